This is an optimization exercise on Yosys and OpenROAD, whose aim is small area, not a production implementation. RTL that was checked went through simulation tests only; none was proved equivalent to the original. Runs are listed by start time; runs that overlapped did not see each other's results, and the first one shown may already differ from the original design. Not every run is shown, and edits may drop behaviour that the tests do not exercise. Function not checked in run 1: the RTL went through the layout flow alone.

===== design/flow/config.mk =====
export PLATFORM = sky130hd
export DESIGN_NAME = filter_all
export DESIGN_NICKNAME = filter_all
export VERILOG_FILES = /design/flow/design.v
export SDC_FILE = /design/flow/constraint.sdc
export NUM_CORES = 8
export LEC_CHECK = 0
export CAP_MARGIN = 20
export CORE_MARGIN = 2
export CORE_UTILIZATION = 40
export SLEW_MARGIN = 20

===== design/flow/constraint.sdc =====
create_clock -name core_clock -period 10.0 [get_ports {clk}]
set_input_delay 2.0000 -clock core_clock [delete_from_list [all_inputs] [get_ports {clk}]]
set_output_delay 2.0000 -clock core_clock [all_outputs]
set_load 0.01 [all_outputs]

===== design/flow/design.v =====
module multiplier (
    input wire clk,
    input wire rst,
    input wire [15:0] X,
    input wire [15:0] Y,
    output  reg [31:0] product
);
    reg [31:0] P;
    reg [15:0] Q;
    reg [5:0] count;
    wire [15:0] X_abs;
    wire [15:0] Y_abs;
    reg [15:0] X_reg;
    reg [15:0] Y_reg;
    assign X_abs = (X_reg[15]==1) ? ~X_reg + 1 : X_reg ;     
    assign Y_abs = (Y[15]==1) ? ~Y + 1 : Y ;            
    always @(posedge clk or negedge rst)                 
    begin
        if (!rst)
            count <= 6'd0;
        else if (count == 6'd33)
            count <= 6'd0;
        else
            count <= count + 6'd1;
    end
    always @(posedge clk or negedge rst)
    begin
        if (!rst) begin
            P <= 16'd0;
            Q <= 16'd0;
        end
        else if (count == 6'd0) begin                     
            P <= 16'd0; 
            Q <= Y_abs;                                 
            X_reg<=X;
            Y_reg<=Y;
        end
        else if(count[0]==6'd1 && count[0]!=6'd33)begin      
            if(Q[0]==1)begin
                P<=P+X_abs;
                Q<=Q;
            end
            else begin
                P<=P;
                Q<=Q;
            end
        end
        else if(count[0]==6'd0 && count!=6'd0)begin      
            {P,Q}<={P,Q}>>1;
        end
    end
always @(posedge clk or negedge rst)                 
    begin
        if (!rst) begin
            product<=32'd0;
        end
        else if(count==6'd33&&X==X_reg&&Y==Y_reg)begin
            if(X[15] ^ Y[15]==1'b0)                                             
                product <= {P[15:0],Q[15:0]};
            else
                product <=  ~ { P[15:0], Q[15:0] } + 1;                 
        end
    end
endmodule
module filter_cx_2node 
#(  
     parameter a1 =  16'd0,
     parameter a2 =  16'd0,
     parameter a3 =  16'd0,
     parameter a4 =  16'd0,
     parameter a5 =  16'd0,   
     parameter a6 =  16'd0,
     parameter b1 =  16'd0,     
     parameter b2 =  16'd0,
     parameter b3 =  16'd0,     
     parameter b4 =  16'd0,      
     parameter b5 =  16'd0,
     parameter b6 =  16'd0
)(
	input   	rst,
	input		clk,
	input	 signed [15:0]	din,
	output   signed [15:0]	dout,
    input  [15:0] yiwei_1 ,
    input  [15:0] yiwei_2 
	);
	wire signed [33:0] Xout_1;
	wire signed [15:0] Yin_1;
	wire signed [33:0] Yout_1;
    wire signed [15:0]	dout_node;
	 Zero_2node 
    #(
     .a1(a1), 
     .a2(a2),
     .a3(a3)
    )U0(
		.rst (rst),
		.clk (clk),
		.Xin (din),
		.Xout (Xout_1)
		);
    Pole_2node  
    #(
     .b1(b1), 
     .b2(b2),
     .b3(b3)
    )U1(
		.rst (rst),
		.clk (clk),
		.Yin (Yin_1),
		.Yout (Yout_1)
		);
    wire signed [33:0] Ysum_1;
    assign Ysum_1 = Xout_1 - Yout_1;
	wire signed [33:0] Ydiv_1;
	assign Ydiv_1 = Ysum_1 >>> b1;
	assign Yin_1 = ((!rst) ? 16'd0 : Ydiv_1[15:0]);
	assign dout_node = Yin_1<<yiwei_1;
    wire signed [33:0] Xout_2;
    wire signed [15:0] Yin_2;
	wire signed [33:0] Yout_2;
    Zero_2node 
    #(
     .a1(a4), 
     .a2(a5),
     .a3(a6)
    )U2(
		.rst (rst),
		.clk (clk),
		.Xin (dout_node),
		.Xout (Xout_2)
		);
    Pole_2node  
    #(
     .b1(b4), 
     .b2(b5),
     .b3(b6)
    )U3(
		.rst (rst),
		.clk (clk),
		.Yin (Yin_2),
		.Yout (Yout_2)
		);
    wire signed [33:0] Ysum_2;
    assign Ysum_2 = Xout_2 - Yout_2;
	wire signed [33:0] Ydiv_2;
	assign Ydiv_2 = Ysum_2 >>> b4;   
	assign Yin_2 = ((!rst) ? 16'd0 : Ydiv_2[15:0]);
	assign dout = Yin_2<<yiwei_2;
endmodule
module Zero_2node
#(
     parameter a1 =  16'd0, 
     parameter a2 =  16'd0,
     parameter a3 =  16'd0
)
(
    input               rst,  
    input               clk,
    input   signed [15:0] Xin,   
    output  signed [33:0] Xout    
);
    reg signed [15:0] Xin_Reg[2:0];   
    always @(posedge clk or negedge rst) begin
        if (!rst) begin 
         Xin_Reg[0] <= 16'd0;   
         Xin_Reg[1] <= 16'd0;   
         Xin_Reg[2] <= 16'd0;   
        end else begin
        if(Xin_Reg[0]!=Xin)begin
         Xin_Reg[2] <= Xin_Reg[1];   
         Xin_Reg[1] <= Xin_Reg[0];   
         Xin_Reg[0] <= Xin;   
        end
        end
    end
    wire signed [31:0] Mult_Reg[2:0];    
    multiplier Umult0 (
        .clk(clk),
        .rst(rst),
        .X (Xin_Reg[0]),
        .Y (a1),
        .product (Mult_Reg[0])   
    );	
    multiplier Umult1 (
        .clk(clk),
        .rst(rst),
        .X (Xin_Reg[1]),
        .Y (a2),
        .product (Mult_Reg[1])   
    );
    multiplier Umult2 (
        .clk(clk),
        .rst(rst),
        .X (Xin_Reg[2]),
        .Y (a3),
        .product (Mult_Reg[2])   
    );
    assign Xout = {{2{Mult_Reg[0][31]}}, Mult_Reg[0]} +   
                   {{2{Mult_Reg[1][31]}}, Mult_Reg[1]} +   
                   {{2{Mult_Reg[2][31]}},  Mult_Reg[2]};   
endmodule
module Pole_2node
#(
     parameter b1 =  16'd0, 
     parameter b2 =  16'd0,
     parameter b3 =  16'd0
)(
    input               rst,  
    input               clk,
    input   signed [15:0] Yin,   
    output  signed [33:0] Yout    
);
    reg signed [15:0] Yin_Reg[2:0];   
    always @(posedge clk or negedge rst) begin
        if (!rst) begin 
         Yin_Reg[0] <= 16'd0;   
         Yin_Reg[1] <= 16'd0;   
         Yin_Reg[2] <= 16'd0;   
        end else begin
        if(Yin_Reg[0]!=Yin)begin
         Yin_Reg[2] <= Yin_Reg[1];   
         Yin_Reg[1] <= Yin_Reg[0];   
         Yin_Reg[0] <= Yin;   
        end
        end
    end
    wire signed [31:0] Mult_Reg[1:0];    
    multiplier Umult0 (
        .clk(clk),
        .rst(rst),
        .X (Yin_Reg[1]),
        .Y (b2),
        .product (Mult_Reg[0])   
    );	
    multiplier Umult1 (
        .clk(clk),
        .rst(rst),
        .X (Yin_Reg[2]),
        .Y (b3),
        .product (Mult_Reg[1])   
    );
    assign Yout = {{2{Mult_Reg[0][31]}}, Mult_Reg[0]} +   
                   {{2{Mult_Reg[1][31]}}, Mult_Reg[1]};   
endmodule
module mix_filter_32bits
#(  
     parameter a1 =  16'd0,
     parameter a2 =  16'd0,
     parameter a3 =  16'd0,
     parameter a4 =  16'd0,
     parameter a5 =  16'd0,   
     parameter a6 =  16'd0,
     parameter b1 =  16'd0,     
     parameter b2 =  16'd0,
     parameter b3 =  16'd0,     
     parameter b4 =  16'd0,      
     parameter b5 =  16'd0,
     parameter b6 =  16'd0
)(
        input clk,
        input reset_n,
        input [31:0] audio_in,  
        output reg [31:0] audio_out,  
        input valid_in,  
        output reg valid_out,  
        input  [15:0] yiwei_1,
        input  [15:0] yiwei_2 
);
    wire signed [15:0] left_channel = audio_in[31:16] ;
    wire signed [15:0] right_channel = audio_in[15:0] ;
    wire signed [15:0] filtered_left ;
    wire signed [15:0] filtered_right ;
 filter_cx_2node
 #(
     .a1(a1), 
     .a2(a2),
     .a3(a3),
     .a4(a4),
     .a5(a5),
     .a6(a6),  
     .b1(b1), 
     .b2(b2),
     .b3(b3),
     .b4(b4),
     .b5(b5),
     .b6(b6)
    )
 filter_left_0 (
        .clk(clk),
        .rst(reset_n),
        .din(left_channel),
        .dout(filtered_left),
     .yiwei_1(yiwei_1),
     .yiwei_2(yiwei_2)
    ); 
always @(posedge clk or negedge reset_n) begin
        if (!reset_n) begin
            valid_out <= 0;
            audio_out <= 0;
        end else begin
            if (valid_in) begin
                if (1) begin
                   audio_out <= {filtered_left, filtered_left};  
                    valid_out <= 1;  
                end else begin
                    valid_out <= 0;  
                end
            end
        end
end  
endmodule
module filter_all
               (
             input   clk,
             input    clk_enable,
             input     reset,
             input signed [31:0]   filter_in,
             output  reg signed [31:0]   filter_out_all,
      input  [15:0]  filter_gain_100_1k_1,
      input  [15:0]  filter_gain_100_1k_2,
      input  [15:0]  filter_gain_1k_3k_1,
      input  [15:0]  filter_gain_1k_3k_2,
      input  [15:0]  filter_gain_3k_5k_1,
      input  [15:0]  filter_gain_3k_5k_2,
      input  [15:0]  filter_gain_5k_8k_1,
      input  [15:0]  filter_gain_5k_8k_2,
      input  [15:0]  filter_gain_6k_15k_1,
      input  [15:0]  filter_gain_6k_15k_2
                );
  wire   signed [31:0] filter_out[4:0];
  wire   signed [31:0]filter_out_a;
  assign filter_out_a=(filter_gain_100_1k_1)?filter_in:0;
     parameter a1_100_1k =  16'd927 ; 
     parameter a2_100_1k =  16'd0;
     parameter a3_100_1k =  -16'd927;     
     parameter a4_100_1k =  16'd927;
     parameter a5_100_1k =  16'd0;
     parameter a6_100_1k =  -16'd927; 
     parameter b1_100_1k =  16'd16;    
     parameter b2_100_1k =  -16'd32478;
     parameter b3_100_1k =  16'd16097;
     parameter b4_100_1k =  16'd16;
     parameter b5_100_1k =  -16'd30279;
     parameter b6_100_1k =  16'd14116;
     parameter a1_1k_3k =  16'd1966 ; 
     parameter a2_1k_3k =  16'd0;
     parameter a3_1k_3k =  -16'd1966;     
     parameter a4_1k_3k =  16'd1966;
     parameter a5_1k_3k =  16'd0;
     parameter a6_1k_3k =  -16'd1966; 
     parameter b1_1k_3k =  16'd16;    
     parameter b2_1k_3k =  -16'd30704;
     parameter b3_1k_3k =  16'd14659;
     parameter b4_1k_3k =  16'd16;
     parameter b5_1k_3k =  -16'd27287;
     parameter b6_1k_3k =  16'd12647;
     parameter a1_3k_5k =  16'd1966 ; 
     parameter a2_3k_5k =  16'd0;
     parameter a3_3k_5k =  -16'd1966;     
     parameter a4_3k_5k =  16'd1966;
     parameter a5_3k_5k =  16'd0;
     parameter a6_3k_5k =  -16'd1966; 
     parameter b1_3k_5k =  16'd16;    
     parameter b2_3k_5k =  -16'd24232;
     parameter b3_3k_5k =  16'd13199;
     parameter b4_3k_5k =  16'd16;
     parameter b5_3k_5k =  -16'd27761;
     parameter b6_3k_5k =  16'd14044;
     parameter a1_5k_8k =  16'd3056 ; 
     parameter a2_5k_8k =  16'd0;
     parameter a3_5k_8k =  -16'd3056;     
     parameter a4_5k_8k =  16'd3056;
     parameter a5_5k_8k =  16'd0;
     parameter a6_5k_8k =  -16'd3056; 
     parameter b1_5k_8k =  16'd16;    
     parameter b2_5k_8k =  -16'd20931;
     parameter b3_5k_8k =  16'd12567;
     parameter b4_5k_8k =  16'd16;
     parameter b5_5k_8k =  -16'd13402;
     parameter b6_5k_8k =  16'd11679;
     parameter a1_6k_15k =  16'd2238 ; 
     parameter a2_6k_15k =  16'd0;
     parameter a3_6k_15k =  -16'd2238;     
     parameter a4_6k_15k =  16'd2238;
     parameter a5_6k_15k =  16'd0;
     parameter a6_6k_15k =  -16'd2238; 
     parameter b1_6k_15k =  16'd16;    
     parameter b2_6k_15k =  -16'd29802;
     parameter b3_6k_15k =  16'd14189;
     parameter b4_6k_15k =  16'd16;
     parameter b5_6k_15k =  -16'd25864;
     parameter b6_6k_15k =  16'd412350;
   mix_filter_32bits   
#(
     .a1(a1_100_1k), 
     .a2(a2_100_1k),
     .a3(a3_100_1k),
     .a4(a4_100_1k),
     .a5(a5_100_1k),
     .a6(a6_100_1k),  
     .b1(b1_100_1k), 
     .b2(b2_100_1k),
     .b3(b3_100_1k),
     .b4(b4_100_1k),
     .b5(b5_100_1k),
     .b6(b6_100_1k)
    )filter_100_1k( 
        .clk(clk),
        .reset_n(reset),
        .valid_in(clk_enable),
        .audio_in(filter_in),
        .audio_out(filter_out[0]),
        .valid_out(),
     .yiwei_1(filter_gain_100_1k_1),
     .yiwei_2(filter_gain_100_1k_2));
 mix_filter_32bits   
#(
     .a1(a1_1k_3k), 
     .a2(a2_1k_3k),
     .a3(a3_1k_3k),
     .a4(a4_1k_3k),
     .a5(a5_1k_3k),
     .a6(a6_1k_3k),  
     .b1(b1_1k_3k), 
     .b2(b2_1k_3k),
     .b3(b3_1k_3k),
     .b4(b4_1k_3k),
     .b5(b5_1k_3k),
     .b6(b6_1k_3k)
    )filter_1k_3k( 
        .clk(clk),
        .reset_n(reset),
        .valid_in(clk_enable),
        .audio_in(filter_in),
        .audio_out(filter_out[1]),
        .valid_out(),
      .yiwei_1(filter_gain_1k_3k_1),
     .yiwei_2(filter_gain_1k_3k_2));
  mix_filter_32bits   
#(
     .a1(a1_3k_5k), 
     .a2(a2_3k_5k),
     .a3(a3_3k_5k),
     .a4(a4_3k_5k),
     .a5(a5_3k_5k),
     .a6(a6_3k_5k),  
     .b1(b1_3k_5k), 
     .b2(b2_3k_5k),
     .b3(b3_3k_5k),
     .b4(b4_3k_5k),
     .b5(b5_3k_5k),
     .b6(b6_3k_5k)
    )filter_3k_5k( 
        .clk(clk),
        .reset_n(reset),
        .valid_in(clk_enable),
        .audio_in(filter_in),
        .audio_out(filter_out[2]),
        .valid_out(),
     .yiwei_1(filter_gain_3k_5k_1),
     .yiwei_2(filter_gain_3k_5k_2));
  mix_filter_32bits   
#(
     .a1(a1_5k_8k), 
     .a2(a2_5k_8k),
     .a3(a3_5k_8k),
     .a4(a4_5k_8k),
     .a5(a5_5k_8k),
     .a6(a6_5k_8k),  
     .b1(b1_5k_8k), 
     .b2(b2_5k_8k),
     .b3(b3_5k_8k),
     .b4(b4_5k_8k),
     .b5(b5_5k_8k),
     .b6(b6_5k_8k)
    )filter_5k_8k( 
        .clk(clk),
        .reset_n(reset),
        .valid_in(clk_enable),
        .audio_in(filter_in),
        .audio_out(filter_out[3]),
        .valid_out(),
     .yiwei_1(filter_gain_5k_8k_2),
     .yiwei_2(filter_gain_5k_8k_2));
  mix_filter_32bits   
#(
     .a1(a1_6k_15k), 
     .a2(a2_6k_15k),
     .a3(a3_6k_15k),
     .a4(a4_6k_15k),
     .a5(a5_6k_15k),
     .a6(a6_6k_15k),  
     .b1(b1_6k_15k), 
     .b2(b2_6k_15k),
     .b3(b3_6k_15k),
     .b4(b4_6k_15k),
     .b5(b5_6k_15k),
     .b6(b6_6k_15k)
    )filter_6k_15k( 
        .clk(clk),
        .reset_n(reset),
        .valid_in(clk_enable),
        .audio_in(filter_in),
        .audio_out(filter_out[4]),
        .valid_out(),
     .yiwei_1(filter_gain_6k_15k_1),
     .yiwei_2(filter_gain_6k_15k_2));      
   always @( posedge clk or negedge reset)
      if (!reset) filter_out_all <= 0;
      else begin
      filter_out_all <=  filter_out_a  + filter_out[0] + filter_out[1] + filter_out[2] + filter_out[3] + filter_out[4]   ;
        end
endmodule

===== design/flow/run.sh =====
#!/bin/bash
# synth_recipe.tcl (not shown) runs the flow's synth.tcl, then flattens the netlist and writes it again
# the make line also repeats each setting of config.mk as NAME=value (left out here)
make -C /OpenROAD-flow-scripts/flow DESIGN_CONFIG=/design/flow/config.mk WORK_HOME=/design/flow/orfs CLKGATE_MAP_FILE= SYNTH_SCRIPT=/design/flow/synth_recipe.tcl finish

==> results.json, run 1 <==
{
  "remaining_drc_errors": 0,
  "numCtsBuffers": 731,
  "drv_cap": 0,
  "synth_area_per_cell_um2": 9.529,
  "grt_pass1_vias": 286800,
  "r2r_slack_ns": 2.46,
  "min_to": "filter_1k_3k.filter_left_0.U1.Umult1.product[17]",
  "crit_type": "in2reg",
  "ys_ff_latch": 6172,
  "core_area_um2": 965200,
  "synth_compound_area_frac": 0.1389,
  "drt-initial-drc-count": 24090,
  "synth_top_family_by_area": "simple AND/OR/NAND/NOR gates",
  "place.port_buffers": 210,
  "syn_to_final_growth_pct": 10.37,
  "setup_viol": 0,
  "layout.nets": 42660,
  "cts_tree": "done",
  "yosysTopAreaCell": "dfrtp_1",
  "via_count": 294600,
  "ctsLongestPathBuffers": 5,
  "drive_gt1_frac": 0.06775,
  "final-instance-count-excl-fill": 53540,
  "ys_async_sr_fraction": 0.8704,
  "fmax_ghz": 0.1235,
  "antenna_found_initial": 51,
  "netlist_area_um2": 386800,
  "cts.clk_slew.worst_paths_ns": 0.06,
  "synth_edf_count": 800,
  "worstReg2RegEnd": "filter_100_1k.filter_left_0.U2.Xin_Reg[2][14]",
  "synth_ff_type": "dfrtp_1",
  "wirelength_mm": 1060,
  "slowest_delay_ns": 0.55,
  "period_minus_slack_ns": 8.095,
  "worst_slack_ns": 1.905,
  "yosys_warnings": 50,
  "ctsHoldBuffers": 0,
  "cts.sinks": 6172,
  "cts_resized": 0,
  "seq_area_frac_synth": 0.4097,
  "dp_slack_ns": 0.7426,
  "grt_max_degree": 162,
  "synth_simple_gate_area_frac": 0.1456,
  "ios": 227,
  "rsz0062_at_grt": "false",
  "crit_family": "compound AO/OA/AOI/OAI gates",
  "r2r_cells": 23,
  "setup_tns_ns": 0,
  "overflow": 0,
  "synthTopCellsByArea": "dfrtp_1 35%, xnor2_1 6.9%, edfxtp_1 6.2%",
  "hpwl_mm": 783.5,
  "startpoint_type": "input port",
  "htreeDepth": 6,
  "syn-num-nets": 43250,
  "synth_xor_area_frac": 0.1069,
  "insertion_delay_ns": 1.11,
  "rows": 361,
  "slew_violations": 0,
  "netlist_instances": 40590,
  "place.gp.congestion": 0.9317,
  "grt_pass1_wl_mm": 1674,
  "ys_types": 105,
  "cp.buffers_inverters": 6,
  "synth_top_area_frac": 0.3476,
  "worstMarginPinSlew_ns": 1.249,
  "ant_nets": 0,
  "timing.slew.headroom": 0.1623,
  "yosys.area_share.adder": 0.1002,
  "die_x_um": 987.4,
  "viasPerCell": 5.502,
  "critPathCaptureType": "register",
  "post-cts-setup-buffers": 0,
  "start_util": 0.4007,
  "status": "finished clean",
  "critPathMaxFanout": 29,
  "die_area_um2": 974900,
  "grt_util_all_layers": 0.2115,
  "dp_cells": 52150,
  "wire_per_inst_um": 19.80,
  "die_height_um": 987.4,
  "cts_root_buf": "clkbuf_16",
  "post-route-period-util": 0.8095,
  "cp.arrival_ns": 9.12,
  "hold_viol": 0,
  "crit_slowest_cell": "fa_1",
  "synth.area.mux_share": 0.05657,
  "firstDrtPassIters": 6,
  "hold_start": "filter_1k_3k.filter_left_0.U1.Umult1.product[17]",
  "hp-class": "reg2reg",
  "skew_ns": 0.1009,
  "critPathRequiredTime_ns": 11.03,
  "hold_depth": 2
}
cell usage after synthesis (42+ instances only):
| cell type | number |
|---|---|
| o21ai_0 | 3056 |
| a21boi_0 | 198 |
| nor3_1 | 1114 |
| o31a_1 | 48 |
| nor2_1 | 3816 |
| a2111oi_0 | 70 |
| mux2i_1 | 1277 |
| nor3b_1 | 78 |
| edfxtp_1 | 800 |
| mux2_2 | 765 |
| o211ai_1 | 136 |
| nand3_1 | 721 |
| nand2_1 | 3362 |
| o2111ai_1 | 55 |
| or3_1 | 393 |
| nor2b_1 | 308 |
| a31oi_1 | 238 |
| o21bai_1 | 74 |
| o31ai_1 | 461 |
| clkbuf_1 | 1803 |
| o21a_1 | 102 |
| and2_1 | 204 |
| xor2_1 | 1679 |
| or4_1 | 246 |
| ha_1 | 1390 |
| and4_1 | 74 |
| nand2b_1 | 315 |
| dfrtp_1 | 5372 |
| and3_1 | 396 |
| buf_1 | 156 |
| a21o_1 | 231 |
| a211o_1 | 42 |
| or2_2 | 106 |
| nand4_1 | 333 |
| nor4_1 | 387 |
| a21oi_1 | 2305 |
| xnor2_1 | 3040 |
| inv_1 | 2292 |
| nand3b_1 | 59 |
| o41ai_1 | 247 |
| a211oi_1 | 1010 |
| fa_1 | 1068 |
worst max path at each step:
stage                                  from                  to  cells after the start
finish              filter_gain_100_1k_1[7]  filter_out_all[30]                     28
global route        filter_gain_100_1k_1[6]  filter_out_all[30]                     29
CTS                 filter_gain_100_1k_1[6]  filter_out_all[30]                     28
detailed placement  filter_gain_100_1k_1[6]  filter_out_all[30]                     28
global placement    filter_gain_100_1k_1[7]  filter_out_all[30]                     28
floorplan           filter_gain_100_1k_1[1]  filter_out_all[30]                     28
worst register-to-register path: cells and delay by family (launching register included):
family          cells  cell delay, ns
fa+ha+maj           4            1.88
buf+inv             5            0.65
flops               1            0.34
xor+xnor            1            0.24
mux                 1            0.41
simple gates        4            1.44
compound gates      8            2.42
layout by cell type, fill, tap and decap left out, types with 1009 or more instances in the layout:
cell and instances:
mux2i_1 1277, xnor2_1 3039, a21oi_1 2305, nor3_1 1111
dfrtp_1 5321, nor2_1 3806, a211oi_1 1009, xor2_1 1679
o21ai_0 3055, fa_1 1068, nand2_1 3362, inv_1 2290
ha_1 1390
layer usage:
metal,global-route usage,share of wire,vias up
met5,0,0.000080,-
met4,0.05894,0.030,14
met3,0.02735,0.055,1466
met2,0.3294,0.44,6962
met1,0.3096,0.47,145900
li1,-,-,140300
cell type report:
class | instances | area [um2]
Antenna cell | 50 | 125.1
Clock buffer | 1002 | 20640
Clock inverter | 333 | 4502
Fill cell | 91330 | 538400
Inverter | 2322 | 8725
Multi-Input combinational cell | 30100 | 212500
Sequential cell | 6172 | 158500
Tap cell | 12890 | 16120
Timing Repair Buffer | 672 | 5751
metrics by stage:
stage	cell area (um2)	hold slack, ns	utilization
final	426900	0.4777	0.4423
after detailed placement	401400	0.4705	0.4159
after CTS	426600	0.4826	0.4419
after floorplan	386800	0.4231	-
after global placement	401300	0.4640	0.4157
after global routing	426800	0.4955	0.4422
cell families after synthesis:
group | after synthesis
buf+inv | 4316
mux | 2070
xor+xnor | 4719
compound gates | 8795
simple gates | 12060
flops | 6172
fa+ha+maj | 2458
Power of run 1 is not shown: the default activity estimate is doubtful for this run.
==> run 2, diff against run 1 <==
==> design/flow/design.v (replaced) <==
module eq_band #(
    parameter integer A  = 0,
    parameter integer B2 = 0,
    parameter integer B3 = 0,
    parameter integer B5 = 0,
    parameter integer B6 = 0
) (
    input         clk,
    input         rst,
    input         f0,
    input         f33,
    input         ser,
    input  [3:0]  k,
    input  [31:0] az1,
    input  [15:0] g1,
    input  [15:0] g2,
    output [15:0] dout
);
  wire [15:0] y1, y2;
  eq_pole #(.B2(B2), .B3(B3)) p1 (
    .clk(clk), .rst(rst), .f33(f33), .ser(ser), .k(k), .az(az1), .y(y1));
  wire [15:0] x2 = y1 << g1;
  wire signed [16:0] d2;
  eq_zero z2 (.clk(clk), .rst(rst), .f0(f0), .f33(f33), .x(x2), .d(d2));
  wire signed [31:0] d2x = d2;
  wire [31:0] az2;
  generate
    if (A == 927)
      assign az2 = (d2x <<< 10) - (d2x <<< 7) + (d2x <<< 5) - d2x;
    else if (A == 1966)
      assign az2 = (d2x <<< 11) - (d2x <<< 6) - (d2x <<< 4) - (d2x <<< 1);
    else if (A == 3056)
      assign az2 = (d2x <<< 12) - (d2x <<< 10) - (d2x <<< 4);
    else
      assign az2 = (d2x <<< 11) + (d2x <<< 8) - (d2x <<< 6) - (d2x <<< 1);
  endgenerate
  eq_pole #(.B2(B5), .B3(B6)) p2 (
    .clk(clk), .rst(rst), .f33(f33), .ser(ser), .k(k), .az(az2), .y(y2));
  assign dout = y2 << g2;
endmodule
module eq_zero (
    input                clk,
    input                rst,
    input                f0,
    input                f33,
    input         [15:0] x,
    output signed [16:0] d
);
  reg [15:0] r0, r1, r2, v0, v2;
  reg [15:0] s0, s2;
  wire u0 = (r0 == s0);
  wire u2 = (r2 == s2);
  always @(posedge clk or negedge rst)
    if (!rst) begin
      r0 <= 16'd0; r1 <= 16'd0; r2 <= 16'd0;
      v0 <= 16'd0; v2 <= 16'd0;
    end else begin
      if (x != r0) begin
        r0 <= x; r1 <= r0; r2 <= r1;
      end
      if (f33 & u0) v0 <= r0;
      if (f33 & u2) v2 <= r2;
    end
  always @(posedge clk)
    if (f0) begin
      s0 <= r0; s2 <= r2;
    end
  wire signed [15:0] n0 = u0 ? s0 : v0;
  wire signed [15:0] n2 = u2 ? s2 : v2;
  assign d = n0 - n2;
endmodule
module eq_pole #(
    parameter integer B2 = 0,
    parameter integer B3 = 0
) (
    input         clk,
    input         rst,
    input         f33,
    input         ser,
    input  [3:0]  k,
    input  [31:0] az,
    output reg [15:0] y
);
  reg [15:0] h1, h2;
  reg        shifted;
  reg [31:0] tp;
  wire [31:0] t = az - tp;
  wire [15:0] ynew = t[31:16];
  wire        chg = (ynew != y);
  always @(posedge clk or negedge rst)
    if (!rst) begin
      y <= 16'd0; h1 <= 16'd0; h2 <= 16'd0; shifted <= 1'b0;
    end else if (f33) begin
      y <= ynew;
      shifted <= chg;
      if (chg) begin
        h1 <= y; h2 <= h1;
      end
    end
  wire        bit1 = h1[k];
  wire        bit2 = h2[k];
  wire signed [15:0] c2 = B2;
  wire signed [15:0] c3 = B3;
  wire signed [15:0] c23 = B2 + B3;
  wire signed [15:0] xs = bit1 ? (bit2 ? c23 : c2) : (bit2 ? c3 : 16'sd0);
  wire signed [16:0] xa = (k == 4'd15) ? -{xs[15], xs} : {xs[15], xs};
  wire signed [16:0] acc = (k == 4'd0) ? 17'sd0 : {tp[31], tp[31:16]};
  wire signed [16:0] sum = acc + xa;
  always @(posedge clk)
    if (ser & ~shifted)
      tp <= {sum[16:1], sum[0], tp[15:1]};
endmodule
module filter_all (
    input             clk,
    input             clk_enable,
    input             reset,
    input      [31:0] filter_in,
    output reg [31:0] filter_out_all,
    input      [15:0] filter_gain_100_1k_1,
    input      [15:0] filter_gain_100_1k_2,
    input      [15:0] filter_gain_1k_3k_1,
    input      [15:0] filter_gain_1k_3k_2,
    input      [15:0] filter_gain_3k_5k_1,
    input      [15:0] filter_gain_3k_5k_2,
    input      [15:0] filter_gain_5k_8k_1,
    input      [15:0] filter_gain_5k_8k_2,
    input      [15:0] filter_gain_6k_15k_1,
    input      [15:0] filter_gain_6k_15k_2
);
  reg [5:0] cnt;
  always @(posedge clk or negedge reset)
    if (!reset) cnt <= 6'd0;
    else if (cnt == 6'd33) cnt <= 6'd0;
    else cnt <= cnt + 6'd1;
  wire f0  = (cnt == 6'd0);
  wire f33 = (cnt == 6'd33);
  wire ser = ~cnt[5] & ~cnt[4];         
  wire [3:0] k = cnt[3:0];
  wire signed [16:0] d1;
  eq_zero z1 (.clk(clk), .rst(reset), .f0(f0), .f33(f33),
              .x(filter_in[31:16]), .d(d1));
  wire signed [31:0] d1x = d1;
  wire [31:0] p927  = (d1x <<< 10) - (d1x <<< 7) + (d1x <<< 5) - d1x;
  wire [31:0] p1966 = (d1x <<< 11) - (d1x <<< 6) - (d1x <<< 4) - (d1x <<< 1);
  wire [31:0] p3056 = (d1x <<< 12) - (d1x <<< 10) - (d1x <<< 4);
  wire [31:0] p2238 = (d1x <<< 11) + (d1x <<< 8) - (d1x <<< 6) - (d1x <<< 1);
  wire [15:0] o0, o1, o2, o3, o4;
  eq_band #(.A(927),  .B2(-32478), .B3(16097), .B5(-30279), .B6(14116)) b0 (
    .clk(clk), .rst(reset), .f0(f0), .f33(f33), .ser(ser), .k(k), .az1(p927),
    .g1(filter_gain_100_1k_1), .g2(filter_gain_100_1k_2), .dout(o0));
  eq_band #(.A(1966), .B2(-30704), .B3(14659), .B5(-27287), .B6(12647)) b1 (
    .clk(clk), .rst(reset), .f0(f0), .f33(f33), .ser(ser), .k(k), .az1(p1966),
    .g1(filter_gain_1k_3k_1), .g2(filter_gain_1k_3k_2), .dout(o1));
  eq_band #(.A(1966), .B2(-24232), .B3(13199), .B5(-27761), .B6(14044)) b2 (
    .clk(clk), .rst(reset), .f0(f0), .f33(f33), .ser(ser), .k(k), .az1(p1966),
    .g1(filter_gain_3k_5k_1), .g2(filter_gain_3k_5k_2), .dout(o2));
  eq_band #(.A(3056), .B2(-20931), .B3(12567), .B5(-13402), .B6(11679)) b3 (
    .clk(clk), .rst(reset), .f0(f0), .f33(f33), .ser(ser), .k(k), .az1(p3056),
    .g1(filter_gain_5k_8k_2), .g2(filter_gain_5k_8k_2), .dout(o3));
  eq_band #(.A(2238), .B2(-29802), .B3(14189), .B5(-25864), .B6(19134)) b4 (
    .clk(clk), .rst(reset), .f0(f0), .f33(f33), .ser(ser), .k(k), .az1(p2238),
    .g1(filter_gain_6k_15k_1), .g2(filter_gain_6k_15k_2), .dout(o4));
  reg [18:0] s;
  always @(posedge clk or negedge reset)
    if (!reset) s <= 19'd0;
    else if (clk_enable) s <= o0 + o1 + o2 + o3 + o4;
  wire [31:0] dry = (|filter_gain_100_1k_1) ? filter_in : 32'd0;
  wire [31:0] bands = {s[15:0] + {13'd0, s[18:16]}, s[15:0]};
  always @(posedge clk or negedge reset)
    if (!reset) filter_out_all <= 32'd0;
    else filter_out_all <= dry + bands;
endmodule
==> run 2 against run 1 <==
Against the previous run:
- the layout now fails its checks (negative setup slack)
- fmax shrank 21%
- via count fell by 69%
- first-iteration DRC count shrank 77%
- final area is 66% lower
- sequential cell count decreased by 4633
- non-clock buffer count up 1013
- setup slack worse by 2.1 ns
- critical path depth up 25
- area after synthesis fell by 70%
- wire length fell by 70%
- largest cell class unchanged
==> results.json, run 2 <==
{
  "ant_nets": 0,
  "start_util": 0.4028,
  "cp.buffers_inverters": 14,
  "fmax_ghz": 0.09774,
  "slew_violations": 0,
  "rows": 197,
  "wl_met3_mm": 14.62,
  "htreeDepth": 4,
  "whs_ns": 0.4444,
  "place_area_um2": 131000,
  "hpwl_mm": 240.2,
  "drv_cap": 0,
  "core_area_um2": 288600,
  "overflow": 0,
  "synth_edf_count": 512,
  "cts.sinks": 1539,
  "setup_viol": 108,
  "top_layer_used": "met5",
  "hold_viol": 0,
  "place.gp.congestion": 0.9303,
  "viasPerCell": 5.303,
  "critPathRequiredTime_ns": 10.73,
  "yosysMostFrequentCell": "ha_1",
  "layout.nets": 14490,
  "die_area_um2": 295000,
  "ctsHoldBuffers": 0,
  "so_faults": "negative setup slack",
  "syn-num-nets": 13040,
  "wire_per_inst_um": 18.74,
  "wirelength_mm": 320.4,
  "synth_ff_type": "dfrtp_1",
  "setup_tns_ns": -11.94,
  "ys_types": 121,
  "syn_to_final_growth_pct": 23.19,
  "crit_type": "reg2reg",
  "antenna_found_initial": 25,
  "slowest_delay_ns": 0.52,
  "cp_common_cell": "buf_4",
  "netlist_instances": 11600,
  "worst_slack_ns": -0.2312,
  "critPathCaptureType": "register",
  "ctsLongestPathBuffers": 4,
  "ys_async_sr_fraction": 0.6673,
  "via_count": 90650,
  "cp.arrival_ns": 10.96,
  "rsz0062_at_grt": "true",
  "final_common_cell": "buf_4",
  "insertion_delay_ns": 0.87,
  "post-route-period-util": 1.023,
  "period_minus_slack_ns": 10.23,
  "startpoint_type": "register",
  "grt_pass1_vias": 92110,
  "synth_area_per_cell_um2": 10.03,
  "drive_gt1_frac": 0.2509,
  "cts_root_buf": "clkbuf_16",
  "skew_ns": 0.03853,
  "netlist_area_um2": 116300,
  "wl_met1_mm": 145.9,
  "die_height_um": 543.1,
  "drt-initial-drc-count": 5610,
  "numCtsBuffers": 184,
  "cts.clk_slew.worst_paths_ns": 0.06,
  "critPathMaxFanout": 7,
  "firstDrtPassIters": 6,
  "crit_slowest_cell": "fa_1",
  "ys_top_cells_by_count": "1,031 x ha_1, 1,027 x dfrtp_1, 995 x inv_1",
  "yosysTopAreaCell": "dfrtp_1",
  "stdcell_area_um2": 143200,
  "most-common-layout-cells": "1,367 x buf_4, 1,018 x dfrtp_1, 978 x inv_1, 965 x ha_1, 902 x nand2_1",
  "ios": 227,
  "crit_family": "compound AO/OA/AOI/OAI gates",
  "grt_util_all_layers": 0.2101,
  "yosys_warnings": 12,
  "synthTopCellsByArea": "dfrtp_1 22%, edfxtp_1 13%, ha_1 11%",
  "hp-class": "reg2reg",
  "place.port_buffers": 210,
  "grt_pass1_wl_mm": 501.7,
  "grt_max_degree": 172,
  "ys_ff_latch": 1539,
  "seq_area_frac_synth": 0.3533,
  "remaining_drc_errors": 0,
  "wl_met2_mm": 151.3,
  "timing.slew.headroom": 0.1870,
  "synth_top_area_frac": 0.2210,
  "worstMarginPinSlew_ns": 1.211,
  "status": "failed layout checks",
  "die_x_um": 543.1,
  "cts_tree": "done"
}
run 2: worst register-to-register path: cells and delay by family (launching register included):
kind            cells  cell delay (ns)
xor+xnor            5             0.88
fa+ha+maj           5             1.63
mux                 2             0.49
buf+inv            14             1.81
simple gates        8             1.87
flops               1             0.40
compound gates     19             3.00
run 2: cell families (layout without fill, tap and decap cells):
group                      after synthesis  in the layout  synth area share
and+or+nand+nor                       2823           2823            0.1128
DFF                                   1539           1539            0.3533
other                                    0              6                 0
muxes                                 1222           1222            0.1301
adders and majority gates             1246           1246            0.1476
xor gates and xnor gates              1071           1071           0.08278
buffers and inverters                 1424           3033           0.04746
AOI/OAI and AO/OA                     2273           2273            0.1260
run 2: final cells by class:
cell class | count | area [um2]
Tap cell | 3880 | 4855
Sequential cell | 1539 | 41090
Clock inverter | 75 | 743.2
Fill cell | 25890 | 145400
Clock buffer | 266 | 5313
Inverter | 1007 | 3790
Multi-Input combinational cell | 8635 | 73240
Timing Repair Buffer | 1685 | 14190
Antenna cell | 6 | 15.01
run 2: per-layer routing:
layer	vias to the layer above	global-route usage
met3	443	0.02562
met4	10	0.05970
met1	44480	0.2843
met2	1835	0.3523
met5	-	0
li1	43880	-
run 2: through the flow:
stage / util / worst slack (ns) / std cells
floorplan: - / 0.0009850 / 11600
global placement: 0.4539 / -0.7928 / 16480
detailed placement: 0.4539 / -1.010 / 16480
CTS: 0.4859 / -0.2266 / 16970
global route: 0.4962 / -0.6981 / 17090
finish: 0.4962 / -0.2312 / 17090
run 2: timing repair:
| action | 4_1_cts | 5_1_grt |
|---|---|---|
| pin swaps | 177 | 271 |
| resized for setup | 369 | 443 |
| cloned | 13 | 17 |
| setup endpoints to repair | 267 | 331 |
| buffers inserted | 142 | 113 |
run 2: worst paths after layout:
kind | from | end | slack, ns | cells after the start
min in group asynchronous | reset | b4.z2.r2[8] | 1.06 | 1
min reg2reg | b3.p1.tp[1] | b3.p1.tp[0] | 0.44 | 0
max in group asynchronous | reset | b2.z2.r2[8] | 6.90 | 3
max reg2reg | b4.z2.s0[9] | b4.p2.h1[12] | -0.23 | 53
max | b4.z2.s0[9] | b4.p2.h1[12] | -0.23 | 53
min | b3.p1.tp[1] | b3.p1.tp[0] | 0.44 | 0
Power of run 2 is not shown: the default activity estimate is doubtful for this run.
==> run 3, diff against run 2 <==
==> design/flow/design.v (replaced) <==
module eq_amul #(
    parameter integer A = 0
) (
    input  [16:0] d,
    output [31:0] s,
    output [31:0] c
);
  wire [31:0] p = {{15{d[16]}}, d};
  wire [31:0] n = ~p;
  wire [31:0] s1, c1, c0;
  assign c = {c0[30:0], 1'b0};
  generate
    if (A == 927) begin : a927          
      eq_csa #(.W(32)) r1 (.a((p << 10) | 32'd129), .b(n << 7), .c(p << 5), .s(s1), .y(c1));
      eq_csa #(.W(32)) r2 (.a(s1), .b(c1 << 1), .c(n), .s(s), .y(c0));
    end else if (A == 1966) begin : a1966  
      eq_csa #(.W(32)) r1 (.a((p << 11) | 32'd82), .b(n << 6), .c(n << 4), .s(s1), .y(c1));
      eq_csa #(.W(32)) r2 (.a(s1), .b(c1 << 1), .c(n << 1), .s(s), .y(c0));
    end else if (A == 3056) begin : a3056  
      eq_csa #(.W(32)) r1 (.a((p << 12) | 32'd1040), .b(n << 10), .c(n << 4), .s(s), .y(c0));
    end else begin : a2238               
      eq_csa #(.W(32)) r1 (.a(p << 11), .b((p << 8) | 32'd66), .c(n << 6), .s(s1), .y(c1));
      eq_csa #(.W(32)) r2 (.a(s1), .b(c1 << 1), .c(n << 1), .s(s), .y(c0));
    end
  endgenerate
endmodule
module eq_csa #(
    parameter integer W = 32
) (
    input  [W-1:0] a,
    input  [W-1:0] b,
    input  [W-1:0] c,
    output [W-1:0] s,
    output [W-1:0] y
);
  assign s = a ^ b ^ c;
  assign y = (a & b) | (a & c) | (b & c);
endmodule
module eq_rca #(
    parameter integer W = 16
) (
    input  [W-1:0] a,
    input  [W-1:0] b,
    input          ci,
    output [W-1:0] s
);
  wire [W:0] c;
  assign c[0] = ci;
  genvar i;
  generate
    for (i = 0; i < W; i = i + 1) begin : g
      assign s[i]   = a[i] ^ b[i] ^ c[i];
      assign c[i+1] = (a[i] & b[i]) | (c[i] & (a[i] ^ b[i]));
    end
  endgenerate
endmodule
module eq_band #(
    parameter integer A  = 0,
    parameter integer B2 = 0,
    parameter integer B3 = 0,
    parameter integer B5 = 0,
    parameter integer B6 = 0
) (
    input         clk,
    input         rst,
    input         f0,
    input         f32,
    input         f33,
    input         ser,
    input         sfst,
    input         slst,
    input  [3:0]  k,
    input  [31:0] zs1,
    input  [31:0] zc1,
    input  [15:0] g1,
    input  [15:0] g2,
    output [15:0] dout
);
  wire [15:0] y1, y2;
  eq_pole #(.B2(B2), .B3(B3)) p1 (
    .clk(clk), .rst(rst), .f33(f33), .ser(ser), .sfst(sfst), .slst(slst), .k(k),
    .zs(zs1), .zc(zc1), .y(y1));
  wire [15:0] x2 = y1 << g1;
  wire [16:0] d2;
  eq_zero z2 (.clk(clk), .rst(rst), .f0(f0), .f32(f32), .x(x2), .d(d2));
  wire [31:0] zs2, zc2;
  eq_amul #(.A(A)) m2 (.d(d2), .s(zs2), .c(zc2));
  eq_pole #(.B2(B5), .B3(B6)) p2 (
    .clk(clk), .rst(rst), .f33(f33), .ser(ser), .sfst(sfst), .slst(slst), .k(k),
    .zs(zs2), .zc(zc2), .y(y2));
  assign dout = y2 << g2;
endmodule
module eq_zero (
    input         clk,
    input         rst,
    input         f0,
    input         f32,
    input  [15:0] x,
    output reg [16:0] d
);
  reg [15:0] r0, r1, r2, v0, v2;
  reg [15:0] s0, s2;
  reg q1, q2;
  wire sh = (x != r0);
  wire e0 = f32 & (x == s0);
  wire e2 = f32 & (sh ? q1 : q2);
  wire signed [15:0] n0 = e0 ? s0 : v0;
  wire signed [15:0] n2 = e2 ? s2 : v2;
  always @(posedge clk or negedge rst)
    if (!rst) begin
      r0 <= 16'd0; r1 <= 16'd0; r2 <= 16'd0;
      v0 <= 16'd0; v2 <= 16'd0;
    end else begin
      r0 <= x;
      if (sh) begin
        r1 <= r0; r2 <= r1;
      end
      v0 <= n0;
      v2 <= n2;
    end
  always @(posedge clk)
    if (f0) begin
      s0 <= r0; s2 <= r2;
    end
  always @(posedge clk)
    d <= n0 - n2;
  always @(posedge clk) begin
    q1 <= ((sh ? r0 : r1) == s2);
    q2 <= ((sh ? r1 : r2) == s2);
  end
endmodule
module eq_pole #(
    parameter integer B2 = 0,
    parameter integer B3 = 0
) (
    input         clk,
    input         rst,
    input         f33,
    input         ser,
    input         sfst,
    input         slst,
    input  [3:0]  k,
    input  [31:0] zs,
    input  [31:0] zc,
    output reg [15:0] y
);
  reg [15:0] h1, h2;
  reg        shifted;
  reg [31:0] tp;
  wire [31:0] ts, tc;
  eq_csa #(.W(32)) sub (.a(zs), .b(zc), .c(~tp), .s(ts), .y(tc));
  wire [31:0] t = ts + {tc[30:0], 1'b1};
  wire [15:0] ynew = t[31:16];
  wire        chg = (ynew != y);
  always @(posedge clk or negedge rst)
    if (!rst) begin
      y <= 16'd0; h1 <= 16'd0; h2 <= 16'd0; shifted <= 1'b0;
    end else if (f33) begin
      y <= ynew;
      shifted <= chg;
      if (chg) begin
        h1 <= y; h2 <= h1;
      end
    end
  reg         bit1, bit2;
  always @(posedge clk) begin
    bit1 <= h1[k];
    bit2 <= h2[k];
  end
  wire signed [15:0] c2 = B2;
  wire signed [15:0] c3 = B3;
  wire signed [15:0] c23 = B2 + B3;
  wire signed [15:0] xs = bit1 ? (bit2 ? c23 : c2) : (bit2 ? c3 : 16'sd0);
  wire signed [16:0] xa = slst ? -{xs[15], xs} : {xs[15], xs};
  wire signed [16:0] acc = sfst ? 17'sd0 : {tp[31], tp[31:16]};
  wire signed [16:0] sum = acc + xa;
  always @(posedge clk)
    if (ser & ~shifted)
      tp <= {sum[16:1], sum[0], tp[15:1]};
endmodule
module filter_all (
    input             clk,
    input             clk_enable,
    input             reset,
    input      [31:0] filter_in,
    output reg [31:0] filter_out_all,
    input      [15:0] filter_gain_100_1k_1,
    input      [15:0] filter_gain_100_1k_2,
    input      [15:0] filter_gain_1k_3k_1,
    input      [15:0] filter_gain_1k_3k_2,
    input      [15:0] filter_gain_3k_5k_1,
    input      [15:0] filter_gain_3k_5k_2,
    input      [15:0] filter_gain_5k_8k_1,
    input      [15:0] filter_gain_5k_8k_2,
    input      [15:0] filter_gain_6k_15k_1,
    input      [15:0] filter_gain_6k_15k_2
);
  reg [5:0] cnt;
  always @(posedge clk or negedge reset)
    if (!reset) cnt <= 6'd0;
    else if (cnt == 6'd33) cnt <= 6'd0;
    else cnt <= cnt + 6'd1;
  wire f0  = (cnt == 6'd0);
  wire f32 = (cnt == 6'd32);
  wire [3:0] k = cnt[3:0];              
  reg f33, ser, sfst, slst;
  always @(posedge clk or negedge reset)
    if (!reset) begin
      f33 <= 1'b0; ser <= 1'b0; sfst <= 1'b0; slst <= 1'b0;
    end else begin
      f33  <= f32;
      ser  <= ~cnt[5] & ~cnt[4];
      sfst <= f0;
      slst <= (cnt == 6'd15);
    end
  wire [16:0] d1;
  eq_zero z1 (.clk(clk), .rst(reset), .f0(f0), .f32(f32),
              .x(filter_in[31:16]), .d(d1));
  wire [31:0] s927, c927, s1966, c1966, s3056, c3056, s2238, c2238;
  eq_amul #(.A(927))  m0 (.d(d1), .s(s927),  .c(c927));
  eq_amul #(.A(1966)) m1 (.d(d1), .s(s1966), .c(c1966));
  eq_amul #(.A(3056)) m3 (.d(d1), .s(s3056), .c(c3056));
  eq_amul #(.A(2238)) m4 (.d(d1), .s(s2238), .c(c2238));
  wire [15:0] o0, o1, o2, o3, o4;
  eq_band #(.A(927),  .B2(-32478), .B3(16097), .B5(-30279), .B6(14116)) b0 (
    .clk(clk), .rst(reset), .f0(f0), .f32(f32), .f33(f33), .ser(ser), .sfst(sfst), .slst(slst), .k(k),
    .zs1(s927), .zc1(c927),
    .g1(filter_gain_100_1k_1), .g2(filter_gain_100_1k_2), .dout(o0));
  eq_band #(.A(1966), .B2(-30704), .B3(14659), .B5(-27287), .B6(12647)) b1 (
    .clk(clk), .rst(reset), .f0(f0), .f32(f32), .f33(f33), .ser(ser), .sfst(sfst), .slst(slst), .k(k),
    .zs1(s1966), .zc1(c1966),
    .g1(filter_gain_1k_3k_1), .g2(filter_gain_1k_3k_2), .dout(o1));
  eq_band #(.A(1966), .B2(-24232), .B3(13199), .B5(-27761), .B6(14044)) b2 (
    .clk(clk), .rst(reset), .f0(f0), .f32(f32), .f33(f33), .ser(ser), .sfst(sfst), .slst(slst), .k(k),
    .zs1(s1966), .zc1(c1966),
    .g1(filter_gain_3k_5k_1), .g2(filter_gain_3k_5k_2), .dout(o2));
  eq_band #(.A(3056), .B2(-20931), .B3(12567), .B5(-13402), .B6(11679)) b3 (
    .clk(clk), .rst(reset), .f0(f0), .f32(f32), .f33(f33), .ser(ser), .sfst(sfst), .slst(slst), .k(k),
    .zs1(s3056), .zc1(c3056),
    .g1(filter_gain_5k_8k_2), .g2(filter_gain_5k_8k_2), .dout(o3));
  eq_band #(.A(2238), .B2(-29802), .B3(14189), .B5(-25864), .B6(19134)) b4 (
    .clk(clk), .rst(reset), .f0(f0), .f32(f32), .f33(f33), .ser(ser), .sfst(sfst), .slst(slst), .k(k),
    .zs1(s2238), .zc1(c2238),
    .g1(filter_gain_6k_15k_1), .g2(filter_gain_6k_15k_2), .dout(o4));
  reg [18:0] s;
  always @(posedge clk or negedge reset)
    if (!reset) s <= 19'd0;
    else if (clk_enable) s <= o0 + o1 + o2 + o3 + o4;
  wire [31:0] dry = (|filter_gain_100_1k_1) ? filter_in : 32'd0;
  wire [31:0] bands = {s[15:0] + {13'd0, s[18:16]}, s[15:0]};
  always @(posedge clk or negedge reset)
    if (!reset) filter_out_all <= 32'd0;
    else filter_out_all <= dry + bands;
endmodule
==> run 3 against run 2 <==
Against the previous run:
- now clean on timing, DRC and antenna
- sequential cell count up 138
- setup slack better by 2.1 ns
- core utilization down 4.9 points
- via count decreased by 11%
==> results.json, run 3 <==
{
  "synth_area_per_cell_um2": 10.71,
  "insertion_delay_ns": 0.89,
  "grt_pass1_vias": 83440,
  "wirelength_mm": 300.2,
  "numCtsBuffers": 195,
  "critPathRequiredTime_ns": 10.75,
  "die_x_um": 544.6,
  "die_height_um": 544.6,
  "cp.arrival_ns": 8.87,
  "cts_root_buf": "clkbuf_16",
  "htreeDepth": 4,
  "hpwl_mm": 230.5,
  "die_area_um2": 296500,
  "rows": 198,
  "setup_viol": 0,
  "critPathCaptureType": "register",
  "synth.area.mux_share": 0.1286,
  "antenna_found_initial": 27,
  "fmax_ghz": 0.1232,
  "yosys.area_share.adder": 0.1676,
  "fillers": 26950,
  "r2r-start": "z1.d[6]",
  "place.port_buffers": 210,
  "status": "finished clean",
  "start_util": 0.4019,
  "period_minus_slack_ns": 8.114,
  "final_common_cell": "inv_1",
  "rsz0062_at_grt": "false",
  "r2r_cells": 20,
  "post-cts-setup-buffers": 0,
  "grt_util_all_layers": 0.2019,
  "whs_ns": 0.4160,
  "worstReg2RegEnd": "b1.p1.h1[3]",
  "netlist_area_um2": 116900,
  "ios": 227,
  "layout.nets": 12540,
  "timing.slew.headroom": 0.2777,
  "worstMarginPinSlew_ns": 1.084,
  "post-route-period-util": 0.8114,
  "syn_to_final_growth_pct": 11.32,
  "crit_type": "reg2reg",
  "ctsLongestPathBuffers": 4,
  "ys_top_cells_by_count": "1,297 x inv_1, 1,031 x dfrtp_1, 819 x ha_1",
  "wire_per_inst_um": 19.83,
  "ant_nets": 0,
  "cts.sinks": 1677,
  "r2r_slack_ns": 1.89,
  "overflow": 0,
  "grt_max_degree": 163,
  "remaining_drc_errors": 0,
  "drt-initial-drc-count": 5418,
  "setup_tns_ns": 0,
  "synth_compound_area_frac": 0.09661,
  "viasPerCell": 5.343,
  "yosys_warnings": 12,
  "synth_top_area_frac": 0.2207,
  "firstDrtPassIters": 6,
  "syn-num-nets": 12390,
  "drive_gt1_frac": 0.1293,
  "synth_ff_type": "dfrtp_1",
  "ctsHoldBuffers": 0,
  "ys_types": 110,
  "via_count": 80870,
  "netlist_instances": 10910,
  "synth_xor_area_frac": 0.07582,
  "worstSetupEndpoint": "b1.p1.h1[3]",
  "ys_ff_latch": 1677,
  "startpoint_type": "register",
  "ys_async_sr_fraction": 0.6148,
  "cts_tree": "done",
  "slew_violations": 0,
  "place.gp.congestion": 0.8966,
  "hold_viol": 0,
  "synthTopCellsByArea": "dfrtp_1 22%, edfxtp_1 13%, ha_1 8.8%",
  "cts.clk_slew.worst_paths_ns": 0.06,
  "yosysTopAreaCell": "dfrtp_1",
  "core_area_um2": 290800,
  "grt_pass1_wl_mm": 476.0,
  "yosysMostFrequentCell": "inv_1",
  "crit_start": "z1.d[6]",
  "hp-class": "reg2reg",
  "most-common-layout-cells": "1,297 x inv_1, 1,025 x dfrtp_1, 819 x ha_1, 769 x mux2_2, 660 x xnor2_1",
  "synth_top_family_by_area": "adder cells",
  "seq_area_frac_synth": 0.3752,
  "drv_cap": 0,
  "synth_edf_count": 512,
  "skew_ns": 0.06715,
  "cts_resized": 0,
  "synth_simple_gate_area_frac": 0.1014,
  "critPathMaxFanout": 21
}
[run 3: cell count changes in the layout (fill, tap and decap cells not counted), sizes merged, moves of 81 or more]
cell,previous run,this run
a21oi,637,421
nor2,820,652
fa,211,466
xnor2,579,660
a21o,240,131
dfxtp,0,134
ha,1031,819
nand2,914,553
nor2b,119,257
o21ai,556,376
xor2,476,300
inv,1017,1312
buf,1465,98
[run 3: cell families after synthesis]
kind of cell | count (synthesis)
multiplexers | 1200
adder cells (fa/ha/maj) | 1286
AND/OR/NAND/NOR | 2394
buffers and inverters | 1668
XOR/XNOR | 980
AO/OA/AOI/OAI | 1709
flip-flops | 1677
[run 3: per-layer routing]
| metal | routed length [um] | track usage | up-vias | share of wire |
|---|---|---|---|---|
| met5 | 42 | 0 | - | 0.00014 |
| met4 | 8339 | 0.05657 | 6 | 0.028 |
| met3 | 12590 | 0.02234 | 402 | 0.042 |
| met2 | 141800 | 0.3355 | 1758 | 0.47 |
| met1 | 137500 | 0.2782 | 40420 | 0.46 |
| li1 | - | - | 38290 | - |
[run 3: worst min path at each step]
stage                    to  cells after the start          from
2_1_floorplan   b3.p1.tp[1]                      0   b3.p1.tp[2]
3_3_place_gp       z1.s2[4]                      0      z1.r2[4]
3_5_place_dp       z1.s2[5]                      0      z1.r2[5]
4_1_cts        b4.z2.s2[13]                      0  b4.z2.r2[13]
5_1_grt        b4.z2.s2[13]                      0  b4.z2.r2[13]
6_report       b4.z2.s2[13]                      0  b4.z2.r2[13]
[run 3: area by class of cell]
| cell class | count | area (um2) | share of cell area |
|---|---|---|---|
| flip-flops and latches | 1677 | 43880 | 0.3372 |
| clock buffers | 277 | 5723 | 0.04398 |
| clock inverters | 87 | 988.4 | 0.007597 |
| diodes | 11 | 27.53 | 0.0002116 |
| inverters | 1308 | 4911 | 0.03774 |
| well taps | 3900 | 4880 | 0.03750 |
| repair buffers | 306 | 2917 | 0.02241 |
| multi-input cells | 7569 | 66790 | 0.5133 |
[run 3: critical path: stages, from the launching register on]
cell	delay, ns
dfxtp_1	0.86
inv_1	0.61
fa_1	0.68
inv_1	0.05
fa_1	0.52
inv_1	0.06
fa_1	0.47
ha_1	0.34
o21ai_0	0.16
o21ai_0	0.15
a221o_1	0.38
a22o_1	0.25
o31ai_1	0.60
a21oi_1	0.17
a2111o_1	0.38
a2111oi_0	0.67
nand4_1	0.23
nor4_1	0.46
a41oi_4	0.37
buf_16	0.28
mux2_2	0.28
[run 3: stage by stage]
stage                     instance area, um2  setup slack (ns)  instances  utilization
after floorplan                       116900             2.329      10910            -
after global placement                123300             1.094      14760       0.4240
after detailed placement              123300            0.9867      14760       0.4240
after CTS                             130000             1.775      15120       0.4471
after global routing                  130100             1.181      15130       0.4473
final                                 130100             1.886      15140       0.4474
Power of run 3 is not shown: the default activity estimate is doubtful for this run.
==> run 4, diff against run 3 <==
--- a/design/flow/design.v
+++ b/design/flow/design.v
@@ -55,2 +55,35 @@
   endgenerate
+endmodule
+module eq_add #(
+    parameter integer W = 32
+) (
+    input  [W-1:0] a,
+    input  [W-1:0] b,
+    input          ci,
+    output [W-1:0] s
+);
+  localparam integer L = (W <= 2) ? 1 : (W <= 4) ? 2 : (W <= 8) ? 3 :
+                         (W <= 16) ? 4 : (W <= 32) ? 5 : 6;
+  wire [W-1:0] p0 = a ^ b;
+  wire [W-1:0] g0 = (a & b) | {{(W-1){1'b0}}, p0[0] & ci};
+  wire [W-1:0] gl [0:L];
+  wire [W-1:0] pl [0:L];
+  assign gl[0] = g0;
+  assign pl[0] = p0;
+  genvar l, i;
+  generate
+    for (l = 0; l < L; l = l + 1) begin : lv
+      for (i = 0; i < W; i = i + 1) begin : bt
+        if ((i >> l) & 1) begin : m
+          localparam integer J = ((i >> l) << l) - 1;
+          assign gl[l+1][i] = gl[l][i] | (pl[l][i] & gl[l][J]);
+          assign pl[l+1][i] = pl[l][i] & pl[l][J];
+        end else begin : t
+          assign gl[l+1][i] = gl[l][i];
+          assign pl[l+1][i] = pl[l][i];
+        end
+      end
+    end
+  endgenerate
+  assign s = p0 ^ {gl[L][W-2:0], ci};
 endmodule
@@ -124,4 +157,6 @@
     end
+  wire [16:0] dn;
+  eq_add #(.W(17)) sub (.a({n0[15], n0}), .b(~{n2[15], n2}), .ci(1'b1), .s(dn));
   always @(posedge clk)
-    d <= n0 - n2;
+    d <= dn;
   always @(posedge clk) begin
@@ -147,7 +182,9 @@
   reg [15:0] h1, h2;
+  reg        hv1, hv2;
   reg        shifted;
-  reg [31:0] tp;
+  reg [31:0] ntp;
   wire [31:0] ts, tc;
-  eq_csa #(.W(32)) sub (.a(zs), .b(zc), .c(~tp), .s(ts), .y(tc));
-  wire [31:0] t = ts + {tc[30:0], 1'b1};
+  eq_csa #(.W(32)) sub (.a(zs), .b(zc), .c(ntp), .s(ts), .y(tc));
+  wire [31:0] t;
+  eq_add #(.W(32)) cpa (.a(ts), .b({tc[30:0], 1'b0}), .ci(1'b0), .s(t));
   wire [15:0] ynew = t[31:16];
@@ -156,3 +193,3 @@
     if (!rst) begin
-      y <= 16'd0; h1 <= 16'd0; h2 <= 16'd0; shifted <= 1'b0;
+      y <= 16'd0; hv1 <= 1'b0; hv2 <= 1'b0; shifted <= 1'b0;
     end else if (f33) begin
@@ -161,4 +198,8 @@
       if (chg) begin
-        h1 <= y; h2 <= h1;
+        hv1 <= 1'b1; hv2 <= hv1;
       end
+    end
+  always @(posedge clk)
+    if (f33 & chg) begin
+      h1 <= y; h2 <= h1;
     end
@@ -166,15 +207,16 @@
   always @(posedge clk) begin
-    bit1 <= h1[k];
-    bit2 <= h2[k];
+    bit1 <= h1[k] & hv1;
+    bit2 <= h2[k] & hv2;
   end
-  wire signed [15:0] c2 = B2;
-  wire signed [15:0] c3 = B3;
-  wire signed [15:0] c23 = B2 + B3;
+  wire signed [15:0] c2 = -B2;
+  wire signed [15:0] c3 = -B3;
+  wire signed [15:0] c23 = -(B2 + B3);
   wire signed [15:0] xs = bit1 ? (bit2 ? c23 : c2) : (bit2 ? c3 : 16'sd0);
   wire signed [16:0] xa = slst ? -{xs[15], xs} : {xs[15], xs};
-  wire signed [16:0] acc = sfst ? 17'sd0 : {tp[31], tp[31:16]};
-  wire signed [16:0] sum = acc + xa;
+  wire signed [16:0] acc = sfst ? 17'sd0 : {ntp[31], ntp[31:16]};
+  wire signed [16:0] sum;
+  eq_rca #(.W(17)) add (.a(acc), .b(xa), .ci(1'b0), .s(sum));
   always @(posedge clk)
     if (ser & ~shifted)
-      tp <= {sum[16:1], sum[0], tp[15:1]};
+      ntp <= {sum[16:1], sum[0], ntp[15:1]};
 endmodule
@@ -244,2 +286,9 @@
     .g1(filter_gain_6k_15k_1), .g2(filter_gain_6k_15k_2), .dout(o4));
+  wire [18:0] a0 = {3'd0, o0}, a1 = {3'd0, o1}, a2 = {3'd0, o2},
+              a3 = {3'd0, o3}, a4 = {3'd0, o4};
+  wire [18:0] u1s, u1c, u2s, u2c, u3s, u3c, sn;
+  eq_csa #(.W(19)) sa1 (.a(a0), .b(a1), .c(a2), .s(u1s), .y(u1c));
+  eq_csa #(.W(19)) sa2 (.a(u1s), .b({u1c[17:0], 1'b0}), .c(a3), .s(u2s), .y(u2c));
+  eq_csa #(.W(19)) sa3 (.a(u2s), .b({u2c[17:0], 1'b0}), .c(a4), .s(u3s), .y(u3c));
+  eq_add #(.W(19)) sa4 (.a(u3s), .b({u3c[17:0], 1'b0}), .ci(1'b0), .s(sn));
   reg [18:0] s;
@@ -247,8 +296,10 @@
     if (!reset) s <= 19'd0;
-    else if (clk_enable) s <= o0 + o1 + o2 + o3 + o4;
+    else if (clk_enable) s <= sn;
   wire [31:0] dry = (|filter_gain_100_1k_1) ? filter_in : 32'd0;
-  wire [31:0] bands = {s[15:0] + {13'd0, s[18:16]}, s[15:0]};
+  wire [15:0] bh = s[15:0] + {13'd0, s[18:16]};
+  wire [31:0] on;
+  eq_add #(.W(32)) oa2 (.a(dry), .b({bh, s[15:0]}), .ci(1'b0), .s(on));
   always @(posedge clk or negedge reset)
     if (!reset) filter_out_all <= 32'd0;
-    else filter_out_all <= dry + bands;
-endmodule
+    else filter_out_all <= on;
+endmodule
==> run 4 against run 3 <==
Against the previous run:
- critical endpoint is now b4.p1.h1[15]
- sequential cell count is 6 higher
- area after synthesis is 7.2% lower
- core utilization is 0.23 points higher
- clock-buffer cell count is 10 higher
- critical path depth is 3 higher
- register-to-register slack worse by 0.51 ns
- still clean on timing, DRC and antenna
- final area is 6.6% lower
- final cell count is 14% lower
- clock skew is 0.016 ns higher
- non-clock buffer count is 26 higher
- die area is 7.2% lower
==> results.json, run 4 <==
{
  "via_count": 68830,
  "ys_top_cells_by_count": "962 x inv_1, 818 x edfxtp_1, 731 x dfrtp_1",
  "status": "finished clean",
  "worstReg2RegEnd": "b4.p1.h1[15]",
  "hold_depth": 0,
  "dp_cells": 12650,
  "cts_tree": "done",
  "cts.clk_slew.worst_paths_ns": 0.06,
  "firstDrtPassIters": 9,
  "timing.slew.headroom": 0.2713,
  "r2r_slack_ns": 1.37,
  "min_to": "b3.p2.h2[10]",
  "ys_types": 108,
  "remaining_drc_errors": 0,
  "ctsLongestPathBuffers": 4,
  "dp_slack_ns": 0.7187,
  "hold_viol": 0,
  "drv_cap": 0,
  "viasPerCell": 5.281,
  "yosysMostFrequentCell": "inv_1",
  "startpoint_type": "register",
  "die_height_um": 524.7,
  "wire_per_inst_um": 20.92,
  "ff_latch_area_um2": 45560,
  "numCtsBuffers": 201,
  "synth_ff_type": "edfxtp_1",
  "fillers": 24390,
  "setup_viol": 0,
  "stdcell_area_um2": 121500,
  "antenna_found_initial": 28,
  "cp_common_cell": "fa_1",
  "ant_nets": 0,
  "critPathRequiredTime_ns": 10.59,
  "netlist_area_um2": 108400,
  "crit_slowest_cell": "o41ai_1",
  "place_area_um2": 114900,
  "synth_area_per_cell_um2": 12.00,
  "hpwl_mm": 208.6,
  "drt-initial-drc-count": 4719,
  "fmax_ghz": 0.1159,
  "final-instance-count-excl-fill": 13030,
  "cts.sinks": 1683,
  "place.port_buffers": 210,
  "die_x_um": 524.7,
  "skew_ns": 0.08356,
  "yosysTopAreaCell": "edfxtp_1",
  "grt_pass1_vias": 72460,
  "htreeDepth": 4,
  "drive_gt1_frac": 0.1185,
  "yosys_warnings": 15,
  "ys_async_sr_fraction": 0.4343,
  "slowest_delay_ns": 0.87,
  "rsz0062_at_grt": "false",
  "grt_util_all_layers": 0.1975,
  "cts_root_buf": "clkbuf_16",
  "multi_input_area_um2": 58160,
  "period_minus_slack_ns": 8.627,
  "grt_max_degree": 151,
  "hold_start": "b3.p2.h1[10]",
  "overflow": 0,
  "worstMarginPinSlew_ns": 1.093,
  "worst_slack_ns": 1.373,
  "synth_edf_count": 818,
  "insertion_delay_ns": 0.88,
  "syn-num-nets": 10510,
  "synth_top_area_frac": 0.2265,
  "hp-class": "reg2reg",
  "post-cts-setup-buffers": 0,
  "top_regs": "b0.p1.ntp: 32 flops, b0.p2.ntp: 32 flops, filter_out_all: 32 flops",
  "syn_to_final_growth_pct": 12.08,
  "post-route-period-util": 0.8627,
  "die_area_um2": 275300,
  "ys_ff_latch": 1683,
  "grt_pass1_wl_mm": 427.9,
  "core_area_um2": 270300,
  "final_common_cell": "inv_1",
  "start_util": 0.4012,
  "place.gp.congestion": 0.9092,
  "slew_violations": 0,
  "rows": 191,
  "synthTopCellsByArea": "edfxtp_1 23%, dfrtp_1 17%, fa_1 12%",
  "setup_tns_ns": 0,
  "cts_resized": 0,
  "critPathMaxFanout": 32,
  "critPathCaptureType": "register",
  "netlist_instances": 9038,
  "layout.nets": 10760,
  "r2r_cells": 23,
  "wirelength_mm": 272.7,
  "crit_chain": "inv_1, fa_1, fa_1, inv_1, fa_1, ha_1, and3_1, o211ai_1, nor4_1, a211oi_2, nand2_1, fa_1, xor2_1, a31oi_1, nand3_1, nor3_1, nand4_1, a311oi_1, o311ai_0, or4_1, o41ai_1, inv_1, buf_4",
  "most-common-layout-cells": "957 x inv_1, 818 x edfxtp_1, 725 x dfrtp_1, 645 x fa_1, 630 x ha_1",
  "ios": 227,
  "cp.arrival_ns": 9.22,
  "r2r-start": "z1.d[4]",
  "crit_type": "reg2reg",
  "seq_area_frac_synth": 0.4200,
  "ctsHoldBuffers": 0
}
==> run 4: cell types whose count changed in the layout (fill, tap and decap cells not counted), sizes merged, moves of 94 or more <==
cell,change
a21oi,-125
dfrtp,-300
edfxtp,+306
fa,+179
ha,-189
inv,-334
mux2,-358
mux2i,+94
nand2,-242
nand2b,+97
nor2,-231
nor2b,-126
o21ai,-150
xnor2,-99
==> run 4: layout make-up <==
cell class	count	area share
Antenna cell	11	0.0002265
Clock buffer	287	0.04790
Timing Repair Buffer	332	0.02513
Sequential cell	1683	0.3749
Multi-Input combinational cell	6097	0.4786
Clock inverter	81	0.006527
Tap cell	3570	0.03675
Inverter	972	0.03002
==> run 4: worst max path at each step <==
stage | startpoint | to | slack, ns | depth (start not counted)
2_1_floorplan | filter_gain_100_1k_2[1] | s[16] | 1.80 | 24
3_3_place_gp | filter_gain_1k_3k_1[0] | b1.z2.d[16] | 0.86 | 27
3_5_place_dp | filter_gain_1k_3k_1[0] | b1.z2.d[15] | 0.72 | 27
4_1_cts | z1.d[5] | b4.p1.h2[4] | 1.43 | 23
5_1_grt | z1.d[4] | b4.p1.h1[13] | 0.99 | 23
6_report | z1.d[4] | b4.p1.h1[15] | 1.37 | 23
==> run 4: layer usage <==
metal  GRT usage  vias up  wire length (um)
met5           0        -               172
met4     0.05975       26              8310
met3     0.03040      402             12520
met2      0.3320     1356            132200
met1      0.2626    34850            119500
li1            -    32200                 -
==> run 4: cells by family (layout without fill, tap and decap cells) <==
kind of cell	count (synthesis)	in the layout	synth area share
AO/OA/AOI/OAI	1169	1169	0.07206
buffers and inverters	1258	1672	0.04446
XOR/XNOR	864	864	0.07084
flip-flops	1683	1683	0.4200
AND/OR/NAND/NOR	1841	1841	0.08836
other	0	11	0
multiplexers	946	946	0.1124
adder cells (fa/ha/maj)	1277	1277	0.1920
==> run 4: critical path, delay by kind of cell, from the launching register on <==
family	cells	cell delay, ns
compound gates	6	2.44
buf+inv	4	1.03
xor+xnor	1	0.18
flops	1	0.69
fa+ha+maj	5	2.50
simple gates	7	1.50
==> run 4: metrics by stage <==
step,util,hold WS [ns]
6_report,0.4497,0.4051
5_1_grt,0.4496,0.4182
4_1_cts,0.4495,0.3954
2_1_floorplan,-,0.4194
3_3_place_gp,0.4250,0.4238
3_5_place_dp,0.4250,0.4274
Power of run 4 is not shown: the default activity estimate is doubtful for this run.
==> run 5, diff against run 4 <==
--- a/design/flow/design.v
+++ b/design/flow/design.v
@@ -101,6 +101,7 @@
     input         f33,
-    input         ser,
+    input         stp1,
+    input         stp2,
     input         sfst,
     input         slst,
-    input  [3:0]  k,
+    input  [4:0]  k,
     input  [31:0] zs1,
@@ -112,5 +113,10 @@
   wire [15:0] y1, y2;
-  eq_pole #(.B2(B2), .B3(B3)) p1 (
-    .clk(clk), .rst(rst), .f33(f33), .ser(ser), .sfst(sfst), .slst(slst), .k(k),
-    .zs(zs1), .zc(zc1), .y(y1));
+  wire [31:0] ntp1, ntp2;
+  wire [15:0] h11, h12, h21, h22;
+  wire        hv11, hv12, hv21, hv22;
+  wire [16:0] sum;
+  eq_pole p1 (
+    .clk(clk), .rst(rst), .f33(f33), .stp(stp1), .sum(sum),
+    .zs(zs1), .zc(zc1), .ntp(ntp1),
+    .h1(h11), .h2(h12), .hv1(hv11), .hv2(hv12), .y(y1));
   wire [15:0] x2 = y1 << g1;
@@ -120,6 +126,38 @@
   eq_amul #(.A(A)) m2 (.d(d2), .s(zs2), .c(zc2));
-  eq_pole #(.B2(B5), .B3(B6)) p2 (
-    .clk(clk), .rst(rst), .f33(f33), .ser(ser), .sfst(sfst), .slst(slst), .k(k),
-    .zs(zs2), .zc(zc2), .y(y2));
+  eq_pole p2 (
+    .clk(clk), .rst(rst), .f33(f33), .stp(stp2), .sum(sum),
+    .zs(zs2), .zc(zc2), .ntp(ntp2),
+    .h1(h21), .h2(h22), .hv1(hv21), .hv2(hv22), .y(y2));
   assign dout = y2 << g2;
+  reg bit1, bit2, ph;
+  always @(posedge clk) begin
+    bit1 <= k[4] ? (h21[k[3:0]] & hv21) : (h11[k[3:0]] & hv11);
+    bit2 <= k[4] ? (h22[k[3:0]] & hv22) : (h12[k[3:0]] & hv12);
+    ph   <= k[4];
+  end
+  localparam signed [16:0] C2  = -B2;
+  localparam signed [16:0] C3  = -B3;
+  localparam signed [16:0] C23 = -(B2 + B3);
+  localparam signed [16:0] C5  = -B5;
+  localparam signed [16:0] C6  = -B6;
+  localparam signed [16:0] C56 = -(B5 + B6);
+  reg signed [16:0] xa;
+  always @(*)
+    case ({ph, slst, bit1, bit2})
+      4'b0001: xa = C3;
+      4'b0010: xa = C2;
+      4'b0011: xa = C23;
+      4'b0101: xa = -C3;
+      4'b0110: xa = -C2;
+      4'b0111: xa = -C23;
+      4'b1001: xa = C6;
+      4'b1010: xa = C5;
+      4'b1011: xa = C56;
+      4'b1101: xa = -C6;
+      4'b1110: xa = -C5;
+      4'b1111: xa = -C56;
+      default: xa = 17'sd0;
+    endcase
+  wire [16:0] acc = sfst ? 17'd0 : (ph ? {ntp2[31], ntp2[31:16]} : {ntp1[31], ntp1[31:16]});
+  eq_rca #(.W(17)) add (.a(acc), .b(xa), .ci(1'b0), .s(sum));
 endmodule
@@ -131,3 +169,3 @@
     input  [15:0] x,
-    output reg [16:0] d
+    output [16:0] d
 );
@@ -157,6 +195,3 @@
     end
-  wire [16:0] dn;
-  eq_add #(.W(17)) sub (.a({n0[15], n0}), .b(~{n2[15], n2}), .ci(1'b1), .s(dn));
-  always @(posedge clk)
-    d <= dn;
+  eq_add #(.W(17)) sub (.a({v0[15], v0}), .b(~{v2[15], v2}), .ci(1'b1), .s(d));
   always @(posedge clk) begin
@@ -166,21 +201,18 @@
 endmodule
-module eq_pole #(
-    parameter integer B2 = 0,
-    parameter integer B3 = 0
-) (
-    input         clk,
-    input         rst,
-    input         f33,
-    input         ser,
-    input         sfst,
-    input         slst,
-    input  [3:0]  k,
-    input  [31:0] zs,
-    input  [31:0] zc,
+module eq_pole (
+    input             clk,
+    input             rst,
+    input             f33,
+    input             stp,
+    input      [16:0] sum,
+    input      [31:0] zs,
+    input      [31:0] zc,
+    output reg [31:0] ntp,
+    output reg [15:0] h1,
+    output reg [15:0] h2,
+    output reg        hv1,
+    output reg        hv2,
     output reg [15:0] y
 );
-  reg [15:0] h1, h2;
-  reg        hv1, hv2;
-  reg        shifted;
-  reg [31:0] ntp;
+  reg         shifted;
   wire [31:0] ts, tc;
@@ -205,17 +237,4 @@
     end
-  reg         bit1, bit2;
-  always @(posedge clk) begin
-    bit1 <= h1[k] & hv1;
-    bit2 <= h2[k] & hv2;
-  end
-  wire signed [15:0] c2 = -B2;
-  wire signed [15:0] c3 = -B3;
-  wire signed [15:0] c23 = -(B2 + B3);
-  wire signed [15:0] xs = bit1 ? (bit2 ? c23 : c2) : (bit2 ? c3 : 16'sd0);
-  wire signed [16:0] xa = slst ? -{xs[15], xs} : {xs[15], xs};
-  wire signed [16:0] acc = sfst ? 17'sd0 : {ntp[31], ntp[31:16]};
-  wire signed [16:0] sum;
-  eq_rca #(.W(17)) add (.a(acc), .b(xa), .ci(1'b0), .s(sum));
   always @(posedge clk)
-    if (ser & ~shifted)
+    if (stp & ~shifted)
       ntp <= {sum[16:1], sum[0], ntp[15:1]};
@@ -246,12 +265,13 @@
   wire f32 = (cnt == 6'd32);
-  wire [3:0] k = cnt[3:0];              
-  reg f33, ser, sfst, slst;
+  wire [4:0] k = cnt[4:0];              
+  reg f33, stp1, stp2, sfst, slst;
   always @(posedge clk or negedge reset)
     if (!reset) begin
-      f33 <= 1'b0; ser <= 1'b0; sfst <= 1'b0; slst <= 1'b0;
+      f33 <= 1'b0; stp1 <= 1'b0; stp2 <= 1'b0; sfst <= 1'b0; slst <= 1'b0;
     end else begin
       f33  <= f32;
-      ser  <= ~cnt[5] & ~cnt[4];
-      sfst <= f0;
-      slst <= (cnt == 6'd15);
+      stp1 <= ~cnt[5] & ~cnt[4];
+      stp2 <= ~cnt[5] & cnt[4];
+      sfst <= ~cnt[5] & (cnt[3:0] == 4'd0);
+      slst <= ~cnt[5] & (cnt[3:0] == 4'd15);
     end
@@ -267,3 +287,3 @@
   eq_band #(.A(927),  .B2(-32478), .B3(16097), .B5(-30279), .B6(14116)) b0 (
-    .clk(clk), .rst(reset), .f0(f0), .f32(f32), .f33(f33), .ser(ser), .sfst(sfst), .slst(slst), .k(k),
+    .clk(clk), .rst(reset), .f0(f0), .f32(f32), .f33(f33), .stp1(stp1), .stp2(stp2), .sfst(sfst), .slst(slst), .k(k),
     .zs1(s927), .zc1(c927),
@@ -271,3 +291,3 @@
   eq_band #(.A(1966), .B2(-30704), .B3(14659), .B5(-27287), .B6(12647)) b1 (
-    .clk(clk), .rst(reset), .f0(f0), .f32(f32), .f33(f33), .ser(ser), .sfst(sfst), .slst(slst), .k(k),
+    .clk(clk), .rst(reset), .f0(f0), .f32(f32), .f33(f33), .stp1(stp1), .stp2(stp2), .sfst(sfst), .slst(slst), .k(k),
     .zs1(s1966), .zc1(c1966),
@@ -275,3 +295,3 @@
   eq_band #(.A(1966), .B2(-24232), .B3(13199), .B5(-27761), .B6(14044)) b2 (
-    .clk(clk), .rst(reset), .f0(f0), .f32(f32), .f33(f33), .ser(ser), .sfst(sfst), .slst(slst), .k(k),
+    .clk(clk), .rst(reset), .f0(f0), .f32(f32), .f33(f33), .stp1(stp1), .stp2(stp2), .sfst(sfst), .slst(slst), .k(k),
     .zs1(s1966), .zc1(c1966),
@@ -279,3 +299,3 @@
   eq_band #(.A(3056), .B2(-20931), .B3(12567), .B5(-13402), .B6(11679)) b3 (
-    .clk(clk), .rst(reset), .f0(f0), .f32(f32), .f33(f33), .ser(ser), .sfst(sfst), .slst(slst), .k(k),
+    .clk(clk), .rst(reset), .f0(f0), .f32(f32), .f33(f33), .stp1(stp1), .stp2(stp2), .sfst(sfst), .slst(slst), .k(k),
     .zs1(s3056), .zc1(c3056),
@@ -283,3 +303,3 @@
   eq_band #(.A(2238), .B2(-29802), .B3(14189), .B5(-25864), .B6(19134)) b4 (
-    .clk(clk), .rst(reset), .f0(f0), .f32(f32), .f33(f33), .ser(ser), .sfst(sfst), .slst(slst), .k(k),
+    .clk(clk), .rst(reset), .f0(f0), .f32(f32), .f33(f33), .stp1(stp1), .stp2(stp2), .sfst(sfst), .slst(slst), .k(k),
     .zs1(s2238), .zc1(c2238),
==> run 5 against run 4 <==
Against the previous run:
- core utilization is 0.055 points higher
- register-to-register slack worse by 0.71 ns
- sequential share of layout area is 0.40 points lower
- clock-buffer cell count is 51 lower
- first-iteration DRC count is 5.2% higher
- die area is 3.7% lower
- critical path depth is 14 higher
- critical path type unchanged
- critical endpoint is now b2.p1.hv2
- highest routed layer unchanged
==> results.json, run 5 <==
{
  "r2r-start": "z1.v0[0]",
  "synth_top_area_frac": 0.2352,
  "yosys_warnings": 11,
  "hp-class": "reg2reg",
  "critPathMaxFanout": 12,
  "r2r_cells": 37,
  "startpoint_type": "register",
  "cts_tree": "done",
  "critPathCaptureType": "register",
  "grt_pass1_vias": 70680,
  "slew_violations": 0,
  "die_x_um": 514.9,
  "synthTopCellsByArea": "edfxtp_1 24%, dfrtp_1 18%, fa_1 11%",
  "die_area_um2": 265100,
  "place.gp.congestion": 0.9628,
  "overflow": 0,
  "htreeDepth": 4,
  "slowest_delay_ns": 0.69,
  "drive_gt1_frac": 0.1268,
  "ctsLongestPathBuffers": 3,
  "rows": 187,
  "cp.arrival_ns": 10.00,
  "period_minus_slack_ns": 9.335,
  "ios": 227,
  "setup_tns_ns": 0,
  "cts.clk_slew.worst_paths_ns": 0.06,
  "grt_pass1_wl_mm": 430.1,
  "syn-num-nets": 10340,
  "post-route-period-util": 0.9335,
  "core_area_um2": 259700,
  "crit_start": "z1.v0[0]",
  "seq_area_frac_synth": 0.4151,
  "worstMarginPinSlew_ns": 1.227,
  "synth_edf_count": 818,
  "wirelength_mm": 279.3,
  "netlist_instances": 8987,
  "crit_type": "reg2reg",
  "firstDrtPassIters": 6,
  "cp_common_cell": "fa_1",
  "final_common_cell": "inv_1",
  "netlist_area_um2": 104400,
  "antenna_found_initial": 23,
  "start_util": 0.4021,
  "place.port_buffers": 210,
  "ys_top_cells_by_count": "859 x inv_1, 818 x edfxtp_1, 732 x dfrtp_1",
  "numCtsBuffers": 178,
  "hold_viol": 0,
  "fillers": 23820,
  "ys_async_sr_fraction": 0.4654,
  "layout.nets": 10530,
  "grt_max_degree": 157,
  "remaining_drc_errors": 0,
  "cts_root_buf": "clkbuf_16",
  "worstReg2RegEnd": "b2.p1.hv2",
  "via_count": 69150,
  "ys_ff_latch": 1573,
  "rsz0062_at_grt": "false",
  "ys_types": 114,
  "grt_util_all_layers": 0.2104,
  "critPathRequiredTime_ns": 10.66,
  "yosysMostFrequentCell": "inv_1",
  "yosysTopAreaCell": "edfxtp_1",
  "status": "finished clean",
  "die_height_um": 514.9,
  "timing.slew.headroom": 0.1819,
  "setup_viol": 0,
  "most-common-layout-cells": "857 x inv_1, 818 x edfxtp_1, 726 x dfrtp_1, 606 x ha_1, 586 x xnor2_1",
  "top_regs": "b0.p1.ntp: 32 flops, b0.p2.ntp: 32 flops, filter_out_all: 32 flops",
  "r2r_slack_ns": 0.66,
  "viasPerCell": 5.424,
  "synth_area_per_cell_um2": 11.62,
  "hpwl_mm": 215.7,
  "insertion_delay_ns": 0.84,
  "crit_slowest_cell": "fa_1",
  "synth_ff_type": "edfxtp_1",
  "worstSetupEndpoint": "b2.p1.hv2",
  "wire_per_inst_um": 21.91,
  "cts.sinks": 1573,
  "drt-initial-drc-count": 4965,
  "skew_ns": 0.06118,
  "fmax_ghz": 0.1071,
  "drv_cap": 0,
  "ant_nets": 0,
  "syn_to_final_growth_pct": 11.98
}
## run 5: changes by cell type after synthesis, sizes merged, moves of 31 or more
cell	previous run	this run
or2	27	58
nand2	311	425
o21ai	226	339
nand2b	189	81
dfxtp	134	23
inv	964	863
nor2	421	528
mux2	427	459
and2	122	86
a21oi	296	374
mux2i	346	292
fa	645	548
nor2b	131	69
## run 5: cells by family (layout without fill, tap and decap cells)
logic type,Yosys count,after routing,share of synthesized area
buffers and inverters,1196,1545,0.04438
adder cells (fa/ha/maj),1159,1159,0.1782
AO/OA/AOI/OAI,1357,1357,0.08320
XOR/XNOR,898,898,0.07587
flip-flops,1573,1573,0.4151
other,0,11,0
AND/OR/NAND/NOR,1895,1895,0.09140
multiplexers,909,909,0.1119
## run 5: timing repair
item,4_1_cts,5_1_grt
hold buffers,0,0
setup endpoints to repair,0,114
gates resized for setup,0,7
setup buffers,0,0
## run 5: metrics by stage
step	hold slack, ns	setup slack (ns)	std cells	utilization	area [um2]
finish	0.4242	0.6649	12750	0.4502	116900
global route	0.4441	0.09959	12750	0.4502	116900
detailed placement	0.4270	0.5088	12400	0.4259	110600
CTS	0.4188	0.4248	12740	0.4499	116800
floorplan	0.3454	0.7654	8987	-	104400
global placement	0.4206	0.5373	12400	0.4259	110600
## run 5: area by class of cell
type | count | area [um2] | area share
clock buffer | 236 | 4986 | 0.04264
clock inverter | 101 | 1245 | 0.01065
sequential | 1573 | 43360 | 0.3708
timing repair buffer | 338 | 3161 | 0.02703
antenna | 11 | 27.53 | 0.0002354
multi-input combinational | 6218 | 56620 | 0.4843
inverter | 870 | 3266 | 0.02793
tap | 3402 | 4257 | 0.03641
## run 5: critical path, delay by kind of cell, from the launching register on
family,cells,cell delay (ns)
DFF,1,0.38
muxes,1,0.32
and+or+nand+nor,6,0.73
AOI/OAI and AO/OA,13,3.03
adders and majority gates,8,3.47
xor gates and xnor gates,1,0.15
buffers and inverters,8,1.05
## run 5: worst min-delay path by stage
stage                        end  depth (start not counted)         start  slack [ns]
floorplan                  b3.ph                          0        cnt[4]        0.35
finish              b3.p1.h2[14]                          0  b3.p1.h1[14]        0.42
CTS                 b3.p1.h2[14]                          0  b3.p1.h1[14]        0.42
detailed placement  b1.p2.h2[14]                          0  b1.p2.h1[14]        0.43
global route        b4.p2.h2[11]                          0  b4.p2.h1[11]        0.44
global placement     b1.p2.h2[2]                          0   b1.p2.h1[2]        0.42
## run 5: routing by layer
layer  up-vias  GRT usage  wire [um]
li1      32150          -          -
met1     35020     0.2917     125700
met2      1651     0.3433     131400
met3       321    0.03404      15340
met4         6    0.05180       6857
met5         -          0         47
Power of run 5 is not shown: the default activity estimate is doubtful for this run.
==> run 6, diff against run 5 <==
--- a/design/flow/config.mk
+++ b/design/flow/config.mk
@@ -9,3 +9,6 @@
 export CORE_MARGIN = 2
-export CORE_UTILIZATION = 40
+export CORE_UTILIZATION = 65
+export CTS_BUF_LIST = sky130_fd_sc_hd__clkbuf_8 sky130_fd_sc_hd__clkbuf_16
+export CTS_CLUSTER_DIAMETER = 70
+export CTS_CLUSTER_SIZE = 25
 export SLEW_MARGIN = 20
==> run 6 against run 5 <==
Against the previous run:
- core utilization increased by 26 points
- sequential share of layout area increased by 1.3 points
- critical path type unchanged
- still clean on timing, DRC and antenna
- critical endpoint unchanged
- setup slack got worse by 0.034 ns
- hold slack improved by 0.015 ns
- clock skew is 0.021 ns lower
- die area is 38% lower
- sequential cell count stayed put
- critical path depth unchanged
- largest cell class unchanged
==> results.json, run 6 <==
{
  "status": "finished clean",
  "hp-class": "reg2reg",
  "layout.nets": 10460,
  "cts_root_buf": "clkbuf_16",
  "rsz0062_at_grt": "false",
  "ctsHoldBuffers": 0,
  "ant_nets": 0,
  "ys_ff_latch": 1573,
  "grt_use_met2": 0.5369,
  "fmax_ghz": 0.1067,
  "netlist_instances": 8987,
  "skew_ns": 0.03970,
  "start_util": 0.6525,
  "via_count": 69610,
  "grt_util_all_layers": 0.3292,
  "crit_type": "reg2reg",
  "hold_depth": 0,
  "cts_tree": "done",
  "dp_cells": 11080,
  "yosys.area_share.adder": 0.1782,
  "period_minus_slack_ns": 9.370,
  "drive_gt1_frac": 0.1171,
  "timing.slew.headroom": 0.2863,
  "yosysMostFrequentCell": "inv_1",
  "setup_viol": 0,
  "ios": 227,
  "worstReg2RegEnd": "b2.p1.hv2",
  "grt_pass1_vias": 70620,
  "synth_top_area_frac": 0.2352,
  "slew_violations": 0,
  "met3_usage": 0.05080,
  "insertion_delay_ns": 0.78,
  "wire_per_inst_um": 23.55,
  "synth_compound_area_frac": 0.08320,
  "synth_top_family_by_area": "adder cells",
  "place.port_buffers": 210,
  "worst_slack_ns": 0.6304,
  "synth.area.mux_share": 0.1119,
  "die_height_um": 404.8,
  "crit_slowest_cell": "fa_1",
  "ys_types": 114,
  "numCtsBuffers": 109,
  "cts_resized": 0,
  "ys_top_cells_by_count": "859 x inv_1, 818 x edfxtp_1, 732 x dfrtp_1",
  "ctsLongestPathBuffers": 3,
  "remaining_drc_errors": 0,
  "gr-usage-met1": 0.4597,
  "netlist_area_um2": 104400,
  "most-common-layout-cells": "868 x inv_1, 818 x edfxtp_1, 726 x dfrtp_1, 606 x ha_1, 586 x xnor2_1",
  "min_to": "b1.p1.h2[13]",
  "r2r_cells": 37,
  "top_regs": "b0.p1.ntp: 32 flops, b0.p2.ntp: 32 flops, filter_out_all: 32 flops",
  "r2r_slack_ns": 0.63,
  "hold_viol": 0,
  "core_area_um2": 160000,
  "drt-initial-drc-count": 6294,
  "cp.arrival_ns": 10.03,
  "yosys_warnings": 11,
  "synth_simple_gate_area_frac": 0.09140,
  "grt_busiest_layer": "met2",
  "viasPerCell": 6.160,
  "hpwl_mm": 205.0,
  "cts.sinks": 1573,
  "post-cts-setup-buffers": 0,
  "slowest_delay_ns": 0.60,
  "critPathMaxFanout": 9,
  "final-instance-count-excl-fill": 11300,
  "setup_tns_ns": 0,
  "synthTopCellsByArea": "edfxtp_1 24%, dfrtp_1 18%, fa_1 11%",
  "place_area_um2": 108900,
  "firstDrtPassIters": 8,
  "yosysTopAreaCell": "edfxtp_1",
  "hold_start": "b1.p1.h1[13]",
  "antenna_found_initial": 26,
  "synth_ff_type": "edfxtp_1",
  "final_common_cell": "inv_1",
  "drv_cap": 0,
  "rows": 147,
  "syn-num-nets": 10340,
  "r2r-start": "z1.v0[0]",
  "wirelength_mm": 266.1,
  "cts.clk_slew.worst_paths_ns": 0.09,
  "syn_to_final_growth_pct": 8.289,
  "critPathCaptureType": "register",
  "synth_xor_area_frac": 0.07587,
  "post-route-period-util": 0.9370,
  "ys_async_sr_fraction": 0.4654,
  "worstMarginPinSlew_ns": 1.067,
  "synth_edf_count": 818,
  "htreeDepth": 3,
  "die_x_um": 404.8,
  "stdcell_area_um2": 113100,
  "grt_pass1_wl_mm": 414.3,
  "seq_area_frac_synth": 0.4151,
  "grt_max_degree": 162,
  "startpoint_type": "register",
  "die_area_um2": 163900,
  "overflow": 0,
  "dp_slack_ns": 0.5686,
  "synth_area_per_cell_um2": 11.62,
  "place.gp.congestion": 0.9869,
  "critPathRequiredTime_ns": 10.67
}
==> run 6: cell counts after synthesis <==
No cell type changed its count.
==> run 6: area by class of cell <==
type	count	area (um2)
antenna	13	32.53
fill	11580	46940
inverter	870	3269
clock inverter	90	1237
tap	2086	2610
timing repair buffer	334	3102
multi-input combinational	6218	56600
clock buffer	116	2858
sequential	1573	43360
==> run 6: through the flow <==
stage	hold WS (ns)	util
after floorplan	0.3454	-
after global placement	0.4218	0.6805
after detailed placement	0.4260	0.6806
after CTS	0.4390	0.7062
after global routing	0.4449	0.7066
final	0.4388	0.7066
==> run 6: worst max-delay path: cells and delay by family, from the launching register on <==
kind | cells | cell delay, ns
and+or+nand+nor | 7 | 1.14
buffers and inverters | 7 | 1.12
DFF | 1 | 0.38
xor gates and xnor gates | 1 | 0.17
muxes | 1 | 0.32
adders and majority gates | 7 | 2.87
AOI/OAI and AO/OA | 14 | 3.26
==> run 6: cell families after synthesis <==
group / Yosys count
AO/OA/AOI/OAI: 1357
flip-flops: 1573
buffers and inverters: 1196
AND/OR/NAND/NOR: 1895
XOR/XNOR: 898
adder cells (fa/ha/maj): 1159
multiplexers: 909
==> run 6: worst max-delay path by stage <==
| stage | end | depth (start not counted) | from |
|---|---|---|---|
| after floorplan | b0.z2.s0[0] | 6 | cnt[0] |
| after global placement | b2.p1.hv2 | 32 | z1.v0[0] |
| after detailed placement | b4.p1.h1[8] | 33 | z1.v0[0] |
| after CTS | b2.p1.hv2 | 32 | z1.v0[0] |
| after global routing | b0.p2.h1[4] | 32 | b0.z2.v0[0] |
| final | b2.p1.hv2 | 37 | z1.v0[0] |
==> run 6: layer usage <==
metal  vias up  wire (um)
met4        14       8584
li1      31960          -
met5         -         82
met2      2184     127800
met1     35080     112100
met3       371      17640
Power of run 6 is not shown: the default activity estimate is doubtful for this run.
==> run 7, diff against run 6 <==
--- a/design/flow/design.v
+++ b/design/flow/design.v
@@ -173,6 +173,7 @@
   reg [15:0] s0, s2;
-  reg q1, q2;
-  wire sh = (x != r0);
-  wire e0 = f32 & (x == s0);
-  wire e2 = f32 & (sh ? q1 : q2);
+  wire        sh  = (x != r0);
+  wire [15:0] r1n = sh ? r0 : r1;
+  wire [15:0] r2n = sh ? r1 : r2;
+  wire        e0  = f32 & (x == s0);
+  wire        e2  = f32 & (r2n == s2);
   wire signed [15:0] n0 = e0 ? s0 : v0;
@@ -185,5 +186,4 @@
       r0 <= x;
-      if (sh) begin
-        r1 <= r0; r2 <= r1;
-      end
+      r1 <= r1n;
+      r2 <= r2n;
       v0 <= n0;
@@ -196,6 +196,2 @@
   eq_add #(.W(17)) sub (.a({v0[15], v0}), .b(~{v2[15], v2}), .ci(1'b1), .s(d));
-  always @(posedge clk) begin
-    q1 <= ((sh ? r0 : r1) == s2);
-    q2 <= ((sh ? r1 : r2) == s2);
-  end
 endmodule
==> run 7 against run 6 <==
Against the previous run:
- still clean
- fmax rose by 0.13%
- clock skew rose by 0.011 ns
- area after synthesis fell by 0.57%
- core utilization rose by 0.45 points
- final area fell by 0.28%
- critical path depth fell by 3
- sequential share of layout area fell by 0.11 points
- setup slack improved by 0.012 ns
- sequential cell count fell by 12
- first-iteration DRC count rose by 6.3%
- global-route usage barely moved
- non-clock buffer count rose by 8
- critical endpoint is now b0.p1.h2[1]
- largest cell class unchanged
- highest routed layer unchanged
==> results.json, run 7 <==
{
  "rows": 146,
  "fmax_ghz": 0.1069,
  "top_regs": "b0.p1.ntp: 32 flops, b0.p2.ntp: 32 flops, filter_out_all: 32 flops",
  "remaining_drc_errors": 0,
  "synth_edf_count": 818,
  "grt_util_all_layers": 0.3287,
  "r2r-start": "z1.v0[0]",
  "drt-initial-drc-count": 6691,
  "place.gp.congestion": 0.9664,
  "cts.sinks": 1561,
  "netlist_instances": 8770,
  "place_area_um2": 108300,
  "final-instance-count-excl-fill": 11080,
  "start_util": 0.6548,
  "gr-usage-met1": 0.4703,
  "htreeDepth": 3,
  "ctsLongestPathBuffers": 3,
  "seq_area_frac_synth": 0.4151,
  "hpwl_mm": 203.8,
  "hp-class": "reg2reg",
  "grt_pass1_vias": 69400,
  "syn_to_final_growth_pct": 8.604,
  "firstDrtPassIters": 6,
  "critPathRequiredTime_ns": 10.51,
  "die_height_um": 403.7,
  "ios": 227,
  "cts_tree": "done",
  "ys_async_sr_fraction": 0.4689,
  "slew_violations": 0,
  "startpoint_type": "register",
  "post-route-period-util": 0.9358,
  "viasPerCell": 6.229,
  "synth_top_area_frac": 0.2366,
  "grt_pass1_wl_mm": 410.1,
  "insertion_delay_ns": 0.82,
  "cts_root_buf": "clkbuf_16",
  "ant_nets": 0,
  "yosys_warnings": 11,
  "syn-num-nets": 10120,
  "setup_viol": 0,
  "critPathMaxFanout": 32,
  "status": "finished clean",
  "crit_type": "reg2reg",
  "hold_start": "b3.z2.r2[15]",
  "most-common-layout-cells": "902 x inv_1, 818 x edfxtp_1, 726 x dfrtp_1, 606 x ha_1, 547 x fa_1",
  "crit_slowest_cell": "fa_1",
  "netlist_area_um2": 103800,
  "critPathCaptureType": "register",
  "hold_viol": 0,
  "yosysTopAreaCell": "edfxtp_1",
  "overflow": 0,
  "synthTopCellsByArea": "edfxtp_1 24%, dfrtp_1 18%, fa_1 11%",
  "core_area_um2": 158600,
  "crit_family": "compound AO/OA/AOI/OAI gates",
  "cts.clk_slew.worst_paths_ns": 0.10,
  "antenna_found_initial": 16,
  "worstMarginPinSlew_ns": 1.149,
  "dp_cells": 10850,
  "yosysMostFrequentCell": "inv_1",
  "numCtsBuffers": 113,
  "cp.buffers_inverters": 7,
  "fillers": 11190,
  "final_common_cell": "inv_1",
  "drive_gt1_frac": 0.1300,
  "whs_ns": 0.4319,
  "synth_area_per_cell_um2": 11.84,
  "grt_use_met2": 0.5288,
  "place.port_buffers": 210,
  "ys_types": 118,
  "stdcell_area_um2": 112800,
  "ys_ff_latch": 1561,
  "setup_tns_ns": 0,
  "slowest_delay_ns": 0.53,
  "skew_ns": 0.05101,
  "layout.nets": 10250,
  "grt_busiest_layer": "met2",
  "timing.slew.headroom": 0.2272,
  "synth_ff_type": "edfxtp_1",
  "crit_start": "z1.v0[0]",
  "die_area_um2": 162900,
  "wire_per_inst_um": 23.91,
  "wirelength_mm": 264.9,
  "ys_top_cells_by_count": "900 x inv_1, 818 x edfxtp_1, 732 x dfrtp_1",
  "die_x_um": 403.7,
  "via_count": 69010,
  "met3_usage": 0.04886,
  "drv_cap": 0,
  "cp.arrival_ns": 9.87,
  "period_minus_slack_ns": 9.358,
  "grt_max_degree": 180
}
-- run 7: cell count changes after synthesis, moves of 16 or more --
cell and change:
a21oi_1 -22, a31oi_1 -26, and2_1 -33, inv_1 +41, mux4_2 +26, nand2_1 -28, nand3_1 -17, nor2_1 -68
nor2b_1 +38, o21ai_0 -66, or3_1 +16, xnor2_1 -95, xor2_1 -51
-- run 7: kinds of logic after synthesis --
group	after synthesis	synth area share
compound gates	1301	0.08293
xor+xnor	768	0.06747
fa+ha+maj	1159	0.1792
buf+inv	1236	0.04654
flops	1561	0.4151
mux	972	0.1220
simple gates	1773	0.08674
-- run 7: path summary, 6_finish.rpt --
check | end | slack (ns) | cells after the start
worst max-delay path | b0.p1.h2[1] | 0.64 | 34
worst min-delay path | b3.z2.s2[15] | 0.43 | 0
worst max register to register | b0.p1.h2[1] | 0.64 | 34
worst min register to register | b3.z2.s2[15] | 0.43 | 0
max in group asynchronous | filter_out_all[26] | 6.99 | 3
min in group asynchronous | b0.z2.v2[2] | 1.08 | 1
-- run 7: what timing repair did --
| item | 4_1_cts | 5_1_grt |
|---|---|---|
| hold buffers | 0 | 0 |
| setup endpoints to repair | 0 | 68 |
| gates resized for setup | 0 | 15 |
| setup buffers | 0 | 5 |
-- run 7: final cells by class --
class / instances / area, um2 / area share
flip-flops and latches: 1561 / 43120 / 0.3824
clock inverters: 98 / 1434 / 0.01272
clock buffers: 117 / 2905 / 0.02577
diodes: 6 / 15.01 / 0.0001332
repair buffers: 342 / 3194 / 0.02833
multi-input cells: 5973 / 56080 / 0.4974
well taps: 2072 / 2592 / 0.02299
inverters: 909 / 3416 / 0.03029
-- run 7: per-stage QoR --
stage	utilization	worst slack, ns
finish	0.7111	0.6424
CTS	0.7101	0.2758
global placement	0.6827	0.5278
detailed placement	0.6827	0.3430
global route	0.7111	-0.02737
floorplan	-	0.1108
-- run 7: routing by layer --
metal / up-vias / wire length, um
li1: 31320 / -
met1: 35000 / 112800
met2: 2305 / 125900
met3: 373 / 18280
met4: 8 / 7896
met5: - / 48
-- run 7: worst reg2reg max path, delay by kind of cell (launching register included) --
kind	cells	cell delay (ns)
adder cells (fa/ha/maj)	6	2.46
XOR/XNOR	2	0.49
AO/OA/AOI/OAI	15	3.92
buffers and inverters	7	0.89
flip-flops	1	0.39
AND/OR/NAND/NOR	4	0.91
Power of run 7 is not shown: the default activity estimate is doubtful for this run.
==> run 8, diff against run 7 <==
==> design/flow/flow/run.sh (new file) <==
#!/bin/bash
# Own layout flow. It runs the standard synthesis unchanged, then maps the
# combinational logic again for area (registers, adder cells and tie cells
# stay as the standard synthesis made them), then the standard layout
# steps with two changes: the port buffers are buf_1 cells, and clock tree
# synthesis inserts no dummy loads. Each tool writes its output to a log file
# of its own in the work folder (log_*.txt).
set -euo pipefail
W=$(pwd)
F=$W/flow
R=$W/orfs/results/${FLOW_PLATFORM}/filter_all/base
LIB=$FLOW_HOME/platforms/${FLOW_PLATFORM}/lib/sky130_fd_sc_hd__tt_025C_1v80.lib
YOSYS=$FLOW_HOME/../tools/install/yosys/bin/yosys
[ -x "$YOSYS" ] || YOSYS=yosys

# 1. the standard synthesis
bash standard.sh synth > $W/log_1_synth.txt 2>&1

# 2. area-oriented re-mapping of the combinational logic
cp $R/1_2_yosys.v $W/netlist_standard.v
python3 $F/conv.py $LIB $W/netlist_standard.v $W/remap_in.v $W/remap_stubs.v > $W/log_2_conv.txt 2>&1
DONT_USE="-dont_use sky130_fd_sc_hd__lpflow_bleeder_1 -dont_use sky130_fd_sc_hd__lpflow_clkbufkapwr_1 -dont_use sky130_fd_sc_hd__lpflow_clkbufkapwr_16 -dont_use sky130_fd_sc_hd__lpflow_clkbufkapwr_2 -dont_use sky130_fd_sc_hd__lpflow_clkbufkapwr_4 -dont_use sky130_fd_sc_hd__lpflow_clkbufkapwr_8 -dont_use sky130_fd_sc_hd__lpflow_clkinvkapwr_1 -dont_use sky130_fd_sc_hd__lpflow_clkinvkapwr_16 -dont_use sky130_fd_sc_hd__lpflow_clkinvkapwr_2 -dont_use sky130_fd_sc_hd__lpflow_clkinvkapwr_4 -dont_use sky130_fd_sc_hd__lpflow_clkinvkapwr_8 -dont_use sky130_fd_sc_hd__lpflow_decapkapwr_12 -dont_use sky130_fd_sc_hd__lpflow_decapkapwr_3 -dont_use sky130_fd_sc_hd__lpflow_decapkapwr_4 -dont_use sky130_fd_sc_hd__lpflow_decapkapwr_6 -dont_use sky130_fd_sc_hd__lpflow_decapkapwr_8 -dont_use sky130_fd_sc_hd__lpflow_inputiso0n_1 -dont_use sky130_fd_sc_hd__lpflow_inputiso0p_1 -dont_use sky130_fd_sc_hd__lpflow_inputiso1n_1 -dont_use sky130_fd_sc_hd__lpflow_inputiso1p_1 -dont_use sky130_fd_sc_hd__lpflow_inputisolatch_1 -dont_use sky130_fd_sc_hd__lpflow_isobufsrc_1 -dont_use sky130_fd_sc_hd__lpflow_isobufsrc_16 -dont_use sky130_fd_sc_hd__lpflow_isobufsrc_2 -dont_use sky130_fd_sc_hd__lpflow_isobufsrc_4 -dont_use sky130_fd_sc_hd__lpflow_isobufsrc_8 -dont_use sky130_fd_sc_hd__lpflow_isobufsrckapwr_16 -dont_use sky130_fd_sc_hd__lpflow_lsbuf_lh_hl_isowell_tap_1 -dont_use sky130_fd_sc_hd__lpflow_lsbuf_lh_hl_isowell_tap_2 -dont_use sky130_fd_sc_hd__lpflow_lsbuf_lh_hl_isowell_tap_4 -dont_use sky130_fd_sc_hd__lpflow_lsbuf_lh_isowell_4 -dont_use sky130_fd_sc_hd__lpflow_lsbuf_lh_isowell_tap_1 -dont_use sky130_fd_sc_hd__lpflow_lsbuf_lh_isowell_tap_2 -dont_use sky130_fd_sc_hd__lpflow_lsbuf_lh_isowell_tap_4 -dont_use sky130_fd_sc_hd__probe_p_8 -dont_use sky130_fd_sc_hd__probec_p_8 "
$YOSYS -l $W/log_3_remap.txt -p "read_verilog $W/remap_stubs.v; read_verilog $W/remap_in.v; hierarchy -check -top $FLOW_TOP; proc; opt; techmap; opt -purge; abc -liberty $LIB $DONT_USE -constr $F/abc.constr -script $F/remap.abc; opt_clean -purge; stat -liberty $LIB; write_verilog -noattr $W/netlist_remapped.v" > /dev/null 2>&1
cp $W/netlist_remapped.v $R/1_2_yosys.v
touch $R/1_2_yosys.v

# 3. the standard layout of the re-mapped netlist
bash standard.sh \
  "BUFFER_PORTS_ARGS=-buffer_cell sky130_fd_sc_hd__buf_1" \
  "CTS_ARGS=-sink_clustering_enable -repair_clock_nets -dont_use_dummy_load -sink_clustering_size 25 -sink_clustering_max_diameter 70 -buf_list {sky130_fd_sc_hd__clkbuf_8 sky130_fd_sc_hd__clkbuf_16}" \
  finish > $W/log_4_layout.txt 2>&1
==> design/flow/flow/abc.constr (new file) <==
set_driving_cell sky130_fd_sc_hd__buf_1
set_load 5
==> design/flow/flow/conv.py (new file) <==
#!/usr/bin/env python3
"""Turn a mapped netlist into one yosys can re-map: every single-output
combinational cell becomes an assign of its liberty function; registers,
adder cells (fa, ha), tie cells and multi-output cells stay as instances of
black-box modules (written to the stub file).

usage: conv.py LIBERTY NETLIST OUT_NETLIST OUT_STUBS
"""
import re
import sys

lib_path, net_path, out_path, stub_path = sys.argv[1:5]
lib = open(lib_path).read()


def cell_body(name):
    m = re.search(r'\n\s*cell\s*\(\s*"?%s"?\s*\)\s*\{' % re.escape(name), lib)
    start = m.end()
    depth, i = 1, start
    while depth > 0:
        c = lib[i]
        if c == '{':
            depth += 1
        elif c == '}':
            depth -= 1
        i += 1
    return lib[start:i]


info = {}


def cell_info(name):
    if name not in info:
        body = cell_body(name)
        outs = re.findall(r'pin\s*\(\s*"?(\w+)"?\s*\)\s*\{[^{}]*?direction\s*:\s*"?output"?\s*;'
                          r'[^{}]*?function\s*:\s*"([^"]+)"', body, re.S)
        seq = ('ff (' in body or 'ff(' in body or 'latch (' in body or 'latch(' in body
               or 'statetable' in body)
        pins = re.findall(r'pin\s*\(\s*"?(\w+)"?\s*\)\s*\{[^{}]*?direction\s*:\s*"?(\w+)"?',
                          body, re.S)
        info[name] = (outs, seq, pins)
    return info[name]


def keep(t):
    outs, seq, _ = cell_info(t)
    base = t.split('__', 1)[1]
    return seq or len(outs) != 1 or base.startswith(('fa_', 'ha_', 'conb_'))


kept = set()


def conv(m):
    typ, conns = m.group(1), m.group(3)
    pins = dict((p, n.strip()) for p, n in re.findall(r'\.(\w+)\(([^()]*)\)', conns))
    if keep(typ):
        kept.add(typ)
        return m.group(0)
    (opin, f), = cell_info(typ)[0]
    e = re.sub(r'\b([A-Za-z]\w*)\b',
               lambda mm: '(' + pins[mm.group(1)] + ' )' if mm.group(1) in pins else mm.group(1), f)
    e = e.replace('!', '~')
    e = re.sub(r'\)\s+\(', ') & (', e)
    return "assign %s = %s;" % (pins[opin], e)


net = open(net_path).read()
net = re.sub(r'(sky130_fd_sc_hd__\w+)\s+(\S+)\s*\((.*?)\);', conv, net, flags=re.S)
open(out_path, 'w').write(net)

stubs = []
for t in sorted(kept):
    pins = cell_info(t)[2]
    decl = "\n".join("  %s %s;" % ('output' if d == 'output' else 'input', p) for p, d in pins)
    stubs.append("(* blackbox *)\nmodule %s(%s);\n%s\nendmodule\n" % (t, ", ".join(p for p, d in pins), decl))
open(stub_path, 'w').write("\n".join(stubs))
print("kept cell types:", " ".join(sorted(kept)))
==> design/flow/flow/remap.abc (new file) <==
strash
dc2
&get -n
&st
&syn2
&dch
&nf -a
&put
&get -n
&st
&dch
&nf -a
&put
topo
buffer -c
upsize -c
dnsize -c
stime -c
==> design/flow/standard.sh (new file) <==
#!/bin/bash
# synth_recipe.tcl (not shown) runs the flow's synth.tcl, then flattens the netlist and writes it again
# the make line also repeats each setting of config.mk as NAME=value (left out here)
make -C /OpenROAD-flow-scripts/flow DESIGN_CONFIG=/design/flow/config.mk WORK_HOME=/design/flow/orfs CLKGATE_MAP_FILE= SYNTH_SCRIPT=/design/flow/synth_recipe.tcl "${@:-finish}"
removed: design/flow/run.sh
==> run 8 against run 7 <==
Against the previous run:
- setup slack worse by 0.22 ns
- non-clock buffer count is 40 higher
- fmax is 2.3% lower
- hold slack worse by 0.021 ns
- via count is 2.4% lower
- die area is 4.8% lower
- clock-buffer cell count is 7 lower
- critical path type unchanged
- final area is 6.2% lower
- area after synthesis is 4.8% lower
- final cell count is 1.3% lower
- critical endpoint is now b2.p1.h2[10]
==> results.json, run 8 <==
{
  "die_height_um": 394.0,
  "critPathRequiredTime_ns": 10.46,
  "grt_util_all_layers": 0.3427,
  "firstDrtPassIters": 6,
  "setup_viol": 0,
  "start_util": 0.6522,
  "wirelength_mm": 263.0,
  "grt_pass1_wl_mm": 406.9,
  "die_x_um": 394.0,
  "cts.clk_slew.worst_paths_ns": 0.09,
  "period_minus_slack_ns": 9.582,
  "post-route-period-util": 0.9582,
  "syn-num-nets": 10040,
  "antenna_found_initial": 12,
  "yosys_warnings": 11,
  "hold_start": "b3.p1.h1[12]",
  "rows": 143,
  "hp-class": "reg2reg",
  "remaining_drc_errors": 0,
  "r2r_slack_ns": 0.42,
  "place.gp.congestion": 0.9604,
  "startpoint_type": "register",
  "place.port_buffers": 210,
  "fillers": 11140,
  "cts.sinks": 1561,
  "hold_viol": 0,
  "fmax_ghz": 0.1044,
  "r2r_cells": 45,
  "drt-initial-drc-count": 6278,
  "status": "finished clean",
  "dp_slack_ns": 0.1294,
  "final-instance-count-excl-fill": 10940,
  "stdcell_area_um2": 105800,
  "cp_common_cell": "a21oi_2",
  "synth_area_per_cell_um2": 11.37,
  "htreeDepth": 3,
  "wl_met2_mm": 121.5,
  "post-route-util": 0.6981,
  "syn_to_final_growth_pct": 7.031,
  "via_count": 67370,
  "netlist_area_um2": 98840,
  "r2r-start": "z1.v0[0]",
  "hold_depth": 0,
  "skew_ns": 0.09580,
  "ant_nets": 0,
  "multi_input_area_um2": 51760,
  "worstReg2RegEnd": "b2.p1.h2[10]",
  "grt_pass1_vias": 67880,
  "cp.arrival_ns": 10.05,
  "worst_slack_ns": 0.4185,
  "worstMarginPinSlew_ns": 1.133,
  "wl_met3_mm": 19.51,
  "critPathCaptureType": "register",
  "ff_latch_area_um2": 43120,
  "hpwl_mm": 202.6,
  "slew_violations": 0,
  "die_area_um2": 155200,
  "insertion_delay_ns": 0.78,
  "ios": 227,
  "place_area_um2": 102600,
  "grt_max_degree": 160,
  "ctsLongestPathBuffers": 3,
  "timing.slew.headroom": 0.2444,
  "wire_per_inst_um": 24.04,
  "most-common-layout-cells": "883 x inv_1, 818 x edfxtp_1, 726 x dfrtp_1, 703 x nor2_1, 605 x ha_1",
  "crit_start": "z1.v0[0]",
  "viasPerCell": 6.159,
  "crit_slowest_cell": "a21oi_4",
  "cts_root_buf": "clkbuf_16",
  "wl_met1_mm": 111.3,
  "min_to": "b3.p1.h2[12]",
  "critPathMaxFanout": 23,
  "overflow": 0,
  "drv_cap": 0,
  "netlist_instances": 8694,
  "core_area_um2": 151500,
  "slowest_delay_ns": 0.64,
  "numCtsBuffers": 110,
  "top_layer_used": "met5",
  "cts_tree": "done",
  "drive_gt1_frac": 0.1024,
  "crit_type": "reg2reg",
  "final_common_cell": "inv_1",
  "dp_cells": 10810,
  "layout.nets": 10260,
  "top_regs": "b0.p1.ntp: 32 flops, b0.p2.ntp: 32 flops, filter_out_all: 32 flops"
}
run 8: per-layer routing:
metal | track usage | vias to the layer above
met2 | 0.5353 | 2321
li1 | - | 30750
met5 | 0 | -
met3 | 0.05597 | 473
met1 | 0.4921 | 33810
met4 | 0.1183 | 12
run 8: repair_timing:
item,CTS,global route
hold buffers,0,0
buffers inserted,0,12
gates resized for setup,2,77
pin swaps,0,19
setup endpoints to repair,3,346
run 8: worst max-delay path by stage:
stage / slack (ns) / depth (start not counted) / end
2_1_floorplan: 0.03 / 47 / b1.p1.hv1
3_3_place_gp: 0.25 / 48 / b1.p1.h1[14]
3_5_place_dp: 0.13 / 48 / b1.p1.h1[12]
4_1_cts: 0.05 / 49 / b1.p1.h1[12]
5_1_grt: -0.14 / 49 / b1.p1.h2[14]
6_report: 0.42 / 45 / b2.p1.h2[10]
run 8: area by class of cell:
cell class | count | share of cell area
multi-input combinational | 5954 | 0.4892
sequential | 1561 | 0.4076
inverter | 900 | 0.03205
clock buffer | 110 | 0.02602
tap | 2030 | 0.02401
timing repair buffer | 382 | 0.02104
antenna | 1 | 0.00002365
run 8: through the flow:
| stage | setup TNS (ns) | hold WS, ns |
|---|---|---|
| 2_1_floorplan | 0 | 0.3454 |
| 3_3_place_gp | 0 | 0.4222 |
| 3_5_place_dp | 0 | 0.4280 |
| 4_1_cts | 0 | 0.4109 |
| 5_1_grt | -4.919 | 0.4055 |
| 6_report | 0 | 0.4113 |
run 8: critical path: cells and delay by family, from the launching register on:
kind            cells  cell delay (ns)
compound gates     23             4.32
xor+xnor            1             0.36
fa+ha+maj           6             2.22
buf+inv             8             1.30
flops               1             0.38
simple gates        7             0.68
Power of run 8 is not shown: the default activity estimate is doubtful for this run.
==> run 9, diff against run 8 <==
--- a/design/flow/flow/run.sh
+++ b/design/flow/flow/run.sh
@@ -2,4 +2,6 @@
 # Own layout flow. It runs the standard synthesis unchanged, then maps the
-# combinational logic again for area (registers, adder cells and tie cells
-# stay as the standard synthesis made them), then the standard layout
+# combinational logic again for area (registers, full-adder cells and tie
+# cells stay as the standard synthesis made them; a full adder may be turned
+# into its dual, with inverted inputs and outputs, where that saves
+# inverters), then the standard layout
 # steps with two changes: the port buffers are buf_1 cells, and clock tree
@@ -20,3 +22,4 @@
 cp $R/1_2_yosys.v $W/netlist_standard.v
-python3 $F/conv.py $LIB $W/netlist_standard.v $W/remap_in.v $W/remap_stubs.v > $W/log_2_conv.txt 2>&1
+python3 $F/conv.py $LIB $W/netlist_standard.v $W/remap_conv.v $W/remap_stubs.v fa_,conb_ > $W/log_2_conv.txt 2>&1
+python3 $F/faflip.py $W/remap_conv.v $W/remap_in.v > $W/log_2_faflip.txt 2>&1
 DONT_USE="-dont_use sky130_fd_sc_hd__lpflow_bleeder_1 -dont_use sky130_fd_sc_hd__lpflow_clkbufkapwr_1 -dont_use sky130_fd_sc_hd__lpflow_clkbufkapwr_16 -dont_use sky130_fd_sc_hd__lpflow_clkbufkapwr_2 -dont_use sky130_fd_sc_hd__lpflow_clkbufkapwr_4 -dont_use sky130_fd_sc_hd__lpflow_clkbufkapwr_8 -dont_use sky130_fd_sc_hd__lpflow_clkinvkapwr_1 -dont_use sky130_fd_sc_hd__lpflow_clkinvkapwr_16 -dont_use sky130_fd_sc_hd__lpflow_clkinvkapwr_2 -dont_use sky130_fd_sc_hd__lpflow_clkinvkapwr_4 -dont_use sky130_fd_sc_hd__lpflow_clkinvkapwr_8 -dont_use sky130_fd_sc_hd__lpflow_decapkapwr_12 -dont_use sky130_fd_sc_hd__lpflow_decapkapwr_3 -dont_use sky130_fd_sc_hd__lpflow_decapkapwr_4 -dont_use sky130_fd_sc_hd__lpflow_decapkapwr_6 -dont_use sky130_fd_sc_hd__lpflow_decapkapwr_8 -dont_use sky130_fd_sc_hd__lpflow_inputiso0n_1 -dont_use sky130_fd_sc_hd__lpflow_inputiso0p_1 -dont_use sky130_fd_sc_hd__lpflow_inputiso1n_1 -dont_use sky130_fd_sc_hd__lpflow_inputiso1p_1 -dont_use sky130_fd_sc_hd__lpflow_inputisolatch_1 -dont_use sky130_fd_sc_hd__lpflow_isobufsrc_1 -dont_use sky130_fd_sc_hd__lpflow_isobufsrc_16 -dont_use sky130_fd_sc_hd__lpflow_isobufsrc_2 -dont_use sky130_fd_sc_hd__lpflow_isobufsrc_4 -dont_use sky130_fd_sc_hd__lpflow_isobufsrc_8 -dont_use sky130_fd_sc_hd__lpflow_isobufsrckapwr_16 -dont_use sky130_fd_sc_hd__lpflow_lsbuf_lh_hl_isowell_tap_1 -dont_use sky130_fd_sc_hd__lpflow_lsbuf_lh_hl_isowell_tap_2 -dont_use sky130_fd_sc_hd__lpflow_lsbuf_lh_hl_isowell_tap_4 -dont_use sky130_fd_sc_hd__lpflow_lsbuf_lh_isowell_4 -dont_use sky130_fd_sc_hd__lpflow_lsbuf_lh_isowell_tap_1 -dont_use sky130_fd_sc_hd__lpflow_lsbuf_lh_isowell_tap_2 -dont_use sky130_fd_sc_hd__lpflow_lsbuf_lh_isowell_tap_4 -dont_use sky130_fd_sc_hd__probe_p_8 -dont_use sky130_fd_sc_hd__probec_p_8 "
--- a/design/flow/flow/conv.py
+++ b/design/flow/flow/conv.py
@@ -1,8 +1,8 @@
 #!/usr/bin/env python3
-"""Turn a mapped netlist into one yosys can re-map: every single-output
-combinational cell becomes an assign of its liberty function; registers,
-adder cells (fa, ha), tie cells and multi-output cells stay as instances of
+"""Turn a mapped netlist into one yosys can re-map: every combinational cell
+becomes assigns of its liberty functions; registers and the cells whose names
+start with one of KEEP_PREFIXES (default fa_,ha_,conb_) stay as instances of
 black-box modules (written to the stub file).
 
-usage: conv.py LIBERTY NETLIST OUT_NETLIST OUT_STUBS
+usage: conv.py LIBERTY NETLIST OUT_NETLIST OUT_STUBS [KEEP_PREFIXES]
 """
@@ -48,5 +48,6 @@
     base = t.split('__', 1)[1]
-    return seq or len(outs) != 1 or base.startswith(('fa_', 'ha_', 'conb_'))
+    return seq or len(outs) == 0 or base.startswith(KEEP_PREFIX)
 
 
+KEEP_PREFIX = tuple(sys.argv[5].split(',')) if len(sys.argv) > 5 else ('fa_', 'ha_', 'conb_')
 kept = set()
@@ -60,8 +61,12 @@
         return m.group(0)
-    (opin, f), = cell_info(typ)[0]
-    e = re.sub(r'\b([A-Za-z]\w*)\b',
-               lambda mm: '(' + pins[mm.group(1)] + ' )' if mm.group(1) in pins else mm.group(1), f)
-    e = e.replace('!', '~')
-    e = re.sub(r'\)\s+\(', ') & (', e)
-    return "assign %s = %s;" % (pins[opin], e)
+    res = []
+    for opin, f in cell_info(typ)[0]:
+        if opin not in pins:
+            continue
+        e = re.sub(r'\b([A-Za-z]\w*)\b',
+                   lambda mm: '(' + pins[mm.group(1)] + ' )' if mm.group(1) in pins else mm.group(1), f)
+        e = e.replace('!', '~')
+        e = re.sub(r'\)\s+\(', ') & (', e)
+        res.append("assign %s = %s;" % (pins[opin], e))
+    return "\n  ".join(res)
 
==> design/flow/flow/faflip.py (new file) <==
#!/usr/bin/env python3
"""Choose, for each full-adder cell of a converted netlist, whether to use it
with all inputs and outputs inverted (a full adder is self-dual), so that
fewer inverters are left between full adders and registers, where the
re-mapping cannot absorb them. Rewrites the netlist with the chosen cells
wrapped in inverters; the re-mapping cancels inverter pairs.

usage: faflip.py IN_NETLIST OUT_NETLIST
"""
import re
import sys
import collections

src = open(sys.argv[1]).read()
inst_re = re.compile(r'(sky130_fd_sc_hd__\w+)\s+(\S+)\s*\((.*?)\);', re.S)
assign_re = re.compile(r'assign\s+(.+?)\s*=\s*(.+?);', re.S)

cells = []
for m in inst_re.finditer(src):
    typ, name, conns = m.group(1), m.group(2), m.group(3)
    pins = dict((p, n.strip()) for p, n in re.findall(r'\.(\w+)\(([^()]*)\)', conns))
    cells.append((typ, name, pins, m.span()))

inv_of = {}          # net -> (net it copies or inverts, parity)
for m in assign_re.finditer(src):
    lhs, rhs = m.group(1).strip(), m.group(2).strip()
    k = 0
    while True:
        r = rhs.strip()
        if r.startswith('~'):
            k ^= 1
            rhs = r[1:]
            continue
        if r.startswith('(') and r.endswith(')'):
            # strip one pair of outer parentheses if they match each other
            depth = 0
            ok = True
            for i, ch in enumerate(r):
                depth += (ch == '(') - (ch == ')')
                if depth == 0 and i < len(r) - 1:
                    ok = False
                    break
            if ok:
                rhs = r[1:-1]
                continue
        break
    r = rhs.strip()
    if re.fullmatch(r'\\?\S+', r) and not re.search(r'[&|^~()]', r):
        inv_of[lhs] = (r, k)

fa = [c for c in cells if c[0].split('__')[1].startswith('fa_')]
fa_idx = {c[1]: i for i, c in enumerate(fa)}
out_of = {}          # net -> (fa index, pin)
for i, (t, n, p, s) in enumerate(fa):
    out_of[p['SUM']] = (i, 'SUM')
    out_of[p['COUT']] = (i, 'COUT')
fixed_out = set()    # nets driven by registers
fixed_in = collections.defaultdict(int)  # net -> count of register D pins reading it
for t, n, p, s in cells:
    b = t.split('__')[1]
    if b.startswith(('df', 'edf', 'sdf')):
        for k, v in p.items():
            if k in ('Q', 'Q_N'):
                fixed_out.add(v)
            elif k == 'D':
                fixed_in[v] += 1


def source(net):
    """walk back through inverters: (root net, parity)"""
    k = 0
    seen = 0
    while net in inv_of and seen < 8:
        net, kk = inv_of[net]
        k ^= kk
        seen += 1
    return net, k


# edges: (fa_i or None for fixed, parity k, fa_j or None for fixed consumer)
edges = []
for j, (t, n, p, s) in enumerate(fa):
    for pin in ('A', 'B', 'CIN'):
        root, k = source(p[pin])
        if root in out_of:
            edges.append((out_of[root][0], k, j))
        elif root in fixed_out:
            edges.append((None, k, j))
# FA outputs read by registers (possibly through inverters)
for net, cnt in fixed_in.items():
    root, k = source(net)
    if root in out_of:
        edges.append((out_of[root][0], k, None))

flip = [0] * len(fa)


def cost():
    return sum(((flip[a] if a is not None else 0) ^ k ^ (flip[b] if b is not None else 0)) for a, k, b in edges)


adj = collections.defaultdict(list)
for e in edges:
    a, k, b = e
    if a is not None:
        adj[a].append(e)
    if b is not None and b != a:
        adj[b].append(e)

before = cost()
improved = True
while improved:
    improved = False
    for i in range(len(fa)):
        c0 = sum(((flip[a] if a is not None else 0) ^ k ^ (flip[b] if b is not None else 0)) for a, k, b in adj[i])
        flip[i] ^= 1
        c1 = sum(((flip[a] if a is not None else 0) ^ k ^ (flip[b] if b is not None else 0)) for a, k, b in adj[i])
        if c1 < c0:
            improved = True
        else:
            flip[i] ^= 1
after = cost()

# rewrite
out = []
last = 0
extra = []
for i, (t, n, p, span) in enumerate(fa):
    if not flip[i]:
        continue
    newp = dict(p)
    tag = re.sub(r'\W', '_', n)
    for pin in ('A', 'B', 'CIN'):
        w = 'fi_%s_%s' % (tag, pin)
        extra.append('  wire %s;\n  assign %s = ~(%s );' % (w, w, p[pin]))
        newp[pin] = w
    for pin in ('SUM', 'COUT'):
        w = 'fo_%s_%s' % (tag, pin)
        extra.append('  wire %s;\n  assign %s = ~(%s );' % (w, p[pin], w))
        newp[pin] = w
    txt = '%s %s (\n%s\n  );' % (t, n, ',\n'.join('    .%s(%s)' % (k, v) for k, v in newp.items()))
    out.append((span, txt))
res = []
pos = 0
for (a, b), txt in sorted(out):
    res.append(src[pos:a])
    res.append(txt)
    pos = b
res.append(src[pos:])
res = ''.join(res)
k = res.rfind('endmodule')
res = res[:k] + '\n'.join(extra) + '\n' + res[k:]
open(sys.argv[2], 'w').write(res)
print('full adders %d, flipped %d, inverter edges %d -> %d' % (len(fa), sum(flip), before, after))
--- a/design/flow/flow/remap.abc
+++ b/design/flow/flow/remap.abc
@@ -2,2 +2,14 @@
 dc2
+&get -n
+&st
+&syn2
+&dch
+&nf -a
+&put
+&get -n
+&st
+&syn2
+&dch
+&nf -a
+&put
 &get -n
==> run 9 against run 8 <==
Against the previous run:
- register-to-register slack barely moved
- highest routed layer unchanged
- via count up 1.6%
- largest cell class unchanged
- critical path depth decreased by 7
- critical path type unchanged
- first-iteration DRC count shrank 3.3%
- synthesized cell count decreased by 0.61%
- sequential share of layout area rose by 1.2 points
- final cell count down 1.1%
==> results.json, run 9 <==
{
  "status": "finished clean",
  "die_x_um": 385.6,
  "cts_root_buf": "clkbuf_16",
  "r2r_cells": 38,
  "ctsLongestPathBuffers": 3,
  "stdcell_area_um2": 102700,
  "grt_max_degree": 173,
  "ios": 227,
  "final-instance-count-excl-fill": 10820,
  "die_height_um": 385.6,
  "cts.sinks": 1561,
  "most-common-layout-cells": "887 x nor2_1, 818 x edfxtp_1, 727 x dfrtp_1, 578 x nand2_1, 534 x fa_1",
  "wl_met2_mm": 117.4,
  "period_minus_slack_ns": 9.591,
  "remaining_drc_errors": 0,
  "crit_type": "reg2reg",
  "start_util": 0.6527,
  "min_to": "b0.p1.h2[4]",
  "slowest_delay_ns": 0.52,
  "fillers": 10530,
  "crit_slowest_cell": "fa_1",
  "yosys_warnings": 11,
  "wl_met3_mm": 20.82,
  "fmax_ghz": 0.1043,
  "viasPerCell": 6.325,
  "hold_start": "b0.p1.h1[4]",
  "timing.slew.headroom": 0.1996,
  "via_count": 68440,
  "grt_pass1_vias": 66780,
  "wl_met1_mm": 106.7,
  "crit_start": "b1.z2.v0[0]",
  "synth_area_per_cell_um2": 10.96,
  "syn-num-nets": 9384,
  "netlist_instances": 8641,
  "netlist_area_um2": 94670,
  "final_common_cell": "nor2_1",
  "dp_cells": 10660,
  "cp.buffers_inverters": 4,
  "antenna_found_initial": 11,
  "place_area_um2": 98660,
  "setup_viol": 0,
  "hpwl_mm": 194.5,
  "critPathMaxFanout": 8,
  "r2r-start": "b1.z2.v0[0]",
  "htreeDepth": 3,
  "slew_violations": 0,
  "place.gp.congestion": 1.014,
  "top_layer_used": "met5",
  "drive_gt1_frac": 0.1207,
  "syn_to_final_growth_pct": 8.440,
  "skew_ns": 0.09783,
  "core_area_um2": 145000,
  "cts_tree": "done",
  "numCtsBuffers": 110,
  "ant_nets": 0,
  "cp.arrival_ns": 10.09,
  "wire_per_inst_um": 23.78,
  "top_regs": "b0.p1.ntp: 32 flops, b0.p2.ntp: 32 flops, filter_out_all: 32 flops",
  "wirelength_mm": 257.3,
  "insertion_delay_ns": 0.77,
  "place.port_buffers": 210,
  "r2r_slack_ns": 0.41,
  "layout.nets": 9644,
  "grt_util_all_layers": 0.3457,
  "post-route-util": 0.7078,
  "hold_viol": 0,
  "cp_common_cell": "maj3_2",
  "grt_pass1_wl_mm": 393.0,
  "drt-initial-drc-count": 6069,
  "critPathRequiredTime_ns": 10.50,
  "hold_depth": 0,
  "critPathCaptureType": "register",
  "post-route-period-util": 0.9591,
  "cts.clk_slew.worst_paths_ns": 0.10,
  "worstMarginPinSlew_ns": 1.196,
  "whs_ns": 0.3561,
  "ctsHoldBuffers": 0,
  "die_area_um2": 148700,
  "hp-class": "reg2reg",
  "rows": 140,
  "startpoint_type": "register",
  "crit_family": "adder cells",
  "drv_cap": 0,
  "firstDrtPassIters": 6,
  "overflow": 0,
  "worstReg2RegEnd": "b1.p2.h2[14]"
}
==> run 9: layer usage <==
metal  vias to the layer above  global-route usage
met1                     33980              0.4874
met3                       512             0.06109
met2                      2696              0.5369
li1                      31240                   -
met4                         8              0.1391
met5                         -                   0
==> run 9: final cells by class <==
type / instances / area, um2 / area share
clock buffer: 110 / 2753 / 0.02681
inverter: 394 / 1485 / 0.01447
timing repair buffer: 483 / 3058 / 0.02979
multi-input combinational: 6351 / 49840 / 0.4855
antenna: 5 / 12.51 / 0.0001219
sequential: 1561 / 43120 / 0.4200
tap: 1917 / 2399 / 0.02336
==> run 9: worst reg2reg max path, delay by kind of cell (launching register included) <==
kind	cells	cell delay [ns]
buffers and inverters	4	0.75
XOR/XNOR	3	0.47
flip-flops	1	0.41
AND/OR/NAND/NOR	4	0.51
adder cells (fa/ha/maj)	13	4.45
AO/OA/AOI/OAI	14	2.75
==> run 9: how the worst max path moves through the flow <==
stage | endpoint | cells after the start
floorplan | b1.p1.hv2 | 33
global placement | b3.p2.hv2 | 48
detailed placement | b3.p2.hv2 | 48
CTS | b3.p2.hv2 | 48
global route | b2.p2.h1[5] | 45
finish | b1.p2.h2[14] | 38
==> run 9: what timing repair did <==
| item | in CTS | in global routing |
|---|---|---|
| gates cloned | 1 | 4 |
| endpoints found under the setup margin | 294 | 345 |
| pin swaps | 21 | 105 |
| buffers inserted | 7 | 34 |
| resized for setup | 40 | 162 |
==> run 9: per-stage QoR <==
stage               worst slack (ns)  TNS [ns]
floorplan                   0.001101         0
global placement            -0.06391    -1.443
detailed placement           -0.5021    -46.60
CTS                         -0.03730  -0.03730
global route                 -0.1463    -11.47
finish                        0.4094         0
Power of run 9 is not shown: the default activity estimate is doubtful for this run.
==> run 10, diff against run 9 <==
--- a/design/flow/design.v
+++ b/design/flow/design.v
@@ -113,2 +113,3 @@
   wire [15:0] y1, y2;
+  wire        vy1, vy2;
   wire [31:0] ntp1, ntp2;
@@ -120,4 +121,4 @@
     .zs(zs1), .zc(zc1), .ntp(ntp1),
-    .h1(h11), .h2(h12), .hv1(hv11), .hv2(hv12), .y(y1));
-  wire [15:0] x2 = y1 << g1;
+    .h1(h11), .h2(h12), .hv1(hv11), .hv2(hv12), .y(y1), .vy(vy1));
+  wire [15:0] x2 = vy1 ? (y1 << g1) : 16'd0;
   wire [16:0] d2;
@@ -129,5 +130,5 @@
     .zs(zs2), .zc(zc2), .ntp(ntp2),
-    .h1(h21), .h2(h22), .hv1(hv21), .hv2(hv22), .y(y2));
-  assign dout = y2 << g2;
-  reg bit1, bit2, ph;
+    .h1(h21), .h2(h22), .hv1(hv21), .hv2(hv22), .y(y2), .vy(vy2));
+  assign dout = vy2 ? (y2 << g2) : 16'd0;
+  reg bit1, bit2;
   always @(posedge clk) begin
@@ -135,4 +136,4 @@
     bit2 <= k[4] ? (h22[k[3:0]] & hv22) : (h12[k[3:0]] & hv12);
-    ph   <= k[4];
   end
+  wire ph = stp2;
   localparam signed [16:0] C2  = -B2;
@@ -210,3 +211,4 @@
     output reg        hv2,
-    output reg [15:0] y
+    output reg [15:0] y,
+    output reg        vy
 );
@@ -218,11 +220,11 @@
   wire [15:0] ynew = t[31:16];
-  wire        chg = (ynew != y);
+  wire        chg = vy ? (ynew != y) : (ynew != 16'd0);
   always @(posedge clk or negedge rst)
     if (!rst) begin
-      y <= 16'd0; hv1 <= 1'b0; hv2 <= 1'b0; shifted <= 1'b0;
+      vy <= 1'b0; hv1 <= 1'b0; hv2 <= 1'b0; shifted <= 1'b0;
     end else if (f33) begin
-      y <= ynew;
+      vy <= 1'b1;
       shifted <= chg;
       if (chg) begin
-        hv1 <= 1'b1; hv2 <= hv1;
+        hv1 <= vy; hv2 <= hv1;
       end
@@ -230,4 +232,7 @@
   always @(posedge clk)
-    if (f33 & chg) begin
-      h1 <= y; h2 <= h1;
+    if (f33) begin
+      y <= ynew;
+      if (chg) begin
+        h1 <= y; h2 <= h1;
+      end
     end
==> run 10 against run 9 <==
Against the previous run:
- the layout now fails its checks (negative setup slack)
- global-route usage grew 0.81 points
- die area shrank 0.85%
- synthesized cell count shrank 4.4%
- sequential share of layout area grew 0.72 points
- core utilization increased by 0.87 points
==> results.json, run 10 <==
{
  "crit_slowest_cell": "fa_2",
  "syn-num-nets": 9012,
  "layout.nets": 9372,
  "wirelength_mm": 263.4,
  "gr-usage-met1": 0.4981,
  "die_area_um2": 147400,
  "syn_to_final_growth_pct": 9.533,
  "die_height_um": 384.0,
  "netlist_instances": 8263,
  "rsz0062_at_grt": "true",
  "netlist_area_um2": 93860,
  "slowest_delay_ns": 0.61,
  "fmax_ghz": 0.09619,
  "grt_pass1_wl_mm": 395.9,
  "wire_per_inst_um": 25.01,
  "met3_usage": 0.07381,
  "grt_busiest_layer": "met2",
  "post-route-period-util": 1.040,
  "core_area_um2": 143500,
  "worstMarginPinSlew_ns": 1.157,
  "setup_viol": 35,
  "most-common-layout-cells": "978 x edfxtp_1, 620 x nor2_1, 593 x nand2_1, 569 x dfrtp_1, 546 x fa_1",
  "final_common_cell": "edfxtp_1",
  "insertion_delay_ns": 0.78,
  "cts.clk_slew.worst_paths_ns": 0.10,
  "grt_pass1_vias": 66550,
  "antenna_found_initial": 13,
  "top_regs": "b0.p1.ntp: 32 flops, b0.p2.ntp: 32 flops, filter_out_all: 32 flops",
  "place.gp.congestion": 0.9595,
  "synth_area_per_cell_um2": 11.36,
  "timing.slew.headroom": 0.2249,
  "worst_slack_ns": -0.3963,
  "cp.arrival_ns": 10.91,
  "yosys_warnings": 11,
  "drt-initial-drc-count": 7251,
  "final-instance-count-excl-fill": 10530,
  "grt_use_met2": 0.5571,
  "period_minus_slack_ns": 10.40,
  "slew_violations": 0,
  "cts.sinks": 1561,
  "hp-class": "reg2reg",
  "startpoint_type": "register",
  "place.port_buffers": 210,
  "drv_cap": 0,
  "htreeDepth": 3,
  "grt_util_all_layers": 0.3539,
  "cts_root_buf": "clkbuf_16",
  "dp_cells": 10350,
  "ios": 227,
  "numCtsBuffers": 115,
  "setup_tns_ns": -12.84,
  "ctsHoldBuffers": 0,
  "so_faults": "negative setup slack",
  "firstDrtPassIters": 9,
  "critPathMaxFanout": 8,
  "drive_gt1_frac": 0.1337,
  "critPathCaptureType": "register",
  "cts_tree": "done",
  "start_util": 0.6541,
  "crit_type": "reg2reg",
  "hpwl_mm": 198.1,
  "status": "failed layout checks",
  "via_count": 67940,
  "die_x_um": 384.0,
  "critPathRequiredTime_ns": 10.52,
  "grt_max_degree": 150,
  "ctsLongestPathBuffers": 3,
  "ant_nets": 0,
  "remaining_drc_errors": 0,
  "hold_viol": 0,
  "rows": 139,
  "viasPerCell": 6.450,
  "cp_common_cell": "maj3_2",
  "overflow": 0,
  "skew_ns": 0.1143
}
-- run 10: worst paths after layout --
path,from,end,slack (ns),cells past startpoint
min reg2reg,b0.p2.h1[0],b0.p2.h2[0],0.42,0
max in group asynchronous,reset,b1.z2.v2[14],6.54,3
min in group asynchronous,reset,b4.z2.v0[3],1.33,1
max reg2reg,b4.z2.v0[0],b4.p2.h2[4],-0.40,44
min,b0.p2.h1[0],b0.p2.h2[0],0.42,0
max,b4.z2.v0[0],b4.p2.h2[4],-0.40,44
-- run 10: timing repair --
item	4_1_cts	5_1_grt
buffers inserted	6	47
pin swaps	16	87
hold endpoints to repair	0	0
resized for setup	17	139
endpoints found under the setup margin	107	329
cloned	1	8
-- run 10: routing by layer --
layer  part of all wire  wire length [um]  vias to the layer above
met5            0.00043               113                        -
met4              0.035              9313                        8
met3              0.096             25330                      528
met2               0.47            122900                     3129
met1               0.40            105800                    33960
li1                   -                 -                    30320
-- run 10: cell type report --
type / instances / area [um2]
multi-input combinational: 6011 / 48550
antenna: 10 / 25.02
sequential: 1561 / 43920
clock buffer: 115 / 2878
tap: 1903 / 2381
timing repair buffer: 533 / 3535
inverter: 401 / 1514
fill: 10170 / 40680
-- run 10: worst max-delay path, delay by kind of cell, from the launching register on --
kind	cells	cell delay, ns
adder cells (fa/ha/maj)	17	6.09
AND/OR/NAND/NOR	9	1.53
AO/OA/AOI/OAI	12	1.33
buffers and inverters	5	0.73
flip-flops	1	0.38
XOR/XNOR	1	0.11
-- run 10: metrics by stage --
| stage | hold slack, ns | utilization | instance area (um2) | setup slack, ns |
|---|---|---|---|---|
| final | 0.4171 | 0.7165 | 102800 | -0.3963 |
| after global routing | 0.4272 | 0.7163 | 102800 | -0.7006 |
| after CTS | 0.4221 | 0.7083 | 101600 | -0.2223 |
| after detailed placement | 0.4258 | 0.6872 | 98600 | -0.2745 |
| after global placement | 0.4225 | 0.6872 | 98600 | -0.1081 |
| after floorplan | 0.4194 | - | 94180 | -0.4679 |
Power of run 10 is not shown: the default activity estimate is doubtful for this run.
==> run 11, diff against run 10 <==
--- a/design/flow/config.mk
+++ b/design/flow/config.mk
@@ -7,3 +7,3 @@
 export LEC_CHECK = 0
-export CAP_MARGIN = 20
+export CAP_MARGIN = 5
 export CORE_MARGIN = 2
@@ -13,2 +13,2 @@
 export CTS_CLUSTER_SIZE = 25
-export SLEW_MARGIN = 20
+export SLEW_MARGIN = 5
==> run 11 against run 10 <==
Against the previous run:
- clock skew barely moved
- final area barely moved
- sequential share of layout area barely moved
- hold slack got worse by 0.00060 ns
- the layout still fails its checks (negative setup slack)
- core utilization barely moved
- wire length fell by 0.24%
- synthesized cell count did not move
- critical path depth did not move
- first-iteration DRC count rose by 1.9%
- area after synthesis did not move
- fmax barely moved
==> results.json, run 11 <==
{
  "cp.buffers_inverters": 5,
  "drv_cap": 0,
  "so_faults": "negative setup slack",
  "netlist_instances": 8263,
  "hp-class": "reg2reg",
  "critPathMaxFanout": 8,
  "cts.clk_slew.worst_paths_ns": 0.10,
  "cts.sinks": 1561,
  "antenna_found_initial": 13,
  "insertion_delay_ns": 0.78,
  "drive_gt1_frac": 0.1336,
  "most-common-layout-cells": "978 x edfxtp_1, 620 x nor2_1, 593 x nand2_1, 569 x dfrtp_1, 546 x fa_1",
  "wirelength_mm": 262.8,
  "fillers": 10170,
  "core_area_um2": 143500,
  "drt-initial-drc-count": 7387,
  "worst_slack_ns": -0.4034,
  "top_regs": "b0.p1.ntp: 32 flops, b0.p2.ntp: 32 flops, filter_out_all: 32 flops",
  "die_height_um": 384.0,
  "ctsLongestPathBuffers": 3,
  "grt_pass1_wl_mm": 395.9,
  "period_minus_slack_ns": 10.40,
  "place_area_um2": 98600,
  "setup_viol": 35,
  "final-instance-count-excl-fill": 10530,
  "viasPerCell": 6.448,
  "skew_ns": 0.1140,
  "ant_nets": 0,
  "ctsHoldBuffers": 0,
  "firstDrtPassIters": 9,
  "slew_violations": 0,
  "whs_ns": 0.4165,
  "layout.nets": 9371,
  "yosys_warnings": 11,
  "worstMarginPinSlew_ns": 1.165,
  "grt_util_all_layers": 0.3539,
  "via_count": 67910,
  "cp_common_cell": "maj3_2",
  "slowest_delay_ns": 0.61,
  "remaining_drc_errors": 0,
  "rsz0062_at_grt": "true",
  "numCtsBuffers": 115,
  "netlist_area_um2": 93860,
  "start_util": 0.6541,
  "hold_viol": 0,
  "startpoint_type": "register",
  "rows": 139,
  "timing.slew.headroom": 0.2224,
  "grt_pass1_vias": 66550,
  "critPathRequiredTime_ns": 10.51,
  "r2r_slack_ns": -0.40,
  "ios": 227,
  "die_x_um": 384.0,
  "setup_tns_ns": -12.96,
  "post-route-period-util": 1.040,
  "hpwl_mm": 198.1,
  "crit_slowest_cell": "fa_2",
  "cts_tree": "done",
  "stdcell_area_um2": 102800,
  "synth_area_per_cell_um2": 11.36,
  "crit_type": "reg2reg",
  "ff_latch_area_um2": 43920,
  "status": "failed layout checks",
  "final_common_cell": "edfxtp_1",
  "cts_root_buf": "clkbuf_16",
  "cp.arrival_ns": 10.91,
  "dp_cells": 10350,
  "die_area_um2": 147400,
  "overflow": 0,
  "fmax_ghz": 0.09612,
  "syn_to_final_growth_pct": 9.512,
  "multi_input_area_um2": 48550,
  "wire_per_inst_um": 24.95,
  "crit_family": "adder cells",
  "syn-num-nets": 9012,
  "grt_max_degree": 150,
  "critPathCaptureType": "register",
  "place.gp.congestion": 0.9595,
  "place.port_buffers": 210,
  "htreeDepth": 3
}
run 11: cell count changes in the layout (fill, tap and decap cells not counted), sizes merged:
cell | before | now
clkbuf | 125 | 124
diode | 10 | 8
run 11: metrics by stage:
stage	worst slack (ns)	utilization
finish	-0.4034	0.7164
global route	-0.7006	0.7162
CTS	-0.2223	0.7083
detailed placement	-0.2745	0.6872
global placement	-0.1081	0.6872
floorplan	-0.4679	-
run 11: cell type report:
class / instances / share of cell area
inverters: 401 / 0.01473
well taps: 1903 / 0.02317
flip-flops and latches: 1561 / 0.4273
multi-input cells: 6011 / 0.4724
clock buffers: 115 / 0.02800
diodes: 8 / 0.0001948
repair buffers: 532 / 0.03426
run 11: metal layers:
| metal | GRT usage | wire length, um | vias to the layer above |
|---|---|---|---|
| li1 | - | - | 30340 |
| met1 | 0.4981 | 105400 | 33970 |
| met2 | 0.5571 | 122700 | 3081 |
| met3 | 0.07381 | 25490 | 508 |
| met4 | 0.1087 | 9033 | 14 |
| met5 | 0.003899 | 152 | - |
run 11: path summary, 6_finish.rpt:
check / depth (start not counted) / to / start
min reg2reg: 0 / b0.p2.h2[0] / b0.p2.h1[0]
min: 0 / b0.p2.h2[0] / b0.p2.h1[0]
max reg2reg: 44 / b4.p2.h2[4] / b4.z2.v0[0]
max in group asynchronous: 3 / b1.z2.v2[14] / reset
max: 44 / b4.p2.h2[4] / b4.z2.v0[0]
min in group asynchronous: 1 / b4.z2.r2[9] / reset
run 11: what timing repair did:
item,in CTS,in global routing
endpoints found under the setup margin,107,329
pin swaps,16,87
resized for setup,17,139
buffers inserted,6,47
cloned,1,8
Power of run 11 is not shown: the default activity estimate is doubtful for this run.
==> run 12, diff against run 11 <==
==> design/flow/flow/remap.abc (replaced) <==
strash
dc2
&get -n
&st
&syn2
&dch
&put
map -D 4500
topo
buffer -c
upsize -c
dnsize -c
stime -c
--- a/design/flow/config.mk
+++ b/design/flow/config.mk
@@ -7,3 +7,3 @@
 export LEC_CHECK = 0
-export CAP_MARGIN = 5
+export CAP_MARGIN = 20
 export CORE_MARGIN = 2
@@ -13,2 +13,2 @@
 export CTS_CLUSTER_SIZE = 25
-export SLEW_MARGIN = 5
+export SLEW_MARGIN = 20
==> run 12 against run 11 <==
Against the previous run:
- now clean on timing, DRC and antenna
- sequential cell count unchanged
- largest cell class unchanged
- clock skew decreased by 0.017 ns
- critical path type unchanged
- non-clock buffer count decreased by 173
- core utilization decreased by 1.8 points
- area after synthesis increased by 2.3%
- final area about the same
- setup slack improved by 1.0 ns
- die area increased by 2.2%
- critical endpoint is now b1.p1.h1[13]
- synthesized cell count increased by 25%
==> results.json, run 12 <==
{
  "syn-num-nets": 11060,
  "timing.slew.headroom": 0.1889,
  "most-common-layout-cells": "1,649 x nand2_1, 1,415 x inv_1, 1,246 x nor2_1, 978 x edfxtp_1, 874 x o21ai_0",
  "drive_gt1_frac": 0.06166,
  "place.port_buffers": 210,
  "startpoint_type": "register",
  "cp.arrival_ns": 9.82,
  "fillers": 11330,
  "hold_depth": 0,
  "fmax_ghz": 0.1067,
  "final_common_cell": "nand2_1",
  "multi_input_area_um2": 45850,
  "die_area_um2": 150700,
  "rows": 141,
  "ctsLongestPathBuffers": 3,
  "status": "finished clean",
  "whs_ns": 0.4214,
  "cts_tree": "done",
  "critPathMaxFanout": 33,
  "numCtsBuffers": 113,
  "min_to": "b1.z2.s0[15]",
  "grt_util_all_layers": 0.3684,
  "wirelength_mm": 278.8,
  "grt_pass1_vias": 74350,
  "layout.nets": 11290,
  "critPathRequiredTime_ns": 10.45,
  "cts.sinks": 1561,
  "synth_area_per_cell_um2": 9.307,
  "grt_pass1_wl_mm": 426.0,
  "ant_nets": 0,
  "hp-class": "reg2reg",
  "netlist_instances": 10310,
  "worstReg2RegEnd": "b1.p1.h1[13]",
  "period_minus_slack_ns": 9.369,
  "hold_start": "b1.z2.r0[15]",
  "yosys_warnings": 11,
  "drv_cap": 0,
  "slew_violations": 0,
  "r2r-start": "z1.v0[0]",
  "post-route-period-util": 0.9369,
  "remaining_drc_errors": 0,
  "core_area_um2": 147100,
  "wire_per_inst_um": 22.34,
  "drt-initial-drc-count": 8163,
  "crit_slowest_cell": "fa_1",
  "slowest_delay_ns": 0.61,
  "via_count": 76290,
  "die_height_um": 388.3,
  "hpwl_mm": 213.9,
  "overflow": 0,
  "insertion_delay_ns": 0.78,
  "r2r_slack_ns": 0.63,
  "place.gp.congestion": 1.018,
  "cp_common_cell": "nand2_1",
  "netlist_area_um2": 95970,
  "r2r_cells": 47,
  "start_util": 0.6523,
  "skew_ns": 0.09653,
  "ios": 227,
  "ff_latch_area_um2": 43910,
  "critPathCaptureType": "register",
  "antenna_found_initial": 16,
  "setup_viol": 0,
  "top_regs": "b0.p1.ntp: 32 flops, b0.p2.ntp: 32 flops, filter_out_all: 32 flops",
  "die_x_um": 388.3,
  "syn_to_final_growth_pct": 7.012,
  "worstMarginPinSlew_ns": 1.204,
  "cts_root_buf": "clkbuf_16",
  "hold_viol": 0,
  "firstDrtPassIters": 9,
  "htreeDepth": 3,
  "viasPerCell": 6.114,
  "crit_type": "reg2reg",
  "grt_max_degree": 181,
  "cts.clk_slew.worst_paths_ns": 0.08
}
-- run 12: what timing repair did --
item	4_1_cts	5_1_grt
resized for setup	2	64
pin swaps	0	8
setup endpoints to repair	34	263
buffers inserted	0	11
gates cloned	0	2
hold buffers	0	0
-- run 12: worst max-delay path by stage --
stage,start,to,slack [ns],cells after the start
CTS,z1.v0[0],b4.p1.h2[3],0.11,43
finish,z1.v0[0],b1.p1.h1[13],0.63,47
floorplan,z1.v0[0],b4.p1.h1[0],0.45,48
global placement,b0.z2.v0[0],b0.p2.h2[0],0.30,51
detailed placement,z1.v0[0],b4.p1.h1[3],0.04,46
global route,b4.z2.v2[0],b4.p2.h2[8],-0.01,56
-- run 12: area by class of cell --
class                   count  area share
multi-input cells        7028      0.4464
flip-flops and latches   1561      0.4276
inverters                1478     0.05458
clock buffers             113     0.02753
well taps                1930     0.02351
repair buffers            359     0.02002
diodes                      8   0.0001949
repair inverters            2   0.0001584
-- run 12: critical path: cells and delay by family (launching register included) --
family	cells	cell delay, ns
and+or+nand+nor	22	2.98
adders and majority gates	6	2.76
AOI/OAI and AO/OA	14	2.26
buffers and inverters	5	0.66
DFF	1	0.38
-- run 12: metrics by stage --
step | util | instance area [um2] | setup TNS (ns) | instances | setup WS [ns]
floorplan | - | 95980 | 0 | 10310 | 0.4544
global placement | 0.6754 | 99380 | 0 | 12340 | 0.3010
detailed placement | 0.6754 | 99380 | 0 | 12340 | 0.04431
CTS | 0.6947 | 102200 | 0 | 12460 | 0.1132
global route | 0.6979 | 102700 | -0.1471 | 12470 | -0.01133
finish | 0.6980 | 102700 | 0 | 12480 | 0.6314
-- run 12: routing by layer --
metal | share of wire | vias to the layer above | global-route usage
li1 | - | 34800 | -
met1 | 0.40 | 37210 | 0.5143
met2 | 0.46 | 3687 | 0.5788
met3 | 0.098 | 579 | 0.07001
met4 | 0.043 | 14 | 0.1386
met5 | 0.00031 | - | 0
Power of run 12 is not shown: the default activity estimate is doubtful for this run.
==> run 13, diff against run 12 <==
--- a/design/flow/flow/run.sh
+++ b/design/flow/flow/run.sh
@@ -32,3 +32,3 @@
   "BUFFER_PORTS_ARGS=-buffer_cell sky130_fd_sc_hd__buf_1" \
-  "CTS_ARGS=-sink_clustering_enable -repair_clock_nets -dont_use_dummy_load -sink_clustering_size 25 -sink_clustering_max_diameter 70 -buf_list {sky130_fd_sc_hd__clkbuf_8 sky130_fd_sc_hd__clkbuf_16}" \
+  "CTS_ARGS=-sink_clustering_enable -repair_clock_nets -dont_use_dummy_load -sink_clustering_size 30 -sink_clustering_max_diameter 75 -buf_list {sky130_fd_sc_hd__clkbuf_16}" \
   finish > $W/log_4_layout.txt 2>&1
==> design/flow/flow/remap.abc (replaced) <==
strash
dc2
&get -n
&st
&syn2
&dch
&put
map -D 5000
topo
buffer -c
upsize -c
dnsize -c
stime -c
==> run 13 against run 12 <==
Against the previous run:
- clock-buffer cell count down 13
- setup slack worse by 0.025 ns
- first-iteration DRC count down 1.4%
- final cell count down 0.24%
- register-to-register slack worse by 0.03 ns
- sequential cell count unchanged
- critical path depth up 15
- die area about the same
- via count down 1.3%
- largest cell class unchanged
==> results.json, run 13 <==
{
  "netlist_area_um2": 95960,
  "cts_tree": "done",
  "cts.sinks": 1561,
  "setup_viol": 0,
  "antenna_found_initial": 13,
  "slew_violations": 0,
  "ctsHoldBuffers": 0,
  "r2r_slack_ns": 0.61,
  "final_common_cell": "nand2_1",
  "die_height_um": 388.2,
  "period_minus_slack_ns": 9.394,
  "drive_gt1_frac": 0.06110,
  "viasPerCell": 6.050,
  "setup_tns_ns": 0,
  "drv_cap": 0,
  "remaining_drc_errors": 0,
  "crit_type": "reg2reg",
  "hpwl_mm": 208.5,
  "crit_start": "z1.v0[0]",
  "hold_viol": 0,
  "top_regs": "b0.p1.ntp: 32 flops, b0.p2.ntp: 32 flops, filter_out_all: 32 flops",
  "most-common-layout-cells": "1,640 x nand2_1, 1,428 x inv_1, 1,266 x nor2_1, 978 x edfxtp_1, 871 x o21ai_0",
  "netlist_instances": 10320,
  "slowest_delay_ns": 0.58,
  "wl_met3_mm": 24.51,
  "place_area_um2": 99340,
  "status": "finished clean",
  "syn-num-nets": 11070,
  "wire_per_inst_um": 21.81,
  "skew_ns": 0.1045,
  "syn_to_final_growth_pct": 6.666,
  "post-route-util": 0.7006,
  "cp_common_cell": "nor2_1",
  "htreeDepth": 3,
  "die_area_um2": 150700,
  "overflow": 0,
  "wl_met2_mm": 122.8,
  "crit_slowest_cell": "fa_1",
  "grt_pass1_vias": 73690,
  "numCtsBuffers": 100,
  "cts.clk_slew.worst_paths_ns": 0.07,
  "cp.arrival_ns": 9.86,
  "place.gp.congestion": 1.031,
  "ant_nets": 0,
  "drt-initial-drc-count": 8049,
  "dp_cells": 12330,
  "core_area_um2": 146100,
  "critPathCaptureType": "register",
  "worstReg2RegEnd": "b2.p1.h2[11]",
  "grt_util_all_layers": 0.3589,
  "place.port_buffers": 210,
  "firstDrtPassIters": 8,
  "final-instance-count-excl-fill": 12450,
  "timing.slew.headroom": 0.2667,
  "top_layer_used": "met5",
  "ios": 227,
  "layout.nets": 11280,
  "startpoint_type": "register",
  "hold_start": "b1.p2.y[6]",
  "rows": 140,
  "hp-class": "reg2reg",
  "fmax_ghz": 0.1065,
  "cts_root_buf": "clkbuf_16",
  "ctsLongestPathBuffers": 3,
  "stdcell_area_um2": 102400,
  "via_count": 75310,
  "start_util": 0.6568,
  "die_x_um": 388.2,
  "grt_max_degree": 166,
  "wirelength_mm": 271.6,
  "critPathRequiredTime_ns": 10.47,
  "post-route-period-util": 0.9394,
  "grt_pass1_wl_mm": 417.8,
  "yosys_warnings": 11,
  "insertion_delay_ns": 0.75,
  "r2r-start": "z1.v0[0]",
  "r2r_cells": 62,
  "worstSetupEndpoint": "b2.p1.h2[11]",
  "critPathMaxFanout": 17,
  "synth_area_per_cell_um2": 9.301,
  "wl_met1_mm": 111.5,
  "worstMarginPinSlew_ns": 1.086
}
==> run 13: how the worst min path moves through the flow <==
stage | end | cells past startpoint
global route | b1.p2.h1[6] | 0
floorplan | b0.z2.s2[9] | 0
finish | b1.p2.h1[6] | 0
global placement | z1.s2[4] | 0
CTS | b1.p1.h2[3] | 0
detailed placement | z1.s2[10] | 0
==> run 13: per-layer routing <==
layer / GRT usage / up-vias
met5: 0 / -
met4: 0.1520 / 8
met3: 0.06059 / 559
met2: 0.5577 / 3352
met1: 0.5043 / 36620
li1: - / 34770
==> run 13: worst max-delay path, delay by kind of cell, from the launching register on <==
kind	cells	cell delay, ns
flops	1	0.38
xor+xnor	1	0.30
buf+inv	13	1.00
simple gates	29	3.30
compound gates	15	2.33
fa+ha+maj	4	1.78
==> run 13: layout make-up <==
| class | instances | area (um2) |
|---|---|---|
| multi-input combinational | 7019 | 45860 |
| clock buffer | 100 | 2502 |
| tap | 1917 | 2399 |
| timing repair buffer | 349 | 1997 |
| antenna | 8 | 20.02 |
| inverter | 1494 | 5652 |
| timing repair inverter | 1 | 8.758 |
| fill | 11250 | 43740 |
| sequential | 1561 | 43910 |
==> run 13: repair_timing <==
item,CTS,global route
endpoints found under the setup margin,0,310
buffers inserted,0,13
resized for setup,0,82
==> run 13: through the flow <==
step                hold slack [ns]  worst slack (ns)
global placement             0.4213            0.3756
finish                       0.4002            0.6064
detailed placement           0.4279            0.1503
CTS                          0.4061           0.02544
floorplan                    0.4174            0.4274
global route                 0.4153          -0.03411
Power of run 13 is not shown: the default activity estimate is doubtful for this run.
==> run 14, diff against run 13 <==
--- a/design/flow/design.v
+++ b/design/flow/design.v
@@ -13,11 +13,11 @@
     if (A == 927) begin : a927          
-      eq_csa #(.W(32)) r1 (.a((p << 10) | 32'd129), .b(n << 7), .c(p << 5), .s(s1), .y(c1));
+      eq_csa #(.W(32)) r1 (.a((p << 10)), .b(n << 7), .c(p << 5), .s(s1), .y(c1));
       eq_csa #(.W(32)) r2 (.a(s1), .b(c1 << 1), .c(n), .s(s), .y(c0));
     end else if (A == 1966) begin : a1966  
-      eq_csa #(.W(32)) r1 (.a((p << 11) | 32'd82), .b(n << 6), .c(n << 4), .s(s1), .y(c1));
+      eq_csa #(.W(32)) r1 (.a((p << 11)), .b(n << 6), .c(n << 4), .s(s1), .y(c1));
       eq_csa #(.W(32)) r2 (.a(s1), .b(c1 << 1), .c(n << 1), .s(s), .y(c0));
     end else if (A == 3056) begin : a3056  
-      eq_csa #(.W(32)) r1 (.a((p << 12) | 32'd1040), .b(n << 10), .c(n << 4), .s(s), .y(c0));
+      eq_csa #(.W(32)) r1 (.a((p << 12)), .b(n << 10), .c(n << 4), .s(s), .y(c0));
     end else begin : a2238               
-      eq_csa #(.W(32)) r1 (.a(p << 11), .b((p << 8) | 32'd66), .c(n << 6), .s(s1), .y(c1));
+      eq_csa #(.W(32)) r1 (.a(p << 11), .b((p << 8)), .c(n << 6), .s(s1), .y(c1));
       eq_csa #(.W(32)) r2 (.a(s1), .b(c1 << 1), .c(n << 1), .s(s), .y(c0));
@@ -161,3 +161,5 @@
     endcase
-  wire [16:0] acc = sfst ? 17'd0 : (ph ? {ntp2[31], ntp2[31:16]} : {ntp1[31], ntp1[31:16]});
+  localparam [16:0] KA = (A == 927) ? 17'd1056 : (A == 1966) ? 17'd2048 :
+                         (A == 3056) ? 17'd4096 : 17'd2304;
+  wire [16:0] acc = sfst ? KA : (ph ? {ntp2[31], ntp2[31:16]} : {ntp1[31], ntp1[31:16]});
   eq_rca #(.W(17)) add (.a(acc), .b(xa), .ci(1'b0), .s(sum));
@@ -196,3 +198,3 @@
     end
-  eq_add #(.W(17)) sub (.a({v0[15], v0}), .b(~{v2[15], v2}), .ci(1'b1), .s(d));
+  eq_add #(.W(17)) sub (.a({v0[15], v0}), .b(~{v2[15], v2}), .ci(1'b0), .s(d));
 endmodule
--- a/design/flow/flow/run.sh
+++ b/design/flow/flow/run.sh
@@ -32,3 +32,3 @@
   "BUFFER_PORTS_ARGS=-buffer_cell sky130_fd_sc_hd__buf_1" \
-  "CTS_ARGS=-sink_clustering_enable -repair_clock_nets -dont_use_dummy_load -sink_clustering_size 30 -sink_clustering_max_diameter 75 -buf_list {sky130_fd_sc_hd__clkbuf_16}" \
+  "CTS_ARGS=-sink_clustering_enable -repair_clock_nets -dont_use_dummy_load -sink_clustering_size 30 -sink_clustering_max_diameter 70 -buf_list {sky130_fd_sc_hd__clkbuf_16}" \
   finish > $W/log_4_layout.txt 2>&1
==> run 14 against run 13 <==
Against the previous run:
- sequential cell count stayed put
- critical path depth is 16 lower
- setup slack worse by 0.065 ns
- final cell count is 0.88% lower
- final area is 0.72% lower
- sequential share of layout area is 0.32 points higher
- via count is 0.92% lower
- non-clock buffer count is 29 higher
- hold slack better by 0.0025 ns
==> results.json, run 14 <==
{
  "status": "finished clean",
  "cts.clk_slew.worst_paths_ns": 0.11,
  "post-route-period-util": 0.9458,
  "die_x_um": 386.2,
  "critPathMaxFanout": 37,
  "hp-class": "reg2reg",
  "drv_cap": 0,
  "timing.slew.headroom": 0.1553,
  "hold_start": "b4.p2.h1[0]",
  "final_common_cell": "nand2_1",
  "wl_met1_mm": 107.3,
  "syn-num-nets": 10920,
  "die_height_um": 386.2,
  "cts.sinks": 1561,
  "worstMarginPinSlew_ns": 1.267,
  "netlist_instances": 10190,
  "skew_ns": 0.09886,
  "ios": 227,
  "fmax_ghz": 0.1057,
  "critPathRequiredTime_ns": 10.41,
  "viasPerCell": 6.047,
  "cts_tree": "done",
  "critPathCaptureType": "register",
  "drt-initial-drc-count": 7398,
  "netlist_area_um2": 94940,
  "hpwl_mm": 212.1,
  "die_area_um2": 149100,
  "core_area_um2": 145400,
  "start_util": 0.6530,
  "wl_met3_mm": 25.77,
  "place.port_buffers": 210,
  "place.gp.congestion": 1.030,
  "antenna_found_initial": 11,
  "rows": 140,
  "post-route-util": 0.6989,
  "setup_tns_ns": 0,
  "r2r-start": "z1.v0[0]",
  "slew_violations": 0,
  "numCtsBuffers": 112,
  "startpoint_type": "register",
  "grt_util_all_layers": 0.3716,
  "r2r_slack_ns": 0.54,
  "grt_max_degree": 154,
  "via_count": 74620,
  "cts_root_buf": "clkbuf_16",
  "top_regs": "b0.p1.ntp: 32 flops, b0.p2.ntp: 32 flops, filter_out_all: 32 flops",
  "most-common-layout-cells": "1,494 x nand2_1, 1,398 x nor2_1, 1,344 x inv_1, 978 x edfxtp_1, 935 x o21ai_0",
  "r2r_cells": 46,
  "slowest_delay_ns": 0.63,
  "setup_viol": 0,
  "crit_type": "reg2reg",
  "min_to": "b4.p2.h2[0]",
  "synth_area_per_cell_um2": 9.322,
  "period_minus_slack_ns": 9.458,
  "remaining_drc_errors": 0,
  "wirelength_mm": 275.9,
  "wire_per_inst_um": 22.36,
  "worstReg2RegEnd": "b2.p1.h1[2]",
  "ant_nets": 0,
  "crit_slowest_cell": "fa_1",
  "yosys_warnings": 11,
  "drive_gt1_frac": 0.05655,
  "insertion_delay_ns": 0.81,
  "fillers": 11190,
  "hold_depth": 0,
  "layout.nets": 11150,
  "wl_met2_mm": 125.2,
  "htreeDepth": 3,
  "grt_pass1_vias": 72970,
  "cp.arrival_ns": 9.87,
  "firstDrtPassIters": 9,
  "overflow": 0,
  "top_layer_used": "met5",
  "hold_viol": 0,
  "grt_pass1_wl_mm": 420.9,
  "syn_to_final_growth_pct": 7.031,
  "ctsLongestPathBuffers": 3
}
-- run 14: worst max-delay path: cells and delay by family, from the launching register on --
kind / cells / cell delay, ns
buffers and inverters: 6 / 0.93
AO/OA/AOI/OAI: 11 / 2.10
multiplexers: 1 / 0.19
AND/OR/NAND/NOR: 20 / 2.48
adder cells (fa/ha/maj): 5 / 2.33
flip-flops: 1 / 0.38
XOR/XNOR: 3 / 0.66
-- run 14: layout make-up --
class,count,area (um2),share of cell area
Antenna cell,7,17.52,0.0001724
Clock buffer,112,2803,0.02758
Inverter,1394,5258,0.05174
Multi-Input combinational cell,6971,45060,0.4434
Sequential cell,1561,43920,0.4322
Tap cell,1917,2399,0.02360
Timing Repair Buffer,378,2163,0.02129
-- run 14: metal layers --
| metal | up-vias | track usage |
|---|---|---|
| met2 | 3467 | 0.5757 |
| met1 | 35990 | 0.4938 |
| met5 | - | 0 |
| met4 | 6 | 0.1997 |
| met3 | 677 | 0.08005 |
| li1 | 34490 | - |
-- run 14: through the flow --
step	cell area (um2)	hold WS [ns]	cells	setup slack, ns
after floorplan	94950	0.4174	10190	0.4032
after global placement	98390	0.4226	12200	0.3841
after detailed placement	98410	0.4281	12200	0.1220
after CTS	101200	0.4006	12310	0.02631
after global routing	101600	0.4088	12340	-0.09555
final	101600	0.4028	12340	0.5416
-- run 14: how the worst max path moves through the flow --
stage	cells past startpoint	end	startpoint	slack, ns
floorplan	47	b2.p1.h1[0]	z1.v0[0]	0.40
global placement	56	b1.p1.h1[1]	z1.v0[0]	0.38
detailed placement	56	b1.p1.h2[0]	z1.v0[0]	0.12
CTS	56	b1.p1.h2[4]	z1.v0[0]	0.03
global route	48	b0.p2.h2[2]	b0.z2.v0[0]	-0.1
finish	46	b2.p1.h1[2]	z1.v0[0]	0.54
-- run 14: timing repair --
item | 4_1_cts | 5_1_grt
endpoints found under the setup margin | 0 | 278
setup buffers | 0 | 17
hold buffers | 0 | 0
gates resized for setup | 0 | 59
Power of run 14 is not shown: the default activity estimate is doubtful for this run.
==> run 15, diff against run 14 <==
--- a/design/flow/config.mk
+++ b/design/flow/config.mk
@@ -9,3 +9,3 @@
 export CORE_MARGIN = 2
-export CORE_UTILIZATION = 65
+export CORE_UTILIZATION = 78
 export CTS_BUF_LIST = sky130_fd_sc_hd__clkbuf_8 sky130_fd_sc_hd__clkbuf_16
==> run 15 against run 14 <==
Against the previous run:
- clock skew is 0.0080 ns lower
- register-to-register slack worse by 0.21 ns
- core utilization is 13 points higher
- fmax is 2.2% lower
- final area is 0.80% lower
- area after synthesis stayed put
- setup slack worse by 0.21 ns
- via count is 7.0% higher
- critical path type unchanged
- critical endpoint is now b1.p2.h1[13]
==> results.json, run 15 <==
{
  "multi_input_area_um2": 45250,
  "yosys_warnings": 11,
  "overflow": 0,
  "netlist_instances": 10190,
  "crit_type": "reg2reg",
  "htreeDepth": 3,
  "grt_util_all_layers": 0.4686,
  "cts_tree": "done",
  "ios": 227,
  "start_util": 0.7831,
  "ant_nets": 0,
  "die_height_um": 352.9,
  "wirelength_mm": 293.8,
  "startpoint_type": "register",
  "netlist_area_um2": 94940,
  "post-route-period-util": 0.9671,
  "hpwl_mm": 217.2,
  "slowest_delay_ns": 0.62,
  "layout.nets": 11100,
  "crit_slowest_cell": "fa_1",
  "fillers": 6730,
  "most-common-layout-cells": "1,494 x nand2_1, 1,393 x nor2_1, 1,339 x inv_1, 978 x edfxtp_1, 932 x o21ai_0",
  "grt_pass1_vias": 78850,
  "worstMarginPinSlew_ns": 1.211,
  "final_common_cell": "nand2_1",
  "cts_root_buf": "clkbuf_16",
  "grt_max_degree": 137,
  "critPathCaptureType": "register",
  "syn-num-nets": 10920,
  "numCtsBuffers": 96,
  "remaining_drc_errors": 0,
  "ctsLongestPathBuffers": 3,
  "rows": 128,
  "place.port_buffers": 210,
  "critPathRequiredTime_ns": 10.45,
  "drv_cap": 0,
  "drt-initial-drc-count": 12250,
  "slew_violations": 0,
  "timing.slew.headroom": 0.1925,
  "setup_tns_ns": 0,
  "cp.arrival_ns": 10.12,
  "antenna_found_initial": 22,
  "hold_viol": 0,
  "core_area_um2": 121200,
  "wire_per_inst_um": 24.46,
  "cts.clk_slew.worst_paths_ns": 0.11,
  "drive_gt1_frac": 0.05425,
  "period_minus_slack_ns": 9.671,
  "hp-class": "reg2reg",
  "synth_area_per_cell_um2": 9.322,
  "cts.sinks": 1561,
  "top_regs": "b0.p1.ntp: 32 flops, b0.p2.ntp: 32 flops, filter_out_all: 32 flops",
  "status": "finished clean",
  "grt_pass1_wl_mm": 447.2,
  "via_count": 79880,
  "die_area_um2": 124500,
  "syn_to_final_growth_pct": 6.174,
  "skew_ns": 0.09087,
  "ff_latch_area_um2": 43920,
  "setup_viol": 0,
  "die_x_um": 352.9,
  "place.gp.congestion": 1.053,
  "viasPerCell": 6.650,
  "fmax_ghz": 0.1034,
  "critPathMaxFanout": 33,
  "insertion_delay_ns": 0.77,
  "ctsHoldBuffers": 0,
  "firstDrtPassIters": 8
}
-- run 15: stage by stage --
stage / instance area [um2] / utilization / cells / setup slack, ns / hold slack, ns
5_1_grt: 100800 / 0.8312 / 12000 / -0.1448 / 0.4170
4_1_cts: 100200 / 0.8262 / 11970 / 0.01526 / 0.4006
6_report: 100800 / 0.8315 / 12010 / 0.3290 / 0.3851
3_3_place_gp: 97760 / 0.8064 / 11870 / 0.4535 / 0.4205
3_5_place_dp: 97760 / 0.8064 / 11870 / -0.01728 / 0.4275
2_1_floorplan: 94950 / - / 10190 / 0.4032 / 0.4174
-- run 15: repair_timing --
action / CTS / global route
setup endpoints to repair: 62 / 308
buffers inserted: 0 / 13
gates resized for setup: 2 / 101
cloned: 0 / 1
pin swaps: 0 / 8
-- run 15: critical path: cells and delay by family (launching register included) --
| kind | cells | cell delay, ns |
|---|---|---|
| adders and majority gates | 6 | 2.82 |
| xor gates and xnor gates | 2 | 0.54 |
| AOI/OAI and AO/OA | 18 | 3.32 |
| and+or+nand+nor | 12 | 1.35 |
| DFF | 1 | 0.38 |
| buffers and inverters | 7 | 0.94 |
-- run 15: worst paths after layout --
| check | start | end | slack, ns | cells past startpoint |
|---|---|---|---|---|
| min in group asynchronous | reset | b1.z2.r2[9] | 1.41 | 2 |
| min | b1.z2.r0[14] | b1.z2.s0[14] | 0.39 | 0 |
| max reg2reg | b1.z2.v0[0] | b1.p2.h1[13] | 0.33 | 45 |
| max | b1.z2.v0[0] | b1.p2.h1[13] | 0.33 | 45 |
| max in group asynchronous | reset | z1.v0[6] | 7.09 | 3 |
| min reg2reg | b1.z2.r0[14] | b1.z2.s0[14] | 0.39 | 0 |
-- run 15: layout make-up --
type                    count  share of cell area
flip-flops and latches   1561              0.4357
well taps                1625             0.02017
multi-input cells        6972              0.4489
clock buffers              96             0.02383
diodes                     26           0.0006454
inverters                1394             0.05235
repair buffers            337             0.01841
-- run 15: per-layer routing --
metal  vias up  wire, um  GRT usage
met1     37760     98470     0.5904
li1      34370         -          -
met4        16     25110     0.3218
met2      6219    132800     0.7174
met3      1509     37230     0.1244
met5         -       161          0
Power of run 15 is not shown: the default activity estimate is doubtful for this run.
==> run 16, diff against run 15 <==
--- a/design/flow/config.mk
+++ b/design/flow/config.mk
@@ -9,3 +9,3 @@
 export CORE_MARGIN = 2
-export CORE_UTILIZATION = 78
+export CORE_UTILIZATION = 72
 export CTS_BUF_LIST = sky130_fd_sc_hd__clkbuf_8 sky130_fd_sc_hd__clkbuf_16
==> run 16 against run 15 <==
Against the previous run:
- still clean on timing, DRC and antenna
- first-iteration DRC count down 17%
- clock-buffer cell count is 6 higher
- fmax up 0.58%
- final cell count up 1.2%
- register-to-register slack improved by 0.06 ns
- clock skew rose by 0.0012 ns
- sequential share of layout area is 0.13 points lower
- non-clock buffer count rose by 24
- die area is 8.2% higher
- hold slack improved by 0.016 ns
- global-route usage down 5.4 points
- core utilization down 6.0 points
- critical endpoint is now b0.p1.h2[0]
==> results.json, run 16 <==
{
  "status": "finished clean",
  "insertion_delay_ns": 0.77,
  "start_util": 0.7240,
  "core_area_um2": 131100,
  "yosys_warnings": 11,
  "rows": 133,
  "numCtsBuffers": 102,
  "wire_per_inst_um": 23.19,
  "gr-usage-met1": 0.5295,
  "post-route-util": 0.7710,
  "cts_tree": "done",
  "fillers": 8679,
  "netlist_area_um2": 94940,
  "cts.sinks": 1561,
  "hold_depth": 0,
  "top_regs": "b0.p1.ntp: 32 flops, b0.p2.ntp: 32 flops, filter_out_all: 32 flops",
  "remaining_drc_errors": 0,
  "met3_usage": 0.09718,
  "layout.nets": 11130,
  "r2r_slack_ns": 0.38,
  "crit_family": "compound AO/OA/AOI/OAI gates",
  "hold_viol": 0,
  "crit_start": "z1.v0[0]",
  "post-route-period-util": 0.9615,
  "antenna_found_initial": 10,
  "drv_cap": 0,
  "cts_root_buf": "clkbuf_16",
  "min_to": "b1.p2.h2[0]",
  "slowest_delay_ns": 0.59,
  "slew_violations": 0,
  "wirelength_mm": 281.8,
  "synth_area_per_cell_um2": 9.322,
  "place.port_buffers": 210,
  "htreeDepth": 3,
  "fmax_ghz": 0.1040,
  "worstReg2RegEnd": "b0.p1.h2[0]",
  "overflow": 0,
  "netlist_instances": 10190,
  "cp.buffers_inverters": 7,
  "cp_common_cell": "a21oi_2",
  "skew_ns": 0.09210,
  "critPathRequiredTime_ns": 10.46,
  "drt-initial-drc-count": 10150,
  "ant_nets": 0,
  "timing.slew.headroom": 0.2282,
  "critPathCaptureType": "register",
  "die_x_um": 367.1,
  "grt_pass1_vias": 76200,
  "drive_gt1_frac": 0.05410,
  "hold_start": "b1.p2.h1[0]",
  "startpoint_type": "register",
  "hpwl_mm": 212.9,
  "grt_max_degree": 128,
  "via_count": 77060,
  "critPathMaxFanout": 28,
  "firstDrtPassIters": 9,
  "ctsLongestPathBuffers": 3,
  "worstMarginPinSlew_ns": 1.154,
  "crit_type": "reg2reg",
  "place.gp.congestion": 1.034,
  "die_area_um2": 134800,
  "hp-class": "reg2reg",
  "syn-num-nets": 10920,
  "r2r_cells": 52,
  "dp_cells": 12030,
  "most-common-layout-cells": "1,493 x nand2_1, 1,400 x nor2_1, 1,342 x inv_1, 978 x edfxtp_1, 935 x o21ai_0",
  "r2r-start": "z1.v0[0]",
  "grt_busiest_layer": "met2",
  "grt_util_all_layers": 0.4148,
  "ios": 227,
  "final_common_cell": "nand2_1",
  "die_height_um": 367.1,
  "grt_pass1_wl_mm": 429.5,
  "grt_use_met2": 0.6454,
  "final-instance-count-excl-fill": 12150,
  "cp.arrival_ns": 10.07,
  "crit_slowest_cell": "fa_1",
  "setup_viol": 0,
  "syn_to_final_growth_pct": 6.483,
  "period_minus_slack_ns": 9.615,
  "viasPerCell": 6.341,
  "cts.clk_slew.worst_paths_ns": 0.11
}
[run 16: cell types whose count changed in the layout (fill, tap and decap cells not counted), moves of 3 or more]
cell       change
clkbuf_16      +6
a2111oi_0      +3
buf_6          +3
buf_4         +21
nor2_1         +7
nor2_2         -7
diode_2       -18
inv_1          +3
o21ai_0        +3
xor2_2         -7
o21ai_2        -4
xor2_1         +6
[run 16: metal layers]
metal | vias up | routed length [um]
met5 | - | 38
met4 | 6 | 21280
met3 | 1052 | 30340
met2 | 4607 | 128300
met1 | 36990 | 101800
li1 | 34410 | -
[run 16: layout make-up]
cell class              instances  area (um2)  area share
well taps                    1755        2196     0.02172
flip-flops and latches       1561       43920      0.4344
clock buffers                 102        2552     0.02525
multi-input cells            6971       45090      0.4460
repair buffers                361        2064     0.02042
inverters                    1394        5255     0.05198
diodes                          8       20.02   0.0001980
[run 16: how the worst max path moves through the flow]
| stage | end | slack [ns] | cells past startpoint |
|---|---|---|---|
| 2_1_floorplan | b2.p1.h1[0] | 0.40 | 47 |
| 3_5_place_dp | b1.p1.h2[15] | -0.004 | 55 |
| 6_report | b0.p1.h2[0] | 0.38 | 52 |
| 3_3_place_gp | b1.p1.h2[13] | 0.30 | 55 |
| 5_1_grt | b4.p2.h1[10] | -0.06 | 58 |
| 4_1_cts | b0.p2.h2[3] | -0.05 | 49 |
[run 16: stage by stage]
stage / setup TNS [ns] / hold slack, ns / setup slack (ns) / cell area [um2]
6_report: 0 / 0.4014 / 0.3848 / 101100
5_1_grt: -3.014 / 0.4068 / -0.05787 / 101100
4_1_cts: -1.086 / 0.3999 / -0.05247 / 100600
3_5_place_dp: -0.1164 / 0.4257 / -0.003960 / 98070
3_3_place_gp: 0 / 0.4221 / 0.3019 / 98070
2_1_floorplan: 0 / 0.4174 / 0.4032 / 94950
[run 16: what timing repair did]
action / in CTS / in global routing
hold buffers: 0 / 0
setup endpoints to repair: 64 / 275
pin swaps: 0 / 9
endpoints found under the hold margin: 0 / 0
resized for setup: 1 / 68
buffers inserted: 0 / 14
gates cloned: 0 / 0
[run 16: worst reg2reg max path: cells and delay by family, from the launching register on]
| kind | cells | cell delay [ns] |
|---|---|---|
| xor+xnor | 1 | 0.22 |
| fa+ha+maj | 5 | 2.36 |
| flops | 1 | 0.40 |
| buf+inv | 7 | 1.07 |
| simple gates | 16 | 1.60 |
| compound gates | 23 | 3.67 |
Power of run 16 is not shown: the default activity estimate is doubtful for this run.
==> run 17, diff against run 16 <==
==> design/flow/flow/remap.abc (replaced) <==
strash
dc2
&get -n
&st
&syn2
&dch
&put
map -D 5500
topo
buffer -c
upsize -c
dnsize -c
stime -c
--- a/design/flow/config.mk
+++ b/design/flow/config.mk
@@ -9,3 +9,3 @@
 export CORE_MARGIN = 2
-export CORE_UTILIZATION = 72
+export CORE_UTILIZATION = 75
 export CTS_BUF_LIST = sky130_fd_sc_hd__clkbuf_8 sky130_fd_sc_hd__clkbuf_16
==> run 17 against run 16 <==
Against the previous run:
- final area about the same
- setup slack got worse by 0.087 ns
- clock-buffer cell count decreased by 1
- register-to-register slack lost 0.09 ns
- non-clock buffer count increased by 18
- critical path depth grew 9
- highest routed layer unchanged
- critical endpoint is now b2.p1.h2[8]
- sequential share of layout area about the same
- first-iteration DRC count increased by 12%
==> results.json, run 17 <==
{
  "multi_input_area_um2": 45120,
  "top_regs": "b0.p1.ntp: 32 flops, b0.p2.ntp: 32 flops, filter_out_all: 32 flops",
  "synth_area_per_cell_um2": 9.305,
  "top_layer_used": "met5",
  "critPathRequiredTime_ns": 10.44,
  "timing.slew.headroom": 0.2360,
  "ctsLongestPathBuffers": 3,
  "grt_util_all_layers": 0.4327,
  "grt_max_degree": 163,
  "wire_per_inst_um": 23.49,
  "setup_tns_ns": 0,
  "via_count": 78420,
  "crit_family": "simple AND/OR/NAND/NOR gates",
  "fillers": 7686,
  "start_util": 0.7552,
  "ant_nets": 0,
  "place.port_buffers": 210,
  "syn_to_final_growth_pct": 6.652,
  "cts_tree": "done",
  "cp.arrival_ns": 10.15,
  "grt_pass1_vias": 76400,
  "remaining_drc_errors": 0,
  "viasPerCell": 6.492,
  "ff_latch_area_um2": 43920,
  "firstDrtPassIters": 10,
  "yosys_warnings": 11,
  "rows": 130,
  "die_height_um": 359.6,
  "crit_type": "reg2reg",
  "cts.clk_slew.worst_paths_ns": 0.11,
  "overflow": 0,
  "drt-initial-drc-count": 11370,
  "critPathCaptureType": "register",
  "core_area_um2": 125600,
  "layout.nets": 11150,
  "slowest_delay_ns": 0.57,
  "startpoint_type": "register",
  "grt_pass1_wl_mm": 430.4,
  "netlist_area_um2": 94830,
  "hp-class": "reg2reg",
  "skew_ns": 0.1271,
  "dp_cells": 11930,
  "die_area_um2": 129300,
  "final_common_cell": "nand2_1",
  "cp.buffers_inverters": 11,
  "netlist_instances": 10190,
  "post-route-period-util": 0.9703,
  "critPathMaxFanout": 19,
  "place.gp.congestion": 1.038,
  "antenna_found_initial": 17,
  "insertion_delay_ns": 0.80,
  "hpwl_mm": 211.8,
  "drv_cap": 0,
  "wirelength_mm": 283.7,
  "htreeDepth": 3,
  "hold_viol": 0,
  "numCtsBuffers": 101,
  "most-common-layout-cells": "1,502 x nand2_1, 1,412 x nor2_1, 1,350 x inv_1, 978 x edfxtp_1, 954 x o21ai_0",
  "final-instance-count-excl-fill": 12080,
  "crit_slowest_cell": "fa_1",
  "wl_met2_mm": 129.1,
  "wl_met3_mm": 33.50,
  "die_x_um": 359.6,
  "setup_viol": 0,
  "whs_ns": 0.3941,
  "ios": 227,
  "drive_gt1_frac": 0.05426,
  "wl_met1_mm": 100.9,
  "worstMarginPinSlew_ns": 1.134,
  "fmax_ghz": 0.1031,
  "syn-num-nets": 10930,
  "cp_common_cell": "nor2_2",
  "status": "finished clean",
  "period_minus_slack_ns": 9.703,
  "cts.sinks": 1561,
  "cts_root_buf": "clkbuf_16",
  "slew_violations": 0
}
[run 17: changes by cell type in the layout (fill, tap and decap cells not counted), moves of 5 or more]
cell | previous run | this run
buf_4 | 135 | 150
or2_1 | 14 | 8
or2_2 | 54 | 61
o21ai_0 | 935 | 954
o21ai_1 | 54 | 31
nand2_1 | 1493 | 1502
inv_2 | 35 | 27
xnor2_1 | 150 | 155
nor2_1 | 1400 | 1412
diode_2 | 8 | 16
nand2_2 | 20 | 13
inv_1 | 1342 | 1350
[run 17: cell type report]
| type | count | area share |
|---|---|---|
| antenna | 16 | 0.0003959 |
| inverter | 1393 | 0.05185 |
| timing repair inverter | 1 | 0.00007423 |
| sequential | 1561 | 0.4342 |
| multi-input combinational | 6978 | 0.4461 |
| timing repair buffer | 379 | 0.02193 |
| tap | 1650 | 0.02041 |
| clock buffer | 101 | 0.02499 |
[run 17: path summary, 6_finish.rpt]
kind                              start           end  slack, ns  cells past startpoint
setup reg to reg               z1.v0[0]   b2.p1.h2[8]       0.30                     61
max in group asynchronous         reset   b4.z2.v0[7]       6.67                      3
min in group asynchronous         reset   b1.z2.r2[3]       1.17                      1
setup / recovery               z1.v0[0]   b2.p1.h2[8]       0.30                     61
hold / removal             b3.p2.h1[15]  b3.p2.h2[15]       0.39                      0
hold reg to reg            b3.p2.h1[15]  b3.p2.h2[15]       0.39                      0
[run 17: per-layer routing]
metal / GRT usage / vias up
li1: - / 34460
met1: 0.5631 / 37420
met2: 0.6725 / 5372
met3: 0.09994 / 1166
met4: 0.2552 / 10
met5: 0 / -
[run 17: what timing repair did]
action,4_1_cts,5_1_grt
cloned,0,3
pin swaps,0,20
hold buffers,0,0
setup endpoints to repair,63,341
resized for setup,5,99
setup buffers,0,28
[run 17: through the flow]
stage                 util  cell area [um2]  setup slack [ns]
floorplan                -            94830            0.2090
global placement    0.7795            97890            0.2957
detailed placement  0.7796            97890           -0.1807
CTS                 0.7998           100400           0.05272
global route        0.8053           101100           -0.1388
finish              0.8054           101100            0.2974
Power of run 17 is not shown: the default activity estimate is doubtful for this run.
==> run 18, diff against run 17 <==
==> design/flow/flow/remap.abc (replaced) <==
strash
dc2
&get -n
&st
&syn2
&dch
&put
map -D 5000
topo
buffer -c
upsize -c
dnsize -c
stime -c
==> run 18 against run 17 <==
Against the previous run:
- still clean on timing, DRC and antenna
- wire length grew 0.25%
- critical path depth down 10
- clock skew fell by 0.0078 ns
- non-clock buffer count fell by 33
- core utilization decreased by 0.22 points
- setup slack gained 0.11 ns
- synthesized cell count about the same
- fmax rose by 1.1%
- sequential cell count did not move
- sequential share of layout area increased by 0.12 points
- first-iteration DRC count is 3.9% lower
- critical path type unchanged
==> results.json, run 18 <==
{
  "status": "finished clean",
  "hpwl_mm": 213.3,
  "syn_to_final_growth_pct": 6.237,
  "rows": 130,
  "yosys_warnings": 11,
  "start_util": 0.7561,
  "viasPerCell": 6.507,
  "overflow": 0,
  "die_area_um2": 129500,
  "antenna_found_initial": 16,
  "wire_per_inst_um": 23.65,
  "critPathMaxFanout": 33,
  "startpoint_type": "register",
  "cp.arrival_ns": 10.04,
  "grt_pass1_wl_mm": 433.8,
  "cts.clk_slew.worst_paths_ns": 0.10,
  "drt-initial-drc-count": 10930,
  "ant_nets": 0,
  "layout.nets": 11100,
  "via_count": 78260,
  "dp_slack_ns": -0.07956,
  "synth_area_per_cell_um2": 9.322,
  "setup_viol": 0,
  "worst_slack_ns": 0.4040,
  "remaining_drc_errors": 0,
  "post-route-period-util": 0.9596,
  "htreeDepth": 3,
  "post-route-util": 0.8033,
  "firstDrtPassIters": 7,
  "hp-class": "reg2reg",
  "syn-num-nets": 10920,
  "numCtsBuffers": 93,
  "core_area_um2": 125600,
  "top_regs": "b0.p1.ntp: 32 flops, b0.p2.ntp: 32 flops, filter_out_all: 32 flops",
  "fmax_ghz": 0.1042,
  "insertion_delay_ns": 0.79,
  "period_minus_slack_ns": 9.596,
  "ctsLongestPathBuffers": 3,
  "most-common-layout-cells": "1,493 x nand2_1, 1,395 x nor2_1, 1,343 x inv_1, 978 x edfxtp_1, 930 x o21ai_0",
  "netlist_instances": 10190,
  "setup_tns_ns": 0,
  "die_x_um": 359.8,
  "whs_ns": 0.3531,
  "skew_ns": 0.1193,
  "ios": 227,
  "die_height_um": 359.8,
  "grt_max_degree": 148,
  "drv_cap": 0,
  "place.gp.congestion": 1.051,
  "fillers": 7563,
  "slew_violations": 0,
  "grt_pass1_vias": 77200,
  "cts.sinks": 1561,
  "worstMarginPinSlew_ns": 1.284,
  "critPathCaptureType": "register",
  "netlist_area_um2": 94940,
  "cts_tree": "done",
  "slowest_delay_ns": 0.54,
  "crit_type": "reg2reg",
  "crit_slowest_cell": "fa_1",
  "cts_root_buf": "clkbuf_16",
  "wirelength_mm": 284.4,
  "grt_util_all_layers": 0.4359,
  "hold_viol": 0,
  "final_common_cell": "nand2_1",
  "drive_gt1_frac": 0.05567,
  "timing.slew.headroom": 0.1347,
  "place.port_buffers": 210,
  "critPathRequiredTime_ns": 10.44
}
==> run 18: routing by layer <==
metal	track usage	wire length, um
met1	0.5583	99650
met4	0.2668	21890
met5	0	25
met3	0.09746	32690
met2	0.6851	130100
==> run 18: stage by stage <==
step                cells  instance area (um2)
global route        12020               100900
finish              12030               100900
detailed placement  11900                97820
floorplan           10190                94950
CTS                 11990               100200
global placement    11900                97810
==> run 18: repair_timing <==
action | 4_1_cts | 5_1_grt
buffers inserted | 0 | 19
endpoints found under the setup margin | 141 | 313
pin swaps | 0 | 21
hold buffers | 0 | 0
resized for setup | 9 | 108
==> run 18: final cells by class <==
type / count / area, um2 / share of cell area
multi-input combinational: 6971 / 45350 / 0.4496
sequential: 1561 / 43920 / 0.4354
inverter: 1394 / 5250 / 0.05205
clock buffer: 93 / 2327 / 0.02307
tap: 1650 / 2064 / 0.02047
timing repair buffer: 346 / 1931 / 0.01914
antenna: 11 / 27.53 / 0.0002729
==> run 18: path summary, 6_finish.rpt <==
path,from,endpoint,slack (ns),depth (start not counted)
min,b4.p1.h1[6],b4.p1.h2[6],0.35,0
min reg2reg,b4.p1.h1[6],b4.p1.h2[6],0.35,0
max in group asynchronous,reset,z1.v0[2],6.66,3
max,b1.z2.v0[0],b1.p2.h1[2],0.40,51
max reg2reg,b1.z2.v0[0],b1.p2.h1[2],0.40,51
min in group asynchronous,reset,b1.z2.r1[0],1.24,1
==> run 18: critical path: cells and delay by family, from the launching register on <==
family          cells  cell delay, ns
compound gates     15            2.66
simple gates       21            2.57
fa+ha+maj           6            2.51
buf+inv             8            0.95
flops               1            0.40
xor+xnor            1            0.23
Power of run 18 is not shown: the default activity estimate is doubtful for this run.

[static timing again, ports no longer ideal]
The results above use ideal ports. As a check the final layouts listed here were re-extracted and re-timed, cells and wires unchanged. Step 1, drivers: a clkbuf_16 drives clk and a buf_2 each remaining input, both assumed. Step 2 moves the port delays by t, midway between the first and last clock arrival at a register: inputs arrive t later, outputs are due t later. That takes back most of the time a late clock gives input paths. Slacks: ideal / step 1 / step 2; pairs: ideal / step 1.
run | t, ns | setup slack, ns | hold slack, ns
run 1 | 1.212 | 1.905 / 2.027 / 0.815 | 0.478 / 0.478 / 0.478
run 2 | 0.959 | -0.231 / -0.231 / -0.231 | 0.444 / 0.444 / 0.444
run 3 | 0.957 | 1.886 / 1.886 / 0.939 | 0.416 / 0.416 / 0.416
run 4 | 0.941 | 1.373 / 1.373 / 0.614 | 0.405 / 0.405 / 0.405
run 5 | 0.907 | 0.665 / 0.665 / 0.665 | 0.424 / 0.424 / 0.424
run 6 | 0.849 | 0.630 / 0.630 / 0.630 | 0.439 / 0.439 / 0.439
run 7 | 0.885 | 0.642 / 0.642 / 0.642 | 0.432 / 0.432 / 0.432
run 8 | 0.825 | 0.418 / 0.418 / 0.418 | 0.411 / 0.411 / 0.411
run 9 | 0.803 | 0.409 / 0.409 / 0.342 | 0.356 / 0.356 / 0.356
run 10 | 0.802 | -0.396 / -0.396 / -0.396 | 0.417 / 0.417 / 0.417
run 11 | 0.801 | -0.403 / -0.403 / -0.403 | 0.417 / 0.417 / 0.417
run 12 | 0.826 | 0.631 / 0.631 / 0.354 | 0.421 / 0.421 / 0.421
run 13 | 0.814 | 0.606 / 0.606 / 0.486 | 0.400 / 0.400 / 0.400
run 14 | 0.834 | 0.542 / 0.542 / 0.153 | 0.403 / 0.403 / 0.403
run 15 | 0.805 | 0.329 / 0.329 / 0.198 | 0.385 / 0.385 / 0.385
run 16 | 0.807 | 0.385 / 0.385 / 0.219 | 0.401 / 0.401 / 0.401
run 17 | 0.818 | 0.297 / 0.297 / 0.279 | 0.394 / 0.394 / 0.394
run 18 | 0.816 | 0.404 / 0.404 / 0.131 | 0.353 / 0.353 / 0.353
For run 1, which loses most, drivers alone change the setup slack by +0.122 ns; drivers and shift together by -1.090 ns.
